Background: an optimization exercise with open tools, aiming at small area. Do not read the settings as production practice.
Function was checked by simulation only, so behaviour that the tests miss may differ from the original.
The runs stand in the order in which they began. Some may have run side by side, so a run need not build on the results above it, and the first need not be the original design.
Some runs may be left out. An edit can pass the tests and still lose a function that they never use.
No driver is modelled on the clock port, so clocking that relies on it looks cheaper here than on a real chip.
Power is estimated from default activity; no workload was simulated.

**flow/config.mk**
```make
export PLATFORM = sky130hd
export DESIGN_NAME = can_top
export DESIGN_NICKNAME = can_top
export VERILOG_FILES = /design/flow/design.v
export SDC_FILE = /design/flow/constraint.sdc
export NUM_CORES = 4
export LEC_CHECK = 0
export CAP_MARGIN = 20
export CORE_MARGIN = 2
export CORE_UTILIZATION = 40
export PLACE_DENSITY = 0.6
export SLEW_MARGIN = 20
```
**flow/constraint.sdc**
```tcl
create_clock -name core_clock -period 10.0 [get_ports {clk_i}]
set_input_delay 2.0000 -clock core_clock [delete_from_list [all_inputs] [get_ports {clk_i}]]
set_output_delay 2.0000 -clock core_clock [all_outputs]
set_load 0.01 [all_outputs]
```
**flow/design.v**
```verilog
`timescale 1ns/10ps
`timescale 1ns/10ps
module can_register
( data_in,
  data_out,
  we,
  clk
);
parameter WIDTH = 8;  
input [WIDTH-1:0] data_in;
input             we;
input             clk;
output [WIDTH-1:0] data_out;
reg    [WIDTH-1:0] data_out;
always @ (posedge clk)
begin
  if (we)                         
    data_out<=#1 data_in;
end
endmodule
`timescale 1ns/10ps
module can_register_asyn
( data_in,
  data_out,
  we,
  clk,
  rst
);
parameter WIDTH = 8;  
parameter RESET_VALUE = 0;
input [WIDTH-1:0] data_in;
input             we;
input             clk;
input             rst;
output [WIDTH-1:0] data_out;
reg    [WIDTH-1:0] data_out;
always @ (posedge clk or posedge rst)
begin
  if (rst)                             
    data_out<=#1 RESET_VALUE;
  else if (we)                         
    data_out<=#1 data_in;
end
endmodule
`timescale 1ns/10ps
module can_register_syn
( data_in,
  data_out,
  we,
  clk,
  rst_sync
);
parameter WIDTH = 8;  
parameter RESET_VALUE = 0;
input [WIDTH-1:0] data_in;
input             we;
input             clk;
input             rst_sync;
output [WIDTH-1:0] data_out;
reg    [WIDTH-1:0] data_out;
always @ (posedge clk)
begin
  if (rst_sync)                        
    data_out<=#1 RESET_VALUE;
  else if (we)                         
    data_out<=#1 data_in;
end
endmodule
`timescale 1ns/10ps
module can_register_asyn_syn
( data_in,
  data_out,
  we,
  clk,
  rst,
  rst_sync
);
parameter WIDTH = 8;  
parameter RESET_VALUE = 0;
input [WIDTH-1:0] data_in;
input             we;
input             clk;
input             rst;
input             rst_sync;
output [WIDTH-1:0] data_out;
reg    [WIDTH-1:0] data_out;
always @ (posedge clk or posedge rst)
begin
  if(rst)
    data_out<=#1 RESET_VALUE;
  else if (rst_sync)                   
    data_out<=#1 RESET_VALUE;
  else if (we)                         
    data_out<=#1 data_in;
end
endmodule
`timescale 1ns/10ps
module can_crc (clk, data, enable, initialize, crc);
parameter Tp = 1;
input         clk;
input         data;
input         enable;
input         initialize;
output [14:0] crc;
reg    [14:0] crc;
wire          crc_next;
wire   [14:0] crc_tmp;
assign crc_next = data ^ crc[14];
assign crc_tmp = {crc[13:0], 1'b0};
always @ (posedge clk)
begin
  if(initialize)
    crc <= 15'h0;
  else if (enable)
    begin
      if (crc_next)
        crc <= crc_tmp ^ 15'h4599;
      else
        crc <= crc_tmp;
    end    
end
endmodule
module can_ibo
( 
  di,
  d_o
);
input   [7:0] di;
output  [7:0] d_o;
assign d_o[0] = di[7];
assign d_o[1] = di[6];
assign d_o[2] = di[5];
assign d_o[3] = di[4];
assign d_o[4] = di[3];
assign d_o[5] = di[2];
assign d_o[6] = di[1];
assign d_o[7] = di[0];
endmodule
`timescale 1ns/10ps
module can_acf
( 
  clk,
  rst,
  id,
  reset_mode,
  acceptance_filter_mode,
  extended_mode,
  acceptance_code_0,
  acceptance_code_1,
  acceptance_code_2,
  acceptance_code_3,
  acceptance_mask_0,
  acceptance_mask_1,
  acceptance_mask_2,
  acceptance_mask_3,
  go_rx_crc_lim,
  go_rx_inter,
  go_error_frame,
  data0,
  data1,
  rtr1,
  rtr2,
  ide,
  no_byte0,
  no_byte1,
  id_ok
);
parameter Tp = 1;
input         clk;
input         rst;
input  [28:0] id;
input         reset_mode;
input         acceptance_filter_mode;
input         extended_mode;
input   [7:0] acceptance_code_0;
input   [7:0] acceptance_code_1;
input   [7:0] acceptance_code_2;
input   [7:0] acceptance_code_3;
input   [7:0] acceptance_mask_0;
input   [7:0] acceptance_mask_1;
input   [7:0] acceptance_mask_2;
input   [7:0] acceptance_mask_3;
input         go_rx_crc_lim;
input         go_rx_inter;
input         go_error_frame;
input   [7:0] data0;
input   [7:0] data1;
input         rtr1;
input         rtr2;
input         ide;
input         no_byte0;
input         no_byte1;
output        id_ok;
reg           id_ok;
wire          match;
wire          match_sf_std;
wire          match_sf_ext;
wire          match_df_std;
wire          match_df_ext;
   assign match = ((id[10:3] & acceptance_mask_0 ) == ( acceptance_code_0 & acceptance_mask_0 ));
assign match_sf_std = ( (id[3]  == acceptance_code_0[0] | acceptance_mask_0[0] ) &
                        (id[4]  == acceptance_code_0[1] | acceptance_mask_0[1] ) &
                        (id[5]  == acceptance_code_0[2] | acceptance_mask_0[2] ) &
                        (id[6]  == acceptance_code_0[3] | acceptance_mask_0[3] ) &
                        (id[7]  == acceptance_code_0[4] | acceptance_mask_0[4] ) &
                        (id[8]  == acceptance_code_0[5] | acceptance_mask_0[5] ) &
                        (id[9]  == acceptance_code_0[6] | acceptance_mask_0[6] ) &
                        (id[10] == acceptance_code_0[7] | acceptance_mask_0[7] ) &
                        (rtr1   == acceptance_code_1[4] | acceptance_mask_1[4] ) &
                        (id[0]  == acceptance_code_1[5] | acceptance_mask_1[5] ) &
                        (id[1]  == acceptance_code_1[6] | acceptance_mask_1[6] ) &
                        (id[2]  == acceptance_code_1[7] | acceptance_mask_1[7] ) &
                        (data0[0]  == acceptance_code_2[0] | acceptance_mask_2[0] | no_byte0) &
                        (data0[1]  == acceptance_code_2[1] | acceptance_mask_2[1] | no_byte0) &
                        (data0[2]  == acceptance_code_2[2] | acceptance_mask_2[2] | no_byte0) &
                        (data0[3]  == acceptance_code_2[3] | acceptance_mask_2[3] | no_byte0) &
                        (data0[4]  == acceptance_code_2[4] | acceptance_mask_2[4] | no_byte0) &
                        (data0[5]  == acceptance_code_2[5] | acceptance_mask_2[5] | no_byte0) &
                        (data0[6]  == acceptance_code_2[6] | acceptance_mask_2[6] | no_byte0) &
                        (data0[7]  == acceptance_code_2[7] | acceptance_mask_2[7] | no_byte0) &
                        (data1[0]  == acceptance_code_3[0] | acceptance_mask_3[0] | no_byte1) &
                        (data1[1]  == acceptance_code_3[1] | acceptance_mask_3[1] | no_byte1) &
                        (data1[2]  == acceptance_code_3[2] | acceptance_mask_3[2] | no_byte1) &
                        (data1[3]  == acceptance_code_3[3] | acceptance_mask_3[3] | no_byte1) &
                        (data1[4]  == acceptance_code_3[4] | acceptance_mask_3[4] | no_byte1) &
                        (data1[5]  == acceptance_code_3[5] | acceptance_mask_3[5] | no_byte1) &
                        (data1[6]  == acceptance_code_3[6] | acceptance_mask_3[6] | no_byte1) &
                        (data1[7]  == acceptance_code_3[7] | acceptance_mask_3[7] | no_byte1)
                      );
assign match_sf_ext = ( (id[21]  == acceptance_code_0[0] | acceptance_mask_0[0] ) &
                        (id[22]  == acceptance_code_0[1] | acceptance_mask_0[1] ) &
                        (id[23]  == acceptance_code_0[2] | acceptance_mask_0[2] ) &
                        (id[24]  == acceptance_code_0[3] | acceptance_mask_0[3] ) &
                        (id[25]  == acceptance_code_0[4] | acceptance_mask_0[4] ) &
                        (id[26]  == acceptance_code_0[5] | acceptance_mask_0[5] ) &
                        (id[27]  == acceptance_code_0[6] | acceptance_mask_0[6] ) &
                        (id[28]  == acceptance_code_0[7] | acceptance_mask_0[7] ) &
                        (id[13]  == acceptance_code_1[0] | acceptance_mask_1[0] ) &
                        (id[14]  == acceptance_code_1[1] | acceptance_mask_1[1] ) &
                        (id[15]  == acceptance_code_1[2] | acceptance_mask_1[2] ) &
                        (id[16]  == acceptance_code_1[3] | acceptance_mask_1[3] ) &
                        (id[17]  == acceptance_code_1[4] | acceptance_mask_1[4] ) &
                        (id[18]  == acceptance_code_1[5] | acceptance_mask_1[5] ) &
                        (id[19]  == acceptance_code_1[6] | acceptance_mask_1[6] ) &
                        (id[20]  == acceptance_code_1[7] | acceptance_mask_1[7] ) &
                        (id[5]  == acceptance_code_2[0] | acceptance_mask_2[0] ) &
                        (id[6]  == acceptance_code_2[1] | acceptance_mask_2[1] ) &
                        (id[7]  == acceptance_code_2[2] | acceptance_mask_2[2] ) &
                        (id[8]  == acceptance_code_2[3] | acceptance_mask_2[3] ) &
                        (id[9]  == acceptance_code_2[4] | acceptance_mask_2[4] ) &
                        (id[10] == acceptance_code_2[5] | acceptance_mask_2[5] ) &
                        (id[11] == acceptance_code_2[6] | acceptance_mask_2[6] ) &
                        (id[12] == acceptance_code_2[7] | acceptance_mask_2[7] ) &
                        (rtr2   == acceptance_code_3[2] | acceptance_mask_3[2] ) &
                        (id[0]  == acceptance_code_3[3] | acceptance_mask_3[3] ) &
                        (id[1]  == acceptance_code_3[4] | acceptance_mask_3[4] ) &
                        (id[2]  == acceptance_code_3[5] | acceptance_mask_3[5] ) &
                        (id[3]  == acceptance_code_3[6] | acceptance_mask_3[6] ) &
                        (id[4]  == acceptance_code_3[7] | acceptance_mask_3[7] )
                      );
assign match_df_std = (((id[3]  == acceptance_code_0[0] | acceptance_mask_0[0] ) &
                        (id[4]  == acceptance_code_0[1] | acceptance_mask_0[1] ) &
                        (id[5]  == acceptance_code_0[2] | acceptance_mask_0[2] ) &
                        (id[6]  == acceptance_code_0[3] | acceptance_mask_0[3] ) &
                        (id[7]  == acceptance_code_0[4] | acceptance_mask_0[4] ) &
                        (id[8]  == acceptance_code_0[5] | acceptance_mask_0[5] ) &
                        (id[9]  == acceptance_code_0[6] | acceptance_mask_0[6] ) &
                        (id[10] == acceptance_code_0[7] | acceptance_mask_0[7] ) &
                        (rtr1   == acceptance_code_1[4] | acceptance_mask_1[4] ) &
                        (id[0]  == acceptance_code_1[5] | acceptance_mask_1[5] ) &
                        (id[1]  == acceptance_code_1[6] | acceptance_mask_1[6] ) &
                        (id[2]  == acceptance_code_1[7] | acceptance_mask_1[7] ) &
                        (data0[0] == acceptance_code_3[0] | acceptance_mask_3[0] | no_byte0) &
                        (data0[1] == acceptance_code_3[1] | acceptance_mask_3[1] | no_byte0) &
                        (data0[2] == acceptance_code_3[2] | acceptance_mask_3[2] | no_byte0) &
                        (data0[3] == acceptance_code_3[3] | acceptance_mask_3[3] | no_byte0) &
                        (data0[4] == acceptance_code_1[0] | acceptance_mask_1[0] | no_byte0) &
                        (data0[5] == acceptance_code_1[1] | acceptance_mask_1[1] | no_byte0) &
                        (data0[6] == acceptance_code_1[2] | acceptance_mask_1[2] | no_byte0) &
                        (data0[7] == acceptance_code_1[3] | acceptance_mask_1[3] | no_byte0) )
                       |
                       ((id[3]  == acceptance_code_2[0] | acceptance_mask_2[0] ) &
                        (id[4]  == acceptance_code_2[1] | acceptance_mask_2[1] ) &
                        (id[5]  == acceptance_code_2[2] | acceptance_mask_2[2] ) &
                        (id[6]  == acceptance_code_2[3] | acceptance_mask_2[3] ) &
                        (id[7]  == acceptance_code_2[4] | acceptance_mask_2[4] ) &
                        (id[8]  == acceptance_code_2[5] | acceptance_mask_2[5] ) &
                        (id[9]  == acceptance_code_2[6] | acceptance_mask_2[6] ) &
                        (id[10] == acceptance_code_2[7] | acceptance_mask_2[7] ) &
                        (rtr1   == acceptance_code_3[4] | acceptance_mask_3[4] ) &
                        (id[0]  == acceptance_code_3[5] | acceptance_mask_3[5] ) &
                        (id[1]  == acceptance_code_3[6] | acceptance_mask_3[6] ) &
                        (id[2]  == acceptance_code_3[7] | acceptance_mask_3[7] ) )
                      );
assign match_df_ext = (((id[21]  == acceptance_code_0[0] | acceptance_mask_0[0] ) &
                        (id[22]  == acceptance_code_0[1] | acceptance_mask_0[1] ) &
                        (id[23]  == acceptance_code_0[2] | acceptance_mask_0[2] ) &
                        (id[24]  == acceptance_code_0[3] | acceptance_mask_0[3] ) &
                        (id[25]  == acceptance_code_0[4] | acceptance_mask_0[4] ) &
                        (id[26]  == acceptance_code_0[5] | acceptance_mask_0[5] ) &
                        (id[27]  == acceptance_code_0[6] | acceptance_mask_0[6] ) &
                        (id[28]  == acceptance_code_0[7] | acceptance_mask_0[7] ) &
                        (id[13]  == acceptance_code_1[0] | acceptance_mask_1[0] ) &
                        (id[14]  == acceptance_code_1[1] | acceptance_mask_1[1] ) &
                        (id[15]  == acceptance_code_1[2] | acceptance_mask_1[2] ) &
                        (id[16]  == acceptance_code_1[3] | acceptance_mask_1[3] ) &
                        (id[17]  == acceptance_code_1[4] | acceptance_mask_1[4] ) &
                        (id[18]  == acceptance_code_1[5] | acceptance_mask_1[5] ) &
                        (id[19]  == acceptance_code_1[6] | acceptance_mask_1[6] ) &
                        (id[20]  == acceptance_code_1[7] | acceptance_mask_1[7] ) )
                       |
                       ((id[21]  == acceptance_code_2[0] | acceptance_mask_2[0] ) &
                        (id[22]  == acceptance_code_2[1] | acceptance_mask_2[1] ) &
                        (id[23]  == acceptance_code_2[2] | acceptance_mask_2[2] ) &
                        (id[24]  == acceptance_code_2[3] | acceptance_mask_2[3] ) &
                        (id[25]  == acceptance_code_2[4] | acceptance_mask_2[4] ) &
                        (id[26]  == acceptance_code_2[5] | acceptance_mask_2[5] ) &
                        (id[27]  == acceptance_code_2[6] | acceptance_mask_2[6] ) &
                        (id[28]  == acceptance_code_2[7] | acceptance_mask_2[7] ) &
                        (id[13]  == acceptance_code_3[0] | acceptance_mask_3[0] ) &
                        (id[14]  == acceptance_code_3[1] | acceptance_mask_3[1] ) &
                        (id[15]  == acceptance_code_3[2] | acceptance_mask_3[2] ) &
                        (id[16]  == acceptance_code_3[3] | acceptance_mask_3[3] ) &
                        (id[17]  == acceptance_code_3[4] | acceptance_mask_3[4] ) &
                        (id[18]  == acceptance_code_3[5] | acceptance_mask_3[5] ) &
                        (id[19]  == acceptance_code_3[6] | acceptance_mask_3[6] ) &
                        (id[20]  == acceptance_code_3[7] | acceptance_mask_3[7] ) )
                      );
always @ (posedge clk or posedge rst)
begin
  if (rst)
    id_ok <= 1'b0;
  else if (go_rx_crc_lim)                    
    begin
      if (extended_mode)
        begin
          if (~acceptance_filter_mode)       
            begin
              if (ide)                       
                id_ok <= match_df_ext;
              else                           
                id_ok <= match_df_std;
            end           
          else                               
            begin
              if (ide)                       
                id_ok <= match_sf_ext;
              else                           
                id_ok <= match_sf_std;
            end
        end
      else      
        id_ok <= match;
    end
  else if (reset_mode | go_rx_inter | go_error_frame)         
    id_ok <= 1'b0;
end
endmodule
`timescale 1ns/10ps
module can_fifo
( 
  clk,
  rst,
  wr,
  data_in,
  addr,
  data_out,
  fifo_selected,
  reset_mode,
  release_buffer,
  extended_mode,
  overrun,
  info_empty,
  info_cnt
);
parameter Tp = 1;
input         clk;
input         rst;
input         wr;
input   [7:0] data_in;
input   [5:0] addr;
input         reset_mode;
input         release_buffer;
input         extended_mode;
input         fifo_selected;
output  [7:0] data_out;
output        overrun;
output        info_empty;
output  [6:0] info_cnt;
  reg     [7:0] fifo [0:63];
  reg     [3:0] length_fifo[0:63];
  reg           overrun_info[0:63];
reg     [5:0] rd_pointer;
reg     [5:0] wr_pointer;
reg     [5:0] read_address;
reg     [5:0] wr_info_pointer;
reg     [5:0] rd_info_pointer;
reg           wr_q;
reg     [3:0] len_cnt;
reg     [6:0] fifo_cnt;
reg     [6:0] info_cnt;
reg           latch_overrun;
reg           initialize_memories;
wire    [3:0] length_info;
wire          write_length_info;
wire          fifo_empty;
wire          fifo_full;
wire          info_full;
assign write_length_info = (~wr) & wr_q;
always @ (posedge clk or posedge rst)
begin
  if (rst)
    wr_q <= 1'b0;
  else if (reset_mode)
    wr_q <= 1'b0;
  else
    wr_q <= wr;
end
always @ (posedge clk or posedge rst)
begin
  if (rst)
    len_cnt <= 4'h0;
  else if (reset_mode | write_length_info)
    len_cnt <= 4'h0;
  else if (wr & (~fifo_full))
    len_cnt <= len_cnt + 1'b1;
end
always @ (posedge clk or posedge rst)
begin
  if (rst)
    wr_info_pointer <= 6'h0;
  else if (write_length_info & (~info_full) | initialize_memories)
    wr_info_pointer <= wr_info_pointer + 1'b1;
  else if (reset_mode)
    wr_info_pointer <= rd_info_pointer;
end
always @ (posedge clk or posedge rst)
begin
  if (rst)
    rd_info_pointer <= 6'h0;
  else if (release_buffer & (~info_full))
    rd_info_pointer <= rd_info_pointer + 1'b1;
end
always @ (posedge clk or posedge rst)
begin
  if (rst)
    rd_pointer <= 5'h0;
  else if (release_buffer & (~fifo_empty))
    rd_pointer <= rd_pointer + {2'h0, length_info};
end
always @ (posedge clk or posedge rst)
begin
  if (rst)
    wr_pointer <= 5'h0;
  else if (reset_mode)
    wr_pointer <= rd_pointer;
  else if (wr & (~fifo_full))
    wr_pointer <= wr_pointer + 1'b1;
end
always @ (posedge clk or posedge rst)
begin
  if (rst)
    latch_overrun <= 1'b0;
  else if (reset_mode | write_length_info)
    latch_overrun <= 1'b0;
  else if (wr & fifo_full)
    latch_overrun <= 1'b1;
end
always @ (posedge clk or posedge rst)
begin
  if (rst)
    fifo_cnt <= 7'h0;
  else if (reset_mode)
    fifo_cnt <= 7'h0;
  else if (wr & (~release_buffer) & (~fifo_full))
    fifo_cnt <= fifo_cnt + 1'b1;
  else if ((~wr) & release_buffer & (~fifo_empty))
    fifo_cnt <= fifo_cnt - {3'h0, length_info};
  else if (wr & release_buffer & (~fifo_full) & (~fifo_empty))
    fifo_cnt <= fifo_cnt - {3'h0, length_info} + 1'b1;
end
assign fifo_full = fifo_cnt == 7'd64;
assign fifo_empty = fifo_cnt == 7'd0;
always @ (posedge clk or posedge rst)
begin
  if (rst)
    info_cnt <= 7'h0;
  else if (reset_mode)
    info_cnt <= 7'h0;
  else if (write_length_info ^ release_buffer)
    begin
      if (release_buffer & (~info_empty))
        info_cnt <= info_cnt - 1'b1;
      else if (write_length_info & (~info_full))
        info_cnt <= info_cnt + 1'b1;
    end
end
assign info_full = info_cnt == 7'd64;
assign info_empty = info_cnt == 7'd0;
always @ (extended_mode or rd_pointer or addr)
begin
  if (extended_mode)       
    read_address = rd_pointer + (addr - 6'd16);
  else                     
    read_address = rd_pointer + (addr - 6'd20);
end
always @ (posedge clk or posedge rst)
begin
  if (rst)
    initialize_memories <= 1'b1;
  else if (&wr_info_pointer)
    initialize_memories <= 1'b0;
end
  always @ (posedge clk)
  begin
    if (wr & (~fifo_full))
      fifo[wr_pointer] <= data_in;
  end
  assign data_out = fifo[read_address];
  always @ (posedge clk)
  begin
    if (write_length_info & (~info_full) | initialize_memories)
      length_fifo[wr_info_pointer] <= len_cnt & {4{~initialize_memories}};
  end
  assign length_info = length_fifo[rd_info_pointer];
  always @ (posedge clk)
  begin
    if (write_length_info & (~info_full) | initialize_memories)
      overrun_info[wr_info_pointer] <= (latch_overrun | (wr & fifo_full)) & (~initialize_memories);
  end
  assign overrun = overrun_info[rd_info_pointer];
endmodule
`timescale 1ns/10ps
module can_btl
( 
  clk,
  rst,
  rx,
  tx,
  baud_r_presc,
  sync_jump_width,
  time_segment1,
  time_segment2,
  triple_sampling,
  sample_point,
  sampled_bit,
  sampled_bit_q,
  tx_point,
  hard_sync,
  rx_idle,
  rx_inter,
  transmitting,
  transmitter,
  go_rx_inter,
  tx_next,
  go_overload_frame,
  go_error_frame,
  go_tx,
  send_ack,
  node_error_passive
);
parameter Tp = 1;
input         clk;
input         rst;
input         rx;
input         tx;
input   [5:0] baud_r_presc;
input   [1:0] sync_jump_width;
input   [3:0] time_segment1;
input   [2:0] time_segment2;
input         triple_sampling;
input         rx_idle;
input         rx_inter;
input         transmitting;
input         transmitter;
input         go_rx_inter;
input         tx_next;
input         go_overload_frame;
input         go_error_frame;
input         go_tx;
input         send_ack;
input         node_error_passive;
output        sample_point;
output        sampled_bit;
output        sampled_bit_q;
output        tx_point;
output        hard_sync;
reg     [6:0] clk_cnt;
reg           clk_en;
reg           clk_en_q;
reg           sync_blocked;
reg           hard_sync_blocked;
reg           sampled_bit;
reg           sampled_bit_q;
reg     [4:0] quant_cnt;
reg     [3:0] delay;
reg           sync;
reg           seg1;
reg           seg2;
reg           resync_latched;
reg           sample_point;
reg     [1:0] sample;
reg           tx_point;
reg           tx_next_sp;
wire          go_sync;
wire          go_seg1;
wire          go_seg2;
wire [7:0]    preset_cnt;
wire          sync_window;
wire          resync;
assign preset_cnt = (baud_r_presc + 1'b1); 
assign hard_sync  =   (rx_idle | rx_inter)    & (~rx) & sampled_bit & (~hard_sync_blocked);   
assign resync     =  (~rx_idle) & (~rx_inter) & (~rx) & sampled_bit & (~sync_blocked);        
always @ (posedge clk or posedge rst)
begin
  if (rst)
    clk_cnt <= 7'h0;
  else if (clk_cnt >= (preset_cnt-1'b1))
    clk_cnt <= 7'h0;
  else
    clk_cnt <= clk_cnt + 1'b1;
end
always @ (posedge clk or posedge rst)
begin
  if (rst)
    clk_en  <= 1'b0;
  else if ({1'b0, clk_cnt} == (preset_cnt-1'b1))
    clk_en  <= 1'b1;
  else
    clk_en  <= 1'b0;
end
always @ (posedge clk or posedge rst)
begin
  if (rst)
    clk_en_q  <= 1'b0;
  else
    clk_en_q  <= clk_en;
end
assign go_sync = clk_en_q & seg2 & (quant_cnt[2:0] == time_segment2) & (~hard_sync) & (~resync);
assign go_seg1 = clk_en_q & (sync | hard_sync | (resync & seg2 & sync_window) | (resync_latched & sync_window));
assign go_seg2 = clk_en_q & (seg1 & (~hard_sync) & (quant_cnt == (time_segment1 + delay)));
always @ (posedge clk or posedge rst)
begin
  if (rst)
    tx_point <= 1'b0;
  else
    tx_point <= ~tx_point & seg2 & (  clk_en & (quant_cnt[2:0] == time_segment2)
                                       | (clk_en | clk_en_q) & (resync | hard_sync)
                                      );     
end
always @ (posedge clk or posedge rst)
begin
  if (rst)
    resync_latched <= 1'b0;
  else if (resync & seg2 & (~sync_window))
    resync_latched <= 1'b1;
  else if (go_seg1)
    resync_latched <= 1'b0;
end
always @ (posedge clk or posedge rst)
begin
  if (rst)
    sync <= 1'b0;
  else if (clk_en_q)
    sync <= go_sync;
end
always @ (posedge clk or posedge rst)
begin
  if (rst)
    seg1 <= 1'b1;
  else if (go_seg1)
    seg1 <= 1'b1;
  else if (go_seg2)
    seg1 <= 1'b0;
end
always @ (posedge clk or posedge rst)
begin
  if (rst)
    seg2 <= 1'b0;
  else if (go_seg2)
    seg2 <= 1'b1;
  else if (go_sync | go_seg1)
    seg2 <= 1'b0;
end
always @ (posedge clk or posedge rst)
begin
  if (rst)
    quant_cnt <= 5'h0;
  else if (go_sync | go_seg1 | go_seg2)
    quant_cnt <= 5'h0;
  else if (clk_en_q)
    quant_cnt <= quant_cnt + 1'b1;
end
always @ (posedge clk or posedge rst)
begin
  if (rst)
    delay <= 4'h0;
  else if (resync & seg1 & (~transmitting | transmitting & (tx_next_sp | (tx & (~rx)))))   
    delay <= (quant_cnt > {3'h0, sync_jump_width})? ({2'h0, sync_jump_width} + 1'b1) : (quant_cnt + 1'b1);
  else if (go_sync | go_seg1)
    delay <= 4'h0;
end
assign sync_window = ((time_segment2 - quant_cnt[2:0]) < ( sync_jump_width + 1'b1));
always @ (posedge clk or posedge rst)
begin
  if (rst)
    sample <= 2'b11;
  else if (clk_en_q)
    sample <= {sample[0], rx};
end
always @ (posedge clk or posedge rst)
begin
  if (rst)
    begin
      sampled_bit <= 1'b1;
      sampled_bit_q <= 1'b1;
      sample_point <= 1'b0;
    end
  else if (go_error_frame)
    begin
      sampled_bit_q <= sampled_bit;
      sample_point <= 1'b0;
    end
  else if (clk_en_q & (~hard_sync))
    begin
      if (seg1 & (quant_cnt == (time_segment1 + delay)))
        begin
          sample_point <= 1'b1;
          sampled_bit_q <= sampled_bit;
          if (triple_sampling)
            sampled_bit <= (sample[0] & sample[1]) | ( sample[0] & rx) | (sample[1] & rx);
          else
            sampled_bit <= rx;
        end
    end
  else
    sample_point <= 1'b0;
end
always @ (posedge clk or posedge rst)
begin
  if (rst)
    tx_next_sp <= 1'b0;
  else if (go_overload_frame | (go_error_frame & (~node_error_passive)) | go_tx | send_ack)
    tx_next_sp <= 1'b0;
  else if (go_error_frame & node_error_passive)
    tx_next_sp <= 1'b1;
  else if (sample_point)
    tx_next_sp <= tx_next;
end
always @ (posedge clk or posedge rst)
begin
  if (rst)
    sync_blocked <= 1'b1;
  else if (clk_en_q)
    begin
      if (resync)
        sync_blocked <= 1'b1;
      else if (go_seg2)
        sync_blocked <= 1'b0;
    end
end
always @ (posedge clk or posedge rst)
begin
  if (rst)
    hard_sync_blocked <= 1'b0;
  else if (hard_sync & clk_en_q | (transmitting & transmitter | go_tx) & tx_point & (~tx_next))
    hard_sync_blocked <= 1'b1;
  else if (go_rx_inter | (rx_idle | rx_inter) & sample_point & sampled_bit)   
    hard_sync_blocked <= 1'b0;
end
endmodule
`timescale 1ns/10ps
module can_bsp
( 
  clk,
  rst,
  sample_point,
  sampled_bit,
  sampled_bit_q,
  tx_point,
  hard_sync,
  addr,
  data_in,
  data_out,
  fifo_selected,
  reset_mode,
  listen_only_mode,
  acceptance_filter_mode,
  self_test_mode,
  release_buffer,
  tx_request,
  abort_tx,
  self_rx_request,
  single_shot_transmission,
  tx_state,
  tx_state_q,
  overload_request,
  overload_frame,
  read_arbitration_lost_capture_reg,
  read_error_code_capture_reg,
  error_capture_code,
  error_warning_limit,
  we_rx_err_cnt,
  we_tx_err_cnt,
  extended_mode,
  rx_idle,
  transmitting,
  transmitter,
  go_rx_inter,
  not_first_bit_of_inter,
  rx_inter,
  set_reset_mode,
  node_bus_off,
  error_status,
  rx_err_cnt,
  tx_err_cnt,
  transmit_status,
  receive_status,
  tx_successful,
  need_to_tx,
  overrun,
  info_empty,
  set_bus_error_irq,
  set_arbitration_lost_irq,
  arbitration_lost_capture,
  node_error_passive,
  node_error_active,
  rx_message_counter,
  acceptance_code_0,
  acceptance_mask_0,
  acceptance_code_1,
  acceptance_code_2,
  acceptance_code_3,
  acceptance_mask_1,
  acceptance_mask_2,
  acceptance_mask_3,
  tx_data_0,
  tx_data_1,
  tx_data_2,
  tx_data_3,
  tx_data_4,
  tx_data_5,
  tx_data_6,
  tx_data_7,
  tx_data_8,
  tx_data_9,
  tx_data_10,
  tx_data_11,
  tx_data_12,
  tx,
  tx_next,
  bus_off_on,
  go_overload_frame,
  go_error_frame,
  go_tx,
  send_ack
);
parameter Tp = 1;
input         clk;
input         rst;
input         sample_point;
input         sampled_bit;
input         sampled_bit_q;
input         tx_point;
input         hard_sync;
input   [7:0] addr;
input   [7:0] data_in;
output  [7:0] data_out;
input         fifo_selected;
input         reset_mode;
input         listen_only_mode;
input         acceptance_filter_mode;
input         extended_mode;
input         self_test_mode;
input         release_buffer;
input         tx_request;
input         abort_tx;
input         self_rx_request;
input         single_shot_transmission;
output        tx_state;
output        tx_state_q;
input         overload_request;      
output        overload_frame;        
input         read_arbitration_lost_capture_reg;
input         read_error_code_capture_reg;
output  [7:0] error_capture_code;
input   [7:0] error_warning_limit;
input         we_rx_err_cnt;
input         we_tx_err_cnt;
output        rx_idle;
output        transmitting;
output        transmitter;
output        go_rx_inter;
output        not_first_bit_of_inter;
output        rx_inter;
output        set_reset_mode;
output        node_bus_off;
output        error_status;
output  [8:0] rx_err_cnt;
output  [8:0] tx_err_cnt;
output        transmit_status;
output        receive_status;
output        tx_successful;
output        need_to_tx;
output        overrun;
output        info_empty;
output        set_bus_error_irq;
output        set_arbitration_lost_irq;
output  [4:0] arbitration_lost_capture;
output        node_error_passive;
output        node_error_active;
output  [6:0] rx_message_counter;
input   [7:0] acceptance_code_0;
input   [7:0] acceptance_mask_0;
input   [7:0] acceptance_code_1;
input   [7:0] acceptance_code_2;
input   [7:0] acceptance_code_3;
input   [7:0] acceptance_mask_1;
input   [7:0] acceptance_mask_2;
input   [7:0] acceptance_mask_3;
input   [7:0] tx_data_0;
input   [7:0] tx_data_1;
input   [7:0] tx_data_2;
input   [7:0] tx_data_3;
input   [7:0] tx_data_4;
input   [7:0] tx_data_5;
input   [7:0] tx_data_6;
input   [7:0] tx_data_7;
input   [7:0] tx_data_8;
input   [7:0] tx_data_9;
input   [7:0] tx_data_10;
input   [7:0] tx_data_11;
input   [7:0] tx_data_12;
output        tx;
output        tx_next;
output        bus_off_on;
output        go_overload_frame;
output        go_error_frame;
output        go_tx;
output        send_ack;
reg           reset_mode_q;
reg     [5:0] bit_cnt;
reg     [3:0] data_len;
reg    [28:0] id;
reg     [2:0] bit_stuff_cnt;
reg     [2:0] bit_stuff_cnt_tx;
reg           tx_point_q;
reg           rx_idle;
reg           rx_id1;
reg           rx_rtr1;
reg           rx_ide;
reg           rx_id2;
reg           rx_rtr2;
reg           rx_r1;
reg           rx_r0;
reg           rx_dlc;
reg           rx_data;
reg           rx_crc;
reg           rx_crc_lim;
reg           rx_ack;
reg           rx_ack_lim;
reg           rx_eof;
reg           rx_inter;
reg           go_early_tx_latched;
reg           rtr1;
reg           ide;
reg           rtr2;
reg    [14:0] crc_in;
reg     [7:0] tmp_data;
reg     [7:0] tmp_fifo [0:7];
reg           write_data_to_tmp_fifo;
reg     [2:0] byte_cnt;
reg           bit_stuff_cnt_en;
reg           crc_enable;
reg     [2:0] eof_cnt;
reg     [2:0] passive_cnt;
reg           transmitting;
reg           error_frame;
reg           enable_error_cnt2;
reg     [2:0] error_cnt1;
reg     [2:0] error_cnt2;
reg     [2:0] delayed_dominant_cnt;
reg           enable_overload_cnt2;
reg           overload_frame;
reg           overload_frame_blocked;
reg     [1:0] overload_request_cnt;
reg     [2:0] overload_cnt1;
reg     [2:0] overload_cnt2;
reg           tx;
reg           crc_err;
reg           arbitration_lost;
reg           arbitration_lost_q;
reg           arbitration_field_d;
reg     [4:0] arbitration_lost_capture;
reg     [4:0] arbitration_cnt;
reg           arbitration_blocked;
reg           tx_q;
reg           need_to_tx;    
reg     [3:0] data_cnt;      
reg     [2:0] header_cnt;    
reg           wr_fifo;       
reg     [7:0] data_for_fifo; 
reg     [5:0] tx_pointer;
reg           tx_bit;
reg           tx_state;
reg           tx_state_q;
reg           transmitter;
reg           finish_msg;
reg     [8:0] rx_err_cnt;
reg     [8:0] tx_err_cnt;
reg     [3:0] bus_free_cnt;
reg           bus_free_cnt_en;
reg           bus_free;
reg           waiting_for_bus_free;
reg           node_error_passive;
reg           node_bus_off;
reg           node_bus_off_q;
reg           ack_err_latched;
reg           bit_err_latched;
reg           stuff_err_latched;
reg           form_err_latched;
reg           rule3_exc1_1;
reg           rule3_exc1_2;
reg           suspend;
reg           susp_cnt_en;
reg     [2:0] susp_cnt;
reg           error_flag_over_latched;
reg     [7:0] error_capture_code;
reg     [7:6] error_capture_code_type;
reg           error_capture_code_blocked;
reg           tx_next;
reg           first_compare_bit;
wire    [4:0] error_capture_code_segment;
wire          error_capture_code_direction;
wire          bit_de_stuff;
wire          bit_de_stuff_tx;
wire          rule5;
wire          go_rx_idle;
wire          go_rx_id1;
wire          go_rx_rtr1;
wire          go_rx_ide;
wire          go_rx_id2;
wire          go_rx_rtr2;
wire          go_rx_r1;
wire          go_rx_r0;
wire          go_rx_dlc;
wire          go_rx_data;
wire          go_rx_crc;
wire          go_rx_crc_lim;
wire          go_rx_ack;
wire          go_rx_ack_lim;
wire          go_rx_eof;
wire          go_rx_inter;
wire          last_bit_of_inter;
wire          go_crc_enable;
wire          rst_crc_enable;
wire          bit_de_stuff_set;
wire          bit_de_stuff_reset;
wire          go_early_tx;
wire   [14:0] calculated_crc;
wire   [15:0] r_calculated_crc;
wire          remote_rq;
wire    [3:0] limited_data_len;
wire          form_err;
wire          error_frame_ended;
wire          overload_frame_ended;
wire          bit_err;
wire          ack_err;
wire          stuff_err;
wire          id_ok;                 
wire          no_byte0;              
wire          no_byte1;              
wire    [2:0] header_len;
wire          storing_header;
wire    [3:0] limited_data_len_minus1;
wire          reset_wr_fifo;
wire          err;
wire          arbitration_field;
wire   [18:0] basic_chain;
wire   [63:0] basic_chain_data;
wire   [18:0] extended_chain_std;
wire   [38:0] extended_chain_ext;
wire   [63:0] extended_chain_data_std;
wire   [63:0] extended_chain_data_ext;
wire          rst_tx_pointer;
wire    [7:0] r_tx_data_0;
wire    [7:0] r_tx_data_1;
wire    [7:0] r_tx_data_2;
wire    [7:0] r_tx_data_3;
wire    [7:0] r_tx_data_4;
wire    [7:0] r_tx_data_5;
wire    [7:0] r_tx_data_6;
wire    [7:0] r_tx_data_7;
wire    [7:0] r_tx_data_8;
wire    [7:0] r_tx_data_9;
wire    [7:0] r_tx_data_10;
wire    [7:0] r_tx_data_11;
wire    [7:0] r_tx_data_12;
wire          send_ack;
wire          bit_err_exc1;
wire          bit_err_exc2;
wire          bit_err_exc3;
wire          bit_err_exc4;
wire          bit_err_exc5;
wire          bit_err_exc6;
wire          error_flag_over;
wire          overload_flag_over;
wire    [5:0] limited_tx_cnt_ext;
wire    [5:0] limited_tx_cnt_std;
assign go_rx_idle     =                   sample_point &  sampled_bit & last_bit_of_inter | bus_free & (~node_bus_off);
assign go_rx_id1      =                   sample_point &  (~sampled_bit) & (rx_idle | last_bit_of_inter);
assign go_rx_rtr1     = (~bit_de_stuff) & sample_point &  rx_id1  & (bit_cnt[3:0] == 4'd10);
assign go_rx_ide      = (~bit_de_stuff) & sample_point &  rx_rtr1;
assign go_rx_id2      = (~bit_de_stuff) & sample_point &  rx_ide  &   sampled_bit;
assign go_rx_rtr2     = (~bit_de_stuff) & sample_point &  rx_id2  & (bit_cnt[4:0] == 5'd17);
assign go_rx_r1       = (~bit_de_stuff) & sample_point &  rx_rtr2;
assign go_rx_r0       = (~bit_de_stuff) & sample_point & (rx_ide  & (~sampled_bit) | rx_r1);
assign go_rx_dlc      = (~bit_de_stuff) & sample_point &  rx_r0;
assign go_rx_data     = (~bit_de_stuff) & sample_point &  rx_dlc  & (bit_cnt[1:0] == 2'd3) &  (sampled_bit   |   (|data_len[2:0])) & (~remote_rq);
assign go_rx_crc      = (~bit_de_stuff) & sample_point & (rx_dlc  & (bit_cnt[1:0] == 2'd3) & ((~sampled_bit) & (~(|data_len[2:0])) | remote_rq) |
                                                          rx_data & (bit_cnt[5:0] == ((limited_data_len<<3) - 1'b1)));   
assign go_rx_crc_lim  = (~bit_de_stuff) & sample_point &  rx_crc  & (bit_cnt[3:0] == 4'd14);
assign go_rx_ack      = (~bit_de_stuff) & sample_point &  rx_crc_lim;
assign go_rx_ack_lim  =                   sample_point &  rx_ack;
assign go_rx_eof      =                   sample_point &  rx_ack_lim;
assign go_rx_inter    =                 ((sample_point &  rx_eof  & (eof_cnt == 3'd6)) | error_frame_ended | overload_frame_ended) & (~overload_request);
assign go_error_frame = (form_err | stuff_err | bit_err | ack_err | (crc_err & go_rx_eof));
assign error_frame_ended = (error_cnt2 == 3'd7) & tx_point;
assign overload_frame_ended = (overload_cnt2 == 3'd7) & tx_point;
assign go_overload_frame = (     sample_point & ((~sampled_bit) | overload_request) & (rx_eof & (~transmitter) & (eof_cnt == 3'd6) | error_frame_ended | overload_frame_ended) | 
                                 sample_point & (~sampled_bit) & rx_inter & (bit_cnt[1:0] < 2'd2)                                                            |
                                 sample_point & (~sampled_bit) & ((error_cnt2 == 3'd7) | (overload_cnt2 == 3'd7))
                           )
                           & (~overload_frame_blocked)
                           ;
assign go_crc_enable  = hard_sync | go_tx;
assign rst_crc_enable = go_rx_crc;
assign bit_de_stuff_set   = go_rx_id1 & (~go_error_frame);
assign bit_de_stuff_reset = go_rx_ack | go_error_frame | go_overload_frame;
assign remote_rq = ((~ide) & rtr1) | (ide & rtr2);
assign limited_data_len = (data_len < 4'h8)? data_len : 4'h8;
assign ack_err = rx_ack & sample_point & sampled_bit & tx_state & (~self_test_mode);
assign bit_err = (tx_state | error_frame | overload_frame | rx_ack) & sample_point & (tx != sampled_bit) & (~bit_err_exc1) & (~bit_err_exc2) & (~bit_err_exc3) & (~bit_err_exc4) & (~bit_err_exc5) & (~bit_err_exc6) & (~reset_mode);
assign bit_err_exc1 = tx_state & arbitration_field & tx;
assign bit_err_exc2 = rx_ack & tx;
assign bit_err_exc3 = error_frame & node_error_passive & (error_cnt1 < 3'd7);
assign bit_err_exc4 = (error_frame & (error_cnt1 == 3'd7) & (~enable_error_cnt2)) | (overload_frame & (overload_cnt1 == 3'd7) & (~enable_overload_cnt2));
assign bit_err_exc5 = (error_frame & (error_cnt2 == 3'd7)) | (overload_frame & (overload_cnt2 == 3'd7));
assign bit_err_exc6 = (eof_cnt == 3'd6) & rx_eof & (~transmitter); 
assign arbitration_field = rx_id1 | rx_rtr1 | rx_ide | rx_id2 | rx_rtr2;
assign last_bit_of_inter = rx_inter & (bit_cnt[1:0] == 2'd2);
assign not_first_bit_of_inter = rx_inter & (bit_cnt[1:0] != 2'd0);
always @ (posedge clk or posedge rst)
begin
  if (rst)
    rx_idle <= 1'b0;
  else if (go_rx_id1 | go_error_frame)
    rx_idle <= 1'b0;
  else if (go_rx_idle)
    rx_idle <= 1'b1;
end
always @ (posedge clk or posedge rst)
begin
  if (rst)
    rx_id1 <= 1'b0;
  else if (go_rx_rtr1 | go_error_frame)
    rx_id1 <= 1'b0;
  else if (go_rx_id1)
    rx_id1 <= 1'b1;
end
always @ (posedge clk or posedge rst)
begin
  if (rst)
    rx_rtr1 <= 1'b0;
  else if (go_rx_ide | go_error_frame)
    rx_rtr1 <= 1'b0;
  else if (go_rx_rtr1)
    rx_rtr1 <= 1'b1;
end
always @ (posedge clk or posedge rst)
begin
  if (rst)
    rx_ide <= 1'b0;
  else if (go_rx_r0 | go_rx_id2 | go_error_frame)
    rx_ide <= 1'b0;
  else if (go_rx_ide)
    rx_ide <= 1'b1;
end
always @ (posedge clk or posedge rst)
begin
  if (rst)
    rx_id2 <= 1'b0;
  else if (go_rx_rtr2 | go_error_frame)
    rx_id2 <= 1'b0;
  else if (go_rx_id2)
    rx_id2 <= 1'b1;
end
always @ (posedge clk or posedge rst)
begin
  if (rst)
    rx_rtr2 <= 1'b0;
  else if (go_rx_r1 | go_error_frame)
    rx_rtr2 <= 1'b0;
  else if (go_rx_rtr2)
    rx_rtr2 <= 1'b1;
end
always @ (posedge clk or posedge rst)
begin
  if (rst)
    rx_r1 <= 1'b0;
  else if (go_rx_r0 | go_error_frame)
    rx_r1 <= 1'b0;
  else if (go_rx_r1)
    rx_r1 <= 1'b1;
end
always @ (posedge clk or posedge rst)
begin
  if (rst)
    rx_r0 <= 1'b0;
  else if (go_rx_dlc | go_error_frame)
    rx_r0 <= 1'b0;
  else if (go_rx_r0)
    rx_r0 <= 1'b1;
end
always @ (posedge clk or posedge rst)
begin
  if (rst)
    rx_dlc <= 1'b0;
  else if (go_rx_data | go_rx_crc | go_error_frame)
    rx_dlc <= 1'b0;
  else if (go_rx_dlc)
    rx_dlc <= 1'b1;
end
always @ (posedge clk or posedge rst)
begin
  if (rst)
    rx_data <= 1'b0;
  else if (go_rx_crc | go_error_frame)
    rx_data <= 1'b0;
  else if (go_rx_data)
    rx_data <= 1'b1;
end
always @ (posedge clk or posedge rst)
begin
  if (rst)
    rx_crc <= 1'b0;
  else if (go_rx_crc_lim | go_error_frame)
    rx_crc <= 1'b0;
  else if (go_rx_crc)
    rx_crc <= 1'b1;
end
always @ (posedge clk or posedge rst)
begin
  if (rst)
    rx_crc_lim <= 1'b0;
  else if (go_rx_ack | go_error_frame)
    rx_crc_lim <= 1'b0;
  else if (go_rx_crc_lim)
    rx_crc_lim <= 1'b1;
end
always @ (posedge clk or posedge rst)
begin
  if (rst)
    rx_ack <= 1'b0;
  else if (go_rx_ack_lim | go_error_frame)
    rx_ack <= 1'b0;
  else if (go_rx_ack)
    rx_ack <= 1'b1;
end
always @ (posedge clk or posedge rst)
begin
  if (rst)
    rx_ack_lim <= 1'b0;
  else if (go_rx_eof | go_error_frame)
    rx_ack_lim <= 1'b0;
  else if (go_rx_ack_lim)
    rx_ack_lim <= 1'b1;
end
always @ (posedge clk or posedge rst)
begin
  if (rst)
    rx_eof <= 1'b0;
  else if (go_rx_inter | go_error_frame | go_overload_frame)
    rx_eof <= 1'b0;
  else if (go_rx_eof)
    rx_eof <= 1'b1;
end
always @ (posedge clk or posedge rst)
begin
  if (rst)
    rx_inter <= 1'b0;
  else if (go_rx_idle | go_rx_id1 | go_overload_frame | go_error_frame)
    rx_inter <= 1'b0;
  else if (go_rx_inter)
    rx_inter <= 1'b1;
end
always @ (posedge clk or posedge rst)
begin
  if (rst)
    id <= 29'h0;
  else if (sample_point & (rx_id1 | rx_id2) & (~bit_de_stuff))
    id <= {id[27:0], sampled_bit};
end
always @ (posedge clk or posedge rst)
begin
  if (rst)
    rtr1 <= 1'b0;
  else if (sample_point & rx_rtr1 & (~bit_de_stuff))
    rtr1 <= sampled_bit;
end
always @ (posedge clk or posedge rst)
begin
  if (rst)
    rtr2 <= 1'b0;
  else if (sample_point & rx_rtr2 & (~bit_de_stuff))
    rtr2 <= sampled_bit;
end
always @ (posedge clk or posedge rst)
begin
  if (rst)
    ide <= 1'b0;
  else if (sample_point & rx_ide & (~bit_de_stuff))
    ide <= sampled_bit;
end
always @ (posedge clk or posedge rst)
begin
  if (rst)
    data_len <= 4'b0;
  else if (sample_point & rx_dlc & (~bit_de_stuff))
    data_len <= {data_len[2:0], sampled_bit};
end
always @ (posedge clk or posedge rst)
begin
  if (rst)
    tmp_data <= 8'h0;
  else if (sample_point & rx_data & (~bit_de_stuff))
    tmp_data <= {tmp_data[6:0], sampled_bit};
end
always @ (posedge clk or posedge rst)
begin
  if (rst)
    write_data_to_tmp_fifo <= 1'b0;
  else if (sample_point & rx_data & (~bit_de_stuff) & (&bit_cnt[2:0]))
    write_data_to_tmp_fifo <= 1'b1;
  else
    write_data_to_tmp_fifo <= 1'b0;
end
always @ (posedge clk or posedge rst)
begin
  if (rst)
    byte_cnt <= 3'h0;
  else if (write_data_to_tmp_fifo)
    byte_cnt <= byte_cnt + 1'b1;
  else if (sample_point & go_rx_crc_lim)
    byte_cnt <= 3'h0;
end
always @ (posedge clk)
begin
  if (write_data_to_tmp_fifo)
    tmp_fifo[byte_cnt] <= tmp_data;
end
always @ (posedge clk or posedge rst)
begin
  if (rst)
    crc_in <= 15'h0;
  else if (sample_point & rx_crc & (~bit_de_stuff))
    crc_in <= {crc_in[13:0], sampled_bit};
end
always @ (posedge clk or posedge rst)
begin
  if (rst)
    bit_cnt <= 6'd0;
  else if (go_rx_id1 | go_rx_id2 | go_rx_dlc | go_rx_data | go_rx_crc | 
           go_rx_ack | go_rx_eof | go_rx_inter | go_error_frame | go_overload_frame)
    bit_cnt <= 6'd0;
  else if (sample_point & (~bit_de_stuff))
    bit_cnt <= bit_cnt + 1'b1;
end
always @ (posedge clk or posedge rst)
begin
  if (rst)
    eof_cnt <= 3'd0;
  else if (sample_point)
    begin
      if (go_rx_inter | go_error_frame | go_overload_frame)
        eof_cnt <= 3'd0;
      else if (rx_eof)
        eof_cnt <= eof_cnt + 1'b1;
    end
end
always @ (posedge clk or posedge rst)
begin
  if (rst)
    bit_stuff_cnt_en <= 1'b0;
  else if (bit_de_stuff_set)
    bit_stuff_cnt_en <= 1'b1;
  else if (bit_de_stuff_reset)
    bit_stuff_cnt_en <= 1'b0;
end
always @ (posedge clk or posedge rst)
begin
  if (rst)
    bit_stuff_cnt <= 3'h1;
  else if (bit_de_stuff_reset)
    bit_stuff_cnt <= 3'h1;
  else if (sample_point & bit_stuff_cnt_en)
    begin
      if (bit_stuff_cnt == 3'h5)
        bit_stuff_cnt <= 3'h1;
      else if (sampled_bit == sampled_bit_q)
        bit_stuff_cnt <= bit_stuff_cnt + 1'b1;
      else
        bit_stuff_cnt <= 3'h1;
    end
end
always @ (posedge clk or posedge rst)
begin
  if (rst)
    bit_stuff_cnt_tx <= 3'h1;
  else if (reset_mode || bit_de_stuff_reset)
    bit_stuff_cnt_tx <= 3'h1;
  else if (tx_point_q & bit_stuff_cnt_en)
    begin
      if (bit_stuff_cnt_tx == 3'h5)
        bit_stuff_cnt_tx <= 3'h1;
      else if (tx == tx_q)
        bit_stuff_cnt_tx <= bit_stuff_cnt_tx + 1'b1;
      else
        bit_stuff_cnt_tx <= 3'h1;
    end
end
assign bit_de_stuff = bit_stuff_cnt == 3'h5;
assign bit_de_stuff_tx = bit_stuff_cnt_tx == 3'h5;
assign stuff_err = sample_point & bit_stuff_cnt_en & bit_de_stuff & (sampled_bit == sampled_bit_q);
always @ (posedge clk or posedge rst)
begin
  if (rst)
    begin
      reset_mode_q <= 1'b0;
      node_bus_off_q <= 1'b0;
    end
  else
    begin
      reset_mode_q <= reset_mode;
      node_bus_off_q <= node_bus_off;
    end
end
always @ (posedge clk or posedge rst)
begin
  if (rst)
    crc_enable <= 1'b0;
  else if (rst_crc_enable)
    crc_enable <= 1'b0;
  else if (go_crc_enable)
    crc_enable <= 1'b1;
end
always @ (posedge clk or posedge rst)
begin
  if (rst)
    crc_err <= 1'b0;
  else if (reset_mode | error_frame_ended)
    crc_err <= 1'b0;
  else if (go_rx_ack)
    crc_err <= crc_in != calculated_crc;
end
assign form_err = sample_point & ( ((~bit_de_stuff) & rx_crc_lim & (~sampled_bit)                  ) |
                                   (                  rx_ack_lim & (~sampled_bit)                  ) |
                                   ((eof_cnt < 3'd6)& rx_eof     & (~sampled_bit) & (~transmitter) ) |
                                   (                & rx_eof     & (~sampled_bit) &   transmitter  )
                                 );
always @ (posedge clk or posedge rst)
begin
  if (rst)
    ack_err_latched <= 1'b0;
  else if (reset_mode | error_frame_ended | go_overload_frame)
    ack_err_latched <= 1'b0;
  else if (ack_err)
    ack_err_latched <= 1'b1;
end
always @ (posedge clk or posedge rst)
begin
  if (rst)
    bit_err_latched <= 1'b0;
  else if (reset_mode | error_frame_ended | go_overload_frame)
    bit_err_latched <= 1'b0;
  else if (bit_err)
    bit_err_latched <= 1'b1;
end
assign rule5 = bit_err &  ( (~node_error_passive) & error_frame    & (error_cnt1    < 3'd7)
                            | 
                                                    overload_frame & (overload_cnt1 < 3'd7)
                          );
always @ (posedge clk or posedge rst)
begin
  if (rst)
    rule3_exc1_1 <= 1'b0;
  else if (error_flag_over | rule3_exc1_2)
    rule3_exc1_1 <= 1'b0;
  else if (transmitter & node_error_passive & ack_err)
    rule3_exc1_1 <= 1'b1;
end
always @ (posedge clk or posedge rst)
begin
  if (rst)
    rule3_exc1_2 <= 1'b0;
  else if (go_error_frame | rule3_exc1_2)
    rule3_exc1_2 <= 1'b0;
  else if (rule3_exc1_1 & (error_cnt1 < 3'd7) & sample_point & (~sampled_bit))
    rule3_exc1_2 <= 1'b1;
end
always @ (posedge clk or posedge rst)
begin
  if (rst)
    stuff_err_latched <= 1'b0;
  else if (reset_mode | error_frame_ended | go_overload_frame)
    stuff_err_latched <= 1'b0;
  else if (stuff_err)
    stuff_err_latched <= 1'b1;
end
always @ (posedge clk or posedge rst)
begin
  if (rst)
    form_err_latched <= 1'b0;
  else if (reset_mode | error_frame_ended | go_overload_frame)
    form_err_latched <= 1'b0;
  else if (form_err)
    form_err_latched <= 1'b1;
end
can_crc i_can_crc_rx 
(
  .clk(clk),
  .data(sampled_bit),
  .enable(crc_enable & sample_point & (~bit_de_stuff)),
  .initialize(go_crc_enable),
  .crc(calculated_crc)
);
assign no_byte0 = rtr1 | (data_len<4'h1);
assign no_byte1 = rtr1 | (data_len<4'h2);
can_acf i_can_acf
(
  .clk(clk),
  .rst(rst),
  .id(id),
  .reset_mode(reset_mode),
  .acceptance_filter_mode(acceptance_filter_mode),
  .extended_mode(extended_mode),
  .acceptance_code_0(acceptance_code_0),
  .acceptance_mask_0(acceptance_mask_0),
  .acceptance_code_1(acceptance_code_1),
  .acceptance_code_2(acceptance_code_2),
  .acceptance_code_3(acceptance_code_3),
  .acceptance_mask_1(acceptance_mask_1),
  .acceptance_mask_2(acceptance_mask_2),
  .acceptance_mask_3(acceptance_mask_3),
  .go_rx_crc_lim(go_rx_crc_lim),
  .go_rx_inter(go_rx_inter),
  .go_error_frame(go_error_frame),
  .data0(tmp_fifo[0]),
  .data1(tmp_fifo[1]),
  .rtr1(rtr1),
  .rtr2(rtr2),
  .ide(ide),
  .no_byte0(no_byte0),
  .no_byte1(no_byte1),
  .id_ok(id_ok)
);
assign header_len[2:0] = extended_mode ? (ide? (3'h5) : (3'h3)) : 3'h2;
assign storing_header = header_cnt < header_len;
assign limited_data_len_minus1[3:0] = remote_rq? 4'hf : ((data_len < 4'h8)? (data_len -1'b1) : 4'h7);    
assign reset_wr_fifo = (data_cnt == (limited_data_len_minus1 + {1'b0, header_len})) || reset_mode;
assign err = form_err | stuff_err | bit_err | ack_err | form_err_latched | stuff_err_latched | bit_err_latched | ack_err_latched | crc_err;
always @ (posedge clk or posedge rst)
begin
  if (rst)
    wr_fifo <= 1'b0;
  else if (reset_wr_fifo)
    wr_fifo <= 1'b0;
  else if (go_rx_inter & id_ok & (~error_frame_ended) & ((~tx_state) | self_rx_request))
    wr_fifo <= 1'b1;
end
always @ (posedge clk or posedge rst)
begin
  if (rst)
    header_cnt <= 3'h0;
  else if (reset_wr_fifo)
    header_cnt <= 3'h0;
  else if (wr_fifo & storing_header)
    header_cnt <= header_cnt + 1'h1;
end
always @ (posedge clk or posedge rst)
begin
  if (rst)
    data_cnt <= 4'h0;
  else if (reset_wr_fifo)
    data_cnt <= 4'h0;
  else if (wr_fifo)
    data_cnt <= data_cnt + 4'h1;
end
always @ (extended_mode or ide or data_cnt or header_cnt or  header_len or 
          storing_header or id or rtr1 or rtr2 or data_len or
          tmp_fifo[0] or tmp_fifo[2] or tmp_fifo[4] or tmp_fifo[6] or 
          tmp_fifo[1] or tmp_fifo[3] or tmp_fifo[5] or tmp_fifo[7])
begin
  casex ({storing_header, extended_mode, ide, header_cnt})   
    6'b1_1_1_000  : data_for_fifo = {1'b1, rtr2, 2'h0, data_len};   
    6'b1_1_1_001  : data_for_fifo = id[28:21];                      
    6'b1_1_1_010  : data_for_fifo = id[20:13];                      
    6'b1_1_1_011  : data_for_fifo = id[12:5];                       
    6'b1_1_1_100  : data_for_fifo = {id[4:0], 3'h0};                
    6'b1_1_0_000  : data_for_fifo = {1'b0, rtr1, 2'h0, data_len};   
    6'b1_1_0_001  : data_for_fifo = id[10:3];                       
    6'b1_1_0_010  : data_for_fifo = {id[2:0], rtr1, 4'h0};          
    6'b1_0_x_000  : data_for_fifo = id[10:3];                       
    6'b1_0_x_001  : data_for_fifo = {id[2:0], rtr1, data_len};      
    default       : data_for_fifo = tmp_fifo[data_cnt - {1'b0, header_len}];  
  endcase
end
can_fifo i_can_fifo
( 
  .clk(clk),
  .rst(rst),
  .wr(wr_fifo),
  .data_in(data_for_fifo),
  .addr(addr[5:0]),
  .data_out(data_out),
  .fifo_selected(fifo_selected),
  .reset_mode(reset_mode),
  .release_buffer(release_buffer),
  .extended_mode(extended_mode),
  .overrun(overrun),
  .info_empty(info_empty),
  .info_cnt(rx_message_counter)
);
always @ (posedge clk or posedge rst)
begin
  if (rst)
    error_frame <= 1'b0;
  else if (set_reset_mode || error_frame_ended || go_overload_frame)
    error_frame <= 1'b0;
  else if (go_error_frame)
    error_frame <= 1'b1;
end
always @ (posedge clk or posedge rst)
begin
  if (rst)
    error_cnt1 <= 3'd0;
  else if (error_frame_ended | go_error_frame | go_overload_frame)
    error_cnt1 <= 3'd0;
  else if (error_frame & tx_point & (error_cnt1 < 3'd7))
    error_cnt1 <= error_cnt1 + 1'b1;
end
assign error_flag_over = ((~node_error_passive) & sample_point & (error_cnt1 == 3'd7) | node_error_passive  & sample_point & (passive_cnt == 3'h6)) & (~enable_error_cnt2);
always @ (posedge clk or posedge rst)
begin
  if (rst)
    error_flag_over_latched <= 1'b0;
  else if (error_frame_ended | go_error_frame | go_overload_frame)
    error_flag_over_latched <= 1'b0;
  else if (error_flag_over)
    error_flag_over_latched <= 1'b1;
end
always @ (posedge clk or posedge rst)
begin
  if (rst)
    enable_error_cnt2 <= 1'b0;
  else if (error_frame_ended | go_error_frame | go_overload_frame)
    enable_error_cnt2 <= 1'b0;
  else if (error_frame & (error_flag_over & sampled_bit))
    enable_error_cnt2 <= 1'b1;
end
always @ (posedge clk or posedge rst)
begin
  if (rst)
    error_cnt2 <= 3'd0;
  else if (error_frame_ended | go_error_frame | go_overload_frame)
    error_cnt2 <= 3'd0;
  else if (enable_error_cnt2 & tx_point)
    error_cnt2 <= error_cnt2 + 1'b1;
end
always @ (posedge clk or posedge rst)
begin
  if (rst)
    delayed_dominant_cnt <= 3'h0;
  else if (enable_error_cnt2 | go_error_frame | enable_overload_cnt2 | go_overload_frame)
    delayed_dominant_cnt <= 3'h0;
  else if (sample_point & (~sampled_bit) & ((error_cnt1 == 3'd7) | (overload_cnt1 == 3'd7)))
    delayed_dominant_cnt <= delayed_dominant_cnt + 1'b1;
end
always @ (posedge clk or posedge rst)
begin
  if (rst)
    passive_cnt <= 3'h1;
  else if (error_frame_ended | go_error_frame | go_overload_frame | first_compare_bit)
    passive_cnt <= 3'h1;
  else if (sample_point & (passive_cnt < 3'h6))
    begin
      if (error_frame & (~enable_error_cnt2) & (sampled_bit == sampled_bit_q))
        passive_cnt <= passive_cnt + 1'b1;
      else
        passive_cnt <= 3'h1;
    end
end
always @ (posedge clk or posedge rst)
begin
  if (rst)
    first_compare_bit <= 1'b0;
  else if (go_error_frame)
    first_compare_bit <= 1'b1;
  else if (sample_point)
    first_compare_bit <= 1'b0;
end
always @ (posedge clk or posedge rst)
begin
  if (rst)
    overload_frame <= 1'b0;
  else if (overload_frame_ended | go_error_frame)
    overload_frame <= 1'b0;
  else if (go_overload_frame)
    overload_frame <= 1'b1;
end
always @ (posedge clk or posedge rst)
begin
  if (rst)
    overload_cnt1 <= 3'd0;
  else if (overload_frame_ended | go_error_frame | go_overload_frame)
    overload_cnt1 <= 3'd0;
  else if (overload_frame & tx_point & (overload_cnt1 < 3'd7))
    overload_cnt1 <= overload_cnt1 + 1'b1;
end
assign overload_flag_over = sample_point & (overload_cnt1 == 3'd7) & (~enable_overload_cnt2);
always @ (posedge clk or posedge rst)
begin
  if (rst)
    enable_overload_cnt2 <= 1'b0;
  else if (overload_frame_ended | go_error_frame | go_overload_frame)
    enable_overload_cnt2 <= 1'b0;
  else if (overload_frame & (overload_flag_over & sampled_bit))
    enable_overload_cnt2 <= 1'b1;
end
always @ (posedge clk or posedge rst)
begin
  if (rst)
    overload_cnt2 <= 3'd0;
  else if (overload_frame_ended | go_error_frame | go_overload_frame)
    overload_cnt2 <= 3'd0;
  else if (enable_overload_cnt2 & tx_point)
    overload_cnt2 <= overload_cnt2 + 1'b1;
end
always @ (posedge clk or posedge rst)
begin
  if (rst)
    overload_request_cnt <= 2'b0;
  else if (go_error_frame | go_rx_id1)
    overload_request_cnt <= 2'b0;
  else if (overload_request & overload_frame)
    overload_request_cnt <= overload_request_cnt + 1'b1;
end
always @ (posedge clk or posedge rst)
begin
  if (rst)
    overload_frame_blocked <= 1'b0;
  else if (go_error_frame | go_rx_id1)
    overload_frame_blocked <= 1'b0;
  else if (overload_request & overload_frame & overload_request_cnt == 2'h2)    
    overload_frame_blocked <= 1'b1;
end
assign send_ack = (~tx_state) & rx_ack & (~err) & (~listen_only_mode);
always @ (reset_mode or node_bus_off or tx_state or go_tx or bit_de_stuff_tx or tx_bit or tx_q or
          send_ack or go_overload_frame or overload_frame or overload_cnt1 or
          go_error_frame or error_frame or error_cnt1 or node_error_passive)
begin
  if (reset_mode | node_bus_off)                                                 
    tx_next = 1'b1;
  else
    begin
      if (go_error_frame | error_frame)                                          
        begin
          if (error_cnt1 < 3'd6)
            begin
              if (node_error_passive)
                tx_next = 1'b1;
              else
                tx_next = 1'b0;
            end
          else
            tx_next = 1'b1;
        end
      else if (go_overload_frame | overload_frame)                               
        begin
          if (overload_cnt1 < 3'd6)
            tx_next = 1'b0;
          else
            tx_next = 1'b1;
        end
      else if (go_tx | tx_state)                                                         
        tx_next = ((~bit_de_stuff_tx) & tx_bit) | (bit_de_stuff_tx & (~tx_q));
      else if (send_ack)                                                         
        tx_next = 1'b0;
      else
        tx_next = 1'b1;
    end
end
always @ (posedge clk or posedge rst)
begin
  if (rst)
    tx <= 1'b1;
  else if (reset_mode)
    tx <= 1'b1;
  else if (tx_point)
    tx <= tx_next;
end
always @ (posedge clk or posedge rst)
begin
  if (rst)
    tx_q <= 1'b0;
  else if (reset_mode)
    tx_q <= 1'b0;
  else if (tx_point)
    tx_q <= tx & (~go_early_tx_latched);
end
always @ (posedge clk or posedge rst)
begin
  if (rst)
    tx_point_q <= 1'b0;
  else if (reset_mode)
    tx_point_q <= 1'b0;
  else
    tx_point_q <= tx_point;
end
can_ibo i_ibo_tx_data_0  (.di(tx_data_0),  .d_o(r_tx_data_0));
can_ibo i_ibo_tx_data_1  (.di(tx_data_1),  .d_o(r_tx_data_1));
can_ibo i_ibo_tx_data_2  (.di(tx_data_2),  .d_o(r_tx_data_2));
can_ibo i_ibo_tx_data_3  (.di(tx_data_3),  .d_o(r_tx_data_3));
can_ibo i_ibo_tx_data_4  (.di(tx_data_4),  .d_o(r_tx_data_4));
can_ibo i_ibo_tx_data_5  (.di(tx_data_5),  .d_o(r_tx_data_5));
can_ibo i_ibo_tx_data_6  (.di(tx_data_6),  .d_o(r_tx_data_6));
can_ibo i_ibo_tx_data_7  (.di(tx_data_7),  .d_o(r_tx_data_7));
can_ibo i_ibo_tx_data_8  (.di(tx_data_8),  .d_o(r_tx_data_8));
can_ibo i_ibo_tx_data_9  (.di(tx_data_9),  .d_o(r_tx_data_9));
can_ibo i_ibo_tx_data_10 (.di(tx_data_10), .d_o(r_tx_data_10));
can_ibo i_ibo_tx_data_11 (.di(tx_data_11), .d_o(r_tx_data_11));
can_ibo i_ibo_tx_data_12 (.di(tx_data_12), .d_o(r_tx_data_12));
can_ibo i_calculated_crc0 (.di(calculated_crc[14:7]), .d_o(r_calculated_crc[7:0]));
can_ibo i_calculated_crc1 (.di({calculated_crc[6:0], 1'b0}), .d_o(r_calculated_crc[15:8]));
assign basic_chain = {r_tx_data_1[7:4], 2'h0, r_tx_data_1[3:0], r_tx_data_0[7:0], 1'b0};
assign basic_chain_data = {r_tx_data_9, r_tx_data_8, r_tx_data_7, r_tx_data_6, r_tx_data_5, r_tx_data_4, r_tx_data_3, r_tx_data_2};
assign extended_chain_std = {r_tx_data_0[7:4], 2'h0, r_tx_data_0[1], r_tx_data_2[2:0], r_tx_data_1[7:0], 1'b0};
assign extended_chain_ext = {r_tx_data_0[7:4], 2'h0, r_tx_data_0[1], r_tx_data_4[4:0], r_tx_data_3[7:0], r_tx_data_2[7:3], 1'b1, 1'b1, r_tx_data_2[2:0], r_tx_data_1[7:0], 1'b0};
assign extended_chain_data_std = {r_tx_data_10, r_tx_data_9, r_tx_data_8, r_tx_data_7, r_tx_data_6, r_tx_data_5, r_tx_data_4, r_tx_data_3};
assign extended_chain_data_ext = {r_tx_data_12, r_tx_data_11, r_tx_data_10, r_tx_data_9, r_tx_data_8, r_tx_data_7, r_tx_data_6, r_tx_data_5};
always @ (extended_mode or rx_data or tx_pointer or extended_chain_data_std or extended_chain_data_ext or rx_crc or r_calculated_crc or
          r_tx_data_0   or extended_chain_ext or extended_chain_std or basic_chain_data or basic_chain or
          finish_msg)
begin
  if (extended_mode)
    begin
      if (rx_data)   
        if (r_tx_data_0[0])     
          tx_bit = extended_chain_data_ext[tx_pointer];
        else
          tx_bit = extended_chain_data_std[tx_pointer];
      else if (rx_crc)
        tx_bit = r_calculated_crc[tx_pointer];
      else if (finish_msg)
        tx_bit = 1'b1;
      else
        begin
          if (r_tx_data_0[0])     
            tx_bit = extended_chain_ext[tx_pointer];
          else
            tx_bit = extended_chain_std[tx_pointer];
        end
    end
  else   
    begin
      if (rx_data)   
        tx_bit = basic_chain_data[tx_pointer];
      else if (rx_crc)
        tx_bit = r_calculated_crc[tx_pointer];
      else if (finish_msg)
        tx_bit = 1'b1;
      else
        tx_bit = basic_chain[tx_pointer];
    end
end
assign limited_tx_cnt_ext = tx_data_0[3] ? 6'h3f : ((tx_data_0[2:0] <<3) - 1'b1);
assign limited_tx_cnt_std = tx_data_1[3] ? 6'h3f : ((tx_data_1[2:0] <<3) - 1'b1);
assign rst_tx_pointer = ((~bit_de_stuff_tx) & tx_point & (~rx_data) &   extended_mode  &   r_tx_data_0[0]   & tx_pointer == 6'd38             ) |    
                        ((~bit_de_stuff_tx) & tx_point & (~rx_data) &   extended_mode  & (~r_tx_data_0[0])  & tx_pointer == 6'd18             ) |    
                        ((~bit_de_stuff_tx) & tx_point & (~rx_data) & (~extended_mode)                      & tx_pointer == 6'd18             ) |    
                        ((~bit_de_stuff_tx) & tx_point &   rx_data  &   extended_mode                       & tx_pointer == limited_tx_cnt_ext) |    
                        ((~bit_de_stuff_tx) & tx_point &   rx_data  & (~extended_mode)                      & tx_pointer == limited_tx_cnt_std) |    
                        (                     tx_point &   rx_crc_lim                                                                         ) |    
                        (go_rx_idle                                                                                                           ) |    
                        (reset_mode                                                                                                           ) |
                        (overload_frame                                                                                                       ) |
                        (error_frame                                                                                                          ) ;
always @ (posedge clk or posedge rst)
begin
  if (rst)
    tx_pointer <= 6'h0;
  else if (rst_tx_pointer)
    tx_pointer <= 6'h0;
  else if (go_early_tx | (tx_point & (tx_state | go_tx) & (~bit_de_stuff_tx)))
    tx_pointer <= tx_pointer + 1'b1;
end
assign tx_successful = transmitter & go_rx_inter & (~go_error_frame) & (~error_frame_ended) & (~overload_frame_ended) & (~arbitration_lost);
always @ (posedge clk or posedge rst)
begin
  if (rst)
    need_to_tx <= 1'b0;
  else if (tx_successful | reset_mode | (abort_tx & (~transmitting)) | ((~tx_state) & tx_state_q & single_shot_transmission))
    need_to_tx <= 1'h0;
  else if (tx_request & sample_point)
    need_to_tx <= 1'b1;
end
assign go_early_tx = (~listen_only_mode) & need_to_tx & (~tx_state) & (~suspend | (susp_cnt == 3'h7)) & sample_point & (~sampled_bit) & (rx_idle | last_bit_of_inter);
assign go_tx       = (~listen_only_mode) & need_to_tx & (~tx_state) & (~suspend | (sample_point & (susp_cnt == 3'h7))) & (go_early_tx | rx_idle);
always @ (posedge clk or posedge rst)
begin
  if (rst)
    go_early_tx_latched <= 1'b0;
  else if (reset_mode || tx_point)
    go_early_tx_latched <= 1'b0;
  else if (go_early_tx)
    go_early_tx_latched <= 1'b1;
end
always @ (posedge clk or posedge rst)
begin
  if (rst)
    tx_state <= 1'b0;
  else if (reset_mode | go_rx_inter | error_frame | arbitration_lost)
    tx_state <= 1'b0;
  else if (go_tx)
    tx_state <= 1'b1;
end
always @ (posedge clk or posedge rst)
begin
  if (rst)
    tx_state_q <= 1'b0;
  else if (reset_mode)
    tx_state_q <= 1'b0;
  else
    tx_state_q <= tx_state;
end
always @ (posedge clk or posedge rst)
begin
  if (rst)
    transmitter <= 1'b0;
  else if (go_tx)
    transmitter <= 1'b1;
  else if (reset_mode | go_rx_idle | suspend & go_rx_id1)
    transmitter <= 1'b0;
end
always @ (posedge clk or posedge rst)
begin
  if (rst)
    transmitting <= 1'b0;
  else if (go_error_frame | go_overload_frame | go_tx | send_ack)
    transmitting <= 1'b1;
  else if (reset_mode | go_rx_idle | (go_rx_id1 & (~tx_state)) | (arbitration_lost & tx_state))
    transmitting <= 1'b0;
end
always @ (posedge clk or posedge rst)
begin
  if (rst)
    suspend <= 1'b0;
  else if (reset_mode | (sample_point & (susp_cnt == 3'h7)))
    suspend <= 1'b0;
  else if (not_first_bit_of_inter & transmitter & node_error_passive)
    suspend <= 1'b1;
end
always @ (posedge clk or posedge rst)
begin
  if (rst)
    susp_cnt_en <= 1'b0;
  else if (reset_mode | (sample_point & (susp_cnt == 3'h7)))
    susp_cnt_en <= 1'b0;
  else if (suspend & sample_point & last_bit_of_inter)
    susp_cnt_en <= 1'b1;
end
always @ (posedge clk or posedge rst)
begin
  if (rst)
    susp_cnt <= 3'h0;
  else if (reset_mode | (sample_point & (susp_cnt == 3'h7)))
    susp_cnt <= 3'h0;
  else if (susp_cnt_en & sample_point)
    susp_cnt <= susp_cnt + 1'b1;
end
always @ (posedge clk or posedge rst)
begin
  if (rst)
    finish_msg <= 1'b0;
  else if (go_rx_idle | go_rx_id1 | error_frame | reset_mode)
    finish_msg <= 1'b0;
  else if (go_rx_crc_lim)
    finish_msg <= 1'b1;
end
always @ (posedge clk or posedge rst)
begin
  if (rst)
    arbitration_lost <= 1'b0;
  else if (go_rx_idle | error_frame_ended)
    arbitration_lost <= 1'b0;
  else if (transmitter & sample_point & tx & arbitration_field & ~sampled_bit)
    arbitration_lost <= 1'b1;
end
always @ (posedge clk or posedge rst)
begin
  if (rst)
    arbitration_lost_q <= 1'b0;
  else
    arbitration_lost_q <= arbitration_lost;
end
always @ (posedge clk or posedge rst)
begin
  if (rst)
    arbitration_field_d <= 1'b0;
  else if (sample_point)
    arbitration_field_d <= arbitration_field;
end
assign set_arbitration_lost_irq = arbitration_lost & (~arbitration_lost_q) & (~arbitration_blocked);
always @ (posedge clk or posedge rst)
begin
  if (rst)
    arbitration_cnt <= 5'h0;
  else if (sample_point && !bit_de_stuff)
    if (arbitration_field_d)
      arbitration_cnt <= arbitration_cnt + 1'b1;
    else
      arbitration_cnt <= 5'h0;
end
always @ (posedge clk or posedge rst)
begin
  if (rst)
    arbitration_lost_capture <= 5'h0;
  else if (set_arbitration_lost_irq)
    arbitration_lost_capture <= arbitration_cnt;
end
always @ (posedge clk or posedge rst)
begin
  if (rst)
    arbitration_blocked <= 1'b0;
  else if (read_arbitration_lost_capture_reg)
    arbitration_blocked <= 1'b0;
  else if (set_arbitration_lost_irq)
    arbitration_blocked <= 1'b1;
end
always @ (posedge clk or posedge rst)
begin
  if (rst)
    rx_err_cnt <= 9'h0;
  else if (we_rx_err_cnt & (~node_bus_off))
    rx_err_cnt <= {1'b0, data_in};
  else if (set_reset_mode)
    rx_err_cnt <= 9'h0;
  else
    begin
      if ((~listen_only_mode) & (~transmitter | arbitration_lost))
        begin
          if (go_rx_ack_lim & (~go_error_frame) & (~crc_err) & (rx_err_cnt > 9'h0))
            begin
              if (rx_err_cnt > 9'd127)
                rx_err_cnt <= 9'd127;
              else
                rx_err_cnt <= rx_err_cnt - 1'b1;
            end
          else if (rx_err_cnt < 9'd128)
            begin
              if (go_error_frame & (~rule5))                                                                                           
                rx_err_cnt <= rx_err_cnt + 1'b1;
              else if ( (error_flag_over & (~error_flag_over_latched) & sample_point & (~sampled_bit) & (error_cnt1 == 3'd7)     ) |   
                        (go_error_frame & rule5                                                                                  ) |   
                        (sample_point & (~sampled_bit) & (delayed_dominant_cnt == 3'h7)                            )                   
                      )
                rx_err_cnt <= rx_err_cnt + 4'h8;
            end
        end
    end
end
always @ (posedge clk or posedge rst)
begin
  if (rst)
    tx_err_cnt <= 9'h0;
  else if (we_tx_err_cnt)
    tx_err_cnt <= {1'b0, data_in};
  else
    begin
      if (set_reset_mode)
        tx_err_cnt <= 9'd128;
      else if ((tx_err_cnt > 9'd0) & (tx_successful | bus_free))
        tx_err_cnt <= tx_err_cnt - 1'h1;
      else if (transmitter & (~arbitration_lost))
        begin
          if ( (sample_point & (~sampled_bit) & (delayed_dominant_cnt == 3'h7)                                          ) |        
               (go_error_frame & rule5                                                                                  ) |        
               (go_error_frame & (~(transmitter & node_error_passive & ack_err)) & (~(transmitter & stuff_err & 
                arbitration_field & sample_point & tx & (~sampled_bit)))                                                ) |        
               (error_frame & rule3_exc1_2                                                                              )          
             )
            tx_err_cnt <= tx_err_cnt + 4'h8;
        end
    end
end
always @ (posedge clk or posedge rst)
begin
  if (rst)
    node_error_passive <= 1'b0;
  else if ((rx_err_cnt < 128) & (tx_err_cnt < 9'd128))
    node_error_passive <= 1'b0;
  else if (((rx_err_cnt >= 128) | (tx_err_cnt >= 9'd128)) & (error_frame_ended | go_error_frame | (~reset_mode) & reset_mode_q) & (~node_bus_off))
    node_error_passive <= 1'b1;
end
assign node_error_active = ~(node_error_passive | node_bus_off);
always @ (posedge clk or posedge rst)
begin
  if (rst)
    node_bus_off <= 1'b0;
  else if ((rx_err_cnt == 9'h0) & (tx_err_cnt == 9'd0) & (~reset_mode) | (we_tx_err_cnt & (data_in < 8'd255)))
    node_bus_off <= 1'b0;
  else if ((tx_err_cnt >= 9'd256) | (we_tx_err_cnt & (data_in == 8'd255)))
    node_bus_off <= 1'b1;
end
always @ (posedge clk or posedge rst)
begin
  if (rst)
    bus_free_cnt <= 4'h0;
  else if (sample_point)
    begin
      if (sampled_bit & bus_free_cnt_en & (bus_free_cnt < 4'd10))
        bus_free_cnt <= bus_free_cnt + 1'b1;
      else
        bus_free_cnt <= 4'h0;
    end
end
always @ (posedge clk or posedge rst)
begin
  if (rst)
    bus_free_cnt_en <= 1'b0;
  else if ((~reset_mode) & reset_mode_q | node_bus_off_q & (~reset_mode))
    bus_free_cnt_en <= 1'b1;
  else if (sample_point & sampled_bit & (bus_free_cnt==4'd10) & (~node_bus_off))
    bus_free_cnt_en <= 1'b0;
end
always @ (posedge clk or posedge rst)
begin
  if (rst)
    bus_free <= 1'b0;
  else if (sample_point & sampled_bit & (bus_free_cnt==4'd10) && waiting_for_bus_free)
    bus_free <= 1'b1;
  else
    bus_free <= 1'b0;
end
always @ (posedge clk or posedge rst)
begin
  if (rst)
    waiting_for_bus_free <= 1'b1;
  else if (bus_free & (~node_bus_off))
    waiting_for_bus_free <= 1'b0;
  else if (node_bus_off_q & (~reset_mode))
    waiting_for_bus_free <= 1'b1;
end
assign bus_off_on = ~node_bus_off;
assign set_reset_mode = node_bus_off & (~node_bus_off_q);
assign error_status = extended_mode? ((rx_err_cnt >= error_warning_limit) | (tx_err_cnt >= error_warning_limit))    :
                                     ((rx_err_cnt >= 9'd96) | (tx_err_cnt >= 9'd96))                                ;
assign transmit_status = transmitting  || (extended_mode && waiting_for_bus_free);
assign receive_status  = extended_mode ? (waiting_for_bus_free || (!rx_idle) && (!transmitting)) : 
                                         ((!waiting_for_bus_free) && (!rx_idle) && (!transmitting));
always @ (posedge clk or posedge rst)
begin
  if (rst)
    error_capture_code <= 8'h0;
  else if (read_error_code_capture_reg)
    error_capture_code <= 8'h0;
  else if (set_bus_error_irq)
    error_capture_code <= {error_capture_code_type[7:6], error_capture_code_direction, error_capture_code_segment[4:0]};
end
assign error_capture_code_segment[0] = rx_idle | rx_ide | (rx_id2 & (bit_cnt<6'd13)) | rx_r1 | rx_r0 | rx_dlc | rx_ack | rx_ack_lim | error_frame & node_error_active;
assign error_capture_code_segment[1] = rx_idle | rx_id1 | rx_id2 | rx_dlc | rx_data | rx_ack_lim | rx_eof | rx_inter | error_frame & node_error_passive;
assign error_capture_code_segment[2] = (rx_id1 & (bit_cnt>6'd7)) | rx_rtr1 | rx_ide | rx_id2 | rx_rtr2 | rx_r1 | error_frame & node_error_passive | overload_frame;
assign error_capture_code_segment[3] = (rx_id2 & (bit_cnt>6'd4)) | rx_rtr2 | rx_r1 | rx_r0 | rx_dlc | rx_data | rx_crc | rx_crc_lim | rx_ack | rx_ack_lim | rx_eof | overload_frame;
assign error_capture_code_segment[4] = rx_crc_lim | rx_ack | rx_ack_lim | rx_eof | rx_inter | error_frame | overload_frame;
assign error_capture_code_direction  = ~transmitting;
always @ (bit_err or form_err or stuff_err)
begin
  if (bit_err)
    error_capture_code_type[7:6] = 2'b00;
  else if (form_err)
    error_capture_code_type[7:6] = 2'b01;
  else if (stuff_err)
    error_capture_code_type[7:6] = 2'b10;
  else
    error_capture_code_type[7:6] = 2'b11;
end
assign set_bus_error_irq = go_error_frame & (~error_capture_code_blocked);
always @ (posedge clk or posedge rst)
begin
  if (rst)
    error_capture_code_blocked <= 1'b0;
  else if (read_error_code_capture_reg)
    error_capture_code_blocked <= 1'b0;
  else if (set_bus_error_irq)
    error_capture_code_blocked <= 1'b1;
end
endmodule
`timescale 1ns/10ps
module can_registers
( 
  clk,
  rst,
  cs,
  we,
  addr,
  data_in,
  data_out,
  irq_n,
  sample_point,
  transmitting,
  set_reset_mode,
  node_bus_off,
  error_status,
  rx_err_cnt,
  tx_err_cnt,
  transmit_status,
  receive_status,
  tx_successful,
  need_to_tx,
  overrun,
  info_empty,
  set_bus_error_irq,
  set_arbitration_lost_irq,
  arbitration_lost_capture,
  node_error_passive,
  node_error_active,
  rx_message_counter,
  reset_mode,
  listen_only_mode,
  acceptance_filter_mode,
  self_test_mode,
  clear_data_overrun,
  release_buffer,
  abort_tx,
  tx_request,
  self_rx_request,
  single_shot_transmission,
  tx_state,
  tx_state_q,
  overload_request,
  overload_frame,
  read_arbitration_lost_capture_reg,
  read_error_code_capture_reg,
  error_capture_code,
  baud_r_presc,
  sync_jump_width,
  time_segment1,
  time_segment2,
  triple_sampling,
  error_warning_limit,
  we_rx_err_cnt,
  we_tx_err_cnt,
  extended_mode,
  clkout,
  acceptance_code_0,
  acceptance_mask_0,
  acceptance_code_1,
  acceptance_code_2,
  acceptance_code_3,
  acceptance_mask_1,
  acceptance_mask_2,
  acceptance_mask_3,
  tx_data_0,
  tx_data_1,
  tx_data_2,
  tx_data_3,
  tx_data_4,
  tx_data_5,
  tx_data_6,
  tx_data_7,
  tx_data_8,
  tx_data_9,
  tx_data_10,
  tx_data_11,
  tx_data_12
);
parameter Tp = 1;
input         clk;
input         rst;
input         cs;
input         we;
input   [7:0] addr;
input   [7:0] data_in;
output  [7:0] data_out;
reg     [7:0] data_out;
output        irq_n;
input         sample_point;
input         transmitting;
input         set_reset_mode;
input         node_bus_off;
input         error_status;
input   [7:0] rx_err_cnt;
input   [7:0] tx_err_cnt;
input         transmit_status;
input         receive_status;
input         tx_successful;
input         need_to_tx;
input         overrun;
input         info_empty;
input         set_bus_error_irq;
input         set_arbitration_lost_irq;
input   [4:0] arbitration_lost_capture;
input         node_error_passive;
input         node_error_active;
input   [6:0] rx_message_counter;
output        reset_mode;
output        listen_only_mode;
output        acceptance_filter_mode;
output        self_test_mode;
output        clear_data_overrun;
output        release_buffer;
output        abort_tx;
output        tx_request;
output        self_rx_request;
output        single_shot_transmission;
input         tx_state;
input         tx_state_q;
output        overload_request;
input         overload_frame;
output        read_arbitration_lost_capture_reg;
output        read_error_code_capture_reg;
input   [7:0] error_capture_code;
output  [5:0] baud_r_presc;
output  [1:0] sync_jump_width;
output  [3:0] time_segment1;
output  [2:0] time_segment2;
output        triple_sampling;
output  [7:0] error_warning_limit;
output        we_rx_err_cnt;
output        we_tx_err_cnt;
output        extended_mode;
output        clkout;
output  [7:0] acceptance_code_0;
output  [7:0] acceptance_mask_0;
output  [7:0] acceptance_code_1;
output  [7:0] acceptance_code_2;
output  [7:0] acceptance_code_3;
output  [7:0] acceptance_mask_1;
output  [7:0] acceptance_mask_2;
output  [7:0] acceptance_mask_3;
output  [7:0] tx_data_0;
output  [7:0] tx_data_1;
output  [7:0] tx_data_2;
output  [7:0] tx_data_3;
output  [7:0] tx_data_4;
output  [7:0] tx_data_5;
output  [7:0] tx_data_6;
output  [7:0] tx_data_7;
output  [7:0] tx_data_8;
output  [7:0] tx_data_9;
output  [7:0] tx_data_10;
output  [7:0] tx_data_11;
output  [7:0] tx_data_12;
reg           tx_successful_q;
reg           overrun_q;
reg           overrun_status;
reg           transmission_complete;
reg           transmit_buffer_status_q;
reg           receive_buffer_status;
reg           error_status_q;
reg           node_bus_off_q;
reg           node_error_passive_q;
reg           transmit_buffer_status;
reg           single_shot_transmission;
reg           self_rx_request;
reg           irq_n;
wire          data_overrun_irq_en;
wire          error_warning_irq_en;
wire          transmit_irq_en;
wire          receive_irq_en;
wire    [7:0] irq_reg;
wire          irq;
wire we_mode                  = cs & we & (addr == 8'd0);
wire we_command               = cs & we & (addr == 8'd1);
wire we_bus_timing_0          = cs & we & (addr == 8'd6) & reset_mode;
wire we_bus_timing_1          = cs & we & (addr == 8'd7) & reset_mode;
wire we_clock_divider_low     = cs & we & (addr == 8'd31);
wire we_clock_divider_hi      = we_clock_divider_low & reset_mode;
wire read = cs & (~we);
wire read_irq_reg = read & (addr == 8'd3);
assign read_arbitration_lost_capture_reg = read & extended_mode & (addr == 8'd11);
assign read_error_code_capture_reg = read & extended_mode & (addr == 8'd12);
wire we_acceptance_code_0       = cs & we &   reset_mode  & ((~extended_mode) & (addr == 8'd4)  | extended_mode & (addr == 8'd16));
wire we_acceptance_mask_0       = cs & we &   reset_mode  & ((~extended_mode) & (addr == 8'd5)  | extended_mode & (addr == 8'd20));
wire we_tx_data_0               = cs & we & (~reset_mode) & ((~extended_mode) & (addr == 8'd10) | extended_mode & (addr == 8'd16)) & transmit_buffer_status;
wire we_tx_data_1               = cs & we & (~reset_mode) & ((~extended_mode) & (addr == 8'd11) | extended_mode & (addr == 8'd17)) & transmit_buffer_status;
wire we_tx_data_2               = cs & we & (~reset_mode) & ((~extended_mode) & (addr == 8'd12) | extended_mode & (addr == 8'd18)) & transmit_buffer_status;
wire we_tx_data_3               = cs & we & (~reset_mode) & ((~extended_mode) & (addr == 8'd13) | extended_mode & (addr == 8'd19)) & transmit_buffer_status;
wire we_tx_data_4               = cs & we & (~reset_mode) & ((~extended_mode) & (addr == 8'd14) | extended_mode & (addr == 8'd20)) & transmit_buffer_status;
wire we_tx_data_5               = cs & we & (~reset_mode) & ((~extended_mode) & (addr == 8'd15) | extended_mode & (addr == 8'd21)) & transmit_buffer_status;
wire we_tx_data_6               = cs & we & (~reset_mode) & ((~extended_mode) & (addr == 8'd16) | extended_mode & (addr == 8'd22)) & transmit_buffer_status;
wire we_tx_data_7               = cs & we & (~reset_mode) & ((~extended_mode) & (addr == 8'd17) | extended_mode & (addr == 8'd23)) & transmit_buffer_status;
wire we_tx_data_8               = cs & we & (~reset_mode) & ((~extended_mode) & (addr == 8'd18) | extended_mode & (addr == 8'd24)) & transmit_buffer_status;
wire we_tx_data_9               = cs & we & (~reset_mode) & ((~extended_mode) & (addr == 8'd19) | extended_mode & (addr == 8'd25)) & transmit_buffer_status;
wire we_tx_data_10              = cs & we & (~reset_mode) & (                                     extended_mode & (addr == 8'd26)) & transmit_buffer_status;
wire we_tx_data_11              = cs & we & (~reset_mode) & (                                     extended_mode & (addr == 8'd27)) & transmit_buffer_status;
wire we_tx_data_12              = cs & we & (~reset_mode) & (                                     extended_mode & (addr == 8'd28)) & transmit_buffer_status;
wire   we_interrupt_enable      = cs & we & (addr == 8'd4)  & extended_mode;
wire   we_error_warning_limit   = cs & we & (addr == 8'd13) & reset_mode & extended_mode;
assign we_rx_err_cnt            = cs & we & (addr == 8'd14) & reset_mode & extended_mode;
assign we_tx_err_cnt            = cs & we & (addr == 8'd15) & reset_mode & extended_mode;
wire   we_acceptance_code_1     = cs & we & (addr == 8'd17) & reset_mode & extended_mode;
wire   we_acceptance_code_2     = cs & we & (addr == 8'd18) & reset_mode & extended_mode;
wire   we_acceptance_code_3     = cs & we & (addr == 8'd19) & reset_mode & extended_mode;
wire   we_acceptance_mask_1     = cs & we & (addr == 8'd21) & reset_mode & extended_mode;
wire   we_acceptance_mask_2     = cs & we & (addr == 8'd22) & reset_mode & extended_mode;
wire   we_acceptance_mask_3     = cs & we & (addr == 8'd23) & reset_mode & extended_mode;
always @ (posedge clk)
begin
  tx_successful_q           <= tx_successful;
  overrun_q                 <= overrun;
  transmit_buffer_status_q  <= transmit_buffer_status;
  error_status_q            <= error_status;
  node_bus_off_q            <= node_bus_off;
  node_error_passive_q      <= node_error_passive;
end
wire   [0:0] mode;
wire   [4:1] mode_basic;
wire   [3:1] mode_ext;
wire         receive_irq_en_basic;
wire         transmit_irq_en_basic;
wire         error_irq_en_basic;
wire         overrun_irq_en_basic;
can_register_asyn_syn #(1, 1'h1) MODE_REG0
( .data_in(data_in[0]),
  .data_out(mode[0]),
  .we(we_mode),
  .clk(clk),
  .rst(rst),
  .rst_sync(set_reset_mode)
);
can_register_asyn #(4, 0) MODE_REG_BASIC
( .data_in(data_in[4:1]),
  .data_out(mode_basic[4:1]),
  .we(we_mode),
  .clk(clk),
  .rst(rst)
);
can_register_asyn #(3, 0) MODE_REG_EXT
( .data_in(data_in[3:1]),
  .data_out(mode_ext[3:1]),
  .we(we_mode & reset_mode),
  .clk(clk),
  .rst(rst)
);
assign reset_mode             = mode[0];
assign listen_only_mode       = extended_mode & mode_ext[1];
assign self_test_mode         = extended_mode & mode_ext[2];
assign acceptance_filter_mode = extended_mode & mode_ext[3];
assign receive_irq_en_basic  = mode_basic[1];
assign transmit_irq_en_basic = mode_basic[2];
assign error_irq_en_basic    = mode_basic[3];
assign overrun_irq_en_basic  = mode_basic[4];
wire   [4:0] command;
can_register_asyn_syn #(1, 1'h0) COMMAND_REG0
( .data_in(data_in[0]),
  .data_out(command[0]),
  .we(we_command),
  .clk(clk),
  .rst(rst),
  .rst_sync(command[0] & sample_point | reset_mode)
);
can_register_asyn_syn #(1, 1'h0) COMMAND_REG1
( .data_in(data_in[1]),
  .data_out(command[1]),
  .we(we_command),
  .clk(clk),
  .rst(rst),
  .rst_sync(sample_point & (tx_request | (abort_tx & ~transmitting)) | reset_mode)
);
can_register_asyn_syn #(2, 2'h0) COMMAND_REG
( .data_in(data_in[3:2]),
  .data_out(command[3:2]),
  .we(we_command),
  .clk(clk),
  .rst(rst),
  .rst_sync(|command[3:2] | reset_mode)
);
can_register_asyn_syn #(1, 1'h0) COMMAND_REG4
( .data_in(data_in[4]),
  .data_out(command[4]),
  .we(we_command),
  .clk(clk),
  .rst(rst),
  .rst_sync(command[4] & sample_point | reset_mode)
);
always @ (posedge clk or posedge rst)
begin
  if (rst)
    self_rx_request <= 1'b0;
  else if (command[4] & (~command[0]))
    self_rx_request <= 1'b1;
  else if ((~tx_state) & tx_state_q)
    self_rx_request <= 1'b0;
end
assign clear_data_overrun = command[3];
assign release_buffer = command[2];
assign tx_request = command[0] | command[4];
assign abort_tx = command[1] & (~tx_request);
always @ (posedge clk or posedge rst)
begin
  if (rst)
    single_shot_transmission <= 1'b0;
  else if (tx_request & command[1] & sample_point)
    single_shot_transmission <= 1'b1;
  else if ((~tx_state) & tx_state_q)
    single_shot_transmission <= 1'b0;
end
assign overload_request = 0;   
wire   [7:0] status;
assign status[7] = node_bus_off;
assign status[6] = error_status;
assign status[5] = transmit_status;
assign status[4] = receive_status;
assign status[3] = transmission_complete;
assign status[2] = transmit_buffer_status;
assign status[1] = overrun_status;
assign status[0] = receive_buffer_status;
always @ (posedge clk or posedge rst)
begin
  if (rst)
    transmission_complete <= 1'b1;
  else if (tx_successful & (~tx_successful_q) | abort_tx)
    transmission_complete <= 1'b1;
  else if (tx_request)
    transmission_complete <= 1'b0;
end
always @ (posedge clk or posedge rst)
begin
  if (rst)
    transmit_buffer_status <= 1'b1;
  else if (tx_request)
    transmit_buffer_status <= 1'b0;
  else if (reset_mode || !need_to_tx)
    transmit_buffer_status <= 1'b1;
end
always @ (posedge clk or posedge rst)
begin
  if (rst)
    overrun_status <= 1'b0;
  else if (overrun & (~overrun_q))
    overrun_status <= 1'b1;
  else if (reset_mode || clear_data_overrun)
    overrun_status <= 1'b0;
end
always @ (posedge clk or posedge rst)
begin
  if (rst)
    receive_buffer_status <= 1'b0;
  else if (reset_mode || release_buffer)
    receive_buffer_status <= 1'b0;
  else if (~info_empty)
    receive_buffer_status <= 1'b1;
end
wire   [7:0] irq_en_ext;
wire         bus_error_irq_en;
wire         arbitration_lost_irq_en;
wire         error_passive_irq_en;
wire         data_overrun_irq_en_ext;
wire         error_warning_irq_en_ext;
wire         transmit_irq_en_ext;
wire         receive_irq_en_ext;
can_register_asyn #(8, 0) IRQ_EN_REG
( .data_in(data_in),
  .data_out(irq_en_ext),
  .we(we_interrupt_enable),
  .clk(clk),
  .rst(rst)
);
assign bus_error_irq_en             = irq_en_ext[7];
assign arbitration_lost_irq_en      = irq_en_ext[6];
assign error_passive_irq_en         = irq_en_ext[5];
assign data_overrun_irq_en_ext      = irq_en_ext[3];
assign error_warning_irq_en_ext     = irq_en_ext[2];
assign transmit_irq_en_ext          = irq_en_ext[1];
assign receive_irq_en_ext           = irq_en_ext[0];
wire   [7:0] bus_timing_0;
can_register_asyn #(8, 0) BUS_TIMING_0_REG
( .data_in(data_in),
  .data_out(bus_timing_0),
  .we(we_bus_timing_0),
  .clk(clk),
  .rst(rst)
);
assign baud_r_presc = bus_timing_0[5:0];
assign sync_jump_width = bus_timing_0[7:6];
wire   [7:0] bus_timing_1;
can_register_asyn #(8, 0) BUS_TIMING_1_REG
( .data_in(data_in),
  .data_out(bus_timing_1),
  .we(we_bus_timing_1),
  .clk(clk),
  .rst(rst)
);
assign time_segment1 = bus_timing_1[3:0];
assign time_segment2 = bus_timing_1[6:4];
assign triple_sampling = bus_timing_1[7];
can_register_asyn #(8, 96) ERROR_WARNING_REG
( .data_in(data_in),
  .data_out(error_warning_limit),
  .we(we_error_warning_limit),
  .clk(clk),
  .rst(rst)
);
wire   [7:0] clock_divider;
wire         clock_off;
wire   [2:0] cd;
reg    [2:0] clkout_div;
reg    [2:0] clkout_cnt;
reg          clkout_tmp;
can_register_asyn #(1, 0) CLOCK_DIVIDER_REG_7
( .data_in(data_in[7]),
  .data_out(clock_divider[7]),
  .we(we_clock_divider_hi),
  .clk(clk),
  .rst(rst)
);
assign clock_divider[6:4] = 3'h0;
can_register_asyn #(1, 0) CLOCK_DIVIDER_REG_3
( .data_in(data_in[3]),
  .data_out(clock_divider[3]),
  .we(we_clock_divider_hi),
  .clk(clk),
  .rst(rst)
);
can_register_asyn #(3, 0) CLOCK_DIVIDER_REG_LOW
( .data_in(data_in[2:0]),
  .data_out(clock_divider[2:0]),
  .we(we_clock_divider_low),
  .clk(clk),
  .rst(rst)
);
assign extended_mode = clock_divider[7];
assign clock_off     = clock_divider[3];
assign cd[2:0]       = clock_divider[2:0];
always @ (cd)
begin
  case (cd)                         
    3'b000 : clkout_div = 3'd0;
    3'b001 : clkout_div = 3'd1;
    3'b010 : clkout_div = 3'd2;
    3'b011 : clkout_div = 3'd3;
    3'b100 : clkout_div = 3'd4;
    3'b101 : clkout_div = 3'd5;
    3'b110 : clkout_div = 3'd6;
    3'b111 : clkout_div = 3'd0;
  endcase
end
always @ (posedge clk or posedge rst)
begin
  if (rst)
    clkout_cnt <= 3'h0;
  else if (clkout_cnt == clkout_div)
    clkout_cnt <= 3'h0;
  else
    clkout_cnt <= clkout_cnt + 1'b1;
end
always @ (posedge clk or posedge rst)
begin
  if (rst)
    clkout_tmp <= 1'b0;
  else if (clkout_cnt == clkout_div)
    clkout_tmp <= ~clkout_tmp;
end
assign clkout = 1'b1;
can_register #(8) ACCEPTANCE_CODE_REG0
( .data_in(data_in),
  .data_out(acceptance_code_0),
  .we(we_acceptance_code_0),
  .clk(clk)
);
can_register #(8) ACCEPTANCE_MASK_REG0
( .data_in(data_in),
  .data_out(acceptance_mask_0),
  .we(we_acceptance_mask_0),
  .clk(clk)
);
can_register #(8) TX_DATA_REG0
( .data_in(data_in),
  .data_out(tx_data_0),
  .we(we_tx_data_0),
  .clk(clk)
);
can_register #(8) TX_DATA_REG1
( .data_in(data_in),
  .data_out(tx_data_1),
  .we(we_tx_data_1),
  .clk(clk)
);
can_register #(8) TX_DATA_REG2
( .data_in(data_in),
  .data_out(tx_data_2),
  .we(we_tx_data_2),
  .clk(clk)
);
can_register #(8) TX_DATA_REG3
( .data_in(data_in),
  .data_out(tx_data_3),
  .we(we_tx_data_3),
  .clk(clk)
);
can_register #(8) TX_DATA_REG4
( .data_in(data_in),
  .data_out(tx_data_4),
  .we(we_tx_data_4),
  .clk(clk)
);
can_register #(8) TX_DATA_REG5
( .data_in(data_in),
  .data_out(tx_data_5),
  .we(we_tx_data_5),
  .clk(clk)
);
can_register #(8) TX_DATA_REG6
( .data_in(data_in),
  .data_out(tx_data_6),
  .we(we_tx_data_6),
  .clk(clk)
);
can_register #(8) TX_DATA_REG7
( .data_in(data_in),
  .data_out(tx_data_7),
  .we(we_tx_data_7),
  .clk(clk)
);
can_register #(8) TX_DATA_REG8
( .data_in(data_in),
  .data_out(tx_data_8),
  .we(we_tx_data_8),
  .clk(clk)
);
can_register #(8) TX_DATA_REG9
( .data_in(data_in),
  .data_out(tx_data_9),
  .we(we_tx_data_9),
  .clk(clk)
);
can_register #(8) TX_DATA_REG10
( .data_in(data_in),
  .data_out(tx_data_10),
  .we(we_tx_data_10),
  .clk(clk)
);
can_register #(8) TX_DATA_REG11
( .data_in(data_in),
  .data_out(tx_data_11),
  .we(we_tx_data_11),
  .clk(clk)
);
can_register #(8) TX_DATA_REG12
( .data_in(data_in),
  .data_out(tx_data_12),
  .we(we_tx_data_12),
  .clk(clk)
);
can_register #(8) ACCEPTANCE_CODE_REG1
( .data_in(data_in),
  .data_out(acceptance_code_1),
  .we(we_acceptance_code_1),
  .clk(clk)
);
can_register #(8) ACCEPTANCE_CODE_REG2
( .data_in(data_in),
  .data_out(acceptance_code_2),
  .we(we_acceptance_code_2),
  .clk(clk)
);
can_register #(8) ACCEPTANCE_CODE_REG3
( .data_in(data_in),
  .data_out(acceptance_code_3),
  .we(we_acceptance_code_3),
  .clk(clk)
);
can_register #(8) ACCEPTANCE_MASK_REG1
( .data_in(data_in),
  .data_out(acceptance_mask_1),
  .we(we_acceptance_mask_1),
  .clk(clk)
);
can_register #(8) ACCEPTANCE_MASK_REG2
( .data_in(data_in),
  .data_out(acceptance_mask_2),
  .we(we_acceptance_mask_2),
  .clk(clk)
);
can_register #(8) ACCEPTANCE_MASK_REG3
( .data_in(data_in),
  .data_out(acceptance_mask_3),
  .we(we_acceptance_mask_3),
  .clk(clk)
);
always @ ( addr or extended_mode or mode or bus_timing_0 or bus_timing_1 or clock_divider or
           acceptance_code_0 or acceptance_code_1 or acceptance_code_2 or acceptance_code_3 or
           acceptance_mask_0 or acceptance_mask_1 or acceptance_mask_2 or acceptance_mask_3 or
           reset_mode or tx_data_0 or tx_data_1 or tx_data_2 or tx_data_3 or tx_data_4 or 
           tx_data_5 or tx_data_6 or tx_data_7 or tx_data_8 or tx_data_9 or status or 
           error_warning_limit or rx_err_cnt or tx_err_cnt or irq_en_ext or irq_reg or mode_ext or
           arbitration_lost_capture or rx_message_counter or mode_basic or error_capture_code
         )
begin
  case({extended_mode, addr[4:0]})    
    {1'h1, 5'd00} :  data_out = {4'b0000, mode_ext[3:1], mode[0]};       
    {1'h1, 5'd01} :  data_out = 8'h0;                                    
    {1'h1, 5'd02} :  data_out = status;                                  
    {1'h1, 5'd03} :  data_out = irq_reg;                                 
    {1'h1, 5'd04} :  data_out = irq_en_ext;                              
    {1'h1, 5'd06} :  data_out = bus_timing_0;                            
    {1'h1, 5'd07} :  data_out = bus_timing_1;                            
    {1'h1, 5'd11} :  data_out = {3'h0, arbitration_lost_capture[4:0]};   
    {1'h1, 5'd12} :  data_out = error_capture_code;                      
    {1'h1, 5'd13} :  data_out = error_warning_limit;                     
    {1'h1, 5'd14} :  data_out = rx_err_cnt;                              
    {1'h1, 5'd15} :  data_out = tx_err_cnt;                              
    {1'h1, 5'd16} :  data_out = acceptance_code_0;                       
    {1'h1, 5'd17} :  data_out = acceptance_code_1;                       
    {1'h1, 5'd18} :  data_out = acceptance_code_2;                       
    {1'h1, 5'd19} :  data_out = acceptance_code_3;                       
    {1'h1, 5'd20} :  data_out = acceptance_mask_0;                       
    {1'h1, 5'd21} :  data_out = acceptance_mask_1;                       
    {1'h1, 5'd22} :  data_out = acceptance_mask_2;                       
    {1'h1, 5'd23} :  data_out = acceptance_mask_3;                       
    {1'h1, 5'd24} :  data_out = 8'h0;                                    
    {1'h1, 5'd25} :  data_out = 8'h0;                                    
    {1'h1, 5'd26} :  data_out = 8'h0;                                    
    {1'h1, 5'd27} :  data_out = 8'h0;                                    
    {1'h1, 5'd28} :  data_out = 8'h0;                                    
    {1'h1, 5'd29} :  data_out = {1'b0, rx_message_counter};              
    {1'h1, 5'd31} :  data_out = clock_divider;                           
    {1'h0, 5'd00} :  data_out = {3'b001, mode_basic[4:1], mode[0]};      
    {1'h0, 5'd01} :  data_out = 8'hff;                                   
    {1'h0, 5'd02} :  data_out = status;                                  
    {1'h0, 5'd03} :  data_out = {4'he, irq_reg[3:0]};                    
    {1'h0, 5'd04} :  data_out = reset_mode? acceptance_code_0 : 8'hff;   
    {1'h0, 5'd05} :  data_out = reset_mode? acceptance_mask_0 : 8'hff;   
    {1'h0, 5'd06} :  data_out = reset_mode? bus_timing_0 : 8'hff;        
    {1'h0, 5'd07} :  data_out = reset_mode? bus_timing_1 : 8'hff;        
    {1'h0, 5'd10} :  data_out = reset_mode? 8'hff : tx_data_0;           
    {1'h0, 5'd11} :  data_out = reset_mode? 8'hff : tx_data_1;           
    {1'h0, 5'd12} :  data_out = reset_mode? 8'hff : tx_data_2;           
    {1'h0, 5'd13} :  data_out = reset_mode? 8'hff : tx_data_3;           
    {1'h0, 5'd14} :  data_out = reset_mode? 8'hff : tx_data_4;           
    {1'h0, 5'd15} :  data_out = reset_mode? 8'hff : tx_data_5;           
    {1'h0, 5'd16} :  data_out = reset_mode? 8'hff : tx_data_6;           
    {1'h0, 5'd17} :  data_out = reset_mode? 8'hff : tx_data_7;           
    {1'h0, 5'd18} :  data_out = reset_mode? 8'hff : tx_data_8;           
    {1'h0, 5'd19} :  data_out = reset_mode? 8'hff : tx_data_9;           
    {1'h0, 5'd31} :  data_out = clock_divider;                           
    default :  data_out = 8'h0;                                    
  endcase
end
assign data_overrun_irq_en  = extended_mode ? data_overrun_irq_en_ext  : overrun_irq_en_basic;
assign error_warning_irq_en = extended_mode ? error_warning_irq_en_ext : error_irq_en_basic;
assign transmit_irq_en      = extended_mode ? transmit_irq_en_ext      : transmit_irq_en_basic;
assign receive_irq_en       = extended_mode ? receive_irq_en_ext       : receive_irq_en_basic;
reg data_overrun_irq;
always @ (posedge clk or posedge rst)
begin
  if (rst)
    data_overrun_irq <= 1'b0;
  else if (overrun & (~overrun_q) & data_overrun_irq_en)
    data_overrun_irq <= 1'b1;
  else if (reset_mode || read_irq_reg)
    data_overrun_irq <= 1'b0;
end
reg transmit_irq;
always @ (posedge clk or posedge rst)
begin
  if (rst)
    transmit_irq <= 1'b0;
  else if (reset_mode || read_irq_reg)
    transmit_irq <= 1'b0;
  else if (transmit_buffer_status & (~transmit_buffer_status_q) & transmit_irq_en)
    transmit_irq <= 1'b1;
end
reg receive_irq;
always @ (posedge clk or posedge rst)
begin
  if (rst)
    receive_irq <= 1'b0;
  else if ((~info_empty) & (~receive_irq) & receive_irq_en)
    receive_irq <= 1'b1;
  else if (reset_mode || release_buffer)
    receive_irq <= 1'b0;
end
reg error_irq;
always @ (posedge clk or posedge rst)
begin
  if (rst)
    error_irq <= 1'b0;
  else if (((error_status ^ error_status_q) | (node_bus_off ^ node_bus_off_q)) & error_warning_irq_en)
    error_irq <= 1'b1;
  else if (read_irq_reg)
    error_irq <= 1'b0;
end
reg bus_error_irq;
always @ (posedge clk or posedge rst)
begin
  if (rst)
    bus_error_irq <= 1'b0;
  else if (set_bus_error_irq & bus_error_irq_en)
    bus_error_irq <= 1'b1;
  else if (reset_mode || read_irq_reg)
    bus_error_irq <= 1'b0;
end
reg arbitration_lost_irq;
always @ (posedge clk or posedge rst)
begin
  if (rst)
    arbitration_lost_irq <= 1'b0;
  else if (set_arbitration_lost_irq & arbitration_lost_irq_en)
    arbitration_lost_irq <= 1'b1;
  else if (reset_mode || read_irq_reg)
    arbitration_lost_irq <= 1'b0;
end
reg error_passive_irq;
always @ (posedge clk or posedge rst)
begin
  if (rst)
    error_passive_irq <= 1'b0;
  else if ((node_error_passive & (~node_error_passive_q) | (~node_error_passive) & node_error_passive_q & node_error_active) & error_passive_irq_en)
    error_passive_irq <= 1'b1;
  else if (reset_mode || read_irq_reg)
    error_passive_irq <= 1'b0;
end
assign irq_reg = {bus_error_irq, arbitration_lost_irq, error_passive_irq, 1'b0, data_overrun_irq, error_irq, transmit_irq, receive_irq};
assign irq = data_overrun_irq | transmit_irq | receive_irq | error_irq | bus_error_irq | arbitration_lost_irq | error_passive_irq;
always @ (posedge clk or posedge rst)
begin
  if (rst)
    irq_n <= 1'b1;
  else if (read_irq_reg || release_buffer)
    irq_n <= 1'b1;
  else if (irq)
    irq_n <= 1'b0;
end
endmodule
`timescale 1ns/10ps
module can_top
( 
    wb_rst_i,
    wb_dat_i,
    wb_dat_o,
    wb_cyc_i,
    wb_stb_i,
    wb_we_i,
    wb_adr_i,
    wb_ack_o,
  clk_i,
  rx_i,
  tx_o,
  bus_off_on,
  irq_on,
  clkout_o
);
parameter Tp = 1;
  input        wb_rst_i;
  input  [7:0] wb_dat_i;
  output [7:0] wb_dat_o;
  input        wb_cyc_i;
  input        wb_stb_i;
  input        wb_we_i;
  input  [7:0] wb_adr_i;
  output       wb_ack_o;
  reg          wb_ack_o;
  reg          cs_sync1;
  reg          cs_sync2;
  reg          cs_sync3;
  reg          cs_ack1;
  reg          cs_ack2;
  reg          cs_ack3;
  reg          cs_sync_rst1;
  reg          cs_sync_rst2;
  wire         cs_can_i;
input        clk_i;
input        rx_i;
output       tx_o;
output       bus_off_on;
output       irq_on;
output       clkout_o;
reg          data_out_fifo_selected;
wire   [7:0] data_out_fifo;
wire   [7:0] data_out_regs;
wire         reset_mode;
wire         listen_only_mode;
wire         acceptance_filter_mode;
wire         self_test_mode;
wire         release_buffer;
wire         tx_request;
wire         abort_tx;
wire         self_rx_request;
wire         single_shot_transmission;
wire         tx_state;
wire         tx_state_q;
wire         overload_request;
wire         overload_frame;
wire         read_arbitration_lost_capture_reg;
wire         read_error_code_capture_reg;
wire   [7:0] error_capture_code;
wire   [5:0] baud_r_presc;
wire   [1:0] sync_jump_width;
wire   [3:0] time_segment1;
wire   [2:0] time_segment2;
wire         triple_sampling;
wire   [7:0] error_warning_limit;
wire         we_rx_err_cnt;
wire         we_tx_err_cnt;
wire         extended_mode;
wire   [7:0] acceptance_code_0;
wire   [7:0] acceptance_mask_0;
wire   [7:0] acceptance_code_1;
wire   [7:0] acceptance_code_2;
wire   [7:0] acceptance_code_3;
wire   [7:0] acceptance_mask_1;
wire   [7:0] acceptance_mask_2;
wire   [7:0] acceptance_mask_3;
wire   [7:0] tx_data_0;
wire   [7:0] tx_data_1;
wire   [7:0] tx_data_2;
wire   [7:0] tx_data_3;
wire   [7:0] tx_data_4;
wire   [7:0] tx_data_5;
wire   [7:0] tx_data_6;
wire   [7:0] tx_data_7;
wire   [7:0] tx_data_8;
wire   [7:0] tx_data_9;
wire   [7:0] tx_data_10;
wire   [7:0] tx_data_11;
wire   [7:0] tx_data_12;
wire         cs;
wire         sample_point;
wire         sampled_bit;
wire         sampled_bit_q;
wire         tx_point;
wire         hard_sync;
wire         rx_idle;
wire         transmitting;
wire         transmitter;
wire         go_rx_inter;
wire         not_first_bit_of_inter;
wire         set_reset_mode;
wire         node_bus_off;
wire         error_status;
wire   [7:0] rx_err_cnt;
wire   [7:0] tx_err_cnt;
wire         rx_err_cnt_dummy;   
wire         tx_err_cnt_dummy;   
wire         transmit_status;
wire         receive_status;
wire         tx_successful;
wire         need_to_tx;
wire         overrun;
wire         info_empty;
wire         set_bus_error_irq;
wire         set_arbitration_lost_irq;
wire   [4:0] arbitration_lost_capture;
wire         node_error_passive;
wire         node_error_active;
wire   [6:0] rx_message_counter;
wire         tx_next;
wire         go_overload_frame;
wire         go_error_frame;
wire         go_tx;
wire         send_ack;
wire         rst;
wire         we;
wire   [7:0] addr;
wire   [7:0] data_in;
reg    [7:0] data_out;
reg          rx_sync_tmp;
reg          rx_sync;
can_registers i_can_registers
( 
  .clk(clk_i),
  .rst(rst),
  .cs(cs),
  .we(we),
  .addr(addr),
  .data_in(data_in),
  .data_out(data_out_regs),
  .irq_n(irq_on),
  .sample_point(sample_point),
  .transmitting(transmitting),
  .set_reset_mode(set_reset_mode),
  .node_bus_off(node_bus_off),
  .error_status(error_status),
  .rx_err_cnt(rx_err_cnt),
  .tx_err_cnt(tx_err_cnt),
  .transmit_status(transmit_status),
  .receive_status(receive_status),
  .tx_successful(tx_successful),
  .need_to_tx(need_to_tx),
  .overrun(overrun),
  .info_empty(info_empty),
  .set_bus_error_irq(set_bus_error_irq),
  .set_arbitration_lost_irq(set_arbitration_lost_irq),
  .arbitration_lost_capture(arbitration_lost_capture),
  .node_error_passive(node_error_passive),
  .node_error_active(node_error_active),
  .rx_message_counter(rx_message_counter),
  .reset_mode(reset_mode),
  .listen_only_mode(listen_only_mode),
  .acceptance_filter_mode(acceptance_filter_mode),
  .self_test_mode(self_test_mode),
  .clear_data_overrun(),
  .release_buffer(release_buffer),
  .abort_tx(abort_tx),
  .tx_request(tx_request),
  .self_rx_request(self_rx_request),
  .single_shot_transmission(single_shot_transmission),
  .tx_state(tx_state),
  .tx_state_q(tx_state_q),
  .overload_request(overload_request),
  .overload_frame(overload_frame),
  .read_arbitration_lost_capture_reg(read_arbitration_lost_capture_reg),
  .read_error_code_capture_reg(read_error_code_capture_reg),
  .error_capture_code(error_capture_code),
  .baud_r_presc(baud_r_presc),
  .sync_jump_width(sync_jump_width),
  .time_segment1(time_segment1),
  .time_segment2(time_segment2),
  .triple_sampling(triple_sampling),
  .error_warning_limit(error_warning_limit),
  .we_rx_err_cnt(we_rx_err_cnt),
  .we_tx_err_cnt(we_tx_err_cnt),
  .extended_mode(extended_mode),
  .clkout(clkout_o),
  .acceptance_code_0(acceptance_code_0),
  .acceptance_mask_0(acceptance_mask_0),
  .acceptance_code_1(acceptance_code_1),
  .acceptance_code_2(acceptance_code_2),
  .acceptance_code_3(acceptance_code_3),
  .acceptance_mask_1(acceptance_mask_1),
  .acceptance_mask_2(acceptance_mask_2),
  .acceptance_mask_3(acceptance_mask_3),
  .tx_data_0(tx_data_0),
  .tx_data_1(tx_data_1),
  .tx_data_2(tx_data_2),
  .tx_data_3(tx_data_3),
  .tx_data_4(tx_data_4),
  .tx_data_5(tx_data_5),
  .tx_data_6(tx_data_6),
  .tx_data_7(tx_data_7),
  .tx_data_8(tx_data_8),
  .tx_data_9(tx_data_9),
  .tx_data_10(tx_data_10),
  .tx_data_11(tx_data_11),
  .tx_data_12(tx_data_12)
);
can_btl i_can_btl
( 
  .clk(clk_i),
  .rst(rst),
  .rx(rx_sync), 
  .tx(tx_o),
  .baud_r_presc(baud_r_presc),
  .sync_jump_width(sync_jump_width),
  .time_segment1(time_segment1),
  .time_segment2(time_segment2),
  .triple_sampling(triple_sampling),
  .sample_point(sample_point),
  .sampled_bit(sampled_bit),
  .sampled_bit_q(sampled_bit_q),
  .tx_point(tx_point),
  .hard_sync(hard_sync),
  .rx_idle(rx_idle),
  .rx_inter(rx_inter),
  .transmitting(transmitting),
  .transmitter(transmitter),
  .go_rx_inter(go_rx_inter),
  .tx_next(tx_next),
  .go_overload_frame(go_overload_frame),
  .go_error_frame(go_error_frame),
  .go_tx(go_tx),
  .send_ack(send_ack),
  .node_error_passive(node_error_passive)
);
can_bsp i_can_bsp
(
  .clk(clk_i),
  .rst(rst),
  .sample_point(sample_point),
  .sampled_bit(sampled_bit),
  .sampled_bit_q(sampled_bit_q),
  .tx_point(tx_point),
  .hard_sync(hard_sync),
  .addr(addr),
  .data_in(data_in),
  .data_out(data_out_fifo),
  .fifo_selected(data_out_fifo_selected),
  .reset_mode(reset_mode),
  .listen_only_mode(listen_only_mode),
  .acceptance_filter_mode(acceptance_filter_mode),
  .self_test_mode(self_test_mode),
  .release_buffer(release_buffer),
  .tx_request(tx_request),
  .abort_tx(abort_tx),
  .self_rx_request(self_rx_request),
  .single_shot_transmission(single_shot_transmission),
  .tx_state(tx_state),
  .tx_state_q(tx_state_q),
  .overload_request(overload_request),
  .overload_frame(overload_frame),
  .read_arbitration_lost_capture_reg(read_arbitration_lost_capture_reg),
  .read_error_code_capture_reg(read_error_code_capture_reg),
  .error_capture_code(error_capture_code),
  .error_warning_limit(error_warning_limit),
  .we_rx_err_cnt(we_rx_err_cnt),
  .we_tx_err_cnt(we_tx_err_cnt),
  .extended_mode(extended_mode),
  .rx_idle(rx_idle),
  .transmitting(transmitting),
  .transmitter(transmitter),
  .go_rx_inter(go_rx_inter),
  .not_first_bit_of_inter(not_first_bit_of_inter),
  .rx_inter(rx_inter),
  .set_reset_mode(set_reset_mode),
  .node_bus_off(node_bus_off),
  .error_status(error_status),
  .rx_err_cnt({rx_err_cnt_dummy, rx_err_cnt[7:0]}),    
  .tx_err_cnt({tx_err_cnt_dummy, tx_err_cnt[7:0]}),    
  .transmit_status(transmit_status),
  .receive_status(receive_status),
  .tx_successful(tx_successful),
  .need_to_tx(need_to_tx),
  .overrun(overrun),
  .info_empty(info_empty),
  .set_bus_error_irq(set_bus_error_irq),
  .set_arbitration_lost_irq(set_arbitration_lost_irq),
  .arbitration_lost_capture(arbitration_lost_capture),
  .node_error_passive(node_error_passive),
  .node_error_active(node_error_active),
  .rx_message_counter(rx_message_counter),
  .acceptance_code_0(acceptance_code_0),
  .acceptance_mask_0(acceptance_mask_0),
  .acceptance_code_1(acceptance_code_1),
  .acceptance_code_2(acceptance_code_2),
  .acceptance_code_3(acceptance_code_3),
  .acceptance_mask_1(acceptance_mask_1),
  .acceptance_mask_2(acceptance_mask_2),
  .acceptance_mask_3(acceptance_mask_3),
  .tx_data_0(tx_data_0),
  .tx_data_1(tx_data_1),
  .tx_data_2(tx_data_2),
  .tx_data_3(tx_data_3),
  .tx_data_4(tx_data_4),
  .tx_data_5(tx_data_5),
  .tx_data_6(tx_data_6),
  .tx_data_7(tx_data_7),
  .tx_data_8(tx_data_8),
  .tx_data_9(tx_data_9),
  .tx_data_10(tx_data_10),
  .tx_data_11(tx_data_11),
  .tx_data_12(tx_data_12),
  .tx(tx_o),
  .tx_next(tx_next),
  .bus_off_on(bus_off_on),
  .go_overload_frame(go_overload_frame),
  .go_error_frame(go_error_frame),
  .go_tx(go_tx),
  .send_ack(send_ack)
);
always @ (extended_mode or addr or reset_mode)
begin
  if (extended_mode & (~reset_mode) & ((addr >= 8'd16) && (addr <= 8'd28)) | (~extended_mode) & ((addr >= 8'd20) && (addr <= 8'd29)))
    data_out_fifo_selected = 1'b1;
  else
    data_out_fifo_selected = 1'b0;
end
always @ (posedge clk_i)
begin
  if (cs & (~we))
    begin
      if (data_out_fifo_selected)
        data_out <= data_out_fifo;
      else
        data_out <= data_out_regs;
    end
end
always @ (posedge clk_i or posedge rst)
begin
  if (rst)
    begin
      rx_sync_tmp <= 1'b1;
      rx_sync     <= 1'b1;
    end
  else
    begin
      rx_sync_tmp <= rx_i;
      rx_sync     <= rx_sync_tmp;
    end
end
  assign cs_can_i = 1'b1;
  always @ (posedge clk_i or posedge rst)
  begin
    if (rst)
      begin
        cs_sync1     <= 1'b0;
        cs_sync2     <= 1'b0;
        cs_sync3     <= 1'b0;
        cs_sync_rst1 <= 1'b0;
        cs_sync_rst2 <= 1'b0;
      end
    else
      begin
        cs_sync1     <= wb_cyc_i & wb_stb_i & (~cs_sync_rst2) & cs_can_i;
        cs_sync2     <= cs_sync1            & (~cs_sync_rst2);
        cs_sync3     <= cs_sync2            & (~cs_sync_rst2);
        cs_sync_rst1 <= cs_ack3;
        cs_sync_rst2 <= cs_sync_rst1;
      end
  end
  assign cs = cs_sync2 & (~cs_sync3);
  always @ (posedge clk_i)
  begin
    cs_ack1 <= cs_sync3;
    cs_ack2 <= cs_ack1;
    cs_ack3 <= cs_ack2;
  end
  always @ (posedge clk_i)
  begin
    wb_ack_o <= (cs_ack2 & (~cs_ack3));
  end
  assign rst      = wb_rst_i;
  assign we       = wb_we_i;
  assign addr     = wb_adr_i;
  assign data_in  = wb_dat_i;
  assign wb_dat_o = data_out;
endmodule
```
**flow/run.sh**
```bash
#!/bin/bash
# synth_recipe.tcl (not shown) runs the flow's synth.tcl, then flattens the netlist and writes it again
# the make line also repeats each setting of config.mk as NAME=value (left out here)
make -C /OpenROAD-flow-scripts/flow DESIGN_CONFIG=/design/flow/config.mk WORK_HOME=/design/flow/orfs CLKGATE_MAP_FILE= SYNTH_SCRIPT=/design/flow/synth_recipe.tcl finish
```
==> summary.txt, run 1 <==
async set-or-reset flop fraction in the synthesized netlist 0.245; total via count after detailed routing about 43000; transition time at the pin with the least slew margin about 1200 ps; Vias per Instance roughly 6.0; commonest register cell after synthesis sky130_fd_sc_hd__edfxtp_1; synthesized flop and latch total roughly 1500; Post-Synthesis Mean Instance Area 13.9 µm²; count of inserted antenna diode cells 0; Final ANT Viol Nets 0; DRC violation count after routing 0; unique cell type count in the Yosys netlist 100; Die Ht 415 µm; post-route cell area between 70000 and 80000 µm²; worst-case headroom to the max-slew limit 0.185; fraction of final layout cells sized beyond drive strength 1 0.166; least setup slack across all paths after layout 4060 ps; category of the worst setup path launch point primary input; count of hold buffers inserted by post-cts repair 0; max-cap violations 0; Placeable Area about 170000 µm²; post-layout minimum cycle time about 5900 ps; DIE AREA roughly 170000 µm²; average wire length per cell after detail routing about 28 µm; Hold Path Class reg2reg; Final setup viols 0; total standard cell area after synthesis about 67000 µm²; yosys warns 17; deepest clock path buffer count 3; total negative setup slack 0 ps; TritonCTS clock tree built; placed instance area around 70000 µm²; chip width between 400 and 500 µm; gp weighted congestion 1.04; share of the clock period used by the worst path 0.594; Top-Level Pins 35; number of detailed-routing iterations run before antenna repair 6; Post-CTS Setup Repair Bufs 0; most common cell after layout, fill and taps aside sky130_fd_sc_hd__edfxtp_1; antenna violations before repair 12; half-perimeter wire length after placement 139000 µm; sum of routed wire length over all layers just over 200000 µm; gr usage total 0.235; Cell Pwr Density ~170 nW/µm²; gate count of the mapped netlist 4862; setup repair after global routing missed its margin false; most frequent cells in the layout 1072 x sky130_fd_sc_hd__edfxtp_1, 423 x sky130_fd_sc_hd__nor2_1, 405 x sky130_fd_sc_hd__nand2_1; worst clock skew between 90 and 100 ps; Clock Latency Late Sink 840 ps; CTS sink count between 1000 and 1500; clock slew at the register clock pins of the worst setup and hold paths 60 ps; vias in the first global route around 42000; outcome finished clean; Worst Path Max Fanout 65; sequential cell area fraction in the yosys report 0.617; residual overflow from global routing 0; CTS H-tree lvls 4; CTS root buffer sky130_fd_sc_hd__clkbuf_16; data required time of the worst path roughly 11000 ps; Net Count, Synth around 5000; maximum number of pins on one net before global-route repair between 150 and 200; Rows 150; post-layout utilization of the core 0.453; detailed router's first-iteration violation count between 4000 and 5000; EDFF count, synth 1072; leakage power ~24 nW; data arrival time of the worst path around 6500 ps; net total in the final layout between 5000 and 6000; wire length of the first global-routing pass approximately 300000 µm; post-placement setup slack 3280 ps; Setup CP Type in2reg; kind of end point of the critical path register; Gates resized, CTS repair 0; Layout Area Growth over Synthesis 12.2%; IR drop worst, VDD ~0.2 mV; starting density of the core 0.403; Hold Violations, Final 0; count of port buffers added during placement 33; number of pins exceeding their max-slew limit in the final report 0; maximum achievable frequency 168 MHz; Num CTS Buffers 155
==> worst max-delay path: stages <==
cell	delay [ps]
sky130_fd_sc_hd__clkdlybuf4s50_1	890
sky130_fd_sc_hd__ha_4	430
sky130_fd_sc_hd__ha_4	900
sky130_fd_sc_hd__buf_12	400
sky130_fd_sc_hd__mux4_2	360
sky130_fd_sc_hd__and2_1	170
sky130_fd_sc_hd__a211oi_1	220
sky130_fd_sc_hd__a31oi_1	120
sky130_fd_sc_hd__a211oi_1	510
sky130_fd_sc_hd__a31oi_1	80
sky130_fd_sc_hd__mux2_2	280
==> stage by stage <==
step	power, mW	hold WS [ps]	instances
4_1_cts	13.0	341	7195
6_report	12.9	333	7197
2_1_floorplan	6.87	310	4862
5_1_grt	13.3	350	7197
3_3_place_gp	7.04	316	6906
3_5_place_dp	7.05	318	6906
==> path summary, 6_finish.rpt <==
| path | startpoint | end | slack (ps) | depth (start not counted) |
|---|---|---|---|---|
| worst max-delay path | wb_adr_i[0] | data_out[4] | 4060 | 11 |
| worst min-delay path | cs_ack1 | cs_ack2 | 330 | 0 |
| worst max register to register | i_can_bsp.i_can_fifo.rd_info_pointer[0] | i_can_bsp.i_can_fifo.fifo_cnt[4] | 4150 | 14 |
| worst min register to register | cs_ack1 | cs_ack2 | 330 | 0 |
| max in group asynchronous | wb_rst_i | i_can_bsp.crc_in[5] | 6770 | 4 |
| min in group asynchronous | wb_rst_i | i_can_btl.sync | 1710 | 3 |
==> cell type report <==
cell class                 count  area, µm²
clock inverter                74       1040
tap                         2204       2760
sequential                  1453      41600
multi-input combinational   3004      24400
inverter                     121        458
fill                       14600      91600
timing repair buffer         126       1060
clock buffer                 215       4330
==> cells by family (layout without fill, tap and decap cells) <==
group                      count (synthesis)  in the layout  synth area share
AOI/OAI and AO/OA                        823            823            0.0826
xor gates and xnor gates                 221            221            0.0288
adders and majority gates                135            135            0.0261
buffers and inverters                    405            536            0.0244
DFF                                     1453           1453             0.617
muxes                                    469            469             0.126
other                                      1              1         0.0000556
and+or+nand+nor                         1355           1355            0.0948
==> state kept, by name, indices dropped and copies added (netlist names), 9 cells and up <==
name	count
i_can_bsp.i_can_fifo.length_fifo	256
i_can_bsp.tmp_fifo	64
i_can_bsp.id	29
i_can_bsp.i_can_fifo.overrun_info	64
i_can_bsp.rx_err_cnt	9
i_can_bsp.i_can_crc_rx.crc	15
i_can_bsp.tx_err_cnt	9
i_can_bsp.crc_in	15
i_can_bsp.i_can_fifo.fifo	512
==> cells in the mapped netlist, drive strengths merged (15+ instances only) <==
cell     count  area share
or2         21      0.0019
nand4       51      0.0047
and2        34      0.0032
nor3        81      0.0062
xnor2      162       0.021
a221oi      28      0.0037
a211oi      50      0.0056
dfstp       20      0.0078
o21a        23      0.0026
nand2b      37      0.0034
nand3       98      0.0073
nand2      405       0.023
o21ai      143       0.011
dfrtp      336        0.12
mux2       107       0.018
or3         18      0.0017
and3        19      0.0018
inv        119      0.0066
o211ai      31      0.0035
nor3b       15      0.0017
a21o        27      0.0030
nand3b      24      0.0027
nor4        51      0.0054
mux4       292       0.098
nor2b       38      0.0035
a21oi      178       0.013
dfxtp       25      0.0074
xor2        59      0.0078
edfxtp    1072        0.48
ha         126       0.023
mux2i       70       0.010
buf         97      0.0072
o22ai       64      0.0059
nor2       426       0.024
a31oi       35      0.0032
a22oi       65      0.0072
o2111ai     18      0.0023
clkbuf     187       0.010
a22o        26      0.0034
==> where the power goes <==
group | total (mW) | switching (mW) | leakage, nW | internal [mW]
combinational | 0.430 | 0.281 | 8.53 | 0.149
clock | 5.98 | 2.50 | 2.59 | 3.48
sequential | 6.50 | 0.0483 | 12.7 | 6.45
==> routing by layer <==
metal	part of all wire	wire (µm)	track usage	vias to the layer above
li1	-	-	-	18700
met1	0.42	85500	0.325	22200
met2	0.47	96000	0.375	1847
met3	0.072	14700	0.0396	409
met4	0.038	7780	0.0857	14
met5	0.00040	82	0	-
==> run 2: changes to the inputs <==
--- a/flow/design.v
+++ b/flow/design.v
@@ -516,19 +516,37 @@
     if (wr & (~fifo_full))
       fifo[wr_pointer] <= data_in;
   end
-  assign data_out = fifo[read_address];
+  wire   [63:0] rd_sel = 64'h1 << read_address;
+  reg     [7:0] data_out_r;
+  integer       ri;
+  always @*
+  begin
+    data_out_r = 8'h0;
+    for (ri = 0; ri < 64; ri = ri + 1)
+      data_out_r = data_out_r | (fifo[ri] & {8{rd_sel[ri]}});
+  end
+  assign data_out = data_out_r;
   always @ (posedge clk)
   begin
     if (write_length_info & (~info_full) | initialize_memories)
       length_fifo[wr_info_pointer] <= len_cnt & {4{~initialize_memories}};
   end
-  assign length_info = length_fifo[rd_info_pointer];
+  wire   [63:0] info_sel = 64'h1 << rd_info_pointer;
+  reg     [4:0] info_out_r;
+  integer       ii;
+  always @*
+  begin
+    info_out_r = 5'h0;
+    for (ii = 0; ii < 64; ii = ii + 1)
+      info_out_r = info_out_r | ({overrun_info[ii], length_fifo[ii]} & {5{info_sel[ii]}});
+  end
+  assign length_info = info_out_r[3:0];
   always @ (posedge clk)
   begin
     if (write_length_info & (~info_full) | initialize_memories)
       overrun_info[wr_info_pointer] <= (latch_overrun | (wr & fifo_full)) & (~initialize_memories);
   end
-  assign overrun = overrun_info[rd_info_pointer];
+  assign overrun = info_out_r[4];
 endmodule
 `timescale 1ns/10ps
 module can_btl
--- a/flow/config.mk
+++ b/flow/config.mk
@@ -8,5 +8,8 @@
 export CAP_MARGIN = 20
 export CORE_MARGIN = 2
 export CORE_UTILIZATION = 40
+export CTS_BUF_LIST = sky130_fd_sc_hd__clkbuf_16
+export CTS_CLUSTER_DIAMETER = 120
+export CTS_CLUSTER_SIZE = 22
 export PLACE_DENSITY = 0.6
 export SLEW_MARGIN = 20
==> summary.txt, run 2 <==
unique cell type count in the Yosys netlist 96 (-4.0%); post-route cell area 73200 µm² (-3.2%); Net Count, Synth 5665 (+13%); gr usage total 0.292 (+0.0562); Cell Pwr Density 145 nW/µm² (-15%); wire length of the first global-routing pass 363000 µm (+21%); TritonCTS clock tree built; CTS H-tree lvls 3 (-1); commonest register cell after synthesis sky130_fd_sc_hd__edfxtp_1; most frequent cell after synthesis sky130_fd_sc_hd__edfxtp_1; worst-case headroom to the max-slew limit 0.187 (+0.00273); Num CTS Buffers 76 (-51%); Final ANT Viol Nets 0 (unchanged); total via count after detailed routing 50200 (+16%); yosys warns 17 (unchanged); top flop regs i_can_bsp.i_can_fifo.fifo: 512 flops, i_can_bsp.i_can_fifo.length_fifo: 256 flops; Placeable Area 167000 µm² (+0.11%); total standard cell area after synthesis 67500 µm² (about the same); Worst Path Max Fanout 27 (-58%); Hold Violations, Final 0 (unchanged); number of pins exceeding their max-slew limit in the final report 0 (unchanged); leakage power 25.3 nW (+6.3%); Clock Latency Late Sink 760 ps (-80 ps); Hold Path Class reg2reg; residual overflow from global routing 0 (unchanged); Reg power frac 0.617 (+0.114); Rows 150 (unchanged); most frequent cells in the layout 1072 x sky130_fd_sc_hd__edfxtp_1, 518 x sky130_fd_sc_hd__nor2_1, 438 x sky130_fd_sc_hd__nand2_1; Gates resized, CTS repair 0 (unchanged); kind of end point of the critical path register; register with the most flip-flops i_can_bsp.i_can_fifo.fifo; half-perimeter wire length after placement 179000 µm (+29%); vias in the first global route 47500 (+12%); Clk network pwr share 0.329 (-0.134); maximum number of pins on one net before global-route repair 134 (-18%); count of port buffers added during placement 33 (unchanged); CTS root buffer sky130_fd_sc_hd__clkbuf_16; area share of the largest cell type after synthesis 0.477 (about the same); outcome finished clean; Post-CTS Setup Repair Bufs 0 (unchanged); max-cap violations 0 (unchanged); placed instance area 70900 µm² (+0.85%); data required time of the worst path 10480 ps (-90 ps); maximum achievable frequency 121 MHz (-28%); gate count of the mapped netlist 5503 (+13%); sum of routed wire length over all layers 258000 µm (+26%); Top-Level Pins 35 (unchanged); cell-internal power 8.07 mW (-20%); flip-flop count of the largest register, all copies and words added 512 (unchanged); gp weighted congestion 1.06 (+2.0%); detailed router's first-iteration violation count 8061 (+63%); Final setup viols 0 (unchanged); average wire length per cell after detail routing 33.3 µm (+18%); count of hold buffers inserted by post-cts repair 0 (unchanged); sequential cell area fraction in the yosys report 0.617 (about the same); number of detailed-routing iterations run before antenna repair 9 (+3); Die Ht 415 µm (about the same); switching component of the power 2.53 mW (-10%); Setup CP Type in2reg; switching fraction of total power 0.239 (+0.0197); fraction of final layout cells sized beyond drive strength 1 0.0985 (-0.0679); most common cell after layout, fill and taps aside sky130_fd_sc_hd__edfxtp_1; share of the clock period used by the worst path 0.826 (+0.232); CTS sink count 1453 (unchanged); post-placement setup slack 1280 ps (-2000 ps); Post-Synthesis Mean Instance Area 12.3 µm² (-12%); Synth area leaders sky130_fd_sc_hd__edfxtp_1 48%, sky130_fd_sc_hd__dfrtp_1 12%, sky130_fd_sc_hd__nor2_1 3.0%; Layout Area Growth over Synthesis 8.53%; total negative setup slack 0 ps (unchanged); category of the worst setup path launch point primary input; chip width 415 µm (about the same); least setup slack across all paths after layout 1740 ps (-2320 ps); worst clock skew 83.6 ps (-11.1 ps); antenna violations before repair 11 (-1); post-layout minimum cycle time 8260 ps (+2320 ps); IR drop worst, VDD 0.149 mV (-24%); DIE AREA 172000 µm² (about the same); async set-or-reset flop fraction in the synthesized netlist 0.245 (unchanged); transition time at the pin with the least slew margin 1210 ps (+2.60 ps); deepest clock path buffer count 3 (unchanged); net total in the final layout 5621 (+12%); library cell occupying the most area in the post-synthesis netlist sky130_fd_sc_hd__edfxtp_1; starting density of the core 0.403 (about the same); setup repair after global routing missed its margin false; Vias per Instance 6.49 (+8.3%); data arrival time of the worst path 8740 ps (+2230 ps); DRC violation count after routing 0 (unchanged); EDFF count, synth 1072 (unchanged); most instantiated cells after synthesis 1072 x sky130_fd_sc_hd__edfxtp_1, 548 x sky130_fd_sc_hd__nor2_1, 438 x sky130_fd_sc_hd__nand2_1, 336 x sky130_fd_sc_hd__dfrtp_1, 250 x sky130_fd_sc_hd__clkbuf_1; part of the total power dissipated in combinational logic 0.053 (+0.020); clock slew at the register clock pins of the worst setup and hold paths 110 ps (+50 ps); synthesized flop and latch total 1453 (unchanged)
## run 2: through the flow
stage                      util  std cells  hold slack [ps]  total power [mW]
final                     0.437       7730              333              10.6
after global routing      0.437       7727              343              10.9
after CTS                 0.437       7726              333              10.6
after detailed placement  0.423       7584              317              7.22
after global placement    0.423       7584              317              7.21
after floorplan               -       5503              310              6.97
## run 2: worst paths after layout
| check | startpoint | to | slack, ps | depth (start not counted) |
|---|---|---|---|---|
| hold / removal | cs_ack1 | cs_ack2 | 330 | 0 |
| min in group asynchronous | wb_rst_i | i_can_bsp.bit_stuff_cnt[1] | 1830 | 3 |
| hold reg to reg | cs_ack1 | cs_ack2 | 330 | 0 |
| setup reg to reg | i_can_bsp.i_can_fifo.rd_pointer[2] | data_out[3] | 4030 | 13 |
| max in group asynchronous | wb_rst_i | i_can_bsp.tx_pointer[1] | 6700 | 4 |
| setup / recovery | wb_adr_i[3] | data_out[3] | 1740 | 14 |
## run 2: kinds of logic (layout without fill, tap and decap cells)
kind of cell	count (synthesis)	in the layout	synth area share
AND/OR/NAND/NOR	1739	1739	0.122
flip-flops	1453	1453	0.617
AO/OA/AOI/OAI	1239	1239	0.127
buffers and inverters	432	452	0.0245
multiplexers	274	274	0.0530
XOR/XNOR	225	225	0.0293
adder cells (fa/ha/maj)	140	140	0.0270
other	1	4	0.0000556
## run 2: cell type report
class	instances	area, µm²
Antenna cell	3	7.51
Inverter	127	480
Clock inverter	66	389
Multi-Input combinational cell	3618	24500
Sequential cell	1453	41600
Tap cell	2204	2760
Fill cell	15300	94200
Timing Repair Buffer	183	1500
Clock buffer	76	1900
## run 2: power groups by stage
stage | Combinational, mW | Clock [mW] | Sequential, mW
2_1_floorplan | 0.345 | 0 | 6.63
3_3_place_gp | 0.540 | 0 | 6.67
3_5_place_dp | 0.549 | 0 | 6.67
4_1_cts | 0.551 | 3.54 | 6.54
5_1_grt | 0.602 | 3.73 | 6.55
6_report | 0.565 | 3.49 | 6.54
## run 2: routing by layer
metal	global-route usage	vias up	part of all wire
li1	-	20900	-
met1	0.394	25300	0.39
met2	0.448	3285	0.44
met3	0.0562	695	0.10
met4	0.150	12	0.061
met5	0	-	0.00030
## run 2: worst max-delay path: stages
cell	delay, ps
sky130_fd_sc_hd__clkdlybuf4s50_1	1180
sky130_fd_sc_hd__clkinv_1	510
sky130_fd_sc_hd__ha_1	450
sky130_fd_sc_hd__inv_1	50
sky130_fd_sc_hd__ha_1	340
sky130_fd_sc_hd__a21oi_1	190
sky130_fd_sc_hd__a21oi_1	140
sky130_fd_sc_hd__or4_2	1050
sky130_fd_sc_hd__nand2_1	730
sky130_fd_sc_hd__nor2_1	390
sky130_fd_sc_hd__a221oi_1	390
sky130_fd_sc_hd__a21oi_1	170
sky130_fd_sc_hd__nor4_1	880
sky130_fd_sc_hd__a31oi_1	230
==> run 3: changes to the inputs <==
--- a/flow/design.v
+++ b/flow/design.v
@@ -516,37 +516,19 @@
     if (wr & (~fifo_full))
       fifo[wr_pointer] <= data_in;
   end
-  wire   [63:0] rd_sel = 64'h1 << read_address;
-  reg     [7:0] data_out_r;
-  integer       ri;
-  always @*
-  begin
-    data_out_r = 8'h0;
-    for (ri = 0; ri < 64; ri = ri + 1)
-      data_out_r = data_out_r | (fifo[ri] & {8{rd_sel[ri]}});
-  end
-  assign data_out = data_out_r;
+  assign data_out = fifo[read_address];
   always @ (posedge clk)
   begin
     if (write_length_info & (~info_full) | initialize_memories)
       length_fifo[wr_info_pointer] <= len_cnt & {4{~initialize_memories}};
   end
-  wire   [63:0] info_sel = 64'h1 << rd_info_pointer;
-  reg     [4:0] info_out_r;
-  integer       ii;
-  always @*
-  begin
-    info_out_r = 5'h0;
-    for (ii = 0; ii < 64; ii = ii + 1)
-      info_out_r = info_out_r | ({overrun_info[ii], length_fifo[ii]} & {5{info_sel[ii]}});
-  end
-  assign length_info = info_out_r[3:0];
+  assign length_info = length_fifo[rd_info_pointer];
   always @ (posedge clk)
   begin
     if (write_length_info & (~info_full) | initialize_memories)
       overrun_info[wr_info_pointer] <= (latch_overrun | (wr & fifo_full)) & (~initialize_memories);
   end
-  assign overrun = info_out_r[4];
+  assign overrun = overrun_info[rd_info_pointer];
 endmodule
 `timescale 1ns/10ps
 module can_btl
==> flow/flow/run.sh (new file) <==
#!/bin/bash
# Own layout flow: the standard flow, with clock tree synthesis run without
# dummy loads and with larger sink clusters, and a power-recovery resizing pass
# (downsizing gates off the critical path) after CTS.
set -euo pipefail
WORK=$(pwd)
export CTS_ARGS="-sink_clustering_enable -repair_clock_nets -dont_use_dummy_load -buf_list sky130_fd_sc_hd__clkbuf_16 -sink_clustering_size 22 -sink_clustering_max_diameter 120"
export POST_CTS_TCL="$WORK/flow/post_cts.tcl"
bash standard.sh > "$WORK/standard_flow.log" 2>&1
test -f "$WORK/out/final.def"
==> flow/flow/post_cts.tcl (new file) <==
# Downsize gates that have timing slack, then re-legalize the placement.
puts "post_cts: area before recover_power [rsz::design_area]"
repair_timing -recover_power 100
detailed_placement
check_placement -verbose
puts "post_cts: area after recover_power [rsz::design_area]"
==> flow/standard.sh (new file) <==
#!/bin/bash
# synth_recipe.tcl (not shown) runs the flow's synth.tcl, then flattens the netlist and writes it again
# the make line also repeats each setting of config.mk as NAME=value (left out here)
make -C /OpenROAD-flow-scripts/flow DESIGN_CONFIG=/design/flow/config.mk WORK_HOME=/design/flow/orfs CLKGATE_MAP_FILE= SYNTH_SCRIPT=/design/flow/synth_recipe.tcl "${@:-finish}"
--- a/flow/config.mk
+++ b/flow/config.mk
@@ -8,8 +8,5 @@
 export CAP_MARGIN = 20
 export CORE_MARGIN = 2
 export CORE_UTILIZATION = 40
-export CTS_BUF_LIST = sky130_fd_sc_hd__clkbuf_16
-export CTS_CLUSTER_DIAMETER = 120
-export CTS_CLUSTER_SIZE = 22
 export PLACE_DENSITY = 0.6
 export SLEW_MARGIN = 20
removed: flow/run.sh
==> summary.txt, run 3 <==
outcome finished clean; most instantiated cells after synthesis 1072 x sky130_fd_sc_hd__edfxtp_1, 425 x sky130_fd_sc_hd__nor2_1, 405 x sky130_fd_sc_hd__nand2_1, 336 x sky130_fd_sc_hd__dfrtp_1, 292 x sky130_fd_sc_hd__mux4_2; number of pins exceeding their max-slew limit in the final report 0 (unchanged); category of the worst setup path launch point primary input; clock slew at the register clock pins of the worst setup and hold paths 90 ps (-20 ps); area share of the largest cell type after synthesis 0.477 (about the same); most common cell after layout, fill and taps aside sky130_fd_sc_hd__edfxtp_1; Clk network pwr share 0.320 (-0.009); wire length of the first global-routing pass 295000 µm (-19%); leakage power 22.3 nW (-12%); antenna violations before repair 18 (+7); register with the most flip-flops i_can_bsp.i_can_fifo.fifo; Setup CP Type in2reg; setup repair after global routing missed its margin false; total via count after detailed routing 42700 (-15%); most frequent cell after synthesis sky130_fd_sc_hd__edfxtp_1; synthesized flop and latch total 1453 (unchanged); Cell Pwr Density 140 nW/µm² (-2.9%); gp weighted congestion 1.04 (-2.0%); Rows 150 (unchanged); EDFF count, synth 1072 (unchanged); starting density of the core 0.403 (about the same); async set-or-reset flop fraction in the synthesized netlist 0.245 (unchanged); Net Count, Synth 5019 (-11%); count of port buffers added during placement 33 (unchanged); chip width 415 µm (about the same); fill count 14900 (-2.6%); worst clock skew 106 ps (+22.1 ps); most frequent cells in the layout 1072 x sky130_fd_sc_hd__edfxtp_1, 424 x sky130_fd_sc_hd__nor2_1, 405 x sky130_fd_sc_hd__nand2_1; Die Ht 415 µm (about the same); library cell occupying the most area in the post-synthesis netlist sky130_fd_sc_hd__edfxtp_1; DIE AREA 172000 µm² (about the same); Reg power frac 0.637 (+0.020); worst-case headroom to the max-slew limit 0.171 (-0.0166); Placeable Area 167000 µm² (-0.11%); Worst Path Max Fanout 36 (+33%); Post-Synthesis Mean Instance Area 13.9 µm² (+13%); Hold Path Class reg2reg; net total in the final layout 4962 (-12%); detailed router's first-iteration violation count 5177 (-36%); post-layout minimum cycle time 6190 ps (-2070 ps); total negative setup slack 0 ps (unchanged); Top-Level Pins 35 (unchanged); DRC violation count after routing 0 (unchanged); CTS sink count 1453 (unchanged); average wire length per cell after detail routing 28.8 µm (-14%); part of the total power dissipated in combinational logic 0.043 (-0.010); Vias per Instance 6.08 (-6.3%); commonest register cell after synthesis sky130_fd_sc_hd__edfxtp_1; kind of end point of the critical path register; gr usage total 0.231 (-0.0602); IR drop worst, VDD 0.127 mV (-15%); sum of routed wire length over all layers 202000 µm (-22%); gate count of the mapped netlist 4862 (-12%); vias in the first global route 41400 (-13%); top flop regs i_can_bsp.i_can_fifo.fifo: 512 flops, i_can_bsp.i_can_fifo.length_fifo: 256 flops; cell-internal power 7.97 mW (-1.2%); Synth area leaders sky130_fd_sc_hd__edfxtp_1 48%, sky130_fd_sc_hd__dfrtp_1 12%, sky130_fd_sc_hd__mux4_2 9.8%; data required time of the worst path 10440 ps (-40 ps); TritonCTS clock tree built; Final ANT Viol Nets 0 (unchanged); maximum achievable frequency 162 MHz (+33%); share of the clock period used by the worst path 0.619 (-0.207); fraction of final layout cells sized beyond drive strength 1 0.137 (+0.0387); Hold Violations, Final 0 (unchanged); transition time at the pin with the least slew margin 1240 ps (+24.8 ps); switching component of the power 2.22 mW (-12%); Clock Latency Late Sink 740 ps (-20 ps); Layout Area Growth over Synthesis 7.54%; unique cell type count in the Yosys netlist 100 (+4.2%); maximum number of pins on one net before global-route repair 163 (+22%); final hold slack 308 ps (-24.6 ps); residual overflow from global routing 0 (unchanged); yosys warns 17 (unchanged); sequential cell area fraction in the yosys report 0.617 (about the same); number of detailed-routing iterations run before antenna repair 6 (-3); Final setup viols 0 (unchanged); switching fraction of total power 0.218 (-0.0211); flip-flop count of the largest register, all copies and words added 512 (unchanged); half-perimeter wire length after placement 139000 µm (-22%); area used by multi-input combinational logic 24300 µm² (-1.1%); total standard cell area after synthesis 67400 µm² (about the same); max-cap violations 0 (unchanged); data arrival time of the worst path 6630 ps (-2110 ps); register cell area after layout 41600 µm² (about the same)
## run 3: cell families after synthesis
logic type,Yosys count,share of synthesized area
XOR/XNOR,221,0.0288
multiplexers,469,0.126
AO/OA/AOI/OAI,823,0.0826
other,1,0.0000556
adder cells (fa/ha/maj),135,0.0261
flip-flops,1453,0.617
AND/OR/NAND/NOR,1355,0.0948
buffers and inverters,405,0.0244
## run 3: worst paths after layout
kind,start,end,slack (ps),cells past startpoint
setup / recovery,wb_adr_i[2],data_out[4],3810,14
hold / removal,cs_ack1,cs_ack2,310,0
setup reg to reg,i_can_bsp.i_can_fifo.rd_info_pointer[0],i_can_bsp.i_can_fifo.fifo_cnt[4],3930,14
hold reg to reg,cs_ack1,cs_ack2,310,0
max in group asynchronous,wb_rst_i,i_can_bsp.i_can_fifo.rd_info_pointer[0],6590,4
min in group asynchronous,wb_rst_i,i_can_btl.sync,1970,3
## run 3: critical path: stages
cell and delay, ps:
sky130_fd_sc_hd__dlygate4sd3_1 1040, sky130_fd_sc_hd__inv_1 290, sky130_fd_sc_hd__ha_1 440, sky130_fd_sc_hd__inv_1 90, sky130_fd_sc_hd__fa_1 490, sky130_fd_sc_hd__mux2_2 290
sky130_fd_sc_hd__clkbuf_4 330, sky130_fd_sc_hd__buf_12 280, sky130_fd_sc_hd__and2_1 160, sky130_fd_sc_hd__a211oi_1 210, sky130_fd_sc_hd__a31oi_1 110, sky130_fd_sc_hd__a211oi_1 490
sky130_fd_sc_hd__a31oi_1 80, sky130_fd_sc_hd__mux2_2 280
## run 3: power groups by stage
| stage | Combinational [mW] | Sequential [mW] | Clock, mW |
|---|---|---|---|
| detailed placement | 0.429 | 6.62 | 0 |
| finish | 0.440 | 6.49 | 3.26 |
| global route | 0.473 | 6.49 | 3.52 |
| global placement | 0.424 | 6.62 | 0 |
| floorplan | 0.279 | 6.59 | 0 |
## run 3: final cells by class
cell class,count,area share
clock buffer,77,0.0266
multi-input combinational,3004,0.335
sequential,1453,0.574
antenna,5,0.000173
inverter,121,0.00632
tap,2204,0.0380
timing repair buffer,148,0.0197
## run 3: per-stage QoR
stage | utilization | area (µm²) | setup slack [ps] | total power, mW | instances
2_1_floorplan | - | 67400 | 3250 | 6.87 | 4862
3_3_place_gp | 0.420 | 70300 | 3260 | 7.04 | 6906
3_5_place_dp | 0.420 | 70300 | 3280 | 7.05 | 6906
5_1_grt | 0.434 | 72500 | 3500 | 10.5 | 7007
6_report | 0.434 | 72500 | 3810 | 10.2 | 7012
## run 3: metal layers
| layer | track usage | vias to the layer above | wire length (µm) |
|---|---|---|---|
| met1 | 0.324 | 22100 | 85300 |
| li1 | - | 18400 | - |
| met5 | 0 | - | 93 |
| met2 | 0.370 | 1793 | 94700 |
| met4 | 0.0803 | 14 | 7940 |
| met3 | 0.0338 | 383 | 14200 |
==> run 4: changes to the inputs <==
--- a/flow/design.v
+++ b/flow/design.v
@@ -1848,40 +1848,46 @@
 assign extended_chain_ext = {r_tx_data_0[7:4], 2'h0, r_tx_data_0[1], r_tx_data_4[4:0], r_tx_data_3[7:0], r_tx_data_2[7:3], 1'b1, 1'b1, r_tx_data_2[2:0], r_tx_data_1[7:0], 1'b0};
 assign extended_chain_data_std = {r_tx_data_10, r_tx_data_9, r_tx_data_8, r_tx_data_7, r_tx_data_6, r_tx_data_5, r_tx_data_4, r_tx_data_3};
 assign extended_chain_data_ext = {r_tx_data_12, r_tx_data_11, r_tx_data_10, r_tx_data_9, r_tx_data_8, r_tx_data_7, r_tx_data_6, r_tx_data_5};
-always @ (extended_mode or rx_data or tx_pointer or extended_chain_data_std or extended_chain_data_ext or rx_crc or r_calculated_crc or
-          r_tx_data_0   or extended_chain_ext or extended_chain_std or basic_chain_data or basic_chain or
+wire    [3:0] tx_byte_idx = {1'b0, tx_pointer[5:3]} + (extended_mode ? (tx_data_0[7] ? 4'd5 : 4'd3) : 4'd2);
+reg     [7:0] tx_byte;
+always @ (tx_byte_idx or tx_data_2 or tx_data_3 or tx_data_4 or tx_data_5 or tx_data_6 or tx_data_7 or
+          tx_data_8 or tx_data_9 or tx_data_10 or tx_data_11 or tx_data_12)
+begin
+  case (tx_byte_idx)
+    4'd2    : tx_byte = tx_data_2;
+    4'd3    : tx_byte = tx_data_3;
+    4'd4    : tx_byte = tx_data_4;
+    4'd5    : tx_byte = tx_data_5;
+    4'd6    : tx_byte = tx_data_6;
+    4'd7    : tx_byte = tx_data_7;
+    4'd8    : tx_byte = tx_data_8;
+    4'd9    : tx_byte = tx_data_9;
+    4'd10   : tx_byte = tx_data_10;
+    4'd11   : tx_byte = tx_data_11;
+    4'd12   : tx_byte = tx_data_12;
+    default : tx_byte = 8'hxx;
+  endcase
+end
+wire          tx_data_bit = tx_byte[~tx_pointer[2:0]];
+always @ (extended_mode or rx_data or tx_pointer or tx_data_bit or rx_crc or r_calculated_crc or
+          r_tx_data_0   or extended_chain_ext or extended_chain_std or basic_chain or
           finish_msg)
 begin
-  if (extended_mode)
+  if (rx_data)   
+    tx_bit = tx_data_bit;
+  else if (rx_crc)
+    tx_bit = r_calculated_crc[tx_pointer];
+  else if (finish_msg)
+    tx_bit = 1'b1;
+  else if (extended_mode)
     begin
-      if (rx_data)   
-        if (r_tx_data_0[0])     
-          tx_bit = extended_chain_data_ext[tx_pointer];
-        else
-          tx_bit = extended_chain_data_std[tx_pointer];
-      else if (rx_crc)
-        tx_bit = r_calculated_crc[tx_pointer];
-      else if (finish_msg)
-        tx_bit = 1'b1;
+      if (r_tx_data_0[0])     
+        tx_bit = extended_chain_ext[tx_pointer];
       else
-        begin
-          if (r_tx_data_0[0])     
-            tx_bit = extended_chain_ext[tx_pointer];
-          else
-            tx_bit = extended_chain_std[tx_pointer];
-        end
+        tx_bit = extended_chain_std[tx_pointer];
     end
   else   
-    begin
-      if (rx_data)   
-        tx_bit = basic_chain_data[tx_pointer];
-      else if (rx_crc)
-        tx_bit = r_calculated_crc[tx_pointer];
-      else if (finish_msg)
-        tx_bit = 1'b1;
-      else
-        tx_bit = basic_chain[tx_pointer];
-    end
+    tx_bit = basic_chain[tx_pointer];
 end
 assign limited_tx_cnt_ext = tx_data_0[3] ? 6'h3f : ((tx_data_0[2:0] <<3) - 1'b1);
 assign limited_tx_cnt_std = tx_data_1[3] ? 6'h3f : ((tx_data_1[2:0] <<3) - 1'b1);
==> flow/flow/run.sh (replaced) <==
#!/bin/bash
# Own layout flow: the standard flow (standard.sh, unchanged synthesis), with
# clock tree synthesis run without dummy loads and with larger sink clusters.
set -euo pipefail
WORK=$(pwd)
export CTS_ARGS="-sink_clustering_enable -repair_clock_nets -dont_use_dummy_load -buf_list sky130_fd_sc_hd__clkbuf_16 -sink_clustering_size 26 -sink_clustering_max_diameter 80"
bash standard.sh > "$WORK/standard_flow.log" 2>&1
test -f "$WORK/out/final.def"
--- a/flow/config.mk
+++ b/flow/config.mk
@@ -7,6 +7,6 @@
 export LEC_CHECK = 0
 export CAP_MARGIN = 20
 export CORE_MARGIN = 2
-export CORE_UTILIZATION = 40
-export PLACE_DENSITY = 0.6
+export CORE_UTILIZATION = 60
+export PLACE_DENSITY = 0.75
 export SLEW_MARGIN = 20
removed: flow/flow/post_cts.tcl
==> summary.txt, run 4 <==
half-perimeter wire length after placement 133000 µm (-4.2%); count of port buffers added during placement 33 (unchanged); Vias per Instance 6.86 (+13%); async set-or-reset flop fraction in the synthesized netlist 0.245 (unchanged); final total power 10.1 mW (-0.56%); transition time at the pin with the least slew margin 1160 ps (-76.5 ps); ordered list of cells on the worst path clkdlybuf4s50_1 -> ha_1 -> ha_4 -> buf_12 -> mux4_2 -> and2_1 -> a211oi_1 -> a311oi_1 -> a211o_1 -> a21oi_1 -> a21oi_1; CTS H-tree lvls 3; total via count after detailed routing 43700 (+2.5%); maximum achievable frequency 168 MHz (+4.1%); leakage power 22.6 nW (+1.3%); most frequent cells in the layout 1072 x sky130_fd_sc_hd__edfxtp_1, 426 x sky130_fd_sc_hd__nand2_1, 419 x sky130_fd_sc_hd__nor2_1; CTS sink count 1453 (unchanged); CP dominant cell by count sky130_fd_sc_hd__a21oi_1; Synth area leaders sky130_fd_sc_hd__edfxtp_1 48%, sky130_fd_sc_hd__dfrtp_1 12%, sky130_fd_sc_hd__mux4_2 8.7%; Placeable Area 111000 µm² (-34%); number of pins exceeding their max-slew limit in the final report 0 (unchanged); EDFF count, synth 1072 (unchanged); top flop regs i_can_bsp.i_can_fifo.fifo: 512 flops, i_can_bsp.i_can_fifo.length_fifo: 256 flops; synthesized flop and latch total 1453 (unchanged); worst-case headroom to the max-slew limit 0.222 (+0.0512); number of detailed-routing iterations run before antenna repair 6 (unchanged); Hold Violations, Final 0 (unchanged); Die Ht 339 µm (-18%); max-cap violations 0 (unchanged); wire length of the first global-routing pass 285000 µm (-3.3%); library cell occupying the most area in the post-synthesis netlist sky130_fd_sc_hd__edfxtp_1; sequential cell area fraction in the yosys report 0.618 (about the same); Gates resized, CTS repair 0; area share of the largest cell type after synthesis 0.478 (about the same); sum of routed wire length over all layers 194000 µm (-4.1%); net total in the final layout 5050 (+1.8%); cell-internal power 7.91 mW (-0.74%); IR drop worst, VDD 0.184 mV (+45%); Top-Level Pins 35 (unchanged); clock slew at the register clock pins of the worst setup and hold paths 100 ps (about the same); yosys warns 17 (unchanged); count of hold buffers inserted by post-cts repair 0; gp weighted congestion 1.08 (+4.4%); data required time of the worst path 10410 ps (-30 ps); DRC violation count after routing 0 (unchanged); TritonCTS clock tree built; total standard cell area after synthesis 67400 µm² (about the same); fraction of final layout cells sized beyond drive strength 1 0.130 (-0.00747); gate count of the mapped netlist 4973 (+2.3%); chip width 339 µm (-18%); antenna violations before repair 7 (-11); gr usage total 0.337 (+0.105); Reg power frac 0.647 (+0.010); unique cell type count in the Yosys netlist 106 (+6.0%); starting density of the core 0.607 (+0.204); total negative setup slack 0 ps (unchanged); residual overflow from global routing 0 (unchanged); Net Count, Synth 5134 (+2.3%); synthesized-area fraction occupied by ao, oa, aoi and oai cells 0.0894 (+0.00675); share of the synthesized netlist area taken by xor and xnor gates 0.0296 (+0.000804); register with the most flip-flops i_can_bsp.i_can_fifo.fifo; Post-Synthesis Mean Instance Area 13.5 µm² (-2.3%); switching component of the power 2.22 mW (about the same); deepest clock path buffer count 3; largest delay contributor family on the critical path buffers and inverters; portion of netlist area occupied by mux cells 0.113 (-0.0126); Worst Path Max Fanout 56 (+56%); Simple-Gate Fraction of Synth Area 0.0973 (+0.00247); outcome finished clean; critical-path cell with the highest stage delay sky130_fd_sc_hd__clkdlybuf4s50_1; number of buffer and inverter instances along the worst setup path 2 (-3); kind of end point of the critical path register; most instantiated cells after synthesis 1072 x sky130_fd_sc_hd__edfxtp_1, 426 x sky130_fd_sc_hd__nand2_1, 425 x sky130_fd_sc_hd__nor2_1, 336 x sky130_fd_sc_hd__dfrtp_1, 260 x sky130_fd_sc_hd__mux4_2; average wire length per cell after detail routing 30.4 µm (+5.4%); Clock Latency Late Sink 720 ps (-20 ps); Final ANT Viol Nets 0 (unchanged); register cell area after layout 41600 µm² (about the same); most frequent cell after synthesis sky130_fd_sc_hd__edfxtp_1; largest family of logic cells by synthesized area multiplexers; Final setup viols 0 (unchanged); flip-flop count of the largest register, all copies and words added 512 (unchanged); number of cells in the finished layout apart from fillers 6376 (-9.1%); setup repair after global routing missed its margin false; Hold Path Class reg2reg; Num CTS Buffers 70; DIE AREA 115000 µm² (-33%); switching fraction of total power 0.219 (+0.00142); fill count 8140 (-45%); placed cell count 6304 (-8.7%); area used by multi-input combinational logic 24300 µm² (about the same); share of the clock period used by the worst path 0.595 (-0.0242); data arrival time of the worst path 6350 ps (-280 ps); Setup CP Type in2reg; maximum number of pins on one net before global-route repair 172 (+5.5%); category of the worst setup path launch point primary input; fraction of the mapped netlist area in adder cells 0.0269 (+0.000876); post-layout utilization of the core 0.641 (+0.208); Post-CTS Setup Repair Bufs 0; commonest register cell after synthesis sky130_fd_sc_hd__edfxtp_1; CTS root buffer sky130_fd_sc_hd__clkbuf_16; post-layout minimum cycle time 5950 ps (-242 ps); most common cell after layout, fill and taps aside sky130_fd_sc_hd__edfxtp_1; Layout Area Growth over Synthesis 5.67%; worst clock skew 103 ps (-2.72 ps); Clk network pwr share 0.302 (-0.018); worst stage delay on the critical path 900 ps (-140 ps); vias in the first global route 42400 (+2.4%); Cell Pwr Density 142 nW/µm² (+1.3%); part of the total power dissipated in combinational logic 0.051 (+0.008); final hold slack 336 ps (+27.8 ps); Rows 122 (-19%); detailed router's first-iteration violation count 6102 (+18%)
## run 4: cell count changes in the layout (fill, tap and decap cells not counted), moves of 21 or more
cell | previous run | this run
sky130_fd_sc_hd__clkdlybuf4s50_1 | 7 | 33
sky130_fd_sc_hd__dlygate4sd3_1 | 22 | 0
sky130_fd_sc_hd__inv_1 | 117 | 144
sky130_fd_sc_hd__nand2_1 | 405 | 426
sky130_fd_sc_hd__mux4_2 | 292 | 260
sky130_fd_sc_hd__buf_4 | 39 | 90
sky130_fd_sc_hd__o21ai_0 | 141 | 189
## run 4: cell families after synthesis
logic type               count (synthesis)
multiplexers                           425
AND/OR/NAND/NOR                       1397
XOR/XNOR                               227
AO/OA/AOI/OAI                          900
other                                    1
flip-flops                            1453
buffers and inverters                  431
adder cells (fa/ha/maj)                139
## run 4: area by class of cell
class,count,share of cell area
Clock buffer,70,0.0246
Antenna cell,1,0.0000352
Multi-Input combinational cell,3089,0.341
Sequential cell,1453,0.585
Inverter,148,0.00786
Timing Repair Buffer,127,0.0151
Tap cell,1488,0.0262
## run 4: metrics by stage
step	worst slack, ps	cell area, µm²
after floorplan	3250	67400
after global placement	3450	69400
after detailed placement	3390	69400
after CTS	3980	71200
after global routing	3580	71200
final	4050	71200
## run 4: worst register-to-register path: cells and delay by family, from the launching register on
kind | cells | cell delay, ps
compound gates | 6 | 1230
fa+ha+maj | 1 | 250
buf+inv | 2 | 880
flops | 1 | 1070
mux | 4 | 1900
simple gates | 2 | 460
## run 4: path summary, 6_finish.rpt
check | startpoint | endpoint | slack, ps | depth (start not counted)
max | wb_adr_i[1] | data_out[4] | 4050 | 11
min | cs_ack1 | cs_ack2 | 340 | 0
max reg2reg | i_can_bsp.i_can_fifo.rd_info_pointer[0] | i_can_bsp.i_can_fifo.fifo_cnt[6] | 4090 | 15
min reg2reg | cs_ack1 | cs_ack2 | 340 | 0
max in group asynchronous | wb_rst_i | i_can_bsp.i_can_fifo.rd_info_pointer[1] | 6580 | 4
min in group asynchronous | wb_rst_i | i_can_bsp.overload_cnt1[2] | 1860 | 3
## run 4: power groups by stage
stage | combinational, mW | clock [mW] | sequential, mW
after floorplan | 0.368 | 0 | 6.63
after global placement | 0.499 | 0 | 6.69
after detailed placement | 0.513 | 0 | 6.69
after CTS | 0.515 | 3.07 | 6.55
after global routing | 0.572 | 3.28 | 6.56
final | 0.517 | 3.05 | 6.56
## run 4: metal layers
layer | wire length [µm] | up-vias | part of all wire | track usage
li1 | - | 18600 | - | -
met1 | 75700 | 22100 | 0.39 | 0.479
met2 | 89300 | 2518 | 0.46 | 0.518
met3 | 19200 | 459 | 0.099 | 0.0612
met4 | 9510 | 10 | 0.049 | 0.141
met5 | 70 | - | 0.00036 | 0
==> run 5: changes to the inputs <==
--- a/flow/design.v
+++ b/flow/design.v
@@ -192,140 +192,28 @@
 input         no_byte1;
 output        id_ok;
 reg           id_ok;
-wire          match;
-wire          match_sf_std;
-wire          match_sf_ext;
-wire          match_df_std;
-wire          match_df_ext;
-   assign match = ((id[10:3] & acceptance_mask_0 ) == ( acceptance_code_0 & acceptance_mask_0 ));
-assign match_sf_std = ( (id[3]  == acceptance_code_0[0] | acceptance_mask_0[0] ) &
-                        (id[4]  == acceptance_code_0[1] | acceptance_mask_0[1] ) &
-                        (id[5]  == acceptance_code_0[2] | acceptance_mask_0[2] ) &
-                        (id[6]  == acceptance_code_0[3] | acceptance_mask_0[3] ) &
-                        (id[7]  == acceptance_code_0[4] | acceptance_mask_0[4] ) &
-                        (id[8]  == acceptance_code_0[5] | acceptance_mask_0[5] ) &
-                        (id[9]  == acceptance_code_0[6] | acceptance_mask_0[6] ) &
-                        (id[10] == acceptance_code_0[7] | acceptance_mask_0[7] ) &
-                        (rtr1   == acceptance_code_1[4] | acceptance_mask_1[4] ) &
-                        (id[0]  == acceptance_code_1[5] | acceptance_mask_1[5] ) &
-                        (id[1]  == acceptance_code_1[6] | acceptance_mask_1[6] ) &
-                        (id[2]  == acceptance_code_1[7] | acceptance_mask_1[7] ) &
-                        (data0[0]  == acceptance_code_2[0] | acceptance_mask_2[0] | no_byte0) &
-                        (data0[1]  == acceptance_code_2[1] | acceptance_mask_2[1] | no_byte0) &
-                        (data0[2]  == acceptance_code_2[2] | acceptance_mask_2[2] | no_byte0) &
-                        (data0[3]  == acceptance_code_2[3] | acceptance_mask_2[3] | no_byte0) &
-                        (data0[4]  == acceptance_code_2[4] | acceptance_mask_2[4] | no_byte0) &
-                        (data0[5]  == acceptance_code_2[5] | acceptance_mask_2[5] | no_byte0) &
-                        (data0[6]  == acceptance_code_2[6] | acceptance_mask_2[6] | no_byte0) &
-                        (data0[7]  == acceptance_code_2[7] | acceptance_mask_2[7] | no_byte0) &
-                        (data1[0]  == acceptance_code_3[0] | acceptance_mask_3[0] | no_byte1) &
-                        (data1[1]  == acceptance_code_3[1] | acceptance_mask_3[1] | no_byte1) &
-                        (data1[2]  == acceptance_code_3[2] | acceptance_mask_3[2] | no_byte1) &
-                        (data1[3]  == acceptance_code_3[3] | acceptance_mask_3[3] | no_byte1) &
-                        (data1[4]  == acceptance_code_3[4] | acceptance_mask_3[4] | no_byte1) &
-                        (data1[5]  == acceptance_code_3[5] | acceptance_mask_3[5] | no_byte1) &
-                        (data1[6]  == acceptance_code_3[6] | acceptance_mask_3[6] | no_byte1) &
-                        (data1[7]  == acceptance_code_3[7] | acceptance_mask_3[7] | no_byte1)
-                      );
-assign match_sf_ext = ( (id[21]  == acceptance_code_0[0] | acceptance_mask_0[0] ) &
-                        (id[22]  == acceptance_code_0[1] | acceptance_mask_0[1] ) &
-                        (id[23]  == acceptance_code_0[2] | acceptance_mask_0[2] ) &
-                        (id[24]  == acceptance_code_0[3] | acceptance_mask_0[3] ) &
-                        (id[25]  == acceptance_code_0[4] | acceptance_mask_0[4] ) &
-                        (id[26]  == acceptance_code_0[5] | acceptance_mask_0[5] ) &
-                        (id[27]  == acceptance_code_0[6] | acceptance_mask_0[6] ) &
-                        (id[28]  == acceptance_code_0[7] | acceptance_mask_0[7] ) &
-                        (id[13]  == acceptance_code_1[0] | acceptance_mask_1[0] ) &
-                        (id[14]  == acceptance_code_1[1] | acceptance_mask_1[1] ) &
-                        (id[15]  == acceptance_code_1[2] | acceptance_mask_1[2] ) &
-                        (id[16]  == acceptance_code_1[3] | acceptance_mask_1[3] ) &
-                        (id[17]  == acceptance_code_1[4] | acceptance_mask_1[4] ) &
-                        (id[18]  == acceptance_code_1[5] | acceptance_mask_1[5] ) &
-                        (id[19]  == acceptance_code_1[6] | acceptance_mask_1[6] ) &
-                        (id[20]  == acceptance_code_1[7] | acceptance_mask_1[7] ) &
-                        (id[5]  == acceptance_code_2[0] | acceptance_mask_2[0] ) &
-                        (id[6]  == acceptance_code_2[1] | acceptance_mask_2[1] ) &
-                        (id[7]  == acceptance_code_2[2] | acceptance_mask_2[2] ) &
-                        (id[8]  == acceptance_code_2[3] | acceptance_mask_2[3] ) &
-                        (id[9]  == acceptance_code_2[4] | acceptance_mask_2[4] ) &
-                        (id[10] == acceptance_code_2[5] | acceptance_mask_2[5] ) &
-                        (id[11] == acceptance_code_2[6] | acceptance_mask_2[6] ) &
-                        (id[12] == acceptance_code_2[7] | acceptance_mask_2[7] ) &
-                        (rtr2   == acceptance_code_3[2] | acceptance_mask_3[2] ) &
-                        (id[0]  == acceptance_code_3[3] | acceptance_mask_3[3] ) &
-                        (id[1]  == acceptance_code_3[4] | acceptance_mask_3[4] ) &
-                        (id[2]  == acceptance_code_3[5] | acceptance_mask_3[5] ) &
-                        (id[3]  == acceptance_code_3[6] | acceptance_mask_3[6] ) &
-                        (id[4]  == acceptance_code_3[7] | acceptance_mask_3[7] )
-                      );
-assign match_df_std = (((id[3]  == acceptance_code_0[0] | acceptance_mask_0[0] ) &
-                        (id[4]  == acceptance_code_0[1] | acceptance_mask_0[1] ) &
-                        (id[5]  == acceptance_code_0[2] | acceptance_mask_0[2] ) &
-                        (id[6]  == acceptance_code_0[3] | acceptance_mask_0[3] ) &
-                        (id[7]  == acceptance_code_0[4] | acceptance_mask_0[4] ) &
-                        (id[8]  == acceptance_code_0[5] | acceptance_mask_0[5] ) &
-                        (id[9]  == acceptance_code_0[6] | acceptance_mask_0[6] ) &
-                        (id[10] == acceptance_code_0[7] | acceptance_mask_0[7] ) &
-                        (rtr1   == acceptance_code_1[4] | acceptance_mask_1[4] ) &
-                        (id[0]  == acceptance_code_1[5] | acceptance_mask_1[5] ) &
-                        (id[1]  == acceptance_code_1[6] | acceptance_mask_1[6] ) &
-                        (id[2]  == acceptance_code_1[7] | acceptance_mask_1[7] ) &
-                        (data0[0] == acceptance_code_3[0] | acceptance_mask_3[0] | no_byte0) &
-                        (data0[1] == acceptance_code_3[1] | acceptance_mask_3[1] | no_byte0) &
-                        (data0[2] == acceptance_code_3[2] | acceptance_mask_3[2] | no_byte0) &
-                        (data0[3] == acceptance_code_3[3] | acceptance_mask_3[3] | no_byte0) &
-                        (data0[4] == acceptance_code_1[0] | acceptance_mask_1[0] | no_byte0) &
-                        (data0[5] == acceptance_code_1[1] | acceptance_mask_1[1] | no_byte0) &
-                        (data0[6] == acceptance_code_1[2] | acceptance_mask_1[2] | no_byte0) &
-                        (data0[7] == acceptance_code_1[3] | acceptance_mask_1[3] | no_byte0) )
-                       |
-                       ((id[3]  == acceptance_code_2[0] | acceptance_mask_2[0] ) &
-                        (id[4]  == acceptance_code_2[1] | acceptance_mask_2[1] ) &
-                        (id[5]  == acceptance_code_2[2] | acceptance_mask_2[2] ) &
-                        (id[6]  == acceptance_code_2[3] | acceptance_mask_2[3] ) &
-                        (id[7]  == acceptance_code_2[4] | acceptance_mask_2[4] ) &
-                        (id[8]  == acceptance_code_2[5] | acceptance_mask_2[5] ) &
-                        (id[9]  == acceptance_code_2[6] | acceptance_mask_2[6] ) &
-                        (id[10] == acceptance_code_2[7] | acceptance_mask_2[7] ) &
-                        (rtr1   == acceptance_code_3[4] | acceptance_mask_3[4] ) &
-                        (id[0]  == acceptance_code_3[5] | acceptance_mask_3[5] ) &
-                        (id[1]  == acceptance_code_3[6] | acceptance_mask_3[6] ) &
-                        (id[2]  == acceptance_code_3[7] | acceptance_mask_3[7] ) )
-                      );
-assign match_df_ext = (((id[21]  == acceptance_code_0[0] | acceptance_mask_0[0] ) &
-                        (id[22]  == acceptance_code_0[1] | acceptance_mask_0[1] ) &
-                        (id[23]  == acceptance_code_0[2] | acceptance_mask_0[2] ) &
-                        (id[24]  == acceptance_code_0[3] | acceptance_mask_0[3] ) &
-                        (id[25]  == acceptance_code_0[4] | acceptance_mask_0[4] ) &
-                        (id[26]  == acceptance_code_0[5] | acceptance_mask_0[5] ) &
-                        (id[27]  == acceptance_code_0[6] | acceptance_mask_0[6] ) &
-                        (id[28]  == acceptance_code_0[7] | acceptance_mask_0[7] ) &
-                        (id[13]  == acceptance_code_1[0] | acceptance_mask_1[0] ) &
-                        (id[14]  == acceptance_code_1[1] | acceptance_mask_1[1] ) &
-                        (id[15]  == acceptance_code_1[2] | acceptance_mask_1[2] ) &
-                        (id[16]  == acceptance_code_1[3] | acceptance_mask_1[3] ) &
-                        (id[17]  == acceptance_code_1[4] | acceptance_mask_1[4] ) &
-                        (id[18]  == acceptance_code_1[5] | acceptance_mask_1[5] ) &
-                        (id[19]  == acceptance_code_1[6] | acceptance_mask_1[6] ) &
-                        (id[20]  == acceptance_code_1[7] | acceptance_mask_1[7] ) )
-                       |
-                       ((id[21]  == acceptance_code_2[0] | acceptance_mask_2[0] ) &
-                        (id[22]  == acceptance_code_2[1] | acceptance_mask_2[1] ) &
-                        (id[23]  == acceptance_code_2[2] | acceptance_mask_2[2] ) &
-                        (id[24]  == acceptance_code_2[3] | acceptance_mask_2[3] ) &
-                        (id[25]  == acceptance_code_2[4] | acceptance_mask_2[4] ) &
-                        (id[26]  == acceptance_code_2[5] | acceptance_mask_2[5] ) &
-                        (id[27]  == acceptance_code_2[6] | acceptance_mask_2[6] ) &
-                        (id[28]  == acceptance_code_2[7] | acceptance_mask_2[7] ) &
-                        (id[13]  == acceptance_code_3[0] | acceptance_mask_3[0] ) &
-                        (id[14]  == acceptance_code_3[1] | acceptance_mask_3[1] ) &
-                        (id[15]  == acceptance_code_3[2] | acceptance_mask_3[2] ) &
-                        (id[16]  == acceptance_code_3[3] | acceptance_mask_3[3] ) &
-                        (id[17]  == acceptance_code_3[4] | acceptance_mask_3[4] ) &
-                        (id[18]  == acceptance_code_3[5] | acceptance_mask_3[5] ) &
-                        (id[19]  == acceptance_code_3[6] | acceptance_mask_3[6] ) &
-                        (id[20]  == acceptance_code_3[7] | acceptance_mask_3[7] ) )
-                      );
+wire          single_filter = acceptance_filter_mode;
+wire    [7:0] op0   = (extended_mode & ide) ? id[28:21] : id[10:3];
+wire    [7:0] op1   = ide ? id[20:13] : {id[2:0], rtr1, data0[7:4]};
+wire    [7:0] op2   = single_filter ? (ide ? id[12:5] : data0) : (ide ? id[28:21] : id[10:3]);
+wire    [7:0] op3   = single_filter ? (ide ? {id[4:0], rtr2, 2'b00} : data1) : (ide ? id[20:13] : {id[2:0], rtr1, data0[3:0]});
+wire    [7:0] ign0  = extended_mode ? acceptance_mask_0 : ~acceptance_mask_0;
+wire    [7:0] ign1  = acceptance_mask_1 | {4'h0, {4{(~ide) & no_byte0}}};
+wire    [7:0] ign2  = acceptance_mask_2 | {8{single_filter & (~ide) & no_byte0}};
+wire    [7:0] ign3  = acceptance_mask_3 | {{4{single_filter & (~ide) & no_byte1}},
+                                           {2{(~ide) & (single_filter ? no_byte1 : no_byte0)}},
+                                           {2{(~ide) & (single_filter ? no_byte1 : no_byte0) | single_filter & ide}}};
+wire          e0    = &((op0 ~^ acceptance_code_0) | ign0);
+wire    [7:0] b1    =   (op1 ~^ acceptance_code_1) | ign1;
+wire          e2    = &((op2 ~^ acceptance_code_2) | ign2);
+wire    [7:0] b3    =   (op3 ~^ acceptance_code_3) | ign3;
+wire          e1h   = &b1[7:4];
+wire          e1l   = &b1[3:0];
+wire          e3h   = &b3[7:4];
+wire          e3l   = &b3[3:0];
+wire   match_basic  = e0;       
+wire   match_single = e0 & e1h & e2 & e3h & e3l & (e1l | (~ide));
+wire   match_dual   = (e0 & e1h & e1l & (ide | e3l)) | (e2 & e3h & ((~ide) | e3l));
 always @ (posedge clk or posedge rst)
 begin
   if (rst)
@@ -333,24 +221,9 @@
   else if (go_rx_crc_lim)                    
     begin
       if (extended_mode)
-        begin
-          if (~acceptance_filter_mode)       
-            begin
-              if (ide)                       
-                id_ok <= match_df_ext;
-              else                           
-                id_ok <= match_df_std;
-            end           
-          else                               
-            begin
-              if (ide)                       
-                id_ok <= match_sf_ext;
-              else                           
-                id_ok <= match_sf_std;
-            end
-        end
-      else      
-        id_ok <= match;
+        id_ok <= single_filter ? match_single : match_dual;
+      else
+        id_ok <= match_basic;
     end
   else if (reset_mode | go_rx_inter | go_error_frame)         
     id_ok <= 1'b0;
@@ -466,34 +339,29 @@
   else if (wr & fifo_full)
     latch_overrun <= 1'b1;
 end
+wire fifo_cnt_inc = wr & (~fifo_full) & ((~release_buffer) | (~fifo_empty));
+wire fifo_cnt_dec = release_buffer & (~fifo_empty) & ((~wr) | (~fifo_full));
 always @ (posedge clk or posedge rst)
 begin
   if (rst)
     fifo_cnt <= 7'h0;
   else if (reset_mode)
     fifo_cnt <= 7'h0;
-  else if (wr & (~release_buffer) & (~fifo_full))
-    fifo_cnt <= fifo_cnt + 1'b1;
-  else if ((~wr) & release_buffer & (~fifo_empty))
-    fifo_cnt <= fifo_cnt - {3'h0, length_info};
-  else if (wr & release_buffer & (~fifo_full) & (~fifo_empty))
-    fifo_cnt <= fifo_cnt - {3'h0, length_info} + 1'b1;
+  else if (fifo_cnt_inc | fifo_cnt_dec)
+    fifo_cnt <= fifo_cnt + {6'h0, fifo_cnt_inc} - (fifo_cnt_dec ? {3'h0, length_info} : 7'h0);
 end
 assign fifo_full = fifo_cnt == 7'd64;
 assign fifo_empty = fifo_cnt == 7'd0;
+wire info_cnt_dec = release_buffer & (~write_length_info) & (~info_empty);
+wire info_cnt_inc = write_length_info & (~release_buffer) & (~info_full);
 always @ (posedge clk or posedge rst)
 begin
   if (rst)
     info_cnt <= 7'h0;
   else if (reset_mode)
     info_cnt <= 7'h0;
-  else if (write_length_info ^ release_buffer)
-    begin
-      if (release_buffer & (~info_empty))
-        info_cnt <= info_cnt - 1'b1;
-      else if (write_length_info & (~info_full))
-        info_cnt <= info_cnt + 1'b1;
-    end
+  else if (info_cnt_inc | info_cnt_dec)
+    info_cnt <= info_cnt + (info_cnt_dec ? 7'h7f : 7'h01);
 end
 assign info_full = info_cnt == 7'd64;
 assign info_empty = info_cnt == 7'd0;
@@ -2805,63 +2673,44 @@
   .we(we_acceptance_mask_3),
   .clk(clk)
 );
+wire   [7:0] ff_unless_reset = {8{~reset_mode}};
+wire   [7:0] ff_if_reset     = {8{reset_mode}};
 always @ ( addr or extended_mode or mode or bus_timing_0 or bus_timing_1 or clock_divider or
            acceptance_code_0 or acceptance_code_1 or acceptance_code_2 or acceptance_code_3 or
            acceptance_mask_0 or acceptance_mask_1 or acceptance_mask_2 or acceptance_mask_3 or
            reset_mode or tx_data_0 or tx_data_1 or tx_data_2 or tx_data_3 or tx_data_4 or 
            tx_data_5 or tx_data_6 or tx_data_7 or tx_data_8 or tx_data_9 or status or 
            error_warning_limit or rx_err_cnt or tx_err_cnt or irq_en_ext or irq_reg or mode_ext or
-           arbitration_lost_capture or rx_message_counter or mode_basic or error_capture_code
+           arbitration_lost_capture or rx_message_counter or mode_basic or error_capture_code or
+           ff_unless_reset or ff_if_reset
          )
 begin
-  case({extended_mode, addr[4:0]})    
-    {1'h1, 5'd00} :  data_out = {4'b0000, mode_ext[3:1], mode[0]};       
-    {1'h1, 5'd01} :  data_out = 8'h0;                                    
-    {1'h1, 5'd02} :  data_out = status;                                  
-    {1'h1, 5'd03} :  data_out = irq_reg;                                 
-    {1'h1, 5'd04} :  data_out = irq_en_ext;                              
-    {1'h1, 5'd06} :  data_out = bus_timing_0;                            
-    {1'h1, 5'd07} :  data_out = bus_timing_1;                            
-    {1'h1, 5'd11} :  data_out = {3'h0, arbitration_lost_capture[4:0]};   
-    {1'h1, 5'd12} :  data_out = error_capture_code;                      
-    {1'h1, 5'd13} :  data_out = error_warning_limit;                     
-    {1'h1, 5'd14} :  data_out = rx_err_cnt;                              
-    {1'h1, 5'd15} :  data_out = tx_err_cnt;                              
-    {1'h1, 5'd16} :  data_out = acceptance_code_0;                       
-    {1'h1, 5'd17} :  data_out = acceptance_code_1;                       
-    {1'h1, 5'd18} :  data_out = acceptance_code_2;                       
-    {1'h1, 5'd19} :  data_out = acceptance_code_3;                       
-    {1'h1, 5'd20} :  data_out = acceptance_mask_0;                       
-    {1'h1, 5'd21} :  data_out = acceptance_mask_1;                       
-    {1'h1, 5'd22} :  data_out = acceptance_mask_2;                       
-    {1'h1, 5'd23} :  data_out = acceptance_mask_3;                       
-    {1'h1, 5'd24} :  data_out = 8'h0;                                    
-    {1'h1, 5'd25} :  data_out = 8'h0;                                    
-    {1'h1, 5'd26} :  data_out = 8'h0;                                    
-    {1'h1, 5'd27} :  data_out = 8'h0;                                    
-    {1'h1, 5'd28} :  data_out = 8'h0;                                    
-    {1'h1, 5'd29} :  data_out = {1'b0, rx_message_counter};              
-    {1'h1, 5'd31} :  data_out = clock_divider;                           
-    {1'h0, 5'd00} :  data_out = {3'b001, mode_basic[4:1], mode[0]};      
-    {1'h0, 5'd01} :  data_out = 8'hff;                                   
-    {1'h0, 5'd02} :  data_out = status;                                  
-    {1'h0, 5'd03} :  data_out = {4'he, irq_reg[3:0]};                    
-    {1'h0, 5'd04} :  data_out = reset_mode? acceptance_code_0 : 8'hff;   
-    {1'h0, 5'd05} :  data_out = reset_mode? acceptance_mask_0 : 8'hff;   
-    {1'h0, 5'd06} :  data_out = reset_mode? bus_timing_0 : 8'hff;        
-    {1'h0, 5'd07} :  data_out = reset_mode? bus_timing_1 : 8'hff;        
-    {1'h0, 5'd10} :  data_out = reset_mode? 8'hff : tx_data_0;           
-    {1'h0, 5'd11} :  data_out = reset_mode? 8'hff : tx_data_1;           
-    {1'h0, 5'd12} :  data_out = reset_mode? 8'hff : tx_data_2;           
-    {1'h0, 5'd13} :  data_out = reset_mode? 8'hff : tx_data_3;           
-    {1'h0, 5'd14} :  data_out = reset_mode? 8'hff : tx_data_4;           
-    {1'h0, 5'd15} :  data_out = reset_mode? 8'hff : tx_data_5;           
-    {1'h0, 5'd16} :  data_out = reset_mode? 8'hff : tx_data_6;           
-    {1'h0, 5'd17} :  data_out = reset_mode? 8'hff : tx_data_7;           
-    {1'h0, 5'd18} :  data_out = reset_mode? 8'hff : tx_data_8;           
-    {1'h0, 5'd19} :  data_out = reset_mode? 8'hff : tx_data_9;           
-    {1'h0, 5'd31} :  data_out = clock_divider;                           
-    default :  data_out = 8'h0;                                    
+  case (addr[4:0])
+    5'd00 : data_out = extended_mode ? {4'b0000, mode_ext[3:1], mode[0]} : {3'b001, mode_basic[4:1], mode[0]};
+    5'd01 : data_out = {8{~extended_mode}};
+    5'd02 : data_out = status;
+    5'd03 : data_out = {irq_reg[7:5] | {3{~extended_mode}}, irq_reg[4:0]};
+    5'd04 : data_out = extended_mode ? irq_en_ext   : (acceptance_code_0 | ff_unless_reset);
+    5'd05 : data_out = extended_mode ? 8'h0         : (acceptance_mask_0 | ff_unless_reset);
+    5'd06 : data_out = bus_timing_0 | {8{(~extended_mode) & (~reset_mode)}};
+    5'd07 : data_out = bus_timing_1 | {8{(~extended_mode) & (~reset_mode)}};
+    5'd10 : data_out = extended_mode ? 8'h0                               : (tx_data_0 | ff_if_reset);
+    5'd11 : data_out = extended_mode ? {3'h0, arbitration_lost_capture}  : (tx_data_1 | ff_if_reset);
+    5'd12 : data_out = extended_mode ? error_capture_code                 : (tx_data_2 | ff_if_reset);
+    5'd13 : data_out = extended_mode ? error_warning_limit                : (tx_data_3 | ff_if_reset);
+    5'd14 : data_out = extended_mode ? rx_err_cnt                         : (tx_data_4 | ff_if_reset);
+    5'd15 : data_out = extended_mode ? tx_err_cnt                         : (tx_data_5 | ff_if_reset);
+    5'd16 : data_out = extended_mode ? acceptance_code_0                  : (tx_data_6 | ff_if_reset);
+    5'd17 : data_out = extended_mode ? acceptance_code_1                  : (tx_data_7 | ff_if_reset);
+    5'd18 : data_out = extended_mode ? acceptance_code_2                  : (tx_data_8 | ff_if_reset);
+    5'd19 : data_out = extended_mode ? acceptance_code_3                  : (tx_data_9 | ff_if_reset);
+    5'd20 : data_out = acceptance_mask_0 & {8{extended_mode}};
+    5'd21 : data_out = acceptance_mask_1 & {8{extended_mode}};
+    5'd22 : data_out = acceptance_mask_2 & {8{extended_mode}};
+    5'd23 : data_out = acceptance_mask_3 & {8{extended_mode}};
+    5'd29 : data_out = {1'b0, rx_message_counter} & {8{extended_mode}};
+    5'd31 : data_out = clock_divider;
+    default : data_out = 8'h0;                                    
   endcase
 end
 assign data_overrun_irq_en  = extended_mode ? data_overrun_irq_en_ext  : overrun_irq_en_basic;
==> flow/flow/run.sh (replaced) <==
#!/bin/bash
# Own layout flow: the standard flow (standard.sh, unchanged synthesis), with
# clock tree synthesis run without dummy loads and with larger sink clusters.
set -euo pipefail
WORK=$(pwd)
export CTS_ARGS="-sink_clustering_enable -repair_clock_nets -dont_use_dummy_load -buf_list sky130_fd_sc_hd__clkbuf_4 -sink_clustering_size 9 -sink_clustering_max_diameter 40"
bash standard.sh > "$WORK/standard_flow.log" 2>&1
test -f "$WORK/out/final.def"
==> summary.txt, run 5 <==
IR drop worst, VDD 0.112 mV (-39%); total standard cell area after synthesis 66500 µm² (-1.3%); area share of the largest cell type after synthesis 0.484 (+0.00636); Placeable Area 110000 µm² (-0.69%); chip width 337 µm (-0.65%); worst clock skew 176 ps (+72.7 ps); Rows 122 (unchanged); Gates resized, CTS repair 0 (unchanged); transition time at the pin with the least slew margin 1090 ps (-76.4 ps); TritonCTS clock tree built; Hold Path Class reg2reg; Vias per Instance 6.74 (-1.8%); post-layout minimum cycle time 5850 ps (-98.8 ps); synthesized flop and latch total 1453 (unchanged); CTS root buffer sky130_fd_sc_hd__clkbuf_4; kind of end point of the critical path register; total via count after detailed routing 42800 (-2.2%); data required time of the worst path 11010 ps (+600 ps); Layout Area Growth over Synthesis 5.35%; Clock Latency Late Sink 1210 ps (+490 ps); gp weighted congestion 1.10 (+1.7%); category of the worst setup path launch point register; sequential cell area fraction in the yosys report 0.626 (+0.00822); count of hold buffers inserted by post-cts repair 0 (unchanged); number of buffer and inverter instances along the worst setup path 2 (unchanged); deepest clock path buffer count 3 (unchanged); DRC violation count after routing 0 (unchanged); fraction of final layout cells sized beyond drive strength 1 0.157 (+0.0275); worst-case headroom to the max-slew limit 0.276 (+0.0538); wire length of the first global-routing pass 269000 µm (-5.6%); gr usage total 0.322 (-0.0152); Final ANT Viol Nets 0 (unchanged); maximum number of pins on one net before global-route repair 159 (-7.6%); Net Count, Synth 4969 (-3.2%); switching component of the power 2.22 mW (+0.25%); vias in the first global route 41700 (-1.7%); Cell Pwr Density 139 nW/µm² (-2.1%); data arrival time of the worst path 6860 ps (+510 ps); register with the most flip-flops i_can_bsp.i_can_fifo.fifo; average wire length per cell after detail routing 28.3 µm (-6.8%); unique cell type count in the Yosys netlist 99 (-6.6%); Top-Level Pins 35 (unchanged); Num CTS Buffers 201 (+190%); most frequent cell after synthesis sky130_fd_sc_hd__edfxtp_1; flip-flop count of the largest register, all copies and words added 512 (unchanged); maximum achievable frequency 171 MHz (+1.7%); critical-path cell with the highest stage delay sky130_fd_sc_hd__dfrtp_4; share of the clock period used by the worst path 0.585 (-0.00988); Post-CTS Setup Repair Bufs 0 (unchanged); number of detailed-routing iterations run before antenna repair 7 (+1); net total in the final layout 5019 (-0.61%); most common cell after layout, fill and taps aside sky130_fd_sc_hd__edfxtp_1; library cell occupying the most area in the post-synthesis netlist sky130_fd_sc_hd__edfxtp_1; clock slew at the register clock pins of the worst setup and hold paths 90 ps (about the same); residual overflow from global routing 0 (unchanged); CTS sink count 1453 (unchanged); ordered list of cells on the worst path buf_4 -> mux4_2 -> mux4_2 -> mux4_2 -> and2_1 -> ha_1 -> inv_1 -> ha_1 -> fa_1 -> a21o_1 -> a21oi_1 -> nor2b_1 -> nor2_1 -> nor2_1 -> nor2_1 -> xnor2_1 -> nand2_1 -> xor2_1 -> nor2_1; sum of routed wire length over all layers 180000 µm (-7.2%); count of port buffers added during placement 33 (unchanged); Reg power frac 0.666 (+0.019); DIE AREA 113000 µm² (-1.3%); Worst Path Max Fanout 45 (-20%); Hold Violations, Final 0 (unchanged); yosys warns 17 (unchanged); setup repair after global routing missed its margin false; worst stage delay on the critical path 980 ps (+80 ps); most frequent cells in the layout 1072 x sky130_fd_sc_hd__edfxtp_1, 433 x sky130_fd_sc_hd__nand2_1, 421 x sky130_fd_sc_hd__nor2_1; leakage power 24.3 nW (+7.8%); number of pins exceeding their max-slew limit in the final report 0 (unchanged); post-layout utilization of the core 0.635 (-0.00599); top flop regs i_can_bsp.i_can_fifo.fifo: 512 flops, i_can_bsp.i_can_fifo.length_fifo: 256 flops; Synth area leaders sky130_fd_sc_hd__edfxtp_1 48%, sky130_fd_sc_hd__dfrtp_1 13%, sky130_fd_sc_hd__mux4_2 9.7%; CP dominant cell by count sky130_fd_sc_hd__nor2_1; detailed router's first-iteration violation count 6142 (+0.66%); CTS H-tree lvls 4 (+1); Clk network pwr share 0.286 (-0.016); switching fraction of total power 0.228 (+0.00894); Die Ht 337 µm (-0.65%); outcome finished clean; Post-Synthesis Mean Instance Area 13.8 µm² (+2.2%); part of the total power dissipated in combinational logic 0.048 (-0.003); starting density of the core 0.603 (-0.00382); async set-or-reset flop fraction in the synthesized netlist 0.245 (unchanged); most instantiated cells after synthesis 1072 x sky130_fd_sc_hd__edfxtp_1, 434 x sky130_fd_sc_hd__nand2_1, 423 x sky130_fd_sc_hd__nor2_1, 336 x sky130_fd_sc_hd__dfrtp_1, 285 x sky130_fd_sc_hd__mux4_2; EDFF count, synth 1072 (unchanged); gate count of the mapped netlist 4804 (-3.4%); commonest register cell after synthesis sky130_fd_sc_hd__edfxtp_1; half-perimeter wire length after placement 122000 µm (-8.6%); cell-internal power 7.53 mW (-4.8%); antenna violations before repair 8 (+1); total negative setup slack 0 ps (unchanged); Final setup viols 0 (unchanged); Setup CP Type reg2reg; max-cap violations 0 (unchanged); largest delay contributor family on the critical path multiplexers
## run 5: cell count changes after synthesis, moves of 16 or more
cell / before / now
sky130_fd_sc_hd__a22oi_1: 73 / 30
sky130_fd_sc_hd__buf_2: 57 / 37
sky130_fd_sc_hd__inv_1: 145 / 120
sky130_fd_sc_hd__mux4_2: 260 / 285
sky130_fd_sc_hd__nor2b_1: 31 / 47
sky130_fd_sc_hd__o221ai_1: 6 / 66
sky130_fd_sc_hd__o22ai_1: 66 / 41
sky130_fd_sc_hd__xnor2_1: 161 / 95
## run 5: layout make-up
cell class | instances | area (µm²)
Sequential cell | 1453 | 41600
Fill cell | 8162 | 40200
Multi-Input combinational cell | 2960 | 23600
Tap cell | 1488 | 1860
Clock buffer | 201 | 1510
Timing Repair Buffer | 117 | 981
Inverter | 121 | 458
Antenna cell | 8 | 20.0
## run 5: power groups by stage
stage                     Combinational [mW]  Clock [mW]  Sequential, mW
final                                  0.464        2.79            6.50
after global routing                   0.501        3.09            6.51
after CTS                              0.459        2.84            6.50
after detailed placement               0.459           0            6.63
after global placement                 0.451           0            6.63
after floorplan                        0.306           0            6.61
## run 5: stage by stage
stage	instance area (µm²)	setup WS (ps)	instances	total power [mW]	hold WS [ps]
6_report	70000	4150	6348	9.76	339
5_1_grt	70000	3600	6347	10.1	352
4_1_cts	70000	4070	6340	9.80	341
3_5_place_dp	68500	3390	6139	7.09	323
3_3_place_gp	68500	3400	6139	7.08	315
2_1_floorplan	66500	3250	4804	6.92	310
## run 5: routing by layer
metal  up-vias  wire length [µm]  part of all wire  track usage
li1      18400                 -                 -            -
met1     21400             69200              0.38        0.447
met2      2458             83000              0.46        0.492
met3       477             19200              0.11       0.0773
met4        12              8290             0.046        0.136
met5         -                72           0.00040            0
## run 5: kinds of logic after synthesis
family          synth area share
buf+inv                   0.0234
mux                        0.124
simple gates              0.0965
xor+xnor                  0.0223
compound gates            0.0800
flops                      0.626
other cells            0.0000564
fa+ha+maj                 0.0280
## run 5: worst paths after layout
kind                                                         start                                       to  slack [ps]  depth (start not counted)
max in group asynchronous                                 wb_rst_i  i_can_bsp.i_can_fifo.rd_info_pointer[0]        6890                          4
setup reg to reg           i_can_bsp.i_can_fifo.rd_info_pointer[0]         i_can_bsp.i_can_fifo.fifo_cnt[6]        4150                         19
setup / recovery           i_can_bsp.i_can_fifo.rd_info_pointer[0]         i_can_bsp.i_can_fifo.fifo_cnt[6]        4150                         19
hold / removal                                             cs_ack1                                  cs_ack2         340                          0
min in group asynchronous                                 wb_rst_i                     i_can_bsp.crc_in[12]        1460                          3
hold reg to reg                                            cs_ack1                                  cs_ack2         340                          0
## run 5: worst reg2reg max path, delay by kind of cell (launching register included)
family / cells / cell delay [ps]
flops: 1 / 980
fa+ha+maj: 3 / 890
buf+inv: 2 / 840
mux: 3 / 1690
simple gates: 7 / 650
xor+xnor: 2 / 280
compound gates: 2 / 410
==> run 6: changes to the inputs <==
--- a/flow/design.v
+++ b/flow/design.v
@@ -1162,11 +1162,9 @@
   else if (go_rx_inter)
     rx_inter <= 1'b1;
 end
-always @ (posedge clk or posedge rst)
+always @ (posedge clk)
 begin
-  if (rst)
-    id <= 29'h0;
-  else if (sample_point & (rx_id1 | rx_id2) & (~bit_de_stuff))
+  if (sample_point & (rx_id1 | rx_id2) & (~bit_de_stuff))
     id <= {id[27:0], sampled_bit};
 end
 always @ (posedge clk or posedge rst)
@@ -1197,11 +1195,9 @@
   else if (sample_point & rx_dlc & (~bit_de_stuff))
     data_len <= {data_len[2:0], sampled_bit};
 end
-always @ (posedge clk or posedge rst)
+always @ (posedge clk)
 begin
-  if (rst)
-    tmp_data <= 8'h0;
-  else if (sample_point & rx_data & (~bit_de_stuff))
+  if (sample_point & rx_data & (~bit_de_stuff))
     tmp_data <= {tmp_data[6:0], sampled_bit};
 end
 always @ (posedge clk or posedge rst)
@@ -1227,11 +1223,9 @@
   if (write_data_to_tmp_fifo)
     tmp_fifo[byte_cnt] <= tmp_data;
 end
-always @ (posedge clk or posedge rst)
+always @ (posedge clk)
 begin
-  if (rst)
-    crc_in <= 15'h0;
-  else if (sample_point & rx_crc & (~bit_de_stuff))
+  if (sample_point & rx_crc & (~bit_de_stuff))
     crc_in <= {crc_in[13:0], sampled_bit};
 end
 always @ (posedge clk or posedge rst)
==> summary.txt, run 6 <==
CP dominant cell by count sky130_fd_sc_hd__nor2_1; portion of netlist area occupied by mux cells 0.116 (-0.00801); CTS H-tree lvls 4 (unchanged); fraction of the mapped netlist area in adder cells 0.0283 (+0.000217); gp weighted congestion 1.00 (-9.0%); net total in the final layout 4901 (-2.4%); EDFF count, synth 1124 (+4.9%); top flop regs i_can_bsp.i_can_fifo.fifo: 512 flops, i_can_bsp.i_can_fifo.length_fifo: 256 flops; Simple-Gate Fraction of Synth Area 0.0946 (-0.00189); residual overflow from global routing 0 (unchanged); Setup CP Type reg2reg; largest delay contributor family on the critical path multiplexers; half-perimeter wire length after placement 116000 µm (-4.9%); area share of the largest cell type after synthesis 0.512 (+0.0274); unique cell type count in the Yosys netlist 97 (-2.0%); chip width 336 µm (-0.38%); count of port buffers added during placement 33 (unchanged); sum of routed wire length over all layers 174000 µm (-3.4%); library cell occupying the most area in the post-synthesis netlist sky130_fd_sc_hd__edfxtp_1; Hold Path Class reg2reg; most frequent cells in the layout 1124 x sky130_fd_sc_hd__edfxtp_1, 414 x sky130_fd_sc_hd__nand2_1, 403 x sky130_fd_sc_hd__nor2_1; Final setup viols 0 (unchanged); worst clock skew 167 ps (-8.12 ps); Hold Violations, Final 0 (unchanged); number of buffer and inverter instances along the worst setup path 2 (unchanged); async set-or-reset flop fraction in the synthesized netlist 0.209 (-0.0358); share of the synthesized netlist area taken by xor and xnor gates 0.0226 (+0.000381); kind of end point of the critical path register; sequential cell area fraction in the yosys report 0.635 (+0.00879); detailed router's first-iteration violation count 5820 (-5.2%); synthesized-area fraction occupied by ao, oa, aoi and oai cells 0.0817 (+0.00168); worst stage delay on the critical path 1090 ps (+110 ps); Layout Area Growth over Synthesis 5.34% (about the same); max-cap violations 0 (unchanged); Post-Synthesis Mean Instance Area 14.1 µm² (+2.0%); leakage power 21.2 nW (-13%); register with the most flip-flops i_can_bsp.i_can_fifo.fifo; Hold Crit Depth 0 (unchanged); TritonCTS clock tree built; fraction of final layout cells sized beyond drive strength 1 0.153 (-0.00453); DIE AREA 113000 µm² (-0.76%); starting density of the core 0.605 (+0.00199); number of pins exceeding their max-slew limit in the final report 0 (unchanged); Final ANT Viol Nets 0 (unchanged); Placeable Area 109000 µm² (-1.1%); DRC violation count after routing 0 (unchanged); Num CTS Buffers 203 (+1.0%); data required time of the worst path 11030 ps (+20 ps); final total power 9.78 mW (+0.23%); setup repair after global routing missed its margin false; placed cell count 5945 (-3.2%); category of the worst setup path launch point register; flip-flop count of the largest register, all copies and words added 512 (unchanged); largest family of logic cells by synthesized area multiplexers; Net Count, Synth 4839 (-2.6%); Rows 121 (-0.82%); gate count of the mapped netlist 4674 (-2.7%); critical path depth in cells 19 (unchanged); vias in the first global route 41100 (-1.3%); count of hold buffers inserted by post-cts repair 0 (unchanged); Vias per Instance 6.84 (+1.6%); IR drop worst, VDD 0.146 mV (+30%); critical-path cell with the highest stage delay sky130_fd_sc_hd__dfrtp_4; transition time at the pin with the least slew margin 1190 ps (+105 ps); commonest register cell after synthesis sky130_fd_sc_hd__edfxtp_1; number of cells on the worst reg-to-reg path 19 (unchanged); clock slew at the register clock pins of the worst setup and hold paths 90 ps (about the same); data arrival time of the worst path 6960 ps (+100 ps); maximum achievable frequency 168 MHz (-1.5%); maximum number of pins on one net before global-route repair 76 (-52%); worst-case headroom to the max-slew limit 0.196 (-0.0799); Cell Pwr Density 141 nW/µm² (+1.0%); deepest clock path buffer count 3 (unchanged); outcome finished clean; most common cell after layout, fill and taps aside sky130_fd_sc_hd__edfxtp_1; Gates resized, CTS repair 0 (unchanged); r2r setup slk 4060 ps (-90 ps); share of the clock period used by the worst path 0.594 (+0.00887); post-layout minimum cycle time 5940 ps (+88.7 ps); antenna violations before repair 5 (-3); yosys warns 17 (unchanged); most instantiated cells after synthesis 1124 x sky130_fd_sc_hd__edfxtp_1, 416 x sky130_fd_sc_hd__nand2_1, 404 x sky130_fd_sc_hd__nor2_1, 286 x sky130_fd_sc_hd__mux4_2, 284 x sky130_fd_sc_hd__dfrtp_1; CTS root buffer sky130_fd_sc_hd__clkbuf_4; synthesized flop and latch total 1453 (unchanged); Top-Level Pins 35 (unchanged); CTS sink count 1453 (unchanged); Synth area leaders sky130_fd_sc_hd__edfxtp_1 51%, sky130_fd_sc_hd__dfrtp_1 11%, sky130_fd_sc_hd__mux4_2 9.8%; average wire length per cell after detail routing 28.2 µm (-0.44%); most frequent cell after synthesis sky130_fd_sc_hd__edfxtp_1; Die Ht 336 µm (-0.38%); total via count after detailed routing 42100 (-1.5%); Clock Latency Late Sink 1250 ps (+40 ps); number of cells in the finished layout apart from fillers 6159 (-3.0%); total standard cell area after synthesis 66000 µm² (-0.77%); total negative setup slack 0 ps (unchanged); Worst Path Max Fanout 49 (+8.9%); number of detailed-routing iterations run before antenna repair 9 (+2); gr usage total 0.312 (-0.00964); wire length of the first global-routing pass 261000 µm (-3.2%); ordered list of cells on the worst path buf_4 -> mux4_2 -> mux4_2 -> mux4_2 -> and2_1 -> ha_1 -> inv_1 -> ha_1 -> fa_1 -> a21o_1 -> a21oi_1 -> nor2b_1 -> nor2_1 -> nor2_1 -> nor2_1 -> xnor2_1 -> nand2_1 -> xnor2_1 -> nor2_1; Post-CTS Setup Repair Bufs 0 (unchanged)
[run 6: logic make-up after synthesis]
kind of cell               Yosys count
AOI/OAI and AO/OA                  797
muxes                              398
and+or+nand+nor                   1342
DFF                               1453
other                                1
buffers and inverters              372
xor gates and xnor gates           168
adders and majority gates          143
[run 6: per-stage QoR]
step | cell area, µm² | utilization | worst slack (ps) | hold WS, ps
3_5_place_dp | 67900 | 0.623 | 3330 | 327
2_1_floorplan | 66000 | - | 3970 | 310
5_1_grt | 69500 | 0.637 | 3600 | 365
4_1_cts | 69400 | 0.637 | 3970 | 357
3_3_place_gp | 67900 | 0.623 | 3430 | 336
6_report | 69500 | 0.637 | 4060 | 355
[run 6: final timing paths]
check | start | end
max | i_can_bsp.i_can_fifo.rd_info_pointer[0] | i_can_bsp.i_can_fifo.fifo_cnt[6]
min | cs_ack2 | cs_ack3
max reg2reg | i_can_bsp.i_can_fifo.rd_info_pointer[0] | i_can_bsp.i_can_fifo.fifo_cnt[6]
min reg2reg | cs_ack2 | cs_ack3
max in group asynchronous | wb_rst_i | i_can_bsp.arbitration_lost
min in group asynchronous | wb_rst_i | i_can_bsp.node_bus_off_q
[run 6: layout make-up]
type / instances / area [µm²]
Inverter: 115 / 435
Fill cell: 7981 / 39500
Clock buffer: 203 / 1520
Timing Repair Buffer: 114 / 942
Sequential cell: 1453 / 41900
Tap cell: 1414 / 1770
Multi-Input combinational cell: 2849 / 22900
Antenna cell: 11 / 27.5
[run 6: where the power goes]
group / switching (mW) / internal, mW
registers: 0.0497 / 6.48
clock network: 1.88 / 0.925
logic: 0.294 / 0.151
[run 6: layer usage]
metal,vias to the layer above,GRT usage,share of wire,wire length [µm]
met5,-,0,0.00030,52
li1,18100,-,-,-
met4,8,0.141,0.050,8640
met1,20900,0.442,0.39,67100
met3,516,0.0722,0.11,19800
met2,2615,0.466,0.45,78100
==> run 7: changes to the inputs <==
--- a/flow/design.v
+++ b/flow/design.v
@@ -833,7 +833,6 @@
 reg           rtr1;
 reg           ide;
 reg           rtr2;
-reg    [14:0] crc_in;
 reg     [7:0] tmp_data;
 reg     [7:0] tmp_fifo [0:7];
 reg           write_data_to_tmp_fifo;
@@ -1223,10 +1222,15 @@
   if (write_data_to_tmp_fifo)
     tmp_fifo[byte_cnt] <= tmp_data;
 end
-always @ (posedge clk)
+reg           crc_mismatch;
+always @ (posedge clk or posedge rst)
 begin
-  if (sample_point & rx_crc & (~bit_de_stuff))
-    crc_in <= {crc_in[13:0], sampled_bit};
+  if (rst)
+    crc_mismatch <= 1'b0;
+  else if (go_rx_crc)
+    crc_mismatch <= 1'b0;
+  else if (sample_point & rx_crc & (~bit_de_stuff) & (sampled_bit != r_calculated_crc[bit_cnt[3:0]]))
+    crc_mismatch <= 1'b1;
 end
 always @ (posedge clk or posedge rst)
 begin
@@ -1323,7 +1327,7 @@
   else if (reset_mode | error_frame_ended)
     crc_err <= 1'b0;
   else if (go_rx_ack)
-    crc_err <= crc_in != calculated_crc;
+    crc_err <= crc_mismatch;
 end
 assign form_err = sample_point & ( ((~bit_de_stuff) & rx_crc_lim & (~sampled_bit)                  ) |
                                    (                  rx_ack_lim & (~sampled_bit)                  ) |
==> flow/flow/run.sh (replaced) <==
#!/bin/bash
# Own layout flow: the standard flow (standard.sh, unchanged synthesis), with
# clock tree synthesis run without dummy loads and with clkbuf_4 sink clusters, and
# the smallest buffer (buf_1) as the port buffer on every input and output.
set -euo pipefail
WORK=$(pwd)
export CTS_ARGS="-sink_clustering_enable -repair_clock_nets -dont_use_dummy_load -buf_list sky130_fd_sc_hd__clkbuf_4 -sink_clustering_size 9 -sink_clustering_max_diameter 40"
export BUFFER_PORTS_ARGS="-buffer_cell sky130_fd_sc_hd__buf_1"
bash standard.sh > "$WORK/standard_flow.log" 2>&1
test -f "$WORK/out/final.def"
==> summary.txt, run 7 <==
category of the worst setup path launch point primary input; top flop regs i_can_bsp.i_can_fifo.fifo: 512 flops, i_can_bsp.i_can_fifo.length_fifo: 256 flops; unique cell type count in the Yosys netlist 103 (+6.2%); DIE AREA 112000 µm² (-0.26%); share of the clock period used by the worst path 0.549 (-0.0446); detailed router's first-iteration violation count 5879 (+1.0%); maximum number of pins on one net before global-route repair 89 (+17%); max-cap violations 0 (unchanged); sequential cell area fraction in the yosys report 0.630 (-0.00479); sum of routed wire length over all layers 175000 µm (+0.92%); antenna violations before repair 11 (+6); CTS root buffer sky130_fd_sc_hd__clkbuf_4; leakage power 23.0 nW (+8.7%); transition time at the pin with the least slew margin 1150 ps (-44.9 ps); Vias per Instance 6.80 (-0.65%); total standard cell area after synthesis 65800 µm² (-0.26%); most frequent cells in the layout 1109 x sky130_fd_sc_hd__edfxtp_1, 454 x sky130_fd_sc_hd__nand2_1, 393 x sky130_fd_sc_hd__nor2_1; average wire length per cell after detail routing 28.3 µm (+0.19%); most frequent cell after synthesis sky130_fd_sc_hd__edfxtp_1; IR drop worst, VDD 0.131 mV (-9.9%); Post-Synthesis Mean Instance Area 13.9 µm² (-1.5%); gp weighted congestion 1.02 (+1.4%); Net Count, Synth 4899 (+1.2%); Gates resized, CTS repair 0 (unchanged); fraction of final layout cells sized beyond drive strength 1 0.148 (-0.00488); count of port buffers added during placement 33 (unchanged); area share of the largest cell type after synthesis 0.506 (-0.00549); wire length of the first global-routing pass 262000 µm (+0.50%); deepest clock path buffer count 3 (unchanged); library cell occupying the most area in the post-synthesis netlist sky130_fd_sc_hd__edfxtp_1; DRC violation count after routing 0 (unchanged); number of detailed-routing iterations run before antenna repair 8 (-1); Worst Path Max Fanout 40 (-18%); CTS H-tree lvls 4 (unchanged); placed cell count 5996 (+0.86%); clock slew at the register clock pins of the worst setup and hold paths 100 ps (about the same); data required time of the worst path 11050 ps (+20 ps); async set-or-reset flop fraction in the synthesized netlist 0.212 (+0.00273); worst-case headroom to the max-slew limit 0.236 (+0.0400); Final ANT Viol Nets 0 (unchanged); Setup CP Type in2reg; EDFF count, synth 1109 (-1.3%); CTS sink count 1439 (-0.96%); yosys warns 17 (unchanged); Rows 121 (unchanged); count of hold buffers inserted by post-cts repair 0 (unchanged); register with the most flip-flops i_can_bsp.i_can_fifo.fifo; Synth area leaders sky130_fd_sc_hd__edfxtp_1 51%, sky130_fd_sc_hd__dfrtp_1 11%, sky130_fd_sc_hd__mux4_2 9.6%; commonest register cell after synthesis sky130_fd_sc_hd__edfxtp_1; outcome finished clean; most instantiated cells after synthesis 1109 x sky130_fd_sc_hd__edfxtp_1, 455 x sky130_fd_sc_hd__nand2_1, 394 x sky130_fd_sc_hd__nor2_1, 285 x sky130_fd_sc_hd__dfrtp_1, 281 x sky130_fd_sc_hd__mux4_2; starting density of the core 0.604 (-0.000756); Placeable Area 109000 µm² (-0.14%); least setup slack across all paths after layout 4510 ps (+446 ps); post-placement setup slack 3530 ps (+199 ps); most common cell after layout, fill and taps aside sky130_fd_sc_hd__edfxtp_1; data arrival time of the worst path 6540 ps (-420 ps); synthesized flop and latch total 1439 (-0.96%); setup repair after global routing missed its margin false; fill count 7906 (-0.94%); Cell Pwr Density 142 nW/µm² (+1.0%); Num CTS Buffers 200 (-1.5%); Top-Level Pins 35 (unchanged); Die Ht 335 µm (-0.13%); chip width 335 µm (-0.13%); Clock Latency Late Sink 1210 ps (-40 ps); Layout Area Growth over Synthesis 4.97%; half-perimeter wire length after placement 119000 µm (+2.5%); Hold Path Class reg2reg; net total in the final layout 4949 (+0.98%); residual overflow from global routing 0 (unchanged); post-layout utilization of the core 0.634 (-0.00299); Post-CTS Setup Repair Bufs 0 (unchanged); worst clock skew 142 ps (-25.0 ps); total negative setup slack 0 ps (unchanged); maximum achievable frequency 182 MHz (+8.1%); gate count of the mapped netlist 4734 (+1.3%); total via count after detailed routing 42200 (+0.071%); kind of end point of the critical path register; number of pins exceeding their max-slew limit in the final report 0 (unchanged); flip-flop count of the largest register, all copies and words added 512 (unchanged); Hold Violations, Final 0 (unchanged); Final setup viols 0 (unchanged); TritonCTS clock tree built; vias in the first global route 40700 (-1.1%); post-layout minimum cycle time 5490 ps (-446 ps); gr usage total 0.315 (+0.00250); number of cells in the finished layout apart from fillers 6204 (+0.73%)
run 7: power by group:
part	switching (mW)	leakage, nW	internal, mW
combinational	0.338	8.47	0.193
sequential	0.0938	13.6	6.44
clock	1.84	0.920	0.911
run 7: kinds of logic (layout without fill, tap and decap cells):
family,Yosys count,in the layout,share of synthesized area
flip-flops,1439,1439,0.630
AND/OR/NAND/NOR,1368,1368,0.0958
AO/OA/AOI/OAI,805,805,0.0817
multiplexers,429,429,0.120
buffers and inverters,391,439,0.0230
XOR/XNOR,158,158,0.0213
adder cells (fa/ha/maj),143,143,0.0283
other,1,9,0.0000570
run 7: area by class of cell:
type | count | area [µm²] | share of cell area
diodes | 8 | 20.0 | 0.000290
multi-input cells | 2904 | 23100 | 0.334
clock buffers | 200 | 1500 | 0.0217
flip-flops and latches | 1439 | 41500 | 0.601
repair buffers | 112 | 737 | 0.0107
well taps | 1414 | 1770 | 0.0256
inverters | 127 | 480 | 0.00696
run 7: worst max-delay path, cell delays in order:
cell and delay [ps]:
sky130_fd_sc_hd__buf_1 640, sky130_fd_sc_hd__clkinv_1 500, sky130_fd_sc_hd__ha_1 490, sky130_fd_sc_hd__inv_1 90
sky130_fd_sc_hd__fa_1 510, sky130_fd_sc_hd__mux2i_4 640, sky130_fd_sc_hd__buf_4 550, sky130_fd_sc_hd__nand2_1 90
sky130_fd_sc_hd__nand3_1 100, sky130_fd_sc_hd__o21ai_0 150, sky130_fd_sc_hd__o211ai_1 400, sky130_fd_sc_hd__o211a_1 220
sky130_fd_sc_hd__a211o_1 100
run 7: path summary, 6_finish.rpt:
path | startpoint | end | slack, ps | depth (start not counted)
setup / recovery | wb_adr_i[2] | data_out[6] | 4510 | 13
hold / removal | cs_ack1 | cs_ack2 | 350 | 0
setup reg to reg | i_can_bsp.i_can_fifo.rd_info_pointer[0] | i_can_bsp.i_can_fifo.fifo_cnt[6] | 4540 | 18
hold reg to reg | cs_ack1 | cs_ack2 | 350 | 0
max in group asynchronous | wb_rst_i | i_can_bsp.rx_err_cnt[2] | 7090 | 4
min in group asynchronous | wb_rst_i | i_can_registers.MODE_REG_BASIC.data_out[0] | 940 | 2
run 7: metal layers:
metal	wire length, µm	vias up	GRT usage
met4	6790	8	0.115
met1	69200	21100	0.453
li1	-	18200	-
met2	80400	2439	0.478
met5	51	-	0
met3	18900	401	0.0672
run 7: per-stage QoR:
step	total power, mW	cell area [µm²]	hold WS [ps]
after global placement	7.17	67500	324
after detailed placement	7.19	67500	331
after global routing	10.1	69100	355
after CTS	9.85	69000	344
after floorplan	6.99	65800	310
final	9.82	69100	348
==> run 8: changes to the inputs <==
--- a/flow/design.v
+++ b/flow/design.v
@@ -1735,9 +1735,45 @@
   endcase
 end
 wire          tx_data_bit = tx_byte[~tx_pointer[2:0]];
-always @ (extended_mode or rx_data or tx_pointer or tx_data_bit or rx_crc or r_calculated_crc or
-          r_tx_data_0   or extended_chain_ext or extended_chain_std or basic_chain or
-          finish_msg)
+reg     [5:0] hdr_off;
+reg           hdr_const_en;
+reg           hdr_const_val;
+always @ (extended_mode or tx_data_0 or tx_pointer)
+begin
+  hdr_const_en  = 1'b0;
+  hdr_const_val = 1'b0;
+  if (~extended_mode)
+    begin
+      hdr_off = (tx_pointer < 6'd13) ? 6'h3f : 6'h3d;
+      hdr_const_en = (tx_pointer == 6'd0) | (tx_pointer == 6'd13) | (tx_pointer == 6'd14);
+    end
+  else if (~tx_data_0[7])
+    begin
+      hdr_off = (tx_pointer < 6'd12) ? 6'd7 : 6'h35;
+      hdr_const_en = (tx_pointer == 6'd0) | (tx_pointer == 6'd13) | (tx_pointer == 6'd14);
+    end
+  else
+    begin
+      hdr_off = (tx_pointer < 6'd12) ? 6'd7 : ((tx_pointer < 6'd32) ? 6'd5 : 6'h21);
+      hdr_const_en = (tx_pointer == 6'd0) | (tx_pointer == 6'd12) | (tx_pointer == 6'd13) | (tx_pointer == 6'd33) | (tx_pointer == 6'd34);
+      hdr_const_val = (tx_pointer == 6'd12) | (tx_pointer == 6'd13);
+    end
+end
+wire    [5:0] hdr_lin = tx_pointer + hdr_off;
+reg     [7:0] hdr_byte;
+always @ (hdr_lin or tx_data_0 or tx_data_1 or tx_data_2 or tx_data_3 or tx_data_4)
+begin
+  case (hdr_lin[5:3])
+    3'd0    : hdr_byte = tx_data_0;
+    3'd1    : hdr_byte = tx_data_1;
+    3'd2    : hdr_byte = tx_data_2;
+    3'd3    : hdr_byte = tx_data_3;
+    3'd4    : hdr_byte = tx_data_4;
+    default : hdr_byte = 8'hxx;
+  endcase
+end
+wire          hdr_bit = hdr_const_en ? hdr_const_val : hdr_byte[~hdr_lin[2:0]];
+always @ (rx_data or tx_pointer or tx_data_bit or rx_crc or r_calculated_crc or finish_msg or hdr_bit)
 begin
   if (rx_data)   
     tx_bit = tx_data_bit;
@@ -1745,15 +1781,8 @@
     tx_bit = r_calculated_crc[tx_pointer];
   else if (finish_msg)
     tx_bit = 1'b1;
-  else if (extended_mode)
-    begin
-      if (r_tx_data_0[0])     
-        tx_bit = extended_chain_ext[tx_pointer];
-      else
-        tx_bit = extended_chain_std[tx_pointer];
-    end
-  else   
-    tx_bit = basic_chain[tx_pointer];
+  else           
+    tx_bit = hdr_bit;
 end
 assign limited_tx_cnt_ext = tx_data_0[3] ? 6'h3f : ((tx_data_0[2:0] <<3) - 1'b1);
 assign limited_tx_cnt_std = tx_data_1[3] ? 6'h3f : ((tx_data_1[2:0] <<3) - 1'b1);
==> summary.txt, run 8 <==
outcome finished clean; maximum achievable frequency 181 MHz (-0.78%); Setup CP Type reg2reg; leakage power 21.0 nW (-8.6%); Final ANT Viol Nets 0 (unchanged); Die Ht 335 µm (-0.16%); Worst Path Max Fanout 42 (+5.0%); cell-internal power 7.43 mW (-1.4%); average wire length per cell after detail routing 28.5 µm (+0.96%); placed cell count 5947 (-0.82%); Vias per Instance 6.87 (+1.1%); data required time of the worst path 10990 ps (-60 ps); max-cap violations 0 (unchanged); chip width 335 µm (-0.16%); Hold Path Class reg2reg; Placeable Area 109000 µm² (-0.14%); Hold Violations, Final 0 (unchanged); kind of end point of the critical path register; vias in the first global route 41000 (+0.91%); most common cell after layout, fill and taps aside sky130_fd_sc_hd__edfxtp_1; transition time at the pin with the least slew margin 1200 ps (+50.4 ps); Synth area leaders sky130_fd_sc_hd__edfxtp_1 51%, sky130_fd_sc_hd__dfrtp_1 11%, sky130_fd_sc_hd__mux4_2 9.5%; DIE AREA 112000 µm² (-0.31%); share of the clock period used by the worst path 0.553 (+0.00431); Final setup viols 0 (unchanged); net total in the final layout 4906 (-0.87%); Net Count, Synth 4856 (-0.88%); switching component of the power 2.15 mW (-5.3%); unique cell type count in the Yosys netlist 96 (-6.8%); CTS sink count 1439 (unchanged); CTS root buffer sky130_fd_sc_hd__clkbuf_4; Post-CTS Setup Repair Bufs 0 (unchanged); antenna violations before repair 11 (unchanged); async set-or-reset flop fraction in the synthesized netlist 0.212 (unchanged); category of the worst setup path launch point register; deepest clock path buffer count 3 (unchanged); yosys warns 17 (unchanged); DRC violation count after routing 0 (unchanged); total standard cell area after synthesis 65600 µm² (-0.32%); clock slew at the register clock pins of the worst setup and hold paths 90 ps (about the same); top flop regs i_can_bsp.i_can_fifo.fifo: 512 flops, i_can_bsp.i_can_fifo.length_fifo: 256 flops; number of buffer and inverter instances along the worst setup path 2 (-2); half-perimeter wire length after placement 118000 µm (-0.72%); register with the most flip-flops i_can_bsp.i_can_fifo.fifo; critical-path cell with the highest stage delay sky130_fd_sc_hd__buf_4; number of cells in the finished layout apart from fillers 6150 (-0.87%); largest delay contributor family on the critical path multiplexers; gp weighted congestion 1.02 (about the same); Top-Level Pins 35 (unchanged); ordered list of cells on the worst path buf_4 -> mux4_2 -> mux4_2 -> mux4_2 -> and2_1 -> ha_1 -> inv_1 -> ha_1 -> fa_1 -> a21o_1 -> a21oi_1 -> nor2b_1 -> nor2_1 -> nor2_1 -> nor2_1 -> xnor2_1 -> nand2_1 -> xnor2_1 -> nor2_1; EDFF count, synth 1109 (unchanged); area share of the largest cell type after synthesis 0.508 (+0.00161); worst clock skew 158 ps (+15.5 ps); maximum number of pins on one net before global-route repair 176 (+98%); Reg power frac 0.672 (+0.006); total negative setup slack 0 ps (unchanged); Num CTS Buffers 197 (-1.5%); detailed router's first-iteration violation count 5807 (-1.2%); gate count of the mapped netlist 4683 (-1.1%); sequential cell area fraction in the yosys report 0.632 (+0.00201); total via count after detailed routing 42300 (+0.18%); most instantiated cells after synthesis 1109 x sky130_fd_sc_hd__edfxtp_1, 441 x sky130_fd_sc_hd__nor2_1, 402 x sky130_fd_sc_hd__nand2_1, 285 x sky130_fd_sc_hd__dfrtp_1, 278 x sky130_fd_sc_hd__mux4_2; IR drop worst, VDD 0.133 mV (+1.1%); commonest register cell after synthesis sky130_fd_sc_hd__edfxtp_1; residual overflow from global routing 0 (unchanged); worst-case headroom to the max-slew limit 0.202 (-0.0336); switching fraction of total power 0.224 (-0.00710); Layout Area Growth over Synthesis 4.88% (about the same); part of the total power dissipated in combinational logic 0.042 (-0.012); data arrival time of the worst path 6530 ps (about the same); TritonCTS clock tree built; number of detailed-routing iterations run before antenna repair 7 (-1); flip-flop count of the largest register, all copies and words added 512 (unchanged); gr usage total 0.317 (+0.00258); starting density of the core 0.603 (-0.00108); Rows 121 (unchanged); most frequent cell after synthesis sky130_fd_sc_hd__edfxtp_1; Gates resized, CTS repair 0 (unchanged); final hold slack 347 ps (-1.43 ps); CTS H-tree lvls 4 (unchanged); Cell Pwr Density 139 nW/µm² (-2.0%); Clock Latency Late Sink 1210 ps (about the same); worst stage delay on the critical path 700 ps (+60 ps); CP dominant cell by count sky130_fd_sc_hd__nor2_1; synthesized flop and latch total 1439 (unchanged); post-layout minimum cycle time 5530 ps (+43.1 ps); sum of routed wire length over all layers 175000 µm (about the same); wire length of the first global-routing pass 264000 µm (+0.62%); Post-Synthesis Mean Instance Area 14.0 µm² (+0.77%); count of port buffers added during placement 33 (unchanged); fraction of final layout cells sized beyond drive strength 1 0.148 (+0.000537); Clk network pwr share 0.286 (+0.006); library cell occupying the most area in the post-synthesis netlist sky130_fd_sc_hd__edfxtp_1; setup repair after global routing missed its margin false; most frequent cells in the layout 1109 x sky130_fd_sc_hd__edfxtp_1, 438 x sky130_fd_sc_hd__nor2_1, 401 x sky130_fd_sc_hd__nand2_1; number of pins exceeding their max-slew limit in the final report 0 (unchanged); count of hold buffers inserted by post-cts repair 0 (unchanged)
## run 8: cell types whose count changed after synthesis, sizes merged, moves of 24 or more
cell | before | now
nand2 | 455 | 402
a211oi | 29 | 53
o21ai | 181 | 156
a31oi | 23 | 52
nor2 | 395 | 443
nand3 | 137 | 113
mux2i | 95 | 71
## run 8: area by class of cell
class | count | area [µm²]
Clock buffer | 197 | 1480
Sequential cell | 1439 | 41500
Fill cell | 8016 | 39900
Tap cell | 1414 | 1770
Antenna cell | 5 | 12.5
Timing Repair Buffer | 107 | 728
Multi-Input combinational cell | 2860 | 22800
Inverter | 128 | 484
## run 8: cell families (layout without fill, tap and decap cells)
logic type / count (synthesis) / count (layout) / share of synthesized area
flip-flops: 1439 / 1439 / 0.632
AND/OR/NAND/NOR: 1324 / 1324 / 0.0927
AO/OA/AOI/OAI: 814 / 814 / 0.0836
multiplexers: 404 / 404 / 0.116
buffers and inverters: 384 / 432 / 0.0233
XOR/XNOR: 166 / 166 / 0.0224
adder cells (fa/ha/maj): 151 / 151 / 0.0301
other: 1 / 6 / 0.0000572
## run 8: per-layer routing
metal / up-vias / global-route usage / wire [µm]
met5: - / 0 / 99
met4: 12 / 0.135 / 8070
li1: 18100 / - / -
met3: 461 / 0.0765 / 20200
met1: 21100 / 0.449 / 67600
met2: 2643 / 0.476 / 79500
## run 8: path summary, 6_finish.rpt
check | start | to | slack [ps] | cells past startpoint
worst max-delay path | i_can_bsp.i_can_fifo.rd_info_pointer[0] | i_can_bsp.i_can_fifo.fifo_cnt[6] | 4470 | 19
worst min-delay path | cs_sync_rst1 | cs_sync_rst2 | 350 | 0
worst max register to register | i_can_bsp.i_can_fifo.rd_info_pointer[0] | i_can_bsp.i_can_fifo.fifo_cnt[6] | 4470 | 19
worst min register to register | cs_sync_rst1 | cs_sync_rst2 | 350 | 0
max in group asynchronous | wb_rst_i | i_can_bsp.byte_cnt[2] | 7140 | 5
min in group asynchronous | wb_rst_i | i_can_btl.quant_cnt[0] | 830 | 3
## run 8: power groups by stage
stage	clock, mW	sequential, mW	combinational [mW]
floorplan	0	6.56	0.262
detailed placement	0	6.58	0.391
global placement	0	6.58	0.382
global route	3.01	6.45	0.432
CTS	2.79	6.45	0.392
finish	2.74	6.45	0.398
## run 8: metrics by stage
step	util	setup slack (ps)	total power, mW	cell area, µm²
3_3_place_gp	0.618	3460	6.96	67200
5_1_grt	0.633	4110	9.90	68800
6_report	0.633	4470	9.58	68800
2_1_floorplan	-	3960	6.82	65600
3_5_place_dp	0.619	3340	6.97	67200
4_1_cts	0.632	4420	9.63	68700
==> run 9: changes to the inputs <==
--- a/flow/design.v
+++ b/flow/design.v
@@ -365,12 +365,10 @@
 end
 assign info_full = info_cnt == 7'd64;
 assign info_empty = info_cnt == 7'd0;
-always @ (extended_mode or rd_pointer or addr)
+wire    [3:0] read_offset = extended_mode ? addr[3:0] : (addr[3:0] - 4'd4);
+always @ (read_offset or rd_pointer)
 begin
-  if (extended_mode)       
-    read_address = rd_pointer + (addr - 6'd16);
-  else                     
-    read_address = rd_pointer + (addr - 6'd20);
+  read_address = rd_pointer + {2'b00, read_offset};
 end
 always @ (posedge clk or posedge rst)
 begin
==> summary.txt, run 9 <==
post-layout minimum cycle time 5800 ps (+266 ps); CTS H-tree lvls 4 (unchanged); count of hold buffers inserted by post-cts repair 0 (unchanged); Final ANT Viol Nets 0 (unchanged); leakage power 20.6 nW (-2.3%); share of the synthesized netlist area taken by xor and xnor gates 0.0218 (-0.000553); worst-case headroom to the max-slew limit 0.186 (-0.0162); CTS root buffer sky130_fd_sc_hd__clkbuf_4; portion of netlist area occupied by mux cells 0.131 (+0.0150); ordered list of cells on the worst path buf_4 -> mux4_2 -> mux4_2 -> mux4_2 -> and2_1 -> ha_1 -> inv_1 -> ha_1 -> fa_1 -> a21o_1 -> a21oi_1 -> nor2b_1 -> nor2_1 -> nor2_1 -> nor2_1 -> xnor2_1 -> nand2_1 -> xnor2_1 -> nor2_1; Hold Path Class reg2reg; gr busiest metal met2; Placeable Area 108000 µm² (-1.1%); async set-or-reset flop fraction in the synthesized netlist 0.212 (unchanged); Vias per Instance 6.91 (+0.60%); Setup CP Type reg2reg; wire length of the first global-routing pass 261000 µm (-0.83%); half-perimeter wire length after placement 118000 µm (+0.15%); met1 Use GR 0.465 (+0.0162); most frequent cell after synthesis sky130_fd_sc_hd__edfxtp_1; gr usage total 0.318 (+0.00128); unique cell type count in the Yosys netlist 98 (+2.1%); most common cell after layout, fill and taps aside sky130_fd_sc_hd__edfxtp_1; Post-CTS Setup Repair Bufs 0 (unchanged); Synth area leaders sky130_fd_sc_hd__edfxtp_1 51%, sky130_fd_sc_hd__mux4_2 11%, sky130_fd_sc_hd__dfrtp_1 11%; Top-Level Pins 35 (unchanged); Num CTS Buffers 195 (-1.0%); IR drop worst, VDD 0.103 mV (-22%); maximum achievable frequency 172 MHz (-4.6%); worst flop-to-flop path startpoint i_can_bsp.i_can_fifo.rd_info_pointer[0]; critical path depth in cells 19 (unchanged); Layout Area Growth over Synthesis 5.07%; Post-Synthesis Mean Instance Area 14.6 µm² (+4.4%); Gates resized, CTS repair 0 (unchanged); number of pins exceeding their max-slew limit in the final report 0 (unchanged); deepest clock path buffer count 3 (unchanged); detailed router's first-iteration violation count 5675 (-2.3%); count of port buffers added during placement 33 (unchanged); worst clock skew 147 ps (-11.2 ps); Cell Pwr Density 138 nW/µm² (-0.62%); Simple-Gate Fraction of Synth Area 0.0817 (-0.0111); critical-path cell with the highest stage delay sky130_fd_sc_hd__dfrtp_4; origin of the worst setup path i_can_bsp.i_can_fifo.rd_info_pointer[0]; top flop regs i_can_bsp.i_can_fifo.fifo: 512 flops, i_can_bsp.i_can_fifo.length_fifo: 256 flops; area share of the largest cell type after synthesis 0.510 (+0.00268); r2r setup slk 4200 ps (-270 ps); antenna violations before repair 7 (-4); met3 routing resource usage after global routing 0.0686 (-0.00791); gate count of the mapped netlist 4463 (-4.7%); total via count after detailed routing 41100 (-2.8%); DIE AREA 111000 µm² (-0.52%); fraction of the mapped netlist area in adder cells 0.0288 (-0.00130); fraction of final layout cells sized beyond drive strength 1 0.167 (+0.0185); chip width 334 µm (-0.26%); kind of end point of the critical path register; max-cap violations 0 (unchanged); setup repair after global routing missed its margin false; transition time at the pin with the least slew margin 1210 ps (+14.9 ps); net total in the final layout 4699 (-4.2%); Clock Latency Late Sink 1180 ps (-30 ps); Hold Violations, Final 0 (unchanged); synthesized-area fraction occupied by ao, oa, aoi and oai cells 0.0806 (-0.00303); number of cells on the worst reg-to-reg path 19 (unchanged); average wire length per cell after detail routing 29.6 µm (+3.6%); total negative setup slack 0 ps (unchanged); share of the clock period used by the worst path 0.580 (+0.0266); synthesized flop and latch total 1439 (unchanged); Net Count, Synth 4629 (-4.7%); sequential cell area fraction in the yosys report 0.635 (+0.00333); TritonCTS clock tree built; largest family of logic cells by synthesized area multiplexers; gp weighted congestion 1.01 (-0.58%); total standard cell area after synthesis 65200 µm² (-0.52%); number of cells in the finished layout apart from fillers 5940 (-3.4%); number of detailed-routing iterations run before antenna repair 9 (+2); CP dominant cell by count sky130_fd_sc_hd__nor2_1; most frequent cells in the layout 1109 x sky130_fd_sc_hd__edfxtp_1, 399 x sky130_fd_sc_hd__nor2_1, 318 x sky130_fd_sc_hd__mux4_2; residual overflow from global routing 0 (unchanged); Final setup viols 0 (unchanged); met2 routing resource usage after global routing 0.479 (+0.00269); data required time of the worst path 11000 ps (about the same); most instantiated cells after synthesis 1109 x sky130_fd_sc_hd__edfxtp_1, 404 x sky130_fd_sc_hd__nor2_1, 318 x sky130_fd_sc_hd__mux4_2, 294 x sky130_fd_sc_hd__nand2_1, 285 x sky130_fd_sc_hd__dfrtp_1; placed cell count 5735 (-3.6%); Worst Path Max Fanout 45 (+7.1%); data arrival time of the worst path 6800 ps (+270 ps); final total power 9.49 mW (-0.97%); flip-flop count of the largest register, all copies and words added 512 (unchanged); R2R Path End i_can_bsp.i_can_fifo.fifo_cnt[6]; Rows 120 (-0.83%); Hold Crit Depth 0 (unchanged); number of buffer and inverter instances along the worst setup path 2 (unchanged); commonest register cell after synthesis sky130_fd_sc_hd__edfxtp_1; clock slew at the register clock pins of the worst setup and hold paths 100 ps (about the same); starting density of the core 0.607 (+0.00353); Hold Crit Start cs_sync_rst1; maximum number of pins on one net before global-route repair 154 (-13%); category of the worst setup path launch point register; CTS sink count 1439 (unchanged); worst stage delay on the critical path 960 ps (+260 ps); register with the most flip-flops i_can_bsp.i_can_fifo.fifo; largest delay contributor family on the critical path multiplexers; DRC violation count after routing 0 (unchanged); outcome finished clean; end of the worst hold path cs_sync_rst2; EDFF count, synth 1109 (unchanged); Die Ht 334 µm (-0.26%); library cell occupying the most area in the post-synthesis netlist sky130_fd_sc_hd__edfxtp_1; vias in the first global route 39700 (-3.2%); sum of routed wire length over all layers 176000 µm (about the same); yosys warns 17 (unchanged)
run 9: changes by cell type in the layout (fill, tap and decap cells not counted), moves of 14 or more:
cell / previous run / this run
sky130_fd_sc_hd__nand2_1: 401 / 293
sky130_fd_sc_hd__mux4_2: 278 / 318
sky130_fd_sc_hd__nor2_1: 438 / 399
sky130_fd_sc_hd__a211oi_1: 53 / 26
sky130_fd_sc_hd__nand3_1: 112 / 85
sky130_fd_sc_hd__and2_1: 36 / 18
sky130_fd_sc_hd__inv_1: 123 / 107
sky130_fd_sc_hd__a31oi_1: 52 / 38
run 9: through the flow:
step                       util  hold slack [ps]  instance area (µm²)  setup WS (ps)
after floorplan               -              310                65200           3960
after global placement    0.623              318                67000           3690
after detailed placement  0.623              319                67000           3610
after CTS                 0.637              346                68500           4060
after global routing      0.638              347                68500           3660
final                     0.638              336                68500           4200
run 9: kinds of logic (layout without fill, tap and decap cells):
| family | after synthesis | count (layout) |
|---|---|---|
| fa+ha+maj | 144 | 144 |
| xor+xnor | 161 | 161 |
| simple gates | 1138 | 1138 |
| other cells | 1 | 7 |
| compound gates | 786 | 786 |
| mux | 447 | 447 |
| buf+inv | 347 | 415 |
| flops | 1439 | 1439 |
run 9: final cells by class:
cell class / count / area (µm²)
fillers: 7763 / 39000
diodes: 6 / 15.0
multi-input cells: 2677 / 22700
repair buffers: 109 / 734
flip-flops and latches: 1439 / 41500
clock buffers: 195 / 1460
well taps: 1403 / 1760
inverters: 111 / 420
run 9: worst max-delay path by stage:
stage	to	slack, ps
detailed placement	data_out[0]	3610
global route	i_can_bsp.i_can_fifo.fifo_cnt[6]	3660
global placement	data_out[0]	3690
floorplan	cs_sync1	3960
CTS	i_can_bsp.i_can_fifo.fifo_cnt[6]	4060
finish	i_can_bsp.i_can_fifo.fifo_cnt[6]	4200
run 9: power by group:
part,switching (mW),total [mW],internal (mW)
Clock,1.82,2.71,0.890
Combinational,0.223,0.335,0.112
Sequential,0.0441,6.45,6.40
Total,2.09,9.49,7.41
run 9: routing by layer:
metal | part of all wire | vias up
met2 | 0.45 | 2461
met3 | 0.11 | 412
met1 | 0.40 | 20700
met5 | 0.000074 | -
li1 | - | 17500
met4 | 0.037 | 2
==> run 10: changes to the inputs <==
==> flow/flow/run.sh (replaced) <==
#!/bin/bash
# Own layout flow: the standard flow (standard.sh, unchanged synthesis), with
# clock tree synthesis run without dummy loads and with clkbuf_4 sink clusters, and
# the smallest buffer (buf_1) as the port buffer on every input and output, and ORFS's
# power recovery (downsizing gates off the critical path) after global routing.
set -euo pipefail
WORK=$(pwd)
export CTS_ARGS="-sink_clustering_enable -repair_clock_nets -dont_use_dummy_load -buf_list sky130_fd_sc_hd__clkbuf_4 -sink_clustering_size 9 -sink_clustering_max_diameter 40"
export BUFFER_PORTS_ARGS="-buffer_cell sky130_fd_sc_hd__buf_1"
export RECOVER_POWER=100
bash standard.sh > "$WORK/standard_flow.log" 2>&1
test -f "$WORK/out/final.def"
==> summary.txt, run 10 <==
total negative setup slack 0 ps (unchanged); Clock Latency Late Sink 1190 ps (about the same); async set-or-reset flop fraction in the synthesized netlist 0.212 (unchanged); post-layout minimum cycle time 7360 ps (+1560 ps); wire length of the first global-routing pass 261000 µm (unchanged); setup repair after global routing missed its margin false; worst clock skew 152 ps (+5.81 ps); Post-Synthesis Mean Instance Area 14.6 µm² (unchanged); least setup slack across all paths after layout 2640 ps (-1560 ps); Layout Area Growth over Synthesis 4.66%; outcome complete, but fails checks; register with the most flip-flops i_can_bsp.i_can_fifo.fifo; gp weighted congestion 1.01 (unchanged); Num CTS Buffers 195 (unchanged); Hold Violations, Final 0 (unchanged); Synth area leaders sky130_fd_sc_hd__edfxtp_1 51%, sky130_fd_sc_hd__mux4_2 11%, sky130_fd_sc_hd__dfrtp_1 11%; Placeable Area 108000 µm² (unchanged); post-layout utilization of the core 0.635 (-0.00250); Worst Path Max Fanout 47 (+4.4%); Gates resized, CTS repair 0 (unchanged); r2r setup slk 2640 ps (-1560 ps); half-perimeter wire length after placement 118000 µm (unchanged); synthesized flop and latch total 1439 (unchanged); starting density of the core 0.607 (unchanged); total standard cell area after synthesis 65200 µm² (unchanged); reasons for failing layout checks capacitance limit, slew limit; Die Ht 334 µm (unchanged); data arrival time of the worst path 8180 ps (+1380 ps); most frequent cell after synthesis sky130_fd_sc_hd__edfxtp_1; yosys warns 17 (unchanged); worst stage delay on the critical path 1880 ps (+920 ps); antenna violations before repair 7 (unchanged); kind of end point of the critical path register; sequential cell area fraction in the yosys report 0.635 (unchanged); Setup CP Type reg2reg; number of detailed-routing iterations run before antenna repair 9 (unchanged); Post-CTS Setup Repair Bufs 0 (unchanged); largest delay contributor family on the critical path buffers and inverters; average wire length per cell after detail routing 29.5 µm (about the same); TritonCTS clock tree built; post-placement setup slack 3610 ps (unchanged); Cell Pwr Density 139 nW/µm² (+0.33%); Rows 120 (unchanged); unique cell type count in the Yosys netlist 98 (unchanged); deepest clock path buffer count 3 (unchanged); flip-flop count of the largest register, all copies and words added 512 (unchanged); worst-case headroom to the max-slew limit -1.64 (-1.83); library cell occupying the most area in the post-synthesis netlist sky130_fd_sc_hd__edfxtp_1; fraction of final layout cells sized beyond drive strength 1 0.151 (-0.0157); most frequent cells in the layout 1109 x sky130_fd_sc_hd__edfxtp_1, 402 x sky130_fd_sc_hd__nor2_1, 318 x sky130_fd_sc_hd__mux4_2; top flop regs i_can_bsp.i_can_fifo.fifo: 512 flops, i_can_bsp.i_can_fifo.length_fifo: 256 flops; detailed router's first-iteration violation count 5590 (-1.5%); CTS root buffer sky130_fd_sc_hd__clkbuf_4; commonest register cell after synthesis sky130_fd_sc_hd__edfxtp_1; max-cap violations 32 (+32); net total in the final layout 4699 (unchanged); total via count after detailed routing 41100 (+0.13%); Net Count, Synth 4629 (unchanged); Vias per Instance 6.92 (about the same); chip width 334 µm (unchanged); CTS H-tree lvls 4 (unchanged); leakage power 20.3 nW (-1.0%); Final setup viols 0 (unchanged); count of hold buffers inserted by post-cts repair 0 (unchanged); category of the worst setup path launch point register; vias in the first global route 39700 (unchanged); number of pins exceeding their max-slew limit in the final report 1269 (+1269); IR drop worst, VDD 0.104 mV (+0.50%); count of port buffers added during placement 33 (unchanged); residual overflow from global routing 0 (unchanged); DRC violation count after routing 0 (unchanged); maximum achievable frequency 136 MHz (-21%); Top-Level Pins 35 (unchanged); fill count 7814 (+0.66%); clock slew at the register clock pins of the worst setup and hold paths 100 ps (about the same); data required time of the worst path 10820 ps (-180 ps); gate count of the mapped netlist 4463 (unchanged); Hold Path Class reg2reg; gr usage total 0.318 (unchanged); number of buffer and inverter instances along the worst setup path 4 (+2); most common cell after layout, fill and taps aside sky130_fd_sc_hd__edfxtp_1; area share of the largest cell type after synthesis 0.510 (unchanged); maximum number of pins on one net before global-route repair 154 (unchanged); ordered list of cells on the worst path clkbuf_1 -> inv_1 -> buf_4 -> clkbuf_1 -> nand2_1 -> o221ai_1 -> o21ai_0 -> or4_1 -> o41ai_1 -> nand2_1; DIE AREA 111000 µm² (unchanged); critical-path cell with the highest stage delay sky130_fd_sc_hd__clkbuf_1; most instantiated cells after synthesis 1109 x sky130_fd_sc_hd__edfxtp_1, 404 x sky130_fd_sc_hd__nor2_1, 318 x sky130_fd_sc_hd__mux4_2, 294 x sky130_fd_sc_hd__nand2_1, 285 x sky130_fd_sc_hd__dfrtp_1; share of the clock period used by the worst path 0.736 (+0.156); sum of routed wire length over all layers 176000 µm (about the same); Final ANT Viol Nets 0 (unchanged); CTS sink count 1439 (unchanged); EDFF count, synth 1109 (unchanged); transition time at the pin with the least slew margin 3970 ps (+2760 ps)
==> run 10: cell counts after synthesis <==
Identical to the previous run, type by type.
==> run 10: path summary, 6_finish.rpt <==
path,from,end,cells after the start
max reg2reg,i_can_registers.CLOCK_DIVIDER_REG_7.data_out,data_out[4],10
max,i_can_registers.CLOCK_DIVIDER_REG_7.data_out,data_out[4],10
min,cs_sync_rst1,cs_sync_rst2,0
min reg2reg,cs_sync_rst1,cs_sync_rst2,0
max in group asynchronous,wb_rst_i,i_can_bsp.i_can_fifo.rd_info_pointer[1],3
min in group asynchronous,wb_rst_i,i_can_bsp.bit_cnt[4],2
==> run 10: worst register-to-register path, delay by kind of cell, from the launching register on <==
| kind | cells | cell delay [ps] |
|---|---|---|
| buffers and inverters | 4 | 3630 |
| AOI/OAI and AO/OA | 3 | 1610 |
| DFF | 1 | 390 |
| and+or+nand+nor | 3 | 1410 |
==> run 10: stage by stage <==
| step | power, mW | std cells | cell area, µm² | hold slack, ps |
|---|---|---|---|---|
| 2_1_floorplan | 6.78 | 4463 | 65200 | 310 |
| 3_3_place_gp | 6.90 | 5734 | 67000 | 318 |
| 3_5_place_dp | 6.91 | 5735 | 67000 | 319 |
| 4_1_cts | 9.55 | 5930 | 68500 | 346 |
| 5_1_grt | 9.79 | 5940 | 68300 | 347 |
| 6_report | 9.49 | 5942 | 68300 | 339 |
==> run 10: power breakdown <==
group | total, mW | internal, mW | switching (mW)
logic | 0.332 | 0.109 | 0.223
registers | 6.45 | 6.41 | 0.0444
clock network | 2.70 | 0.890 | 1.81
==> run 10: area by class of cell <==
cell class	instances	area, µm²	area share
timing repair buffer	109	564	0.00826
sequential	1439	41500	0.607
inverter	111	418	0.00612
antenna	8	20.0	0.000293
clock buffer	195	1460	0.0214
multi-input combinational	2677	22600	0.331
tap	1403	1760	0.0257
==> run 10: routing by layer <==
metal  vias up  track usage  share of wire
met3       390       0.0686           0.11
met4         2        0.115          0.037
li1      17500            -              -
met1     20700        0.465           0.40
met5         -            0       0.000074
met2      2512        0.479           0.45
==> run 10: cell families after synthesis <==
logic type               count (synthesis)  share of synthesized area
AO/OA/AOI/OAI                          786                     0.0806
other                                    1                  0.0000575
AND/OR/NAND/NOR                       1138                     0.0817
adder cells (fa/ha/maj)                144                     0.0288
flip-flops                            1439                      0.635
buffers and inverters                  347                     0.0208
XOR/XNOR                               161                     0.0218
multiplexers                           447                      0.131

static timing again, ports no longer ideal:
No port has a modelled driver above. Below, the same layouts with a new extraction and two added sets of constraints.
Step 1 sets driving cells, clkbuf_16 on the clock port and buf_2 on the other inputs (assumed; they add their load-dependent delay and slew).
Step 2 times the ports against the registers' clock, not the clock port: input delays grow and output delays shrink by t, the midpoint of the rising clock arrivals with the driver on.
Slacks: ideal ports / drivers / drivers and shift; pairs: ideal ports / drivers.
run | t, ns | setup slack, ns | worst setup path after step 2 | clock arrival spread, ns | worst slew at a driven data input, ns
run 1 | 0.884 | 4.060 / 4.031 / 3.147 | input to register | 0.095 / 0.096 | 0.18
run 2 | 0.811 | 1.740 / 1.805 / 0.994 | input to register | 0.084 / 0.085 | 0.23
run 3 | 0.764 | 3.811 / 3.836 / 3.072 | input to register | 0.105 / 0.106 | 0.16
run 4 | 0.740 | 4.054 / 4.023 / 3.283 | input to register | 0.108 / 0.108 | 0.11
run 5 | 1.189 | 4.152 / 4.152 / 3.251 | input to register | 0.176 / 0.176 | 0.13
run 6 | 1.250 | 4.064 / 4.064 / 3.393 | input to register | 0.194 / 0.193 | 0.17
run 7 | 1.200 | 4.510 / 4.538 / 3.341 | input to register | 0.153 / 0.153 | 0.13
run 8 | 1.207 | 4.467 / 4.467 / 3.287 | input to register | 0.167 / 0.167 | 0.17
run 9 | 1.175 | 4.201 / 4.201 / 3.589 | input to register | 0.148 / 0.147 | 0.20
run 10 | 1.178 | 2.638 / 2.638 / 2.561 | input, reset recovery | 0.152 / 0.152 | 0.20
For run 8, which loses most, drivers alone change the setup slack by 0.000 ns; drivers and shift together by -1.180 ns. The worst setup slack also covers recovery checks on asynchronous resets.
